Source: an optimization exercise on an open RTL-to-GDS flow (aim: small area and a short achievable clock period). Production flows keep margins and buffers that such runs may drop.
RTL that was checked went through simulation tests only; none was proved equivalent to the original.
Order is by start time. A run may have started before the one above it ended, and the first run may already hold edits.
The series may have gaps, and a smaller design here may also do less where the tests do not look.
No functional check of the RTL was part of runs 1 and 3.
Power and IR drop assume default switching activity.

`design/flow/run.sh`:
```
#!/bin/bash
# synth_recipe.tcl (not shown) runs the flow's synth.tcl, then flattens the netlist and writes it again
# the make line also repeats each setting of config.mk as NAME=value (left out here)
make -C /OpenROAD-flow-scripts/flow DESIGN_CONFIG=/design/flow/config.mk WORK_HOME=/design/flow/orfs CLKGATE_MAP_FILE= SYNTH_SCRIPT=/design/flow/synth_recipe.tcl finish
```
`design/flow/config.mk`:
```
export PLATFORM = sky130hd
export DESIGN_NAME = riscv
export DESIGN_NICKNAME = riscv
export VERILOG_FILES = /design/flow/design.v
export SDC_FILE = /design/flow/constraint.sdc
export NUM_CORES = 4
export LEC_CHECK = 0
export CAP_MARGIN = 20
export CELL_PAD_IN_SITES_DETAIL_PLACEMENT = 1
export CORE_MARGIN = 2
export CORE_UTILIZATION = 35
export PLACE_DENSITY = 0.5
export SLEW_MARGIN = 20
```
`design/flow/constraint.sdc`:
```
create_clock -name core_clock -period 30.0 [get_ports {clk}]
set_input_delay 6.0000 -clock core_clock [delete_from_list [all_inputs] [get_ports {clk}]]
set_output_delay 6.0000 -clock core_clock [all_outputs]
set_load 0.01 [all_outputs]
```
`design/flow/design.v`:
```
module fulladder(
    input a, 
    input b,
    input cin, 
    output reg s,
    output reg cout
);
always @(*) begin
    case({a, b, cin})
        3'b000: begin
            s = 1'b0;
            cout = 1'b0;
        end
        3'b001: begin
            s = 1'b1;
            cout = 1'b0;
        end
        3'b010: begin
            s = 1'b1;
            cout = 1'b0;
        end
        3'b011: begin
            s = 1'b0;
            cout = 1'b1;
        end
        3'b100: begin
            s = 1'b1;
            cout = 1'b0;
        end
        3'b101: begin
            s = 1'b0;
            cout = 1'b1;
        end
        3'b110: begin
            s = 1'b0;
            cout = 1'b1;
        end
        3'b111: begin
            s = 1'b1;
            cout = 1'b1;
        end
        default: begin
            s = 1'b0;
            cout = 1'b0;
        end
    endcase
end
endmodule
module genadder(A, B, S, Cin, Cout);
input [31:0]A;
input [31:0]B;
input Cin;
output [31:0]S;
output Cout;
wire [32:0] internal_carry;
genvar i;
generate
    for(i = 0; i < 32; i = i + 1) begin
        fulladder U (.a(A[i]), .b(B[i]), .cin(internal_carry[i]), .s(S[i]), .cout(internal_carry[i+1]));
    end
endgenerate
assign internal_carry[0] = Cin;
assign Cout = internal_carry[32];
endmodule
module adder32(A, B, S, Cin, Cout);
input [31:0] A;
input [31:0] B;
input Cin;
output [31:0] S, Cout;
wire [31:0] internalcarry;
fulladder B0(.a(A[0]), .b(B[0]), .cin(Cin), .cout(internalcarry[0]), .s(S[0]));
fulladder B1(.a(A[1]), .b(B[1]), .cin(internalcarry[0]), .cout(internalcarry[1]), .s(S[1]));
fulladder B2(.a(A[2]), .b(B[2]), .cin(internalcarry[1]), .cout(internalcarry[2]), .s(S[2]));
fulladder B3(.a(A[3]), .b(B[3]), .cin(internalcarry[2]), .cout(internalcarry[3]), .s(S[3]));
fulladder B4(.a(A[4]), .b(B[4]), .cin(internalcarry[3]), .cout(internalcarry[4]), .s(S[4]));
fulladder B5(.a(A[5]), .b(B[5]), .cin(internalcarry[4]), .cout(internalcarry[5]), .s(S[5]));
fulladder B6(.a(A[6]), .b(B[6]), .cin(internalcarry[5]), .cout(internalcarry[6]), .s(S[6]));
fulladder B7(.a(A[7]), .b(B[7]), .cin(internalcarry[6]), .cout(internalcarry[7]), .s(S[7]));
fulladder B8(.a(A[8]), .b(B[8]), .cin(internalcarry[7]), .cout(internalcarry[8]), .s(S[8]));
fulladder B9(.a(A[9]), .b(B[9]), .cin(internalcarry[8]), .cout(internalcarry[9]), .s(S[9]));
fulladder B10(.a(A[10]), .b(B[10]), .cin(internalcarry[9]), .cout(internalcarry[10]), .s(S[10]));
fulladder B11(.a(A[11]), .b(B[11]), .cin(internalcarry[10]), .cout(internalcarry[11]), .s(S[11]));
fulladder B12(.a(A[12]), .b(B[12]), .cin(internalcarry[11]), .cout(internalcarry[12]), .s(S[12]));
fulladder B13(.a(A[13]), .b(B[13]), .cin(internalcarry[12]), .cout(internalcarry[13]), .s(S[13]));
fulladder B14(.a(A[14]), .b(B[14]), .cin(internalcarry[13]), .cout(internalcarry[14]), .s(S[14]));
fulladder B15(.a(A[15]), .b(B[15]), .cin(internalcarry[14]), .cout(internalcarry[15]), .s(S[15]));
fulladder B16(.a(A[16]), .b(B[16]), .cin(internalcarry[15]), .cout(internalcarry[16]), .s(S[16]));
fulladder B17(.a(A[17]), .b(B[17]), .cin(internalcarry[16]), .cout(internalcarry[17]), .s(S[17]));
fulladder B18(.a(A[18]), .b(B[18]), .cin(internalcarry[17]), .cout(internalcarry[18]), .s(S[18]));
fulladder B19(.a(A[19]), .b(B[19]), .cin(internalcarry[18]), .cout(internalcarry[19]), .s(S[19]));
fulladder B20(.a(A[20]), .b(B[20]), .cin(internalcarry[19]), .cout(internalcarry[20]), .s(S[20]));
fulladder B21(.a(A[21]), .b(B[21]), .cin(internalcarry[20]), .cout(internalcarry[21]), .s(S[21]));
fulladder B22(.a(A[22]), .b(B[22]), .cin(internalcarry[21]), .cout(internalcarry[22]), .s(S[22]));
fulladder B23(.a(A[23]), .b(B[23]), .cin(internalcarry[22]), .cout(internalcarry[23]), .s(S[23]));
fulladder B24(.a(A[24]), .b(B[24]), .cin(internalcarry[23]), .cout(internalcarry[24]), .s(S[24]));
fulladder B25(.a(A[25]), .b(B[25]), .cin(internalcarry[24]), .cout(internalcarry[25]), .s(S[25]));
fulladder B26(.a(A[26]), .b(B[26]), .cin(internalcarry[25]), .cout(internalcarry[26]), .s(S[26]));
fulladder B27(.a(A[27]), .b(B[27]), .cin(internalcarry[26]), .cout(internalcarry[27]), .s(S[27]));
fulladder B28(.a(A[28]), .b(B[28]), .cin(internalcarry[27]), .cout(internalcarry[28]), .s(S[28]));
fulladder B29(.a(A[29]), .b(B[29]), .cin(internalcarry[28]), .cout(internalcarry[29]), .s(S[29]));
fulladder B30(.a(A[30]), .b(B[30]), .cin(internalcarry[29]), .cout(internalcarry[30]), .s(S[30]));
fulladder B31(.a(A[31]), .b(B[31]), .cin(internalcarry[30]), .cout(internalcarry[31]), .s(S[31]));
endmodule
module alu(
input [31:0] a,b,    
input [3:0] func, 
output [31:0] out
);
reg [31:0] result;
assign out = result;
wire [31:0] add_result;
wire [31:0] cout;
adder32 alu_adder(.A(a), .B(b), .Cin(1'b0), .S(add_result), .Cout(cout));
always @(*) begin
    case(func)
        4'b0000: begin  
            result = add_result;
            end
        4'b0001: begin  
            result = a - b;
            end
        4'b0010: begin  
            result = a & b;
            end
        4'b0011: begin  
            result = a | b;
            end
        4'b0100: begin  
            result = a ^ b;
            end
        4'b1011: begin  
            result = a + b;
            end
        default: begin
            result = 32'h00000000;
        end
    endcase
end
endmodule
module alu_mux(r2, imm, sel, out);
input [31:0] r2,imm;
input [6:0] sel;
output reg [31:0] out;
always @ (*) begin
    case (sel)
        7'b0010011, 7'b0110111, 7'b0100011, 7'b0000011, 7'b1100111: begin
            out = imm;
        end
        default: begin
            out = r2;
        end
    endcase
end
endmodule
module decode (
    input  [31:0] inst_encoding,    
    output reg [6:0] opcode,  
    output reg [2:0] funct3,
    output reg [6:0] funct7,
    output reg [4:0] rs1,
    output reg [4:0] rs2,
    output reg [4:0] rd,
    output reg [31:0] imm,
    output reg writeback,
    output reg we,
    output reg mem_we,
    output reg [3:0] alu_op,       
    output reg is_jump                
);
    always @ (*) begin
        opcode = inst_encoding[6:0];
        rd     = inst_encoding[11:7];
        funct3 = inst_encoding[14:12];
        rs1    = inst_encoding[19:15];
        rs2    = inst_encoding[24:20];
        funct7 = inst_encoding[31:25];
        imm    = 32'b0;  
        alu_op = 4'b0000;
        is_jump = 1'b0;  
        case (opcode)
            7'b0110011: begin
                case (funct3)
                    3'b000: begin
                        if (funct7 == 7'b0100000)
                            alu_op = 4'b0001;
                        else
                            alu_op = 4'b0000;
                    end
                    3'b111:	alu_op = 4'b0010;
                    3'b110:		alu_op = 4'b0011;
                    default:		alu_op = 4'b1111;
                endcase
            end
            7'b0010011: begin
                case (funct3)
                    3'b000:	alu_op = 4'b1011;
                    default:		alu_op = 4'b1111;
                endcase
            end
            7'b0110111: begin  
                alu_op = 4'b1011;
                rs1 = 5'b00000;
            end
            7'b1101111: begin
                is_jump = 1'b1;
                alu_op = 4'b0000;  
            end
            7'b1100111: begin
                is_jump = 1'b1;
                alu_op = 4'b0000;
            end
            7'b0100011: begin
                case (funct3)
                    3'b010:     alu_op = 4'b1011;
                endcase
            end
            7'b0000011: begin
                case (funct3)
                    3'b010:     alu_op = 4'b1011;
                endcase
            end
        endcase
        case (opcode)
            7'b1101111: begin
                imm =       {{11{inst_encoding[31]}}, inst_encoding[31], inst_encoding[19:12], inst_encoding[20], inst_encoding[30:21], 1'b0};
            end
            7'b0010011, 7'b0000011: begin
                imm =       {{20{inst_encoding[31]}}, inst_encoding[31:20]};
            end
            7'b0110111: begin  
                imm =       {{inst_encoding[31:12]}, 12'b0};
            end
            7'b1100111: begin
                imm =       {{20{inst_encoding[31]}}, inst_encoding[31:20]};
            end
            7'b0100011: begin
                imm =       {{20{inst_encoding[31]}}, inst_encoding[31:25], inst_encoding[11:7]};
            end
            7'b0000011: begin
                imm =       {{20{inst_encoding[31]}}, inst_encoding[31:20]};
            end
        endcase
        case (opcode)
            7'b0110111, 7'b1101111, 7'b1100111, 7'b0000011: begin
                writeback = 1'b1;
            end
            default: writeback = 1'b0;
        endcase
        case (opcode)
            7'b0110011, 7'b0010011, 7'b0110111, 7'b1101111, 7'b1100111, 7'b0000011: begin
                we = 1'b1;
            end
            default: we = 1'b0;
        endcase
        case (opcode)
            7'b0100011: begin
                mem_we = 1'b1;
            end
            default mem_we = 1'b0;
        endcase
    end
endmodule
module dff (q, d, clk, rst);
    output          q;
    input           d;
    input           clk;
    input           rst;
    reg             state;
    assign q = state;
    always @(posedge clk) begin
        state <= rst? 0 : d;
    end
endmodule
module register32(din, we, dout, clk, rst);
input [31:0] din;
input we, clk, rst;
output [31:0] dout;
genvar i;
generate
    for(i = 0; i < 32; i = i + 1) begin
        dff U (.q(dout[i]), .d(we ? din[i] : dout[i]), .clk(clk), .rst(rst));
    end
endgenerate
endmodule
module register(a0, a1, wr, we, din, clk, rst, q0, q1);
    input [31:0] din;
    input [4:0] wr;
    input clk, rst, we;
    input [4:0] a0;
    input [4:0] a1;
    output [31:0] q0,q1;
    wire [31:0] r[0:31];
    assign r[0] = 32'b0;
    genvar i;
    generate
        for(i = 1; i < 32; i = i + 1) begin
            register32 rgstr(.din(din), .we(we && (wr == i)), .dout(r[i]), .clk(clk), .rst(rst));
        end
    endgenerate
    assign q0 = r[a0];
    assign q1 = r[a1];
endmodule
module tripple_mux(plus_4, jump, ra, sel, out);
input [31:0] plus_4,jump, ra;
input [6:0] sel;
output reg [31:0] out;
always @ (*) begin
    case (sel)
        7'b1101111: begin
            out = jump;
        end
        7'b1100111: begin
            out = ra;
        end
        default: begin
            out = plus_4;
        end
    endcase
end
endmodule
module write_mux(jump, alu_out, dmem_out, sel, out);
input [31:0] jump, alu_out, dmem_out;
input [6:0] sel;
output reg [31:0] out;
always @ (*) begin
    case (sel)
        7'b1101111, 7'b1100111: begin
            out = jump;
        end
        7'b0100011: begin
            out = dmem_out;
        end
        7'b0000011: begin
            out = dmem_out;
        end
        default: begin
            out = alu_out;
        end
    endcase
end
endmodule
module riscv(clk, rst, imem_addr, imem_rdata, dmem_addr, dmem_wdata, dmem_we, dmem_rdata);
input clk, rst;
output [31:0] imem_addr;
input  [31:0] imem_rdata;
output [31:0] dmem_addr;
output [31:0] dmem_wdata;
output        dmem_we;
input  [31:0] dmem_rdata;
wire [31:0] curr_pc;
wire [31:0] next_pc;
wire [31:0] pc_plus_4;
wire [31:0] pc_plus_imm;
wire [31:0] inst_encoding;
wire [6:0] opcode;
wire [2:0] funct3;
wire [6:0] funct7;
wire [4:0] rs1;
wire [4:0] rs2;
wire [4:0] rd;
wire [31:0] imm;
wire writeback;
wire we;
wire [31:0] reg_data_1;
wire [31:0] reg_data_2;
wire [3:0] alu_op;
wire [31:0] alu_out;
wire [31:0] alu_in;
wire is_jump;
wire [31:0] writeback_data;
wire mem_we;
wire [31:0] mem_out;
genadder pcadder(.A(curr_pc), .B(32'h4), .S(pc_plus_4), .Cin(1'b0), .Cout());
genadder pc_imm_adder(.A(curr_pc), .B(imm), .S(pc_plus_imm), .Cin(1'b0), .Cout());
tripple_mux pc_mux(.plus_4(pc_plus_4), .jump(pc_plus_imm), .ra({alu_out[31:1], 1'b0}), .sel(opcode), .out(next_pc));
register32 pcmodule(.din(next_pc), .we(1'b1), .dout(curr_pc), .clk(clk), .rst(rst));
assign imem_addr = curr_pc;
assign inst_encoding = imem_rdata;
decode decoder(.inst_encoding(inst_encoding), .opcode(opcode), .funct3(funct3), .funct7(funct7), .rs1(rs1), .rs2(rs2), .rd(rd), .imm(imm), .writeback(writeback), .we(we), .mem_we(mem_we), .alu_op(alu_op), .is_jump(is_jump));
write_mux reg_mux(.jump(pc_plus_4), .alu_out(alu_out), .dmem_out(mem_out), .sel(opcode), .out(writeback_data));
register registr(.a0(rs1), .a1(rs2), .wr(rd), .we(we), .din(writeback_data), .clk(clk), .rst(rst), .q0(reg_data_1), .q1(reg_data_2));
alu_mux mux1(.r2(reg_data_2), .imm(imm), .sel(opcode), .out(alu_in));
alu riscv_alu(.a(reg_data_1), .b(alu_in), .func(alu_op), .out(alu_out));
assign dmem_addr = alu_out;
assign dmem_wdata = reg_data_2;
assign dmem_we = mem_we;
assign mem_out = dmem_rdata;
endmodule
```
==> flow_metrics.env, run 1 <==
export IMPL_path_clk_slew_ps=60
export IMPL_drc=0
export IMPL_synth_async_reset_ratio_pct=0
export IMPL_skew_ps=62.2
export IMPL_cts_buffer_depth=3
export IMPL_yosysUniqueCellTypes=109
export IMPL_antenna_left=0
export IMPL_clkSinkCount=1024
export IMPL_die_w_um=411
export IMPL_stdcell_area_um2=67600
export IMPL_clockPowerShare_pct=49.0
export IMPL_start_util_pct=35.2
export IMPL_ys_flop_type="dfxtp_1"
export IMPL_avgSynthCellArea_um2=8.13
export IMPL_p_sw_share_pct=27.6
export IMPL_dpl_worst_slack_ps=284
export IMPL_worst_ep_arrival_time_ps=22710
export IMPL_dieArea_um2=169000
export IMPL_critical_path_most_common_cell="ha_1"
export IMPL_cts_tree="built"
export IMPL_grt_max_degree=121
export IMPL_combPwrFrac_pct=8.7
export IMPL_final_max_slew_violation_count=0
export IMPL_cp_slowest_cell="buf_4"
export IMPL_place_area_um2=63000
export IMPL_dp_hpwl_um=274000
export IMPL_drtIter0Drc=11200
export IMPL_switchingPower_mw=0.892
export IMPL_place_gp_congestion=1.08
export IMPL_hold_ws_ps=481
export IMPL_final_nets=7355
export IMPL_maxCapViolations=0
export IMPL_grt_pass1_wl_um=543000
export IMPL_vias=68000
export IMPL_vdd_drop_max_mv=0.0485
export IMPL_cts_buffers=119
export IMPL_cts_hold_buf=0
export IMPL_finish_utilization_pct=41.0
export IMPL_final_cell_count_no_fill=9389
export IMPL_synthCells=7140
export IMPL_fp_coreArea_um2=165000
export IMPL_setup_viol=0
export IMPL_setup_worst_path_class="input pin to output pin"
export IMPL_tns_ps=0
export IMPL_htreeDepth=3
export IMPL_io_buffers=162
export IMPL_die_h_um=411
export IMPL_maxSlewHeadroom_pct=11.7
export IMPL_wire_per_inst_um=43.2
export IMPL_seqPwrFrac_pct=42.3
export IMPL_drive_gt1_share_pct=12.7
export IMPL_ys_seq_area_share_pct=35.3
export IMPL_io_pin_count=163
export IMPL_fin_crit_sh_pct=95.7
export IMPL_viasPerCell=7.24
export IMPL_cpPeakStageDelay_ps=600
export IMPL_timing_fmax_mhz=34.8
export IMPL_core_rowCount=149
export IMPL_dr_pass1_iters=9
export IMPL_dp_cells=9088
export IMPL_worst_pin_slew_ps=1320
export IMPL_setup_ws_ps=1290
export IMPL_intPower_mw=2.34
export IMPL_grt_overflow=0
export IMPL_hold_violations=0
export IMPL_min_path_type="flip-flop to flip-flop"
export IMPL_crit_fanout=30
export IMPL_grt_pass1_vias=63100
export IMPL_cp_required_ps=24000
export IMPL_p_per_area_nw_per_um2=47.7
export IMPL_cts_root_buf="clkbuf_16"
export IMPL_areaGrowthSynthToFinish_pct=16.5
export IMPL_grtUsageTotal_pct=46.1
export IMPL_syn_area_um2=58100
export IMPL_cp_end_kind="output pin"
export IMPL_status="finished clean"
export IMPL_period_needed_ps=28710
export IMPL_synth_edf_count=0
export IMPL_p_leak_nw=25.8
export IMPL_worstSkewPairLatency_ps=830
export IMPL_start_kind="input pin"
export IMPL_ys_ff_latch=1024
export IMPL_wl_um=406000
export IMPL_antenna_found_initial=50
export IMPL_synth_warnings=8
export IMPL_synth_nets=7451
export IMPL_finalPower_mw=3.23
## what timing repair did
item / CTS / global route
setup endpoints to repair: 0 / 4
buffers inserted: 0 / 19
resized for setup: 0 / 31
## kinds of logic (layout without fill, tap and decap cells)
logic type | after synthesis | count (layout) | synth area share (%)
AO/OA/AOI/OAI | 2859 | 2859 | 33.2
AND/OR/NAND/NOR | 1886 | 1887 | 16.5
flip-flops | 1024 | 1024 | 35.3
buffers and inverters | 969 | 971 | 7.18
adder cells (fa/ha/maj) | 245 | 245 | 5.29
XOR/XNOR | 118 | 118 | 1.79
multiplexers | 39 | 39 | 0.806
other | 0 | 57 | 0
## registers in the layout, indices dropped and copies added, names as in the netlist
name	count
pc_mux.plus_4	1
pcmodule.genblk1.U.state	31
registr.genblk1.rgstr.genblk1.U.state	992
## layer usage
| layer | vias up | track usage [%] | share of wire, % |
|---|---|---|---|
| met1 | 33800 | 56.5 | 38 |
| met4 | 22 | 33.0 | 8.7 |
| met3 | 1720 | 21.1 | 15 |
| li1 | 26600 | - | - |
| met2 | 5807 | 63.0 | 39 |
| met5 | - | 0.480 | 0.037 |
## cell usage after synthesis (181+ instances only)
cell,instances,share of area (%)
nand2_1,365,2.4
nor2_1,552,3.6
clkbuf_1,524,3.4
a22oi_1,509,6.6
a21oi_1,724,6.2
dfxtp_1,1024,35
inv_1,181,1.2
a211oi_1,358,4.6
nand3_1,211,1.8
o21ai_0,586,5.1
ha_1,244,5.3
and3_1,405,4.4
## power groups by stage
| stage | logic (mW) | clock network [mW] | registers [mW] |
|---|---|---|---|
| 2_1_floorplan | 0.131 | 0 | 1.39 |
| 3_3_place_gp | 0.258 | 0 | 1.40 |
| 4_1_cts | 0.261 | 1.57 | 1.37 |
| 3_5_place_dp | 0.260 | 0 | 1.40 |
| 6_report | 0.280 | 1.58 | 1.37 |
| 5_1_grt | 0.280 | 1.63 | 1.37 |
## area by class of cell
class                           count  area (um2)
Antenna cell                       57         143
Clock buffer                      165        3450
Clock inverter                     55         682
Fill cell                       19100       97200
Inverter                          185         702
Multi-Input combinational cell   5148       34500
Sequential cell                  1024       20500
Tap cell                         2189        2740
Timing Repair Buffer              566        4930
## critical path, delay by kind of cell
kind / cells / cell delay, ps
AO/OA/AOI/OAI: 31 / 6040
adder cells (fa/ha/maj): 29 / 5300
buffers and inverters: 28 / 3400
AND/OR/NAND/NOR: 12 / 1680
XOR/XNOR: 1 / 160
multiplexers: 1 / 80
## layout by cell type, fill, tap and decap left out, drive strengths merged, types with 213 or more instances in the layout
cell	n
dfxtp	1024
a22oi	509
a211oi	378
a21oi	727
o21ai	595
nand2	366
ha	244
buf	412
and3	406
nand3	213
nor2	556
## worst paths after layout
check	startpoint	to	slack, ps	cells past startpoint
max	imem_rdata[22]	dmem_addr[31]	1290	102
min	registr.genblk1[4].rgstr.genblk1[30].U.state	registr.genblk1[4].rgstr.genblk1[30].U.state	480	2
max reg2reg	registr.genblk1[17].rgstr.genblk1[0].U.state	registr.genblk1[25].rgstr.genblk1[31].U.state	13130	107
min reg2reg	registr.genblk1[4].rgstr.genblk1[30].U.state	registr.genblk1[4].rgstr.genblk1[30].U.state	480	2
==> run 2, diff against run 1 <==
--- a/design/flow/design.v
+++ b/design/flow/design.v
@@ -349,40 +349,102 @@
 input  [31:0] dmem_rdata;
-wire [31:0] curr_pc;
-wire [31:0] next_pc;
-wire [31:0] pc_plus_4;
-wire [31:0] pc_plus_imm;
-wire [31:0] inst_encoding;
-wire [6:0] opcode;
-wire [2:0] funct3;
-wire [6:0] funct7;
-wire [4:0] rs1;
-wire [4:0] rs2;
-wire [4:0] rd;
-wire [31:0] imm;
-wire writeback;
-wire we;
-wire [31:0] reg_data_1;
-wire [31:0] reg_data_2;
-wire [3:0] alu_op;
-wire [31:0] alu_out;
-wire [31:0] alu_in;
-wire is_jump;
-wire [31:0] writeback_data;
-wire mem_we;
-wire [31:0] mem_out;
-genadder pcadder(.A(curr_pc), .B(32'h4), .S(pc_plus_4), .Cin(1'b0), .Cout());
-genadder pc_imm_adder(.A(curr_pc), .B(imm), .S(pc_plus_imm), .Cin(1'b0), .Cout());
-tripple_mux pc_mux(.plus_4(pc_plus_4), .jump(pc_plus_imm), .ra({alu_out[31:1], 1'b0}), .sel(opcode), .out(next_pc));
-register32 pcmodule(.din(next_pc), .we(1'b1), .dout(curr_pc), .clk(clk), .rst(rst));
-assign imem_addr = curr_pc;
-assign inst_encoding = imem_rdata;
-decode decoder(.inst_encoding(inst_encoding), .opcode(opcode), .funct3(funct3), .funct7(funct7), .rs1(rs1), .rs2(rs2), .rd(rd), .imm(imm), .writeback(writeback), .we(we), .mem_we(mem_we), .alu_op(alu_op), .is_jump(is_jump));
-write_mux reg_mux(.jump(pc_plus_4), .alu_out(alu_out), .dmem_out(mem_out), .sel(opcode), .out(writeback_data));
-register registr(.a0(rs1), .a1(rs2), .wr(rd), .we(we), .din(writeback_data), .clk(clk), .rst(rst), .q0(reg_data_1), .q1(reg_data_2));
-alu_mux mux1(.r2(reg_data_2), .imm(imm), .sel(opcode), .out(alu_in));
-alu riscv_alu(.a(reg_data_1), .b(alu_in), .func(alu_op), .out(alu_out));
-assign dmem_addr = alu_out;
-assign dmem_wdata = reg_data_2;
-assign dmem_we = mem_we;
-assign mem_out = dmem_rdata;
+wire [31:0] inst = imem_rdata;
+wire [6:0] op  = inst[6:0];
+wire [4:0] rd  = inst[11:7];
+wire [2:0] f3  = inst[14:12];
+wire [4:0] rs1 = inst[19:15];
+wire [4:0] rs2 = inst[24:20];
+wire [6:0] f7  = inst[31:25];
+wire is_r    = (op == 7'b0110011);
+wire is_i    = (op == 7'b0010011);
+wire is_lui  = (op == 7'b0110111);
+wire is_jal  = (op == 7'b1101111);
+wire is_jalr = (op == 7'b1100111);
+wire is_ld   = (op == 7'b0000011);
+wire is_st   = (op == 7'b0100011);
+reg  [31:0] pc;
+wire [1023:0] xs;                
+assign xs[31:0] = 32'b0;
+wire [31:0] sel1, sel2;
+dec5 dec_rs1 (.a(rs1), .y(sel1));
+dec5 dec_rs2 (.a(rs2), .y(sel2));
+wire [31:0] a, b;
+genvar g, h;
+generate
+    for (h = 0; h < 32; h = h + 1) begin : rd_bit
+        wire [30:0] col;
+        for (g = 1; g < 32; g = g + 1) begin : c
+            assign col[g-1] = xs[32*g + h];
+        end
+        sel_or31 ra (.s(sel1[31:1]), .d(col), .y(a[h]));
+        sel_or31 rb (.s(sel2[31:1]), .d(col), .y(b[h]));
+    end
+endgenerate
+wire        s_form = ~op[6] & op[5] & ~op[4];
+wire [31:0] imm_ls = {{20{inst[31]}}, inst[31:25], s_form ? inst[11:7] : inst[24:20]};
+wire [31:0] addr_sum;
+add32 addr_add (.a(a), .b(imm_ls), .s(addr_sum));
+wire        sub = (f7 == 7'b0100000);
+wire [31:0] r_sum = sub ? (a - b) : (a + b);
+wire [31:0] pc4  = {pc[31:2] + 30'd1, pc[1:0]};
+wire [31:0] immj = {{12{inst[31]}}, inst[19:12], inst[20], inst[30:21], 1'b0};
+wire [31:0] pcj  = {pc[31:1] + immj[31:1], pc[0]};
+wire nr = ~rst;
+wire w_addi = nr & is_i & (f3 == 3'b000);
+wire w_add  = nr & is_r & (f3 == 3'b000);
+wire w_and  = nr & is_r & (f3 == 3'b111);
+wire w_or   = nr & is_r & (f3 == 3'b110);
+wire w_lui  = nr & is_lui;
+wire w_link = nr & (is_jal | is_jalr);
+wire w_ld   = nr & is_ld;
+wire [31:0] wdata = ({32{w_addi}} & addr_sum)
+                  | ({32{w_add}}  & r_sum)
+                  | ({32{w_and}}  & (a & b))
+                  | ({32{w_or}}   & (a | b))
+                  | ({32{w_lui}}  & {inst[31:12], 12'b0})
+                  | ({32{w_link}} & pc4)
+                  | ({32{w_ld}}   & dmem_rdata);
+wire wen = is_r | is_i | is_lui | is_jal | is_jalr | is_ld;
+wire [31:0] seld;
+dec5 dec_rd (.a(rd), .y(seld));
+generate
+    for (g = 1; g < 32; g = g + 1) begin : regs
+        reg  [31:0] x;
+        wire [31:0] nx;
+        wire en = rst | (wen & seld[g]);
+        hold32 hx (.en(en), .en_n(~en), .d(wdata), .q(x), .y(nx));
+        always @(posedge clk)
+            x <= nx;
+        assign xs[32*g +: 32] = x;
+    end
+endgenerate
+wire [31:0] next_pc = ({32{nr & is_jal}}  & pcj)
+                    | ({32{nr & is_jalr}} & {addr_sum[31:1], 1'b0})
+                    | ({32{nr & ~is_jal & ~is_jalr}} & pc4);
+always @(posedge clk)
+    pc <= next_pc;
+assign imem_addr  = pc;
+assign dmem_addr  = addr_sum;
+assign dmem_wdata = b;
+assign dmem_we    = is_st;
+endmodule
+module dec5(a, y);
+input  [4:0]  a;
+output [31:0] y;
+assign y = 32'b1 << a;
+endmodule
+module sel_or31(s, d, y);
+input  [30:0] s, d;
+output        y;
+assign y = |(s & d);
+endmodule
+module hold32(en, en_n, d, q, y);
+input         en, en_n;
+input  [31:0] d, q;
+output [31:0] y;
+assign y = ({32{en}} & d) | ({32{en_n}} & q);
+endmodule
+module add32(a, b, s);
+input  [31:0] a, b;
+output [31:0] s;
+assign s = a + b;
 endmodule
--- a/design/flow/config.mk
+++ b/design/flow/config.mk
@@ -13 +13,3 @@
 export SLEW_MARGIN = 20
+export SYNTH_HIERARCHICAL = 1
+export SYNTH_MINIMUM_KEEP_SIZE = 0
==> flow_metrics.env, run 2 <==
export IMPL_stdcell_area_um2=58200
export IMPL_p_sw_share_pct=26.9
export IMPL_r2r_slack_ps=22390
export IMPL_final_max_slew_violation_count=0
export IMPL_io_pin_count=163
export IMPL_tns_ps=0
export IMPL_dieArea_um2=148000
export IMPL_antenna_found_initial=61
export IMPL_crit_buf_inv=3
export IMPL_setup_worst_path_class="input pin to output pin"
export IMPL_start_util_pct=35.2
export IMPL_grt_setup_unrepaired="false"
export IMPL_min_path_type="flip-flop to flip-flop"
export IMPL_drive_gt1_share_pct=12.0
export IMPL_final_nets=5241
export IMPL_io_buffers=162
export IMPL_regToRegEndpoint="regs[7].x[30]"
export IMPL_drtIter0Drc=6242
export IMPL_grt_pass1_vias=47500
export IMPL_clkSinkCount=1024
export IMPL_skew_ps=54.1
export IMPL_critical_path_most_common_cell="clkdlybuf4s50_1"
export IMPL_cts_hold_buf=0
export IMPL_hold_path_depth=1
export IMPL_place_area_um2=54000
export IMPL_rr_worst_depth=20
export IMPL_clockPowerShare_pct=47.4
export IMPL_cp_end_kind="output pin"
export IMPL_worst_ep_arrival_time_ps=12620
export IMPL_htreeDepth=3
export IMPL_hold_ws_ps=486
export IMPL_viasPerCell=6.99
export IMPL_hp_start="pc[0]"
export IMPL_cts_buffer_depth=3
export IMPL_cp_required_ps=24000
export IMPL_timing_fmax_mhz=53.7
export IMPL_intPower_mw=2.32
export IMPL_cp_cell_sequence="clkdlybuf4s50_1 -> nand2b_1 -> nor2_2 -> buf_4 -> a22o_1 -> a221oi_2 -> nand3_1 -> or4_1 -> ha_1 -> o21ai_1 -> a21o_1 -> a21o_2 -> a21oi_1 -> nor4b_1 -> a311oi_1 -> clkdlybuf4s50_1"
export IMPL_post_cts_buffers=0
export IMPL_layout_commonest_cell="dfxtp_1"
export IMPL_holdPathEnd="pc[0]"
export IMPL_fillers=15800
export IMPL_die_h_um=384
export IMPL_max_flop_register="regs.x"
export IMPL_combPwrFrac_pct=9.3
export IMPL_fin_crit_sh_pct=62.1
export IMPL_cp_slowest_cell="or4_1"
export IMPL_avgSynthCellArea_um2=10.3
export IMPL_finish_utilization_pct=40.6
export IMPL_crit_family="compound AO/OA/AOI/OAI gates"
export IMPL_maxSlewHeadroom_pct=14.3
export IMPL_cpPeakStageDelay_ps=890
export IMPL_synthCells=4887
export IMPL_final_cell_mix="dfxtp_1, a22o_1, a22oi_1, nand3_1, clkdlybuf4s50_1"
export IMPL_syn_area_um2=50600
export IMPL_period_needed_ps=18620
export IMPL_setup_viol=0
export IMPL_p_leak_nw=21.9
export IMPL_cts_tree="built"
export IMPL_maxCapViolations=0
export IMPL_status="finished clean"
export IMPL_wire_per_inst_um=37.9
export IMPL_synth_warnings=7
export IMPL_p_per_area_nw_per_um2=54.4
export IMPL_cts_root_buf="clkbuf_16"
export IMPL_worstSkewPairLatency_ps=780
export IMPL_dr_pass1_iters=9
export IMPL_die_w_um=384
export IMPL_worst_pin_slew_ps=1290
export IMPL_grt_pass1_wl_um=373000
export IMPL_areaGrowthSynthToFinish_pct=15.1
export IMPL_grt_max_degree=36
export IMPL_fp_coreArea_um2=143000
export IMPL_regArea_um2=20500
export IMPL_multi_input_area_um2=28000
export IMPL_dp_hpwl_um=173000
export IMPL_drc=0
export IMPL_start_kind="input pin"
export IMPL_place_gp_congestion=1.02
export IMPL_vdd_drop_max_mv=0.0505
export IMPL_seqPwrFrac_pct=43.4
export IMPL_antenna_left=0
export IMPL_vias=49600
export IMPL_switchingPower_mw=0.852
export IMPL_largest_reg_flops=992
export IMPL_reg2reg_from="regs[8].x[2]"
export IMPL_crit_fanout=32
export IMPL_hold_violations=0
export IMPL_grt_overflow=0
export IMPL_grtUsageTotal_pct=34.9
export IMPL_core_rowCount=139
export IMPL_synth_nets=5052
export IMPL_cts_buffers=112
export IMPL_wl_um=269000
export IMPL_cts_resized=0
export IMPL_path_clk_slew_ps=60
run 2: worst max path at each step:
stage	cells past startpoint	slack (ps)	from	to
after floorplan	14	13320	imem_rdata[18]	dmem_addr[30]
after global placement	16	11600	imem_rdata[18]	dmem_addr[29]
after detailed placement	16	11590	imem_rdata[18]	dmem_addr[29]
after CTS	16	11580	imem_rdata[18]	dmem_addr[29]
after global routing	16	11340	imem_rdata[18]	dmem_addr[29]
final	16	11380	imem_rdata[18]	dmem_addr[27]
run 2: through the flow:
stage	std cells	setup slack (ps)	total power, mW
after floorplan	4887	13320	1.58
after global placement	6855	11600	1.69
after detailed placement	6856	11590	1.69
after CTS	7066	11580	3.18
after global routing	7076	11340	3.25
final	7096	11380	3.17
run 2: power by group through the flow:
stage | sequential (mW) | clock, mW | combinational [mW]
floorplan | 1.40 | 0 | 0.176
global placement | 1.40 | 0 | 0.282
detailed placement | 1.40 | 0 | 0.285
CTS | 1.37 | 1.52 | 0.286
global route | 1.38 | 1.57 | 0.305
finish | 1.38 | 1.50 | 0.293
run 2: cell type report:
| type | count | area share, % |
|---|---|---|
| diodes | 21 | 0.0903 |
| clock buffers | 166 | 5.73 |
| clock inverters | 44 | 1.09 |
| flip-flops and latches | 1024 | 35.2 |
| multi-input cells | 3540 | 48.1 |
| inverters | 71 | 0.458 |
| well taps | 1903 | 4.09 |
| repair buffers | 327 | 5.20 |
run 2: per-layer routing:
| layer | wire length [um] | track usage, % | vias to the layer above |
|---|---|---|---|
| met4 | 19400 | 22.7 | 54 |
| met1 | 106000 | 43.9 | 25300 |
| met5 | 360 | 0 | - |
| met3 | 27200 | 8.93 | 699 |
| met2 | 116000 | 52.8 | 2816 |
| li1 | - | - | 20800 |
==> run 3, diff against run 2 <==
==> design/flow/design.v (replaced) <==
module c_inv(a, y);
input a; output y;
assign y = ~a;
endmodule
module c_nand2(a, b, y);
input a, b; output y;
assign y = ~(a & b);
endmodule
module c_nand3(a, b, c, y);
input a, b, c; output y;
assign y = ~(a & b & c);
endmodule
module c_nand4(a, b, c, d, y);
input a, b, c, d; output y;
assign y = ~(a & b & c & d);
endmodule
module c_nor2(a, b, y);
input a, b; output y;
assign y = ~(a | b);
endmodule
module c_nor3(a, b, c, y);
input a, b, c; output y;
assign y = ~(a | b | c);
endmodule
module c_xor2(a, b, y);
input a, b; output y;
assign y = a ^ b;
endmodule
module c_xnor2(a, b, y);
input a, b; output y;
assign y = ~(a ^ b);
endmodule
module c_maj3(a, b, c, y);
input a, b, c; output y;
assign y = (a & b) | (a & c) | (b & c);
endmodule
module c_a21oi(a1, a2, b1, y);
input a1, a2, b1; output y;
assign y = ~((a1 & a2) | b1);
endmodule
module c_o21ai(a1, a2, b1, y);
input a1, a2, b1; output y;
assign y = ~((a1 | a2) & b1);
endmodule
module c_aoi22(a0, b0, a1, b1, y);
input a0, b0, a1, b1; output y;
assign y = ~((a0 & b0) | (a1 & b1));
endmodule
module c_aoi222(a0, b0, a1, b1, a2, b2, y);
input a0, b0, a1, b1, a2, b2; output y;
assign y = ~((a0 & b0) | (a1 & b1) | (a2 & b2));
endmodule
module c_hold(en, en_n, d, q, y);
input en, en_n, d, q; output y;
assign y = (en & d) | (en_n & q);
endmodule
module c_ha(a, b, s, c);
input a, b; output s, c;
assign s = a ^ b;
assign c = a & b;
endmodule
module add32_ks(a, b, s);
input  [31:0] a, b;
output [31:0] s;
wire p_1, p_3, p_5, p_7, p_9, p_11, p_13, p_15;
wire p_17, p_19, p_21, p_23, p_25, p_27, p_29, p_31;
wire p_33, p_35, p_37, p_39, p_41, p_43, p_45, p_47;
wire p_49, p_51, p_53, p_55, p_57, p_59, p_61, p_63;
wire g_65, g_69, t_70, g_73, t_74, g_77, t_78, g_81;
wire t_82, g_85, t_86, g_89, t_90, g_93, t_94, g_97;
wire t_98, g_101, t_102, g_105, t_106, g_109, t_110, g_113;
wire t_114, g_117, t_118, g_121, t_122, g_125, t_126, g_129;
wire t_130, g_133, t_134, g_137, t_138, g_141, t_142, g_145;
wire t_146, g_149, t_150, g_153, t_154, g_157, t_158, g_161;
wire t_162, g_165, t_166, g_169, t_170, g_173, t_174, g_177;
wire t_178, g_181, t_182, g_185, t_186, G_189, T_191, G_193;
wire T_195, G_197, T_199, G_201, T_203, G_205, T_207, G_209;
wire T_211, G_213, T_215, G_217, T_219, G_221, T_223, G_225;
wire T_227, G_229, T_231, G_233, T_235, G_237, T_239, G_241;
wire T_243, G_245, T_247, G_249, T_251, G_253, T_255, G_257;
wire T_259, G_261, T_263, G_265, T_267, G_269, T_271, G_273;
wire T_275, G_277, T_279, G_281, T_283, G_285, T_287, G_289;
wire T_291, G_293, T_295, G_297, T_299, G_301, T_303, G_305;
wire G_307, T_309, G_311, T_313, G_315, T_317, G_319, T_321;
wire G_323, T_325, G_327, T_329, G_331, T_333, G_335, T_337;
wire G_339, T_341, G_343, T_345, G_347, T_349, G_351, T_353;
wire G_355, T_357, G_359, T_361, G_363, T_365, G_367, T_369;
wire G_371, T_373, G_375, T_377, G_379, T_381, G_383, T_385;
wire G_387, T_389, G_391, T_393, G_395, T_397, G_399, T_401;
wire G_403, T_405, G_407, T_409, G_411, T_413, G_415, i_417;
wire G_419, G_421, T_423, G_425, T_427, G_429, T_431, G_433;
wire T_435, G_437, T_439, G_441, T_443, G_445, T_447, G_449;
wire T_451, G_453, T_455, G_457, T_459, G_461, T_463, G_465;
wire T_467, G_469, T_471, G_473, T_475, G_477, T_479, G_481;
wire T_483, G_485, T_487, G_489, T_491, G_493, T_495, G_497;
wire T_499, G_501, T_503, G_505, T_507, G_509, T_511, G_513;
wire G_515, i_517, G_519, G_521, G_523, T_525, G_527, T_529;
wire G_531, T_533, G_535, T_537, G_539, T_541, G_543, T_545;
wire G_547, T_549, G_551, T_553, G_555, T_557, G_559, T_561;
wire G_563, T_565, G_567, T_569, G_571, T_573, G_575, T_577;
wire G_579, T_581, G_583, G_585, G_587, G_589, i_591, G_593;
wire i_595, G_597, G_599, G_601, G_603, G_605, G_607, G_609;
wire G_611, G_613, G_615, i_617, G_619, i_621, G_623, i_625;
wire G_627, i_629, G_631, G_633, G_635, G_637, G_639;
    c_xor2 u2 (.a(a[0]), .b(b[0]), .y(p_1));
    c_xor2 u4 (.a(a[1]), .b(b[1]), .y(p_3));
    c_xor2 u6 (.a(a[2]), .b(b[2]), .y(p_5));
    c_xor2 u8 (.a(a[3]), .b(b[3]), .y(p_7));
    c_xor2 u10 (.a(a[4]), .b(b[4]), .y(p_9));
    c_xor2 u12 (.a(a[5]), .b(b[5]), .y(p_11));
    c_xor2 u14 (.a(a[6]), .b(b[6]), .y(p_13));
    c_xor2 u16 (.a(a[7]), .b(b[7]), .y(p_15));
    c_xor2 u18 (.a(a[8]), .b(b[8]), .y(p_17));
    c_xor2 u20 (.a(a[9]), .b(b[9]), .y(p_19));
    c_xor2 u22 (.a(a[10]), .b(b[10]), .y(p_21));
    c_xor2 u24 (.a(a[11]), .b(b[11]), .y(p_23));
    c_xor2 u26 (.a(a[12]), .b(b[12]), .y(p_25));
    c_xor2 u28 (.a(a[13]), .b(b[13]), .y(p_27));
    c_xor2 u30 (.a(a[14]), .b(b[14]), .y(p_29));
    c_xor2 u32 (.a(a[15]), .b(b[15]), .y(p_31));
    c_xor2 u34 (.a(a[16]), .b(b[16]), .y(p_33));
    c_xor2 u36 (.a(a[17]), .b(b[17]), .y(p_35));
    c_xor2 u38 (.a(a[18]), .b(b[18]), .y(p_37));
    c_xor2 u40 (.a(a[19]), .b(b[19]), .y(p_39));
    c_xor2 u42 (.a(a[20]), .b(b[20]), .y(p_41));
    c_xor2 u44 (.a(a[21]), .b(b[21]), .y(p_43));
    c_xor2 u46 (.a(a[22]), .b(b[22]), .y(p_45));
    c_xor2 u48 (.a(a[23]), .b(b[23]), .y(p_47));
    c_xor2 u50 (.a(a[24]), .b(b[24]), .y(p_49));
    c_xor2 u52 (.a(a[25]), .b(b[25]), .y(p_51));
    c_xor2 u54 (.a(a[26]), .b(b[26]), .y(p_53));
    c_xor2 u56 (.a(a[27]), .b(b[27]), .y(p_55));
    c_xor2 u58 (.a(a[28]), .b(b[28]), .y(p_57));
    c_xor2 u60 (.a(a[29]), .b(b[29]), .y(p_59));
    c_xor2 u62 (.a(a[30]), .b(b[30]), .y(p_61));
    c_xor2 u64 (.a(a[31]), .b(b[31]), .y(p_63));
    c_nand2 u67 (.a(a[0]), .b(b[0]), .y(g_65));
    c_nand2 u71 (.a(a[1]), .b(b[1]), .y(g_69));
    c_nor2 u72 (.a(a[1]), .b(b[1]), .y(t_70));
    c_nand2 u75 (.a(a[2]), .b(b[2]), .y(g_73));
    c_nor2 u76 (.a(a[2]), .b(b[2]), .y(t_74));
    c_nand2 u79 (.a(a[3]), .b(b[3]), .y(g_77));
    c_nor2 u80 (.a(a[3]), .b(b[3]), .y(t_78));
    c_nand2 u83 (.a(a[4]), .b(b[4]), .y(g_81));
    c_nor2 u84 (.a(a[4]), .b(b[4]), .y(t_82));
    c_nand2 u87 (.a(a[5]), .b(b[5]), .y(g_85));
    c_nor2 u88 (.a(a[5]), .b(b[5]), .y(t_86));
    c_nand2 u91 (.a(a[6]), .b(b[6]), .y(g_89));
    c_nor2 u92 (.a(a[6]), .b(b[6]), .y(t_90));
    c_nand2 u95 (.a(a[7]), .b(b[7]), .y(g_93));
    c_nor2 u96 (.a(a[7]), .b(b[7]), .y(t_94));
    c_nand2 u99 (.a(a[8]), .b(b[8]), .y(g_97));
    c_nor2 u100 (.a(a[8]), .b(b[8]), .y(t_98));
    c_nand2 u103 (.a(a[9]), .b(b[9]), .y(g_101));
    c_nor2 u104 (.a(a[9]), .b(b[9]), .y(t_102));
    c_nand2 u107 (.a(a[10]), .b(b[10]), .y(g_105));
    c_nor2 u108 (.a(a[10]), .b(b[10]), .y(t_106));
    c_nand2 u111 (.a(a[11]), .b(b[11]), .y(g_109));
    c_nor2 u112 (.a(a[11]), .b(b[11]), .y(t_110));
    c_nand2 u115 (.a(a[12]), .b(b[12]), .y(g_113));
    c_nor2 u116 (.a(a[12]), .b(b[12]), .y(t_114));
    c_nand2 u119 (.a(a[13]), .b(b[13]), .y(g_117));
    c_nor2 u120 (.a(a[13]), .b(b[13]), .y(t_118));
    c_nand2 u123 (.a(a[14]), .b(b[14]), .y(g_121));
    c_nor2 u124 (.a(a[14]), .b(b[14]), .y(t_122));
    c_nand2 u127 (.a(a[15]), .b(b[15]), .y(g_125));
    c_nor2 u128 (.a(a[15]), .b(b[15]), .y(t_126));
    c_nand2 u131 (.a(a[16]), .b(b[16]), .y(g_129));
    c_nor2 u132 (.a(a[16]), .b(b[16]), .y(t_130));
    c_nand2 u135 (.a(a[17]), .b(b[17]), .y(g_133));
    c_nor2 u136 (.a(a[17]), .b(b[17]), .y(t_134));
    c_nand2 u139 (.a(a[18]), .b(b[18]), .y(g_137));
    c_nor2 u140 (.a(a[18]), .b(b[18]), .y(t_138));
    c_nand2 u143 (.a(a[19]), .b(b[19]), .y(g_141));
    c_nor2 u144 (.a(a[19]), .b(b[19]), .y(t_142));
    c_nand2 u147 (.a(a[20]), .b(b[20]), .y(g_145));
    c_nor2 u148 (.a(a[20]), .b(b[20]), .y(t_146));
    c_nand2 u151 (.a(a[21]), .b(b[21]), .y(g_149));
    c_nor2 u152 (.a(a[21]), .b(b[21]), .y(t_150));
    c_nand2 u155 (.a(a[22]), .b(b[22]), .y(g_153));
    c_nor2 u156 (.a(a[22]), .b(b[22]), .y(t_154));
    c_nand2 u159 (.a(a[23]), .b(b[23]), .y(g_157));
    c_nor2 u160 (.a(a[23]), .b(b[23]), .y(t_158));
    c_nand2 u163 (.a(a[24]), .b(b[24]), .y(g_161));
    c_nor2 u164 (.a(a[24]), .b(b[24]), .y(t_162));
    c_nand2 u167 (.a(a[25]), .b(b[25]), .y(g_165));
    c_nor2 u168 (.a(a[25]), .b(b[25]), .y(t_166));
    c_nand2 u171 (.a(a[26]), .b(b[26]), .y(g_169));
    c_nor2 u172 (.a(a[26]), .b(b[26]), .y(t_170));
    c_nand2 u175 (.a(a[27]), .b(b[27]), .y(g_173));
    c_nor2 u176 (.a(a[27]), .b(b[27]), .y(t_174));
    c_nand2 u179 (.a(a[28]), .b(b[28]), .y(g_177));
    c_nor2 u180 (.a(a[28]), .b(b[28]), .y(t_178));
    c_nand2 u183 (.a(a[29]), .b(b[29]), .y(g_181));
    c_nor2 u184 (.a(a[29]), .b(b[29]), .y(t_182));
    c_nand2 u187 (.a(a[30]), .b(b[30]), .y(g_185));
    c_nor2 u188 (.a(a[30]), .b(b[30]), .y(t_186));
    c_o21ai u190 (.a1(t_186), .a2(g_181), .b1(g_185), .y(G_189));
    c_nor2 u192 (.a(t_186), .b(t_182), .y(T_191));
    c_o21ai u194 (.a1(t_182), .a2(g_177), .b1(g_181), .y(G_193));
    c_nor2 u196 (.a(t_182), .b(t_178), .y(T_195));
    c_o21ai u198 (.a1(t_178), .a2(g_173), .b1(g_177), .y(G_197));
    c_nor2 u200 (.a(t_178), .b(t_174), .y(T_199));
    c_o21ai u202 (.a1(t_174), .a2(g_169), .b1(g_173), .y(G_201));
    c_nor2 u204 (.a(t_174), .b(t_170), .y(T_203));
    c_o21ai u206 (.a1(t_170), .a2(g_165), .b1(g_169), .y(G_205));
    c_nor2 u208 (.a(t_170), .b(t_166), .y(T_207));
    c_o21ai u210 (.a1(t_166), .a2(g_161), .b1(g_165), .y(G_209));
    c_nor2 u212 (.a(t_166), .b(t_162), .y(T_211));
    c_o21ai u214 (.a1(t_162), .a2(g_157), .b1(g_161), .y(G_213));
    c_nor2 u216 (.a(t_162), .b(t_158), .y(T_215));
    c_o21ai u218 (.a1(t_158), .a2(g_153), .b1(g_157), .y(G_217));
    c_nor2 u220 (.a(t_158), .b(t_154), .y(T_219));
    c_o21ai u222 (.a1(t_154), .a2(g_149), .b1(g_153), .y(G_221));
    c_nor2 u224 (.a(t_154), .b(t_150), .y(T_223));
    c_o21ai u226 (.a1(t_150), .a2(g_145), .b1(g_149), .y(G_225));
    c_nor2 u228 (.a(t_150), .b(t_146), .y(T_227));
    c_o21ai u230 (.a1(t_146), .a2(g_141), .b1(g_145), .y(G_229));
    c_nor2 u232 (.a(t_146), .b(t_142), .y(T_231));
    c_o21ai u234 (.a1(t_142), .a2(g_137), .b1(g_141), .y(G_233));
    c_nor2 u236 (.a(t_142), .b(t_138), .y(T_235));
    c_o21ai u238 (.a1(t_138), .a2(g_133), .b1(g_137), .y(G_237));
    c_nor2 u240 (.a(t_138), .b(t_134), .y(T_239));
    c_o21ai u242 (.a1(t_134), .a2(g_129), .b1(g_133), .y(G_241));
    c_nor2 u244 (.a(t_134), .b(t_130), .y(T_243));
    c_o21ai u246 (.a1(t_130), .a2(g_125), .b1(g_129), .y(G_245));
    c_nor2 u248 (.a(t_130), .b(t_126), .y(T_247));
    c_o21ai u250 (.a1(t_126), .a2(g_121), .b1(g_125), .y(G_249));
    c_nor2 u252 (.a(t_126), .b(t_122), .y(T_251));
    c_o21ai u254 (.a1(t_122), .a2(g_117), .b1(g_121), .y(G_253));
    c_nor2 u256 (.a(t_122), .b(t_118), .y(T_255));
    c_o21ai u258 (.a1(t_118), .a2(g_113), .b1(g_117), .y(G_257));
    c_nor2 u260 (.a(t_118), .b(t_114), .y(T_259));
    c_o21ai u262 (.a1(t_114), .a2(g_109), .b1(g_113), .y(G_261));
    c_nor2 u264 (.a(t_114), .b(t_110), .y(T_263));
    c_o21ai u266 (.a1(t_110), .a2(g_105), .b1(g_109), .y(G_265));
    c_nor2 u268 (.a(t_110), .b(t_106), .y(T_267));
    c_o21ai u270 (.a1(t_106), .a2(g_101), .b1(g_105), .y(G_269));
    c_nor2 u272 (.a(t_106), .b(t_102), .y(T_271));
    c_o21ai u274 (.a1(t_102), .a2(g_97), .b1(g_101), .y(G_273));
    c_nor2 u276 (.a(t_102), .b(t_98), .y(T_275));
    c_o21ai u278 (.a1(t_98), .a2(g_93), .b1(g_97), .y(G_277));
    c_nor2 u280 (.a(t_98), .b(t_94), .y(T_279));
    c_o21ai u282 (.a1(t_94), .a2(g_89), .b1(g_93), .y(G_281));
    c_nor2 u284 (.a(t_94), .b(t_90), .y(T_283));
    c_o21ai u286 (.a1(t_90), .a2(g_85), .b1(g_89), .y(G_285));
    c_nor2 u288 (.a(t_90), .b(t_86), .y(T_287));
    c_o21ai u290 (.a1(t_86), .a2(g_81), .b1(g_85), .y(G_289));
    c_nor2 u292 (.a(t_86), .b(t_82), .y(T_291));
    c_o21ai u294 (.a1(t_82), .a2(g_77), .b1(g_81), .y(G_293));
    c_nor2 u296 (.a(t_82), .b(t_78), .y(T_295));
    c_o21ai u298 (.a1(t_78), .a2(g_73), .b1(g_77), .y(G_297));
    c_nor2 u300 (.a(t_78), .b(t_74), .y(T_299));
    c_o21ai u302 (.a1(t_74), .a2(g_69), .b1(g_73), .y(G_301));
    c_nor2 u304 (.a(t_74), .b(t_70), .y(T_303));
    c_o21ai u306 (.a1(t_70), .a2(g_65), .b1(g_69), .y(G_305));
    c_a21oi u308 (.a1(T_191), .a2(G_197), .b1(G_189), .y(G_307));
    c_nand2 u310 (.a(T_191), .b(T_199), .y(T_309));
    c_a21oi u312 (.a1(T_195), .a2(G_201), .b1(G_193), .y(G_311));
    c_nand2 u314 (.a(T_195), .b(T_203), .y(T_313));
    c_a21oi u316 (.a1(T_199), .a2(G_205), .b1(G_197), .y(G_315));
    c_nand2 u318 (.a(T_199), .b(T_207), .y(T_317));
    c_a21oi u320 (.a1(T_203), .a2(G_209), .b1(G_201), .y(G_319));
    c_nand2 u322 (.a(T_203), .b(T_211), .y(T_321));
    c_a21oi u324 (.a1(T_207), .a2(G_213), .b1(G_205), .y(G_323));
    c_nand2 u326 (.a(T_207), .b(T_215), .y(T_325));
    c_a21oi u328 (.a1(T_211), .a2(G_217), .b1(G_209), .y(G_327));
    c_nand2 u330 (.a(T_211), .b(T_219), .y(T_329));
    c_a21oi u332 (.a1(T_215), .a2(G_221), .b1(G_213), .y(G_331));
    c_nand2 u334 (.a(T_215), .b(T_223), .y(T_333));
    c_a21oi u336 (.a1(T_219), .a2(G_225), .b1(G_217), .y(G_335));
    c_nand2 u338 (.a(T_219), .b(T_227), .y(T_337));
    c_a21oi u340 (.a1(T_223), .a2(G_229), .b1(G_221), .y(G_339));
    c_nand2 u342 (.a(T_223), .b(T_231), .y(T_341));
    c_a21oi u344 (.a1(T_227), .a2(G_233), .b1(G_225), .y(G_343));
    c_nand2 u346 (.a(T_227), .b(T_235), .y(T_345));
    c_a21oi u348 (.a1(T_231), .a2(G_237), .b1(G_229), .y(G_347));
    c_nand2 u350 (.a(T_231), .b(T_239), .y(T_349));
    c_a21oi u352 (.a1(T_235), .a2(G_241), .b1(G_233), .y(G_351));
    c_nand2 u354 (.a(T_235), .b(T_243), .y(T_353));
    c_a21oi u356 (.a1(T_239), .a2(G_245), .b1(G_237), .y(G_355));
    c_nand2 u358 (.a(T_239), .b(T_247), .y(T_357));
    c_a21oi u360 (.a1(T_243), .a2(G_249), .b1(G_241), .y(G_359));
    c_nand2 u362 (.a(T_243), .b(T_251), .y(T_361));
    c_a21oi u364 (.a1(T_247), .a2(G_253), .b1(G_245), .y(G_363));
    c_nand2 u366 (.a(T_247), .b(T_255), .y(T_365));
    c_a21oi u368 (.a1(T_251), .a2(G_257), .b1(G_249), .y(G_367));
    c_nand2 u370 (.a(T_251), .b(T_259), .y(T_369));
    c_a21oi u372 (.a1(T_255), .a2(G_261), .b1(G_253), .y(G_371));
    c_nand2 u374 (.a(T_255), .b(T_263), .y(T_373));
    c_a21oi u376 (.a1(T_259), .a2(G_265), .b1(G_257), .y(G_375));
    c_nand2 u378 (.a(T_259), .b(T_267), .y(T_377));
    c_a21oi u380 (.a1(T_263), .a2(G_269), .b1(G_261), .y(G_379));
    c_nand2 u382 (.a(T_263), .b(T_271), .y(T_381));
    c_a21oi u384 (.a1(T_267), .a2(G_273), .b1(G_265), .y(G_383));
    c_nand2 u386 (.a(T_267), .b(T_275), .y(T_385));
    c_a21oi u388 (.a1(T_271), .a2(G_277), .b1(G_269), .y(G_387));
    c_nand2 u390 (.a(T_271), .b(T_279), .y(T_389));
    c_a21oi u392 (.a1(T_275), .a2(G_281), .b1(G_273), .y(G_391));
    c_nand2 u394 (.a(T_275), .b(T_283), .y(T_393));
    c_a21oi u396 (.a1(T_279), .a2(G_285), .b1(G_277), .y(G_395));
    c_nand2 u398 (.a(T_279), .b(T_287), .y(T_397));
    c_a21oi u400 (.a1(T_283), .a2(G_289), .b1(G_281), .y(G_399));
    c_nand2 u402 (.a(T_283), .b(T_291), .y(T_401));
    c_a21oi u404 (.a1(T_287), .a2(G_293), .b1(G_285), .y(G_403));
    c_nand2 u406 (.a(T_287), .b(T_295), .y(T_405));
    c_a21oi u408 (.a1(T_291), .a2(G_297), .b1(G_289), .y(G_407));
    c_nand2 u410 (.a(T_291), .b(T_299), .y(T_409));
    c_a21oi u412 (.a1(T_295), .a2(G_301), .b1(G_293), .y(G_411));
    c_nand2 u414 (.a(T_295), .b(T_303), .y(T_413));
    c_a21oi u416 (.a1(T_299), .a2(G_305), .b1(G_297), .y(G_415));
    c_inv u418 (.a(g_65), .y(i_417));
    c_a21oi u420 (.a1(T_303), .a2(i_417), .b1(G_301), .y(G_419));
    c_o21ai u422 (.a1(T_309), .a2(G_323), .b1(G_307), .y(G_421));
    c_nor2 u424 (.a(T_309), .b(T_325), .y(T_423));
    c_o21ai u426 (.a1(T_313), .a2(G_327), .b1(G_311), .y(G_425));
    c_nor2 u428 (.a(T_313), .b(T_329), .y(T_427));
    c_o21ai u430 (.a1(T_317), .a2(G_331), .b1(G_315), .y(G_429));
    c_nor2 u432 (.a(T_317), .b(T_333), .y(T_431));
    c_o21ai u434 (.a1(T_321), .a2(G_335), .b1(G_319), .y(G_433));
    c_nor2 u436 (.a(T_321), .b(T_337), .y(T_435));
    c_o21ai u438 (.a1(T_325), .a2(G_339), .b1(G_323), .y(G_437));
    c_nor2 u440 (.a(T_325), .b(T_341), .y(T_439));
    c_o21ai u442 (.a1(T_329), .a2(G_343), .b1(G_327), .y(G_441));
    c_nor2 u444 (.a(T_329), .b(T_345), .y(T_443));
    c_o21ai u446 (.a1(T_333), .a2(G_347), .b1(G_331), .y(G_445));
    c_nor2 u448 (.a(T_333), .b(T_349), .y(T_447));
    c_o21ai u450 (.a1(T_337), .a2(G_351), .b1(G_335), .y(G_449));
    c_nor2 u452 (.a(T_337), .b(T_353), .y(T_451));
    c_o21ai u454 (.a1(T_341), .a2(G_355), .b1(G_339), .y(G_453));
    c_nor2 u456 (.a(T_341), .b(T_357), .y(T_455));
    c_o21ai u458 (.a1(T_345), .a2(G_359), .b1(G_343), .y(G_457));
    c_nor2 u460 (.a(T_345), .b(T_361), .y(T_459));
    c_o21ai u462 (.a1(T_349), .a2(G_363), .b1(G_347), .y(G_461));
    c_nor2 u464 (.a(T_349), .b(T_365), .y(T_463));
    c_o21ai u466 (.a1(T_353), .a2(G_367), .b1(G_351), .y(G_465));
    c_nor2 u468 (.a(T_353), .b(T_369), .y(T_467));
    c_o21ai u470 (.a1(T_357), .a2(G_371), .b1(G_355), .y(G_469));
    c_nor2 u472 (.a(T_357), .b(T_373), .y(T_471));
    c_o21ai u474 (.a1(T_361), .a2(G_375), .b1(G_359), .y(G_473));
    c_nor2 u476 (.a(T_361), .b(T_377), .y(T_475));
    c_o21ai u478 (.a1(T_365), .a2(G_379), .b1(G_363), .y(G_477));
    c_nor2 u480 (.a(T_365), .b(T_381), .y(T_479));
    c_o21ai u482 (.a1(T_369), .a2(G_383), .b1(G_367), .y(G_481));
    c_nor2 u484 (.a(T_369), .b(T_385), .y(T_483));
    c_o21ai u486 (.a1(T_373), .a2(G_387), .b1(G_371), .y(G_485));
    c_nor2 u488 (.a(T_373), .b(T_389), .y(T_487));
    c_o21ai u490 (.a1(T_377), .a2(G_391), .b1(G_375), .y(G_489));
    c_nor2 u492 (.a(T_377), .b(T_393), .y(T_491));
    c_o21ai u494 (.a1(T_381), .a2(G_395), .b1(G_379), .y(G_493));
    c_nor2 u496 (.a(T_381), .b(T_397), .y(T_495));
    c_o21ai u498 (.a1(T_385), .a2(G_399), .b1(G_383), .y(G_497));
    c_nor2 u500 (.a(T_385), .b(T_401), .y(T_499));
    c_o21ai u502 (.a1(T_389), .a2(G_403), .b1(G_387), .y(G_501));
    c_nor2 u504 (.a(T_389), .b(T_405), .y(T_503));
    c_o21ai u506 (.a1(T_393), .a2(G_407), .b1(G_391), .y(G_505));
    c_nor2 u508 (.a(T_393), .b(T_409), .y(T_507));
    c_o21ai u510 (.a1(T_397), .a2(G_411), .b1(G_395), .y(G_509));
    c_nor2 u512 (.a(T_397), .b(T_413), .y(T_511));
    c_o21ai u514 (.a1(T_401), .a2(G_415), .b1(G_399), .y(G_513));
    c_o21ai u516 (.a1(T_405), .a2(G_419), .b1(G_403), .y(G_515));
    c_inv u518 (.a(G_305), .y(i_517));
    c_o21ai u520 (.a1(T_409), .a2(i_517), .b1(G_407), .y(G_519));
    c_o21ai u522 (.a1(T_413), .a2(g_65), .b1(G_411), .y(G_521));
    c_a21oi u524 (.a1(T_423), .a2(G_453), .b1(G_421), .y(G_523));
    c_nand2 u526 (.a(T_423), .b(T_455), .y(T_525));
    c_a21oi u528 (.a1(T_427), .a2(G_457), .b1(G_425), .y(G_527));
    c_nand2 u530 (.a(T_427), .b(T_459), .y(T_529));
    c_a21oi u532 (.a1(T_431), .a2(G_461), .b1(G_429), .y(G_531));
    c_nand2 u534 (.a(T_431), .b(T_463), .y(T_533));
    c_a21oi u536 (.a1(T_435), .a2(G_465), .b1(G_433), .y(G_535));
    c_nand2 u538 (.a(T_435), .b(T_467), .y(T_537));
    c_a21oi u540 (.a1(T_439), .a2(G_469), .b1(G_437), .y(G_539));
    c_nand2 u542 (.a(T_439), .b(T_471), .y(T_541));
    c_a21oi u544 (.a1(T_443), .a2(G_473), .b1(G_441), .y(G_543));
    c_nand2 u546 (.a(T_443), .b(T_475), .y(T_545));
    c_a21oi u548 (.a1(T_447), .a2(G_477), .b1(G_445), .y(G_547));
    c_nand2 u550 (.a(T_447), .b(T_479), .y(T_549));
    c_a21oi u552 (.a1(T_451), .a2(G_481), .b1(G_449), .y(G_551));
    c_nand2 u554 (.a(T_451), .b(T_483), .y(T_553));
    c_a21oi u556 (.a1(T_455), .a2(G_485), .b1(G_453), .y(G_555));
    c_nand2 u558 (.a(T_455), .b(T_487), .y(T_557));
    c_a21oi u560 (.a1(T_459), .a2(G_489), .b1(G_457), .y(G_559));
    c_nand2 u562 (.a(T_459), .b(T_491), .y(T_561));
    c_a21oi u564 (.a1(T_463), .a2(G_493), .b1(G_461), .y(G_563));
    c_nand2 u566 (.a(T_463), .b(T_495), .y(T_565));
    c_a21oi u568 (.a1(T_467), .a2(G_497), .b1(G_465), .y(G_567));
    c_nand2 u570 (.a(T_467), .b(T_499), .y(T_569));
    c_a21oi u572 (.a1(T_471), .a2(G_501), .b1(G_469), .y(G_571));
    c_nand2 u574 (.a(T_471), .b(T_503), .y(T_573));
    c_a21oi u576 (.a1(T_475), .a2(G_505), .b1(G_473), .y(G_575));
    c_nand2 u578 (.a(T_475), .b(T_507), .y(T_577));
    c_a21oi u580 (.a1(T_479), .a2(G_509), .b1(G_477), .y(G_579));
    c_nand2 u582 (.a(T_479), .b(T_511), .y(T_581));
    c_a21oi u584 (.a1(T_483), .a2(G_513), .b1(G_481), .y(G_583));
    c_a21oi u586 (.a1(T_487), .a2(G_515), .b1(G_485), .y(G_585));
    c_a21oi u588 (.a1(T_491), .a2(G_519), .b1(G_489), .y(G_587));
    c_a21oi u590 (.a1(T_495), .a2(G_521), .b1(G_493), .y(G_589));
    c_inv u592 (.a(G_415), .y(i_591));
    c_a21oi u594 (.a1(T_499), .a2(i_591), .b1(G_497), .y(G_593));
    c_inv u596 (.a(G_419), .y(i_595));
    c_a21oi u598 (.a1(T_503), .a2(i_595), .b1(G_501), .y(G_597));
    c_a21oi u600 (.a1(T_507), .a2(G_305), .b1(G_505), .y(G_599));
    c_a21oi u602 (.a1(T_511), .a2(i_417), .b1(G_509), .y(G_601));
    c_o21ai u604 (.a1(T_525), .a2(G_585), .b1(G_523), .y(G_603));
    c_o21ai u606 (.a1(T_529), .a2(G_587), .b1(G_527), .y(G_605));
    c_o21ai u608 (.a1(T_533), .a2(G_589), .b1(G_531), .y(G_607));
    c_o21ai u610 (.a1(T_537), .a2(G_593), .b1(G_535), .y(G_609));
    c_o21ai u612 (.a1(T_541), .a2(G_597), .b1(G_539), .y(G_611));
    c_o21ai u614 (.a1(T_545), .a2(G_599), .b1(G_543), .y(G_613));
    c_o21ai u616 (.a1(T_549), .a2(G_601), .b1(G_547), .y(G_615));
    c_inv u618 (.a(G_513), .y(i_617));
    c_o21ai u620 (.a1(T_553), .a2(i_617), .b1(G_551), .y(G_619));
    c_inv u622 (.a(G_515), .y(i_621));
    c_o21ai u624 (.a1(T_557), .a2(i_621), .b1(G_555), .y(G_623));
    c_inv u626 (.a(G_519), .y(i_625));
    c_o21ai u628 (.a1(T_561), .a2(i_625), .b1(G_559), .y(G_627));
    c_inv u630 (.a(G_521), .y(i_629));
    c_o21ai u632 (.a1(T_565), .a2(i_629), .b1(G_563), .y(G_631));
    c_o21ai u634 (.a1(T_569), .a2(G_415), .b1(G_567), .y(G_633));
    c_o21ai u636 (.a1(T_573), .a2(G_419), .b1(G_571), .y(G_635));
    c_o21ai u638 (.a1(T_577), .a2(i_517), .b1(G_575), .y(G_637));
    c_o21ai u640 (.a1(T_581), .a2(g_65), .b1(G_579), .y(G_639));
    assign s[0] = p_1;
    c_xnor2 u641 (.a(p_3), .b(g_65), .y(s[1]));
    c_xor2 u642 (.a(p_5), .b(G_305), .y(s[2]));
    c_xnor2 u643 (.a(p_7), .b(G_419), .y(s[3]));
    c_xnor2 u644 (.a(p_9), .b(G_415), .y(s[4]));
    c_xor2 u645 (.a(p_11), .b(G_521), .y(s[5]));
    c_xor2 u646 (.a(p_13), .b(G_519), .y(s[6]));
    c_xor2 u647 (.a(p_15), .b(G_515), .y(s[7]));
    c_xor2 u648 (.a(p_17), .b(G_513), .y(s[8]));
    c_xnor2 u649 (.a(p_19), .b(G_601), .y(s[9]));
    c_xnor2 u650 (.a(p_21), .b(G_599), .y(s[10]));
    c_xnor2 u651 (.a(p_23), .b(G_597), .y(s[11]));
    c_xnor2 u652 (.a(p_25), .b(G_593), .y(s[12]));
    c_xnor2 u653 (.a(p_27), .b(G_589), .y(s[13]));
    c_xnor2 u654 (.a(p_29), .b(G_587), .y(s[14]));
    c_xnor2 u655 (.a(p_31), .b(G_585), .y(s[15]));
    c_xnor2 u656 (.a(p_33), .b(G_583), .y(s[16]));
    c_xor2 u657 (.a(p_35), .b(G_639), .y(s[17]));
    c_xor2 u658 (.a(p_37), .b(G_637), .y(s[18]));
    c_xor2 u659 (.a(p_39), .b(G_635), .y(s[19]));
    c_xor2 u660 (.a(p_41), .b(G_633), .y(s[20]));
    c_xor2 u661 (.a(p_43), .b(G_631), .y(s[21]));
    c_xor2 u662 (.a(p_45), .b(G_627), .y(s[22]));
    c_xor2 u663 (.a(p_47), .b(G_623), .y(s[23]));
    c_xor2 u664 (.a(p_49), .b(G_619), .y(s[24]));
    c_xor2 u665 (.a(p_51), .b(G_615), .y(s[25]));
    c_xor2 u666 (.a(p_53), .b(G_613), .y(s[26]));
    c_xor2 u667 (.a(p_55), .b(G_611), .y(s[27]));
    c_xor2 u668 (.a(p_57), .b(G_609), .y(s[28]));
    c_xor2 u669 (.a(p_59), .b(G_607), .y(s[29]));
    c_xor2 u670 (.a(p_61), .b(G_605), .y(s[30]));
    c_xor2 u671 (.a(p_63), .b(G_603), .y(s[31]));
endmodule
module add32_bk(a, b, c, s, andn, orn);
input  [31:0] a, b;
input         c;
output [31:0] s, andn, orn;
wire p_1, p_3, p_5, p_7, p_9, p_11, p_13, p_15;
wire p_17, p_19, p_21, p_23, p_25, p_27, p_29, p_31;
wire p_33, p_35, p_37, p_39, p_41, p_43, p_45, p_47;
wire p_49, p_51, p_53, p_55, p_57, p_59, p_61, p_63;
wire g_65, t_66, g_69, t_70, g_73, t_74, g_77, t_78;
wire g_81, t_82, g_85, t_86, g_89, t_90, g_93, t_94;
wire g_97, t_98, g_101, t_102, g_105, t_106, g_109, t_110;
wire g_113, t_114, g_117, t_118, g_121, t_122, g_125, t_126;
wire g_129, t_130, g_133, t_134, g_137, t_138, g_141, t_142;
wire g_145, t_146, g_149, t_150, g_153, t_154, g_157, t_158;
wire g_161, t_162, g_165, t_166, g_169, t_170, g_173, t_174;
wire g_177, t_178, g_181, t_182, g_185, t_186, g_189, t_190;
wire g_193, i_195, G_197, G_199, T_201, G_203, T_205, G_207;
wire T_209, G_211, T_213, G_215, T_217, G_219, T_221, G_223;
wire T_225, G_227, T_229, G_231, T_233, G_235, T_237, G_239;
wire T_241, G_243, T_245, G_247, T_249, G_251, T_253, G_255;
wire G_257, T_259, G_261, T_263, G_265, T_267, G_269, T_271;
wire G_273, T_275, G_277, T_279, G_281, G_283, T_285, G_287;
wire T_289, G_291, i_293, G_295, i_297, G_299, G_301, G_303;
wire i_305, G_307, G_309, G_311, G_313, G_315, i_317, G_319;
wire G_321, i_323, G_325, G_327, G_329, G_331, G_333, i_335;
wire G_337, G_339, G_341, G_343, i_345, G_347, G_349, G_351;
wire G_353, i_355, G_357, G_359;
    c_xor2 u2 (.a(a[0]), .b(b[0]), .y(p_1));
    c_xor2 u4 (.a(a[1]), .b(b[1]), .y(p_3));
    c_xor2 u6 (.a(a[2]), .b(b[2]), .y(p_5));
    c_xor2 u8 (.a(a[3]), .b(b[3]), .y(p_7));
    c_xor2 u10 (.a(a[4]), .b(b[4]), .y(p_9));
    c_xor2 u12 (.a(a[5]), .b(b[5]), .y(p_11));
    c_xor2 u14 (.a(a[6]), .b(b[6]), .y(p_13));
    c_xor2 u16 (.a(a[7]), .b(b[7]), .y(p_15));
    c_xor2 u18 (.a(a[8]), .b(b[8]), .y(p_17));
    c_xor2 u20 (.a(a[9]), .b(b[9]), .y(p_19));
    c_xor2 u22 (.a(a[10]), .b(b[10]), .y(p_21));
    c_xor2 u24 (.a(a[11]), .b(b[11]), .y(p_23));
    c_xor2 u26 (.a(a[12]), .b(b[12]), .y(p_25));
    c_xor2 u28 (.a(a[13]), .b(b[13]), .y(p_27));
    c_xor2 u30 (.a(a[14]), .b(b[14]), .y(p_29));
    c_xor2 u32 (.a(a[15]), .b(b[15]), .y(p_31));
    c_xor2 u34 (.a(a[16]), .b(b[16]), .y(p_33));
    c_xor2 u36 (.a(a[17]), .b(b[17]), .y(p_35));
    c_xor2 u38 (.a(a[18]), .b(b[18]), .y(p_37));
    c_xor2 u40 (.a(a[19]), .b(b[19]), .y(p_39));
    c_xor2 u42 (.a(a[20]), .b(b[20]), .y(p_41));
    c_xor2 u44 (.a(a[21]), .b(b[21]), .y(p_43));
    c_xor2 u46 (.a(a[22]), .b(b[22]), .y(p_45));
    c_xor2 u48 (.a(a[23]), .b(b[23]), .y(p_47));
    c_xor2 u50 (.a(a[24]), .b(b[24]), .y(p_49));
    c_xor2 u52 (.a(a[25]), .b(b[25]), .y(p_51));
    c_xor2 u54 (.a(a[26]), .b(b[26]), .y(p_53));
    c_xor2 u56 (.a(a[27]), .b(b[27]), .y(p_55));
    c_xor2 u58 (.a(a[28]), .b(b[28]), .y(p_57));
    c_xor2 u60 (.a(a[29]), .b(b[29]), .y(p_59));
    c_xor2 u62 (.a(a[30]), .b(b[30]), .y(p_61));
    c_xor2 u64 (.a(a[31]), .b(b[31]), .y(p_63));
    c_nand2 u67 (.a(a[0]), .b(b[0]), .y(g_65));
    c_nor2 u68 (.a(a[0]), .b(b[0]), .y(t_66));
    c_nand2 u71 (.a(a[1]), .b(b[1]), .y(g_69));
    c_nor2 u72 (.a(a[1]), .b(b[1]), .y(t_70));
    c_nand2 u75 (.a(a[2]), .b(b[2]), .y(g_73));
    c_nor2 u76 (.a(a[2]), .b(b[2]), .y(t_74));
    c_nand2 u79 (.a(a[3]), .b(b[3]), .y(g_77));
    c_nor2 u80 (.a(a[3]), .b(b[3]), .y(t_78));
    c_nand2 u83 (.a(a[4]), .b(b[4]), .y(g_81));
    c_nor2 u84 (.a(a[4]), .b(b[4]), .y(t_82));
    c_nand2 u87 (.a(a[5]), .b(b[5]), .y(g_85));
    c_nor2 u88 (.a(a[5]), .b(b[5]), .y(t_86));
    c_nand2 u91 (.a(a[6]), .b(b[6]), .y(g_89));
    c_nor2 u92 (.a(a[6]), .b(b[6]), .y(t_90));
    c_nand2 u95 (.a(a[7]), .b(b[7]), .y(g_93));
    c_nor2 u96 (.a(a[7]), .b(b[7]), .y(t_94));
    c_nand2 u99 (.a(a[8]), .b(b[8]), .y(g_97));
    c_nor2 u100 (.a(a[8]), .b(b[8]), .y(t_98));
    c_nand2 u103 (.a(a[9]), .b(b[9]), .y(g_101));
    c_nor2 u104 (.a(a[9]), .b(b[9]), .y(t_102));
    c_nand2 u107 (.a(a[10]), .b(b[10]), .y(g_105));
    c_nor2 u108 (.a(a[10]), .b(b[10]), .y(t_106));
    c_nand2 u111 (.a(a[11]), .b(b[11]), .y(g_109));
    c_nor2 u112 (.a(a[11]), .b(b[11]), .y(t_110));
    c_nand2 u115 (.a(a[12]), .b(b[12]), .y(g_113));
    c_nor2 u116 (.a(a[12]), .b(b[12]), .y(t_114));
    c_nand2 u119 (.a(a[13]), .b(b[13]), .y(g_117));
    c_nor2 u120 (.a(a[13]), .b(b[13]), .y(t_118));
    c_nand2 u123 (.a(a[14]), .b(b[14]), .y(g_121));
    c_nor2 u124 (.a(a[14]), .b(b[14]), .y(t_122));
    c_nand2 u127 (.a(a[15]), .b(b[15]), .y(g_125));
    c_nor2 u128 (.a(a[15]), .b(b[15]), .y(t_126));
    c_nand2 u131 (.a(a[16]), .b(b[16]), .y(g_129));
    c_nor2 u132 (.a(a[16]), .b(b[16]), .y(t_130));
    c_nand2 u135 (.a(a[17]), .b(b[17]), .y(g_133));
    c_nor2 u136 (.a(a[17]), .b(b[17]), .y(t_134));
    c_nand2 u139 (.a(a[18]), .b(b[18]), .y(g_137));
    c_nor2 u140 (.a(a[18]), .b(b[18]), .y(t_138));
    c_nand2 u143 (.a(a[19]), .b(b[19]), .y(g_141));
    c_nor2 u144 (.a(a[19]), .b(b[19]), .y(t_142));
    c_nand2 u147 (.a(a[20]), .b(b[20]), .y(g_145));
    c_nor2 u148 (.a(a[20]), .b(b[20]), .y(t_146));
    c_nand2 u151 (.a(a[21]), .b(b[21]), .y(g_149));
    c_nor2 u152 (.a(a[21]), .b(b[21]), .y(t_150));
    c_nand2 u155 (.a(a[22]), .b(b[22]), .y(g_153));
    c_nor2 u156 (.a(a[22]), .b(b[22]), .y(t_154));
    c_nand2 u159 (.a(a[23]), .b(b[23]), .y(g_157));
    c_nor2 u160 (.a(a[23]), .b(b[23]), .y(t_158));
    c_nand2 u163 (.a(a[24]), .b(b[24]), .y(g_161));
    c_nor2 u164 (.a(a[24]), .b(b[24]), .y(t_162));
    c_nand2 u167 (.a(a[25]), .b(b[25]), .y(g_165));
    c_nor2 u168 (.a(a[25]), .b(b[25]), .y(t_166));
    c_nand2 u171 (.a(a[26]), .b(b[26]), .y(g_169));
    c_nor2 u172 (.a(a[26]), .b(b[26]), .y(t_170));
    c_nand2 u175 (.a(a[27]), .b(b[27]), .y(g_173));
    c_nor2 u176 (.a(a[27]), .b(b[27]), .y(t_174));
    c_nand2 u179 (.a(a[28]), .b(b[28]), .y(g_177));
    c_nor2 u180 (.a(a[28]), .b(b[28]), .y(t_178));
    c_nand2 u183 (.a(a[29]), .b(b[29]), .y(g_181));
    c_nor2 u184 (.a(a[29]), .b(b[29]), .y(t_182));
    c_nand2 u187 (.a(a[30]), .b(b[30]), .y(g_185));
    c_nor2 u188 (.a(a[30]), .b(b[30]), .y(t_186));
    c_nand2 u191 (.a(a[31]), .b(b[31]), .y(g_189));
    c_nor2 u192 (.a(a[31]), .b(b[31]), .y(t_190));
    assign andn[0] = g_65;
    assign orn[0] = t_66;
    assign andn[1] = g_69;
    assign orn[1] = t_70;
    assign andn[2] = g_73;
    assign orn[2] = t_74;
    assign andn[3] = g_77;
    assign orn[3] = t_78;
    assign andn[4] = g_81;
    assign orn[4] = t_82;
    assign andn[5] = g_85;
    assign orn[5] = t_86;
    assign andn[6] = g_89;
    assign orn[6] = t_90;
    assign andn[7] = g_93;
    assign orn[7] = t_94;
    assign andn[8] = g_97;
    assign orn[8] = t_98;
    assign andn[9] = g_101;
    assign orn[9] = t_102;
    assign andn[10] = g_105;
    assign orn[10] = t_106;
    assign andn[11] = g_109;
    assign orn[11] = t_110;
    assign andn[12] = g_113;
    assign orn[12] = t_114;
    assign andn[13] = g_117;
    assign orn[13] = t_118;
    assign andn[14] = g_121;
    assign orn[14] = t_122;
    assign andn[15] = g_125;
    assign orn[15] = t_126;
    assign andn[16] = g_129;
    assign orn[16] = t_130;
    assign andn[17] = g_133;
    assign orn[17] = t_134;
    assign andn[18] = g_137;
    assign orn[18] = t_138;
    assign andn[19] = g_141;
    assign orn[19] = t_142;
    assign andn[20] = g_145;
    assign orn[20] = t_146;
    assign andn[21] = g_149;
    assign orn[21] = t_150;
    assign andn[22] = g_153;
    assign orn[22] = t_154;
    assign andn[23] = g_157;
    assign orn[23] = t_158;
    assign andn[24] = g_161;
    assign orn[24] = t_162;
    assign andn[25] = g_165;
    assign orn[25] = t_166;
    assign andn[26] = g_169;
    assign orn[26] = t_170;
    assign andn[27] = g_173;
    assign orn[27] = t_174;
    assign andn[28] = g_177;
    assign orn[28] = t_178;
    assign andn[29] = g_181;
    assign orn[29] = t_182;
    assign andn[30] = g_185;
    assign orn[30] = t_186;
    assign andn[31] = g_189;
    assign orn[31] = t_190;
    c_maj3 u194 (.a(a[0]), .b(b[0]), .c(c), .y(g_193));
    c_inv u196 (.a(g_193), .y(i_195));
    c_o21ai u198 (.a1(t_70), .a2(i_195), .b1(g_69), .y(G_197));
    c_o21ai u200 (.a1(t_78), .a2(g_73), .b1(g_77), .y(G_199));
    c_nor2 u202 (.a(t_78), .b(t_74), .y(T_201));
    c_o21ai u204 (.a1(t_86), .a2(g_81), .b1(g_85), .y(G_203));
    c_nor2 u206 (.a(t_86), .b(t_82), .y(T_205));
    c_o21ai u208 (.a1(t_94), .a2(g_89), .b1(g_93), .y(G_207));
    c_nor2 u210 (.a(t_94), .b(t_90), .y(T_209));
    c_o21ai u212 (.a1(t_102), .a2(g_97), .b1(g_101), .y(G_211));
    c_nor2 u214 (.a(t_102), .b(t_98), .y(T_213));
    c_o21ai u216 (.a1(t_110), .a2(g_105), .b1(g_109), .y(G_215));
    c_nor2 u218 (.a(t_110), .b(t_106), .y(T_217));
    c_o21ai u220 (.a1(t_118), .a2(g_113), .b1(g_117), .y(G_219));
    c_nor2 u222 (.a(t_118), .b(t_114), .y(T_221));
    c_o21ai u224 (.a1(t_126), .a2(g_121), .b1(g_125), .y(G_223));
    c_nor2 u226 (.a(t_126), .b(t_122), .y(T_225));
    c_o21ai u228 (.a1(t_134), .a2(g_129), .b1(g_133), .y(G_227));
    c_nor2 u230 (.a(t_134), .b(t_130), .y(T_229));
    c_o21ai u232 (.a1(t_142), .a2(g_137), .b1(g_141), .y(G_231));
    c_nor2 u234 (.a(t_142), .b(t_138), .y(T_233));
    c_o21ai u236 (.a1(t_150), .a2(g_145), .b1(g_149), .y(G_235));
    c_nor2 u238 (.a(t_150), .b(t_146), .y(T_237));
    c_o21ai u240 (.a1(t_158), .a2(g_153), .b1(g_157), .y(G_239));
    c_nor2 u242 (.a(t_158), .b(t_154), .y(T_241));
    c_o21ai u244 (.a1(t_166), .a2(g_161), .b1(g_165), .y(G_243));
    c_nor2 u246 (.a(t_166), .b(t_162), .y(T_245));
    c_o21ai u248 (.a1(t_174), .a2(g_169), .b1(g_173), .y(G_247));
    c_nor2 u250 (.a(t_174), .b(t_170), .y(T_249));
    c_o21ai u252 (.a1(t_182), .a2(g_177), .b1(g_181), .y(G_251));
    c_nor2 u254 (.a(t_182), .b(t_178), .y(T_253));
    c_a21oi u256 (.a1(T_201), .a2(G_197), .b1(G_199), .y(G_255));
    c_a21oi u258 (.a1(T_209), .a2(G_203), .b1(G_207), .y(G_257));
    c_nand2 u260 (.a(T_209), .b(T_205), .y(T_259));
    c_a21oi u262 (.a1(T_217), .a2(G_211), .b1(G_215), .y(G_261));
    c_nand2 u264 (.a(T_217), .b(T_213), .y(T_263));
    c_a21oi u266 (.a1(T_225), .a2(G_219), .b1(G_223), .y(G_265));
    c_nand2 u268 (.a(T_225), .b(T_221), .y(T_267));
    c_a21oi u270 (.a1(T_233), .a2(G_227), .b1(G_231), .y(G_269));
    c_nand2 u272 (.a(T_233), .b(T_229), .y(T_271));
    c_a21oi u274 (.a1(T_241), .a2(G_235), .b1(G_239), .y(G_273));
    c_nand2 u276 (.a(T_241), .b(T_237), .y(T_275));
    c_a21oi u278 (.a1(T_249), .a2(G_243), .b1(G_247), .y(G_277));
    c_nand2 u280 (.a(T_249), .b(T_245), .y(T_279));
    c_o21ai u282 (.a1(T_259), .a2(G_255), .b1(G_257), .y(G_281));
    c_o21ai u284 (.a1(T_267), .a2(G_261), .b1(G_265), .y(G_283));
    c_nor2 u286 (.a(T_267), .b(T_263), .y(T_285));
    c_o21ai u288 (.a1(T_275), .a2(G_269), .b1(G_273), .y(G_287));
    c_nor2 u290 (.a(T_275), .b(T_271), .y(T_289));
    c_a21oi u292 (.a1(T_285), .a2(G_281), .b1(G_283), .y(G_291));
    c_inv u294 (.a(G_291), .y(i_293));
    c_a21oi u296 (.a1(T_289), .a2(i_293), .b1(G_287), .y(G_295));
    c_inv u298 (.a(G_281), .y(i_297));
    c_o21ai u300 (.a1(T_263), .a2(i_297), .b1(G_261), .y(G_299));
    c_o21ai u302 (.a1(T_271), .a2(G_291), .b1(G_269), .y(G_301));
    c_o21ai u304 (.a1(T_279), .a2(G_295), .b1(G_277), .y(G_303));
    c_inv u306 (.a(G_255), .y(i_305));
    c_a21oi u308 (.a1(T_205), .a2(i_305), .b1(G_203), .y(G_307));
    c_a21oi u310 (.a1(T_213), .a2(G_281), .b1(G_211), .y(G_309));
    c_a21oi u312 (.a1(T_221), .a2(G_299), .b1(G_219), .y(G_311));
    c_a21oi u314 (.a1(T_229), .a2(i_293), .b1(G_227), .y(G_313));
    c_a21oi u316 (.a1(T_237), .a2(G_301), .b1(G_235), .y(G_315));
    c_inv u318 (.a(G_295), .y(i_317));
    c_a21oi u320 (.a1(T_245), .a2(i_317), .b1(G_243), .y(G_319));
    c_a21oi u322 (.a1(T_253), .a2(G_303), .b1(G_251), .y(G_321));
    c_inv u324 (.a(G_197), .y(i_323));
    c_o21ai u326 (.a1(t_74), .a2(i_323), .b1(g_73), .y(G_325));
    c_o21ai u328 (.a1(t_82), .a2(G_255), .b1(g_81), .y(G_327));
    c_o21ai u330 (.a1(t_90), .a2(G_307), .b1(g_89), .y(G_329));
    c_o21ai u332 (.a1(t_98), .a2(i_297), .b1(g_97), .y(G_331));
    c_o21ai u334 (.a1(t_106), .a2(G_309), .b1(g_105), .y(G_333));
    c_inv u336 (.a(G_299), .y(i_335));
    c_o21ai u338 (.a1(t_114), .a2(i_335), .b1(g_113), .y(G_337));
    c_o21ai u340 (.a1(t_122), .a2(G_311), .b1(g_121), .y(G_339));
    c_o21ai u342 (.a1(t_130), .a2(G_291), .b1(g_129), .y(G_341));
    c_o21ai u344 (.a1(t_138), .a2(G_313), .b1(g_137), .y(G_343));
    c_inv u346 (.a(G_301), .y(i_345));
    c_o21ai u348 (.a1(t_146), .a2(i_345), .b1(g_145), .y(G_347));
    c_o21ai u350 (.a1(t_154), .a2(G_315), .b1(g_153), .y(G_349));
    c_o21ai u352 (.a1(t_162), .a2(G_295), .b1(g_161), .y(G_351));
    c_o21ai u354 (.a1(t_170), .a2(G_319), .b1(g_169), .y(G_353));
    c_inv u356 (.a(G_303), .y(i_355));
    c_o21ai u358 (.a1(t_178), .a2(i_355), .b1(g_177), .y(G_357));
    c_o21ai u360 (.a1(t_186), .a2(G_321), .b1(g_185), .y(G_359));
    c_xor2 u362 (.a(p_1), .b(c), .y(s[0]));
    c_xor2 u363 (.a(p_3), .b(g_193), .y(s[1]));
    c_xor2 u364 (.a(p_5), .b(G_197), .y(s[2]));
    c_xor2 u365 (.a(p_7), .b(G_325), .y(s[3]));
    c_xnor2 u366 (.a(p_9), .b(G_255), .y(s[4]));
    c_xor2 u367 (.a(p_11), .b(G_327), .y(s[5]));
    c_xnor2 u368 (.a(p_13), .b(G_307), .y(s[6]));
    c_xor2 u369 (.a(p_15), .b(G_329), .y(s[7]));
    c_xor2 u370 (.a(p_17), .b(G_281), .y(s[8]));
    c_xor2 u371 (.a(p_19), .b(G_331), .y(s[9]));
    c_xnor2 u372 (.a(p_21), .b(G_309), .y(s[10]));
    c_xor2 u373 (.a(p_23), .b(G_333), .y(s[11]));
    c_xor2 u374 (.a(p_25), .b(G_299), .y(s[12]));
    c_xor2 u375 (.a(p_27), .b(G_337), .y(s[13]));
    c_xnor2 u376 (.a(p_29), .b(G_311), .y(s[14]));
    c_xor2 u377 (.a(p_31), .b(G_339), .y(s[15]));
    c_xnor2 u378 (.a(p_33), .b(G_291), .y(s[16]));
    c_xor2 u379 (.a(p_35), .b(G_341), .y(s[17]));
    c_xnor2 u380 (.a(p_37), .b(G_313), .y(s[18]));
    c_xor2 u381 (.a(p_39), .b(G_343), .y(s[19]));
    c_xor2 u382 (.a(p_41), .b(G_301), .y(s[20]));
    c_xor2 u383 (.a(p_43), .b(G_347), .y(s[21]));
    c_xnor2 u384 (.a(p_45), .b(G_315), .y(s[22]));
    c_xor2 u385 (.a(p_47), .b(G_349), .y(s[23]));
    c_xnor2 u386 (.a(p_49), .b(G_295), .y(s[24]));
    c_xor2 u387 (.a(p_51), .b(G_351), .y(s[25]));
    c_xnor2 u388 (.a(p_53), .b(G_319), .y(s[26]));
    c_xor2 u389 (.a(p_55), .b(G_353), .y(s[27]));
    c_xor2 u390 (.a(p_57), .b(G_303), .y(s[28]));
    c_xor2 u391 (.a(p_59), .b(G_357), .y(s[29]));
    c_xnor2 u392 (.a(p_61), .b(G_321), .y(s[30]));
    c_xor2 u393 (.a(p_63), .b(G_359), .y(s[31]));
endmodule
module dec5(a, y);
input  [4:0]  a;
output [31:0] y;
assign y = 32'b1 << a;
endmodule
module rbit(s, d, yn);
input  [30:0] s, d;
output        yn;
wire   [10:0] n;
wire   [2:0]  m;
genvar i;
generate
    for (i = 0; i < 10; i = i + 1) begin : t
        c_aoi222 u (.a0(s[3*i]), .b0(d[3*i]), .a1(s[3*i+1]), .b1(d[3*i+1]),
                    .a2(s[3*i+2]), .b2(d[3*i+2]), .y(n[i]));
    end
endgenerate
c_nand2 u10 (.a(s[30]), .b(d[30]), .y(n[10]));
c_nand4 v0 (.a(n[0]), .b(n[1]), .c(n[2]), .d(n[3]), .y(m[0]));
c_nand4 v1 (.a(n[4]), .b(n[5]), .c(n[6]), .d(n[7]), .y(m[1]));
c_nand3 v2 (.a(n[8]), .b(n[9]), .c(n[10]), .y(m[2]));
c_nor3  w  (.a(m[0]), .b(m[1]), .c(m[2]), .y(yn));
endmodule
module rbit_f(s, d, y);
input  [30:0] s, d;
output        y;
wire   [15:0] n;
wire   [3:0]  m;
wire   [1:0]  k;
genvar i;
generate
    for (i = 0; i < 15; i = i + 1) begin : t
        c_aoi22 u (.a0(s[2*i]), .b0(d[2*i]), .a1(s[2*i+1]), .b1(d[2*i+1]), .y(n[i]));
    end
    for (i = 0; i < 4; i = i + 1) begin : v
        c_nand4 u (.a(n[4*i]), .b(n[4*i+1]), .c(n[4*i+2]), .d(n[4*i+3]), .y(m[i]));
    end
endgenerate
c_nand2 u15 (.a(s[30]), .b(d[30]), .y(n[15]));
c_nor2  w0 (.a(m[0]), .b(m[1]), .y(k[0]));
c_nor2  w1 (.a(m[2]), .b(m[3]), .y(k[1]));
c_nand2 z  (.a(k[0]), .b(k[1]), .y(y));
endmodule
module riscv(clk, rst, imem_addr, imem_rdata, dmem_addr, dmem_wdata, dmem_we, dmem_rdata);
input clk, rst;
output [31:0] imem_addr;
input  [31:0] imem_rdata;
output [31:0] dmem_addr;
output [31:0] dmem_wdata;
output        dmem_we;
input  [31:0] dmem_rdata;
wire [31:0] inst = imem_rdata;
wire [6:0] op  = inst[6:0];
wire [4:0] rd  = inst[11:7];
wire [2:0] f3  = inst[14:12];
wire [4:0] rs1 = inst[19:15];
wire [4:0] rs2 = inst[24:20];
wire [6:0] f7  = inst[31:25];
wire is_r    = (op == 7'b0110011);
wire is_i    = (op == 7'b0010011);
wire is_lui  = (op == 7'b0110111);
wire is_jal  = (op == 7'b1101111);
wire is_jalr = (op == 7'b1100111);
wire is_ld   = (op == 7'b0000011);
wire is_st   = (op == 7'b0100011);
reg  [31:0] pc;
wire [1023:0] xs;                
assign xs[31:0] = 32'b0;
wire [31:0] sel1, sel2;
dec5 dec_rs1 (.a(rs1), .y(sel1));
dec5 dec_rs2 (.a(rs2), .y(sel2));
wire [31:0] a;                   
wire [31:0] bn;                  
wire [31:0] b = ~bn;
genvar g, h;
generate
    for (h = 0; h < 32; h = h + 1) begin : rd_bit
        wire [30:0] col;
        for (g = 1; g < 32; g = g + 1) begin : c
            assign col[g-1] = xs[32*g + h];
        end
        rbit_f ra (.s(sel1[31:1]), .d(col), .y(a[h]));
        rbit   rb (.s(sel2[31:1]), .d(col), .yn(bn[h]));
    end
endgenerate
wire        s_form = ~op[6] & op[5] & ~op[4];
wire [31:0] imm_ls = {{20{inst[31]}}, inst[31:25], s_form ? inst[11:7] : inst[24:20]};
wire [31:0] addr_sum;
add32_ks addr_add (.a(a), .b(imm_ls), .s(addr_sum));
wire        sub  = is_r & (f3 == 3'b000) & (f7 == 7'b0100000);
wire [31:0] immj = {{12{inst[31]}}, inst[19:12], inst[20], inst[30:21], 1'b0};
wire [31:0] ga   = is_jal ? pc : a;
wire [31:0] gb   = is_jal ? immj : (b ^ {32{sub}});
wire [31:0] gsum, g_andn, g_orn;
add32_bk gen_add (.a(ga), .b(gb), .c(sub), .s(gsum), .andn(g_andn), .orn(g_orn));
wire [31:0] pc4;
wire [31:3] ic;                  
assign pc4[1:0] = pc[1:0];
assign pc4[2] = ~pc[2];
assign ic[3] = pc[2];
generate
    for (h = 3; h < 31; h = h + 1) begin : inc
        c_ha u (.a(pc[h]), .b(ic[h]), .s(pc4[h]), .c(ic[h+1]));
    end
endgenerate
assign pc4[31] = pc[31] ^ ic[31];
wire nr = ~rst;
wire w_addi = nr & is_i & (f3 == 3'b000);
wire w_add  = nr & is_r & (f3 == 3'b000);
wire w_and  = nr & is_r & (f3 == 3'b111);
wire w_or   = nr & is_r & (f3 == 3'b110);
wire w_lui  = nr & is_lui;
wire w_link = nr & (is_jal | is_jalr);
wire w_ld   = nr & is_ld;
wire [31:0] wdata = ({32{w_addi}} & addr_sum)
                  | ({32{w_add}}  & gsum)
                  | ({32{w_and}}  & ~g_andn)
                  | ({32{w_or}}   & ~g_orn)
                  | ({32{w_lui}}  & {inst[31:12], 12'b0})
                  | ({32{w_link}} & pc4)
                  | ({32{w_ld}}   & dmem_rdata);
wire wen = is_r | is_i | is_lui | is_jal | is_jalr | is_ld;
wire [31:0] seld;
dec5 dec_rd (.a(rd), .y(seld));
generate
    for (g = 1; g < 32; g = g + 1) begin : regs
        reg  [31:0] x;
        wire [31:0] nx;
        wire en = rst | (wen & seld[g]);
        wire en_n = ~en;
        for (h = 0; h < 32; h = h + 1) begin : b
            c_hold hx (.en(en), .en_n(en_n), .d(wdata[h]), .q(x[h]), .y(nx[h]));
        end
        always @(posedge clk)
            x <= nx;
        assign xs[32*g +: 32] = x;
    end
endgenerate
wire [31:0] next_pc = ({32{nr & is_jal}}  & gsum)
                    | ({32{nr & is_jalr}} & {addr_sum[31:1], 1'b0})
                    | ({32{nr & ~is_jal & ~is_jalr}} & pc4);
always @(posedge clk)
    pc <= next_pc;
assign imem_addr  = pc;
assign dmem_addr  = addr_sum;
assign dmem_wdata = b;
assign dmem_we    = is_st;
endmodule
==> design/flow/flow/run.sh (new file) <==
#!/bin/bash
# Layout flow: the standard ORFS flow (standard.sh, unchanged synthesis),
# run with these differences:
#  - before floorplanning, every logic cell is set to its smallest drive
#    strength (flow/downsize.tcl), so only timing repair sizes cells up;
#  - input/output ports are buffered with buf_1 cells;
set -euo pipefail
export PRE_FLOORPLAN_TCL="$(pwd)/flow/downsize.tcl"
export BUFFER_PORTS_ARGS="-buffer_cell sky130_fd_sc_hd__buf_1"
export SETUP_SLACK_MARGIN=16
bash standard.sh > standard.log 2>&1
==> design/flow/flow/downsize.tcl (new file) <==
# Start the layout from the smallest drive strength of every logic cell:
# each combinational cell is replaced by the member of its family (same
# function and pins, another _N suffix) with the least area. Timing repair
# later sizes up the cells on paths that need it. Flip-flops are left alone.
set db [ord::get_db]
set dont_use {}
if { [info exists ::env(DONT_USE_CELLS)] } { set dont_use $::env(DONT_USE_CELLS) }
set swapped 0
foreach inst [[ord::get_db_block] getInsts] {
  set master [$inst getMaster]
  set name [$master getName]
  if { ![regexp {^(sky130_fd_sc_hd__[a-z0-9]+)_([0-9]+)$} $name -> base size] } { continue }
  if { [regexp {__(s?e?df|dl|conb|tap|fill|decap|diode)} $base] } { continue }
  set best $master
  set best_area [expr { [$master getWidth] * [$master getHeight] }]
  foreach s {0 1 2 4} {
    set cand [$db findMaster ${base}_$s]
    if { $cand eq "NULL" || [lsearch -exact $dont_use ${base}_$s] >= 0 } { continue }
    set a [expr { [$cand getWidth] * [$cand getHeight] }]
    if { $a < $best_area } { set best $cand; set best_area $a }
  }
  if { $best ne $master } {
    $inst swapMaster $best
    incr swapped
  }
}
puts "downsize: $swapped cells swapped to a smaller size"
==> design/flow/standard.sh (new file) <==
#!/bin/bash
# synth_recipe.tcl (not shown) runs the flow's synth.tcl, then flattens the netlist and writes it again
# the make line also repeats each setting of config.mk as NAME=value (left out here)
make -C /OpenROAD-flow-scripts/flow DESIGN_CONFIG=/design/flow/config.mk WORK_HOME=/design/flow/orfs CLKGATE_MAP_FILE= SYNTH_SCRIPT=/design/flow/synth_recipe.tcl "${@:-finish}"
--- a/design/flow/config.mk
+++ b/design/flow/config.mk
@@ -10,4 +10,7 @@
 export CORE_MARGIN = 2
-export CORE_UTILIZATION = 35
-export PLACE_DENSITY = 0.5
+export CORE_UTILIZATION = 55
+export CTS_BUF_LIST = sky130_fd_sc_hd__clkbuf_8
+export CTS_CLUSTER_DIAMETER = 50
+export CTS_CLUSTER_SIZE = 16
+export PLACE_DENSITY = 0.65
 export SLEW_MARGIN = 20
removed: design/flow/run.sh
==> flow_metrics.env, run 3 <==
export IMPL_cts_root_buf="clkbuf_8"
export IMPL_die_h_um=293
export IMPL_worst_path_end_type="output port"
export IMPL_grt_overflow=160
export IMPL_grtUsageTotal_pct=82.8
export IMPL_postGrtWorstEndpoint="dmem_addr[31]"
export IMPL_io_buffers=162
export IMPL_flow_stopped_at="global routing (5_1_grt)"
export IMPL_place_gp_congestion=1.11
export IMPL_synth_nets=4744
export IMPL_die_w_um=293
export IMPL_htreeDepth=3
export IMPL_status="did not finish"
export IMPL_dp_hpwl_um=155000
export IMPL_synth_warnings=7
export IMPL_avgSynthCellArea_um2=9.88
export IMPL_cts_buffer_depth=3
export IMPL_io_pin_count=163
export IMPL_grt_max_degree=65
export IMPL_synthCells=4650
export IMPL_first_error="[ERROR GRT-0232] Routing congestion too high. Check the congestion heatmap in the GUI."
export IMPL_start_util_pct=55.3
export IMPL_syn_area_um2=46000
export IMPL_cts_buffers=109
export IMPL_cts_hold_buf=0
export IMPL_core_rowCount=106
==> run 3: how the worst min path moves through the flow <==
stage | slack [ps] | end | start | cells past startpoint
after CTS | 510 | regs[21].x[7] | regs[21].x[7] | 1
after detailed placement | 480 | regs[20].x[22] | regs[20].x[22] | 1
after global placement | 480 | regs[15].x[30] | regs[15].x[30] | 1
after floorplan | 460 | regs[13].x[10] | regs[13].x[10] | 1
==> run 3: power groups by stage <==
| stage | registers [mW] | clock network, mW | logic [mW] |
|---|---|---|---|
| after CTS | 1.37 | 1.12 | 0.196 |
| after detailed placement | 1.40 | 0 | 0.164 |
| after floorplan | 1.40 | 0 | 0.0802 |
| after global placement | 1.40 | 0 | 0.160 |
==> run 3: through the flow <==
step	utilization (%)	area (um2)	setup WS (ps)	instances
after floorplan	-	46500	15650	4650
after global placement	60.0	49900	13310	5914
after detailed placement	60.0	49900	13210	5916
after CTS	69.0	57400	14870	6314
==> run 3: what timing repair did <==
action                     CTS
cloned                      23
setup buffers              169
setup endpoints to repair   64
resized for setup          641
pin swaps                  218
==> run 3: metal layers <==
metal	overflow	global-route usage [%]
met5	0	40.6
met4	86	81.5
met3	0	72.6
met2	74	95.1
met1	0	83.2
==> run 4, diff against run 3 <==
--- a/design/flow/design.v
+++ b/design/flow/design.v
@@ -763,3 +763,21 @@
 output [31:0] y;
-assign y = 32'b1 << a;
+wire   [4:0]  an;
+wire   [3:0]  lo_n;
+wire   [7:0]  hi_n;
+genvar i;
+generate
+    for (i = 0; i < 5; i = i + 1) begin : iv
+        c_inv u (.a(a[i]), .y(an[i]));
+    end
+    for (i = 0; i < 4; i = i + 1) begin : lo
+        c_nand2 u (.a((i % 2) ? a[0] : an[0]), .b(((i / 2) % 2) ? a[1] : an[1]), .y(lo_n[i]));
+    end
+    for (i = 0; i < 8; i = i + 1) begin : hi
+        c_nand3 u (.a((i % 2) ? a[2] : an[2]), .b(((i / 2) % 2) ? a[3] : an[3]),
+                   .c(((i / 4) % 2) ? a[4] : an[4]), .y(hi_n[i]));
+    end
+    for (i = 0; i < 32; i = i + 1) begin : o
+        c_nor2 u (.a(lo_n[i % 4]), .b(hi_n[i / 4]), .y(y[i]));
+    end
+endgenerate
 endmodule
==> design/flow/flow/run.sh (replaced) <==
#!/bin/bash
# Layout flow: the standard ORFS flow (standard.sh, unchanged synthesis),
# run with these differences:
#  - before floorplanning (flow/downsize.tcl), every logic cell is set to its
#    smallest drive strength, so only timing repair sizes cells up, and the
#    register read decoders start at drive 2 / 4;
#  - input/output ports are buffered with buf_1 cells (repair may size them);
set -euo pipefail
export PRE_FLOORPLAN_TCL="$(pwd)/flow/downsize.tcl"
export BUFFER_PORTS_ARGS="-buffer_cell sky130_fd_sc_hd__buf_1"
export SETUP_SLACK_MARGIN=14
export GRT_SETUP_SLACK_MARGIN=13
export PRE_GLOBAL_ROUTE_TCL="$(pwd)/flow/grt_margin.tcl"
bash standard.sh > standard.log 2>&1
--- a/design/flow/flow/downsize.tcl
+++ b/design/flow/flow/downsize.tcl
@@ -27 +27,29 @@
 puts "downsize: $swapped cells swapped to a smaller size"
+
+# The register read decoders (dec_rs1, dec_rs2) start larger: their outputs
+# drive one gate in each of the 32 bit slices of a read port.
+proc size_driver { pattern size } {
+  set db [ord::get_db]
+  set n 0
+  foreach net [[ord::get_db_block] getNets] {
+    if { ![string match $pattern [$net getName]] } { continue }
+    foreach it [$net getITerms] {
+      if { ![$it isOutputSignal] } { continue }
+      set inst [$it getInst]
+      set name [[$inst getMaster] getName]
+      if { [regexp {^(sky130_fd_sc_hd__[a-z0-9]+)_([0-9]+)$} $name -> base s] } {
+        set cand [$db findMaster ${base}_$size]
+        if { $cand ne "NULL" } { $inst swapMaster $cand; incr n }
+      }
+    }
+  }
+  return $n
+}
+set sized 0
+foreach d {dec_rs1 dec_rs2} {
+  incr sized [size_driver "$d.an*" 2]
+  incr sized [size_driver "$d.lo*" 2]
+  incr sized [size_driver "$d.hi*" 2]
+  incr sized [size_driver "$d.o*" 4]
+}
+puts "downsize: $sized read-decoder cells sized up"
==> design/flow/flow/grt_margin.tcl (new file) <==
# Global-route stage: repair only setup slack below GRT_SETUP_SLACK_MARGIN,
# not the full margin used before, so the more pessimistic global-route
# parasitics do not trigger another round of sizing.
if { [info exists ::env(GRT_SETUP_SLACK_MARGIN)] } {
  set ::env(SETUP_SLACK_MARGIN) $::env(GRT_SETUP_SLACK_MARGIN)
}
--- a/design/flow/config.mk
+++ b/design/flow/config.mk
@@ -12,4 +12,4 @@
 export CTS_BUF_LIST = sky130_fd_sc_hd__clkbuf_8
-export CTS_CLUSTER_DIAMETER = 50
-export CTS_CLUSTER_SIZE = 16
+export CTS_CLUSTER_DIAMETER = 45
+export CTS_CLUSTER_SIZE = 14
 export PLACE_DENSITY = 0.65
==> flow_metrics.env, run 4 <==
export IMPL_drc=0
export IMPL_stdcell_area_um2=53300
export IMPL_critical_path_most_common_cell="buf_1"
export IMPL_min_path_type="flip-flop to flip-flop"
export IMPL_crit_cells=10
export IMPL_worst_pin_slew_ps=1370
export IMPL_grt_overflow=0
export IMPL_grt_setup_unrepaired="false"
export IMPL_rr_worst_depth=23
export IMPL_setup_worst_path_class="input pin to output pin"
export IMPL_timing_fmax_mhz=60.0
export IMPL_crit_fanout=32
export IMPL_cts_tree="built"
export IMPL_worstSkewPairLatency_ps=870
export IMPL_crit_buf_inv=5
export IMPL_reg2reg_from="regs[10].x[0]"
export IMPL_wl_um=256000
export IMPL_synthCells=4656
export IMPL_grt_pass1_vias=49200
export IMPL_maxCapViolations=0
export IMPL_cts_buffers=118
export IMPL_syn_area_um2=46500
export IMPL_path_clk_slew_ps=80
export IMPL_synth_nets=4750
export IMPL_place_gp_congestion=1.07
export IMPL_grtUsageTotal_pct=56.1
export IMPL_avgSynthCellArea_um2=9.98
export IMPL_final_max_slew_violation_count=0
export IMPL_drtIter0Drc=11200
export IMPL_start_kind="input pin"
export IMPL_hold_violations=0
export IMPL_place_area_um2=49800
export IMPL_cp_slowest_cell="nor3_2"
export IMPL_fin_crit_sh_pct=55.6
export IMPL_clkSinkCount=1024
export IMPL_layout_commonest_cell="dfxtp_1"
export IMPL_crit_family="simple AND/OR/NAND/NOR gates"
export IMPL_r2r_slack_ps=21640
export IMPL_setup_viol=0
export IMPL_start_util_pct=55.5
export IMPL_antenna_found_initial=26
export IMPL_vdd_drop_max_mv=0.0554
export IMPL_cp_required_ps=24000
export IMPL_cp_cell_sequence="buf_1 -> inv_2 -> nand2_2 -> nor2_4 -> buf_4 -> a222oi_1 -> nand4_1 -> nor3_2 -> inv_1 -> buf_1"
export IMPL_max_flop_register="regs.x"
export IMPL_io_pin_count=163
export IMPL_cp_end_kind="output pin"
export IMPL_core_rowCount=106
export IMPL_dpl_worst_slack_ps=13300
export IMPL_p_per_area_nw_per_um2=50.5
export IMPL_cpPeakStageDelay_ps=1260
export IMPL_cts_root_buf="clkbuf_8"
export IMPL_fp_coreArea_um2=83700
export IMPL_period_needed_ps=16680
export IMPL_areaGrowthSynthToFinish_pct=14.6
export IMPL_wire_per_inst_um=40.9
export IMPL_viasPerCell=8.36
export IMPL_largest_reg_flops=992
export IMPL_p_leak_nw=19.9
export IMPL_final_nets=5093
export IMPL_status="finished clean"
export IMPL_regToRegEndpoint="regs[14].x[31]"
export IMPL_die_h_um=295
export IMPL_vias=52200
export IMPL_grt_pass1_wl_um=358000
export IMPL_final_cell_mix="dfxtp_1, a22o_1, a22oi_1, nand2_1, a222oi_1"
export IMPL_synth_warnings=7
export IMPL_die_w_um=295
export IMPL_skew_ps=50.4
export IMPL_dp_hpwl_um=158000
export IMPL_cp_endpoint="dmem_wdata[25]"
export IMPL_drive_gt1_share_pct=12.3
export IMPL_htreeDepth=3
export IMPL_dieArea_um2=86800
export IMPL_tns_ps=0
export IMPL_dr_pass1_iters=13
export IMPL_setup_ws_ps=13320
export IMPL_worst_ep_arrival_time_ps=10680
export IMPL_io_buffers=162
export IMPL_finalPower_mw=2.69
export IMPL_cts_buffer_depth=3
export IMPL_grt_max_degree=65
export IMPL_startpoint="imem_rdata[20]"
export IMPL_maxSlewHeadroom_pct=8.43
export IMPL_antenna_left=0
export IMPL_hold_ws_ps=504
## run 4: per-layer routing
layer / up-vias / part of all wire (%) / wire length (um) / global-route usage, %
li1: 20200 / - / - / -
met1: 25500 / 34 / 87400 / 69.3
met2: 5253 / 39 / 98900 / 76.2
met3: 1229 / 18 / 45000 / 26.0
met4: 28 / 9.4 / 24100 / 39.9
met5: - / 0.088 / 226 / 0.0567
## run 4: worst min-delay path by stage
stage,depth (start not counted),endpoint,from,slack (ps)
after floorplan,1,regs[13].x[0],regs[13].x[0],460
after detailed placement,1,regs[31].x[24],regs[31].x[24],480
after global routing,1,regs[28].x[24],regs[28].x[24],520
after CTS,1,regs[29].x[16],regs[29].x[16],500
final,1,regs[31].x[18],regs[31].x[18],500
after global placement,1,regs[10].x[9],regs[10].x[9],480
## run 4: power breakdown
part           switching (mW)  internal (mW)  total [mW]
clock                   0.615          0.520        1.13
sequential            0.00655           1.36        1.37
combinational           0.152         0.0338       0.186
## run 4: repair_timing
item,in CTS,in global routing
gates resized for setup,38,0
hold buffers,0,0
setup buffers,18,0
endpoints found under the setup margin,29,0
## run 4: cell type report
class	count	area (um2)
timing repair buffer	347	2230
clock buffer	129	1780
antenna	12	30.0
fill	9159	30400
tap	1134	1420
sequential	1024	20500
inverter	67	251
clock inverter	90	962
multi-input combinational	3441	26100
## run 4: stage by stage
step | utilization (%) | cells
2_1_floorplan | - | 4656
3_3_place_gp | 59.5 | 5968
3_5_place_dp | 59.5 | 5970
4_1_cts | 63.3 | 6221
5_1_grt | 63.6 | 6238
6_report | 63.6 | 6244
==> run 5, diff against run 4 <==
--- a/design/flow/design.v
+++ b/design/flow/design.v
@@ -61,4 +61,4 @@
 endmodule
-module add32_ks(a, b, s);
-input  [31:0] a, b;
+module add32_ks(a, k0, k1, b, s);
+input  [31:0] a, k0, k1, b;
 output [31:0] s;
@@ -68,17 +68,17 @@
 wire p_49, p_51, p_53, p_55, p_57, p_59, p_61, p_63;
-wire g_65, g_69, t_70, g_73, t_74, g_77, t_78, g_81;
-wire t_82, g_85, t_86, g_89, t_90, g_93, t_94, g_97;
-wire t_98, g_101, t_102, g_105, t_106, g_109, t_110, g_113;
-wire t_114, g_117, t_118, g_121, t_122, g_125, t_126, g_129;
-wire t_130, g_133, t_134, g_137, t_138, g_141, t_142, g_145;
-wire t_146, g_149, t_150, g_153, t_154, g_157, t_158, g_161;
-wire t_162, g_165, t_166, g_169, t_170, g_173, t_174, g_177;
-wire t_178, g_181, t_182, g_185, t_186, G_189, T_191, G_193;
-wire T_195, G_197, T_199, G_201, T_203, G_205, T_207, G_209;
-wire T_211, G_213, T_215, G_217, T_219, G_221, T_223, G_225;
-wire T_227, G_229, T_231, G_233, T_235, G_237, T_239, G_241;
-wire T_243, G_245, T_247, G_249, T_251, G_253, T_255, G_257;
-wire T_259, G_261, T_263, G_265, T_267, G_269, T_271, G_273;
-wire T_275, G_277, T_279, G_281, T_283, G_285, T_287, G_289;
-wire T_291, G_293, T_295, G_297, T_299, G_301, T_303, G_305;
+wire bn_65, bn_67, bn_69, bn_71, bn_73, bn_75, bn_77, bn_79;
+wire bn_81, bn_83, bn_85, bn_87, bn_89, bn_91, bn_93, bn_95;
+wire bn_97, bn_99, bn_101, bn_103, bn_105, bn_107, bn_109, bn_111;
+wire bn_113, bn_115, bn_117, bn_119, bn_121, bn_123, bn_125, g_127;
+wire g_131, t_132, g_135, t_136, g_139, t_140, g_143, t_144;
+wire g_147, t_148, g_151, t_152, g_155, t_156, g_159, t_160;
+wire g_163, t_164, g_167, t_168, g_171, t_172, g_175, t_176;
+wire g_179, t_180, g_183, t_184, g_187, t_188, g_191, t_192;
+wire g_195, t_196, g_199, t_200, g_203, t_204, g_207, t_208;
+wire g_211, t_212, g_215, t_216, g_219, t_220, g_223, t_224;
+wire g_227, t_228, g_231, t_232, g_235, t_236, g_239, t_240;
+wire g_243, t_244, g_247, t_248, G_251, T_253, G_255, T_257;
+wire G_259, T_261, G_263, T_265, G_267, T_269, G_271, T_273;
+wire G_275, T_277, G_279, T_281, G_283, T_285, G_287, T_289;
+wire G_291, T_293, G_295, T_297, G_299, T_301, G_303, T_305;
 wire G_307, T_309, G_311, T_313, G_315, T_317, G_319, T_321;
@@ -86,20 +86,24 @@
 wire G_339, T_341, G_343, T_345, G_347, T_349, G_351, T_353;
-wire G_355, T_357, G_359, T_361, G_363, T_365, G_367, T_369;
-wire G_371, T_373, G_375, T_377, G_379, T_381, G_383, T_385;
-wire G_387, T_389, G_391, T_393, G_395, T_397, G_399, T_401;
-wire G_403, T_405, G_407, T_409, G_411, T_413, G_415, i_417;
-wire G_419, G_421, T_423, G_425, T_427, G_429, T_431, G_433;
+wire G_355, T_357, G_359, T_361, G_363, T_365, G_367, G_369;
+wire T_371, G_373, T_375, G_377, T_379, G_381, T_383, G_385;
+wire T_387, G_389, T_391, G_393, T_395, G_397, T_399, G_401;
+wire T_403, G_405, T_407, G_409, T_411, G_413, T_415, G_417;
+wire T_419, G_421, T_423, G_425, T_427, G_429, T_431, G_433;
 wire T_435, G_437, T_439, G_441, T_443, G_445, T_447, G_449;
 wire T_451, G_453, T_455, G_457, T_459, G_461, T_463, G_465;
-wire T_467, G_469, T_471, G_473, T_475, G_477, T_479, G_481;
-wire T_483, G_485, T_487, G_489, T_491, G_493, T_495, G_497;
-wire T_499, G_501, T_503, G_505, T_507, G_509, T_511, G_513;
-wire G_515, i_517, G_519, G_521, G_523, T_525, G_527, T_529;
+wire T_467, G_469, T_471, G_473, T_475, G_477, i_479, G_481;
+wire G_483, T_485, G_487, T_489, G_491, T_493, G_495, T_497;
+wire G_499, T_501, G_503, T_505, G_507, T_509, G_511, T_513;
+wire G_515, T_517, G_519, T_521, G_523, T_525, G_527, T_529;
 wire G_531, T_533, G_535, T_537, G_539, T_541, G_543, T_545;
 wire G_547, T_549, G_551, T_553, G_555, T_557, G_559, T_561;
-wire G_563, T_565, G_567, T_569, G_571, T_573, G_575, T_577;
-wire G_579, T_581, G_583, G_585, G_587, G_589, i_591, G_593;
-wire i_595, G_597, G_599, G_601, G_603, G_605, G_607, G_609;
-wire G_611, G_613, G_615, i_617, G_619, i_621, G_623, i_625;
-wire G_627, i_629, G_631, G_633, G_635, G_637, G_639;
+wire G_563, T_565, G_567, T_569, G_571, T_573, G_575, G_577;
+wire i_579, G_581, G_583, G_585, T_587, G_589, T_591, G_593;
+wire T_595, G_597, T_599, G_601, T_603, G_605, T_607, G_609;
+wire T_611, G_613, T_615, G_617, T_619, G_621, T_623, G_625;
+wire T_627, G_629, T_631, G_633, T_635, G_637, T_639, G_641;
+wire T_643, G_645, G_647, G_649, G_651, i_653, G_655, i_657;
+wire G_659, G_661, G_663, G_665, G_667, G_669, G_671, G_673;
+wire G_675, G_677, i_679, G_681, i_683, G_685, i_687, G_689;
+wire i_691, G_693, G_695, G_697, G_699, G_701;
     c_xor2 u2 (.a(a[0]), .b(b[0]), .y(p_1));
@@ -136,321 +140,352 @@
     c_xor2 u64 (.a(a[31]), .b(b[31]), .y(p_63));
-    c_nand2 u67 (.a(a[0]), .b(b[0]), .y(g_65));
-    c_nand2 u71 (.a(a[1]), .b(b[1]), .y(g_69));
-    c_nor2 u72 (.a(a[1]), .b(b[1]), .y(t_70));
-    c_nand2 u75 (.a(a[2]), .b(b[2]), .y(g_73));
-    c_nor2 u76 (.a(a[2]), .b(b[2]), .y(t_74));
-    c_nand2 u79 (.a(a[3]), .b(b[3]), .y(g_77));
-    c_nor2 u80 (.a(a[3]), .b(b[3]), .y(t_78));
-    c_nand2 u83 (.a(a[4]), .b(b[4]), .y(g_81));
-    c_nor2 u84 (.a(a[4]), .b(b[4]), .y(t_82));
-    c_nand2 u87 (.a(a[5]), .b(b[5]), .y(g_85));
-    c_nor2 u88 (.a(a[5]), .b(b[5]), .y(t_86));
-    c_nand2 u91 (.a(a[6]), .b(b[6]), .y(g_89));
-    c_nor2 u92 (.a(a[6]), .b(b[6]), .y(t_90));
-    c_nand2 u95 (.a(a[7]), .b(b[7]), .y(g_93));
-    c_nor2 u96 (.a(a[7]), .b(b[7]), .y(t_94));
-    c_nand2 u99 (.a(a[8]), .b(b[8]), .y(g_97));
-    c_nor2 u100 (.a(a[8]), .b(b[8]), .y(t_98));
-    c_nand2 u103 (.a(a[9]), .b(b[9]), .y(g_101));
-    c_nor2 u104 (.a(a[9]), .b(b[9]), .y(t_102));
-    c_nand2 u107 (.a(a[10]), .b(b[10]), .y(g_105));
-    c_nor2 u108 (.a(a[10]), .b(b[10]), .y(t_106));
-    c_nand2 u111 (.a(a[11]), .b(b[11]), .y(g_109));
-    c_nor2 u112 (.a(a[11]), .b(b[11]), .y(t_110));
-    c_nand2 u115 (.a(a[12]), .b(b[12]), .y(g_113));
-    c_nor2 u116 (.a(a[12]), .b(b[12]), .y(t_114));
-    c_nand2 u119 (.a(a[13]), .b(b[13]), .y(g_117));
-    c_nor2 u120 (.a(a[13]), .b(b[13]), .y(t_118));
-    c_nand2 u123 (.a(a[14]), .b(b[14]), .y(g_121));
-    c_nor2 u124 (.a(a[14]), .b(b[14]), .y(t_122));
-    c_nand2 u127 (.a(a[15]), .b(b[15]), .y(g_125));
-    c_nor2 u128 (.a(a[15]), .b(b[15]), .y(t_126));
-    c_nand2 u131 (.a(a[16]), .b(b[16]), .y(g_129));
-    c_nor2 u132 (.a(a[16]), .b(b[16]), .y(t_130));
-    c_nand2 u135 (.a(a[17]), .b(b[17]), .y(g_133));
-    c_nor2 u136 (.a(a[17]), .b(b[17]), .y(t_134));
-    c_nand2 u139 (.a(a[18]), .b(b[18]), .y(g_137));
-    c_nor2 u140 (.a(a[18]), .b(b[18]), .y(t_138));
-    c_nand2 u143 (.a(a[19]), .b(b[19]), .y(g_141));
-    c_nor2 u144 (.a(a[19]), .b(b[19]), .y(t_142));
-    c_nand2 u147 (.a(a[20]), .b(b[20]), .y(g_145));
-    c_nor2 u148 (.a(a[20]), .b(b[20]), .y(t_146));
-    c_nand2 u151 (.a(a[21]), .b(b[21]), .y(g_149));
-    c_nor2 u152 (.a(a[21]), .b(b[21]), .y(t_150));
-    c_nand2 u155 (.a(a[22]), .b(b[22]), .y(g_153));
-    c_nor2 u156 (.a(a[22]), .b(b[22]), .y(t_154));
-    c_nand2 u159 (.a(a[23]), .b(b[23]), .y(g_157));
-    c_nor2 u160 (.a(a[23]), .b(b[23]), .y(t_158));
-    c_nand2 u163 (.a(a[24]), .b(b[24]), .y(g_161));
-    c_nor2 u164 (.a(a[24]), .b(b[24]), .y(t_162));
-    c_nand2 u167 (.a(a[25]), .b(b[25]), .y(g_165));
-    c_nor2 u168 (.a(a[25]), .b(b[25]), .y(t_166));
-    c_nand2 u171 (.a(a[26]), .b(b[26]), .y(g_169));
-    c_nor2 u172 (.a(a[26]), .b(b[26]), .y(t_170));
-    c_nand2 u175 (.a(a[27]), .b(b[27]), .y(g_173));
-    c_nor2 u176 (.a(a[27]), .b(b[27]), .y(t_174));
-    c_nand2 u179 (.a(a[28]), .b(b[28]), .y(g_177));
-    c_nor2 u180 (.a(a[28]), .b(b[28]), .y(t_178));
-    c_nand2 u183 (.a(a[29]), .b(b[29]), .y(g_181));
-    c_nor2 u184 (.a(a[29]), .b(b[29]), .y(t_182));
-    c_nand2 u187 (.a(a[30]), .b(b[30]), .y(g_185));
-    c_nor2 u188 (.a(a[30]), .b(b[30]), .y(t_186));
-    c_o21ai u190 (.a1(t_186), .a2(g_181), .b1(g_185), .y(G_189));
-    c_nor2 u192 (.a(t_186), .b(t_182), .y(T_191));
-    c_o21ai u194 (.a1(t_182), .a2(g_177), .b1(g_181), .y(G_193));
-    c_nor2 u196 (.a(t_182), .b(t_178), .y(T_195));
-    c_o21ai u198 (.a1(t_178), .a2(g_173), .b1(g_177), .y(G_197));
-    c_nor2 u200 (.a(t_178), .b(t_174), .y(T_199));
-    c_o21ai u202 (.a1(t_174), .a2(g_169), .b1(g_173), .y(G_201));
-    c_nor2 u204 (.a(t_174), .b(t_170), .y(T_203));
-    c_o21ai u206 (.a1(t_170), .a2(g_165), .b1(g_169), .y(G_205));
-    c_nor2 u208 (.a(t_170), .b(t_166), .y(T_207));
-    c_o21ai u210 (.a1(t_166), .a2(g_161), .b1(g_165), .y(G_209));
-    c_nor2 u212 (.a(t_166), .b(t_162), .y(T_211));
-    c_o21ai u214 (.a1(t_162), .a2(g_157), .b1(g_161), .y(G_213));
-    c_nor2 u216 (.a(t_162), .b(t_158), .y(T_215));
-    c_o21ai u218 (.a1(t_158), .a2(g_153), .b1(g_157), .y(G_217));
-    c_nor2 u220 (.a(t_158), .b(t_154), .y(T_219));
-    c_o21ai u222 (.a1(t_154), .a2(g_149), .b1(g_153), .y(G_221));
-    c_nor2 u224 (.a(t_154), .b(t_150), .y(T_223));
-    c_o21ai u226 (.a1(t_150), .a2(g_145), .b1(g_149), .y(G_225));
-    c_nor2 u228 (.a(t_150), .b(t_146), .y(T_227));
-    c_o21ai u230 (.a1(t_146), .a2(g_141), .b1(g_145), .y(G_229));
-    c_nor2 u232 (.a(t_146), .b(t_142), .y(T_231));
-    c_o21ai u234 (.a1(t_142), .a2(g_137), .b1(g_141), .y(G_233));
-    c_nor2 u236 (.a(t_142), .b(t_138), .y(T_235));
-    c_o21ai u238 (.a1(t_138), .a2(g_133), .b1(g_137), .y(G_237));
-    c_nor2 u240 (.a(t_138), .b(t_134), .y(T_239));
-    c_o21ai u242 (.a1(t_134), .a2(g_129), .b1(g_133), .y(G_241));
-    c_nor2 u244 (.a(t_134), .b(t_130), .y(T_243));
-    c_o21ai u246 (.a1(t_130), .a2(g_125), .b1(g_129), .y(G_245));
-    c_nor2 u248 (.a(t_130), .b(t_126), .y(T_247));
-    c_o21ai u250 (.a1(t_126), .a2(g_121), .b1(g_125), .y(G_249));
-    c_nor2 u252 (.a(t_126), .b(t_122), .y(T_251));
-    c_o21ai u254 (.a1(t_122), .a2(g_117), .b1(g_121), .y(G_253));
-    c_nor2 u256 (.a(t_122), .b(t_118), .y(T_255));
-    c_o21ai u258 (.a1(t_118), .a2(g_113), .b1(g_117), .y(G_257));
-    c_nor2 u260 (.a(t_118), .b(t_114), .y(T_259));
-    c_o21ai u262 (.a1(t_114), .a2(g_109), .b1(g_113), .y(G_261));
-    c_nor2 u264 (.a(t_114), .b(t_110), .y(T_263));
-    c_o21ai u266 (.a1(t_110), .a2(g_105), .b1(g_109), .y(G_265));
-    c_nor2 u268 (.a(t_110), .b(t_106), .y(T_267));
-    c_o21ai u270 (.a1(t_106), .a2(g_101), .b1(g_105), .y(G_269));
-    c_nor2 u272 (.a(t_106), .b(t_102), .y(T_271));
-    c_o21ai u274 (.a1(t_102), .a2(g_97), .b1(g_101), .y(G_273));
-    c_nor2 u276 (.a(t_102), .b(t_98), .y(T_275));
-    c_o21ai u278 (.a1(t_98), .a2(g_93), .b1(g_97), .y(G_277));
-    c_nor2 u280 (.a(t_98), .b(t_94), .y(T_279));
-    c_o21ai u282 (.a1(t_94), .a2(g_89), .b1(g_93), .y(G_281));
-    c_nor2 u284 (.a(t_94), .b(t_90), .y(T_283));
-    c_o21ai u286 (.a1(t_90), .a2(g_85), .b1(g_89), .y(G_285));
-    c_nor2 u288 (.a(t_90), .b(t_86), .y(T_287));
-    c_o21ai u290 (.a1(t_86), .a2(g_81), .b1(g_85), .y(G_289));
-    c_nor2 u292 (.a(t_86), .b(t_82), .y(T_291));
-    c_o21ai u294 (.a1(t_82), .a2(g_77), .b1(g_81), .y(G_293));
-    c_nor2 u296 (.a(t_82), .b(t_78), .y(T_295));
-    c_o21ai u298 (.a1(t_78), .a2(g_73), .b1(g_77), .y(G_297));
-    c_nor2 u300 (.a(t_78), .b(t_74), .y(T_299));
-    c_o21ai u302 (.a1(t_74), .a2(g_69), .b1(g_73), .y(G_301));
-    c_nor2 u304 (.a(t_74), .b(t_70), .y(T_303));
-    c_o21ai u306 (.a1(t_70), .a2(g_65), .b1(g_69), .y(G_305));
-    c_a21oi u308 (.a1(T_191), .a2(G_197), .b1(G_189), .y(G_307));
-    c_nand2 u310 (.a(T_191), .b(T_199), .y(T_309));
-    c_a21oi u312 (.a1(T_195), .a2(G_201), .b1(G_193), .y(G_311));
-    c_nand2 u314 (.a(T_195), .b(T_203), .y(T_313));
-    c_a21oi u316 (.a1(T_199), .a2(G_205), .b1(G_197), .y(G_315));
-    c_nand2 u318 (.a(T_199), .b(T_207), .y(T_317));
-    c_a21oi u320 (.a1(T_203), .a2(G_209), .b1(G_201), .y(G_319));
-    c_nand2 u322 (.a(T_203), .b(T_211), .y(T_321));
-    c_a21oi u324 (.a1(T_207), .a2(G_213), .b1(G_205), .y(G_323));
-    c_nand2 u326 (.a(T_207), .b(T_215), .y(T_325));
-    c_a21oi u328 (.a1(T_211), .a2(G_217), .b1(G_209), .y(G_327));
-    c_nand2 u330 (.a(T_211), .b(T_219), .y(T_329));
-    c_a21oi u332 (.a1(T_215), .a2(G_221), .b1(G_213), .y(G_331));
-    c_nand2 u334 (.a(T_215), .b(T_223), .y(T_333));
-    c_a21oi u336 (.a1(T_219), .a2(G_225), .b1(G_217), .y(G_335));
-    c_nand2 u338 (.a(T_219), .b(T_227), .y(T_337));
-    c_a21oi u340 (.a1(T_223), .a2(G_229), .b1(G_221), .y(G_339));
-    c_nand2 u342 (.a(T_223), .b(T_231), .y(T_341));
-    c_a21oi u344 (.a1(T_227), .a2(G_233), .b1(G_225), .y(G_343));
-    c_nand2 u346 (.a(T_227), .b(T_235), .y(T_345));
-    c_a21oi u348 (.a1(T_231), .a2(G_237), .b1(G_229), .y(G_347));
-    c_nand2 u350 (.a(T_231), .b(T_239), .y(T_349));
-    c_a21oi u352 (.a1(T_235), .a2(G_241), .b1(G_233), .y(G_351));
-    c_nand2 u354 (.a(T_235), .b(T_243), .y(T_353));
-    c_a21oi u356 (.a1(T_239), .a2(G_245), .b1(G_237), .y(G_355));
-    c_nand2 u358 (.a(T_239), .b(T_247), .y(T_357));
-    c_a21oi u360 (.a1(T_243), .a2(G_249), .b1(G_241), .y(G_359));
-    c_nand2 u362 (.a(T_243), .b(T_251), .y(T_361));
-    c_a21oi u364 (.a1(T_247), .a2(G_253), .b1(G_245), .y(G_363));
-    c_nand2 u366 (.a(T_247), .b(T_255), .y(T_365));
-    c_a21oi u368 (.a1(T_251), .a2(G_257), .b1(G_249), .y(G_367));
-    c_nand2 u370 (.a(T_251), .b(T_259), .y(T_369));
-    c_a21oi u372 (.a1(T_255), .a2(G_261), .b1(G_253), .y(G_371));
-    c_nand2 u374 (.a(T_255), .b(T_263), .y(T_373));
-    c_a21oi u376 (.a1(T_259), .a2(G_265), .b1(G_257), .y(G_375));
-    c_nand2 u378 (.a(T_259), .b(T_267), .y(T_377));
-    c_a21oi u380 (.a1(T_263), .a2(G_269), .b1(G_261), .y(G_379));
-    c_nand2 u382 (.a(T_263), .b(T_271), .y(T_381));
-    c_a21oi u384 (.a1(T_267), .a2(G_273), .b1(G_265), .y(G_383));
-    c_nand2 u386 (.a(T_267), .b(T_275), .y(T_385));
-    c_a21oi u388 (.a1(T_271), .a2(G_277), .b1(G_269), .y(G_387));
-    c_nand2 u390 (.a(T_271), .b(T_279), .y(T_389));
-    c_a21oi u392 (.a1(T_275), .a2(G_281), .b1(G_273), .y(G_391));
-    c_nand2 u394 (.a(T_275), .b(T_283), .y(T_393));
-    c_a21oi u396 (.a1(T_279), .a2(G_285), .b1(G_277), .y(G_395));
-    c_nand2 u398 (.a(T_279), .b(T_287), .y(T_397));
-    c_a21oi u400 (.a1(T_283), .a2(G_289), .b1(G_281), .y(G_399));
-    c_nand2 u402 (.a(T_283), .b(T_291), .y(T_401));
-    c_a21oi u404 (.a1(T_287), .a2(G_293), .b1(G_285), .y(G_403));
-    c_nand2 u406 (.a(T_287), .b(T_295), .y(T_405));
-    c_a21oi u408 (.a1(T_291), .a2(G_297), .b1(G_289), .y(G_407));
-    c_nand2 u410 (.a(T_291), .b(T_299), .y(T_409));
-    c_a21oi u412 (.a1(T_295), .a2(G_301), .b1(G_293), .y(G_411));
-    c_nand2 u414 (.a(T_295), .b(T_303), .y(T_413));
-    c_a21oi u416 (.a1(T_299), .a2(G_305), .b1(G_297), .y(G_415));
-    c_inv u418 (.a(g_65), .y(i_417));
-    c_a21oi u420 (.a1(T_303), .a2(i_417), .b1(G_301), .y(G_419));
-    c_o21ai u422 (.a1(T_309), .a2(G_323), .b1(G_307), .y(G_421));
-    c_nor2 u424 (.a(T_309), .b(T_325), .y(T_423));
-    c_o21ai u426 (.a1(T_313), .a2(G_327), .b1(G_311), .y(G_425));
-    c_nor2 u428 (.a(T_313), .b(T_329), .y(T_427));
-    c_o21ai u430 (.a1(T_317), .a2(G_331), .b1(G_315), .y(G_429));
-    c_nor2 u432 (.a(T_317), .b(T_333), .y(T_431));
-    c_o21ai u434 (.a1(T_321), .a2(G_335), .b1(G_319), .y(G_433));
-    c_nor2 u436 (.a(T_321), .b(T_337), .y(T_435));
-    c_o21ai u438 (.a1(T_325), .a2(G_339), .b1(G_323), .y(G_437));
-    c_nor2 u440 (.a(T_325), .b(T_341), .y(T_439));
-    c_o21ai u442 (.a1(T_329), .a2(G_343), .b1(G_327), .y(G_441));
-    c_nor2 u444 (.a(T_329), .b(T_345), .y(T_443));
-    c_o21ai u446 (.a1(T_333), .a2(G_347), .b1(G_331), .y(G_445));
-    c_nor2 u448 (.a(T_333), .b(T_349), .y(T_447));
-    c_o21ai u450 (.a1(T_337), .a2(G_351), .b1(G_335), .y(G_449));
-    c_nor2 u452 (.a(T_337), .b(T_353), .y(T_451));
-    c_o21ai u454 (.a1(T_341), .a2(G_355), .b1(G_339), .y(G_453));
-    c_nor2 u456 (.a(T_341), .b(T_357), .y(T_455));
-    c_o21ai u458 (.a1(T_345), .a2(G_359), .b1(G_343), .y(G_457));
-    c_nor2 u460 (.a(T_345), .b(T_361), .y(T_459));
-    c_o21ai u462 (.a1(T_349), .a2(G_363), .b1(G_347), .y(G_461));
-    c_nor2 u464 (.a(T_349), .b(T_365), .y(T_463));
-    c_o21ai u466 (.a1(T_353), .a2(G_367), .b1(G_351), .y(G_465));
-    c_nor2 u468 (.a(T_353), .b(T_369), .y(T_467));
-    c_o21ai u470 (.a1(T_357), .a2(G_371), .b1(G_355), .y(G_469));
-    c_nor2 u472 (.a(T_357), .b(T_373), .y(T_471));
-    c_o21ai u474 (.a1(T_361), .a2(G_375), .b1(G_359), .y(G_473));
-    c_nor2 u476 (.a(T_361), .b(T_377), .y(T_475));
-    c_o21ai u478 (.a1(T_365), .a2(G_379), .b1(G_363), .y(G_477));
-    c_nor2 u480 (.a(T_365), .b(T_381), .y(T_479));
-    c_o21ai u482 (.a1(T_369), .a2(G_383), .b1(G_367), .y(G_481));
-    c_nor2 u484 (.a(T_369), .b(T_385), .y(T_483));
-    c_o21ai u486 (.a1(T_373), .a2(G_387), .b1(G_371), .y(G_485));
-    c_nor2 u488 (.a(T_373), .b(T_389), .y(T_487));
-    c_o21ai u490 (.a1(T_377), .a2(G_391), .b1(G_375), .y(G_489));
-    c_nor2 u492 (.a(T_377), .b(T_393), .y(T_491));
-    c_o21ai u494 (.a1(T_381), .a2(G_395), .b1(G_379), .y(G_493));
-    c_nor2 u496 (.a(T_381), .b(T_397), .y(T_495));
-    c_o21ai u498 (.a1(T_385), .a2(G_399), .b1(G_383), .y(G_497));
-    c_nor2 u500 (.a(T_385), .b(T_401), .y(T_499));
-    c_o21ai u502 (.a1(T_389), .a2(G_403), .b1(G_387), .y(G_501));
-    c_nor2 u504 (.a(T_389), .b(T_405), .y(T_503));
-    c_o21ai u506 (.a1(T_393), .a2(G_407), .b1(G_391), .y(G_505));
-    c_nor2 u508 (.a(T_393), .b(T_409), .y(T_507));
-    c_o21ai u510 (.a1(T_397), .a2(G_411), .b1(G_395), .y(G_509));
-    c_nor2 u512 (.a(T_397), .b(T_413), .y(T_511));
-    c_o21ai u514 (.a1(T_401), .a2(G_415), .b1(G_399), .y(G_513));
-    c_o21ai u516 (.a1(T_405), .a2(G_419), .b1(G_403), .y(G_515));
-    c_inv u518 (.a(G_305), .y(i_517));
-    c_o21ai u520 (.a1(T_409), .a2(i_517), .b1(G_407), .y(G_519));
-    c_o21ai u522 (.a1(T_413), .a2(g_65), .b1(G_411), .y(G_521));
-    c_a21oi u524 (.a1(T_423), .a2(G_453), .b1(G_421), .y(G_523));
-    c_nand2 u526 (.a(T_423), .b(T_455), .y(T_525));
-    c_a21oi u528 (.a1(T_427), .a2(G_457), .b1(G_425), .y(G_527));
-    c_nand2 u530 (.a(T_427), .b(T_459), .y(T_529));
-    c_a21oi u532 (.a1(T_431), .a2(G_461), .b1(G_429), .y(G_531));
-    c_nand2 u534 (.a(T_431), .b(T_463), .y(T_533));
-    c_a21oi u536 (.a1(T_435), .a2(G_465), .b1(G_433), .y(G_535));
-    c_nand2 u538 (.a(T_435), .b(T_467), .y(T_537));
-    c_a21oi u540 (.a1(T_439), .a2(G_469), .b1(G_437), .y(G_539));
-    c_nand2 u542 (.a(T_439), .b(T_471), .y(T_541));
-    c_a21oi u544 (.a1(T_443), .a2(G_473), .b1(G_441), .y(G_543));
-    c_nand2 u546 (.a(T_443), .b(T_475), .y(T_545));
-    c_a21oi u548 (.a1(T_447), .a2(G_477), .b1(G_445), .y(G_547));
-    c_nand2 u550 (.a(T_447), .b(T_479), .y(T_549));
-    c_a21oi u552 (.a1(T_451), .a2(G_481), .b1(G_449), .y(G_551));
-    c_nand2 u554 (.a(T_451), .b(T_483), .y(T_553));
-    c_a21oi u556 (.a1(T_455), .a2(G_485), .b1(G_453), .y(G_555));
-    c_nand2 u558 (.a(T_455), .b(T_487), .y(T_557));
-    c_a21oi u560 (.a1(T_459), .a2(G_489), .b1(G_457), .y(G_559));
-    c_nand2 u562 (.a(T_459), .b(T_491), .y(T_561));
-    c_a21oi u564 (.a1(T_463), .a2(G_493), .b1(G_461), .y(G_563));
-    c_nand2 u566 (.a(T_463), .b(T_495), .y(T_565));
-    c_a21oi u568 (.a1(T_467), .a2(G_497), .b1(G_465), .y(G_567));
-    c_nand2 u570 (.a(T_467), .b(T_499), .y(T_569));
-    c_a21oi u572 (.a1(T_471), .a2(G_501), .b1(G_469), .y(G_571));
-    c_nand2 u574 (.a(T_471), .b(T_503), .y(T_573));
-    c_a21oi u576 (.a1(T_475), .a2(G_505), .b1(G_473), .y(G_575));
-    c_nand2 u578 (.a(T_475), .b(T_507), .y(T_577));
-    c_a21oi u580 (.a1(T_479), .a2(G_509), .b1(G_477), .y(G_579));
-    c_nand2 u582 (.a(T_479), .b(T_511), .y(T_581));
-    c_a21oi u584 (.a1(T_483), .a2(G_513), .b1(G_481), .y(G_583));
-    c_a21oi u586 (.a1(T_487), .a2(G_515), .b1(G_485), .y(G_585));
-    c_a21oi u588 (.a1(T_491), .a2(G_519), .b1(G_489), .y(G_587));
-    c_a21oi u590 (.a1(T_495), .a2(G_521), .b1(G_493), .y(G_589));
-    c_inv u592 (.a(G_415), .y(i_591));
-    c_a21oi u594 (.a1(T_499), .a2(i_591), .b1(G_497), .y(G_593));
-    c_inv u596 (.a(G_419), .y(i_595));
-    c_a21oi u598 (.a1(T_503), .a2(i_595), .b1(G_501), .y(G_597));
-    c_a21oi u600 (.a1(T_507), .a2(G_305), .b1(G_505), .y(G_599));
-    c_a21oi u602 (.a1(T_511), .a2(i_417), .b1(G_509), .y(G_601));
-    c_o21ai u604 (.a1(T_525), .a2(G_585), .b1(G_523), .y(G_603));
-    c_o21ai u606 (.a1(T_529), .a2(G_587), .b1(G_527), .y(G_605));
-    c_o21ai u608 (.a1(T_533), .a2(G_589), .b1(G_531), .y(G_607));
-    c_o21ai u610 (.a1(T_537), .a2(G_593), .b1(G_535), .y(G_609));
-    c_o21ai u612 (.a1(T_541), .a2(G_597), .b1(G_539), .y(G_611));
-    c_o21ai u614 (.a1(T_545), .a2(G_599), .b1(G_543), .y(G_613));
-    c_o21ai u616 (.a1(T_549), .a2(G_601), .b1(G_547), .y(G_615));
-    c_inv u618 (.a(G_513), .y(i_617));
-    c_o21ai u620 (.a1(T_553), .a2(i_617), .b1(G_551), .y(G_619));
-    c_inv u622 (.a(G_515), .y(i_621));
-    c_o21ai u624 (.a1(T_557), .a2(i_621), .b1(G_555), .y(G_623));
-    c_inv u626 (.a(G_519), .y(i_625));
-    c_o21ai u628 (.a1(T_561), .a2(i_625), .b1(G_559), .y(G_627));
-    c_inv u630 (.a(G_521), .y(i_629));
-    c_o21ai u632 (.a1(T_565), .a2(i_629), .b1(G_563), .y(G_631));
-    c_o21ai u634 (.a1(T_569), .a2(G_415), .b1(G_567), .y(G_633));
-    c_o21ai u636 (.a1(T_573), .a2(G_419), .b1(G_571), .y(G_635));
-    c_o21ai u638 (.a1(T_577), .a2(i_517), .b1(G_575), .y(G_637));
-    c_o21ai u640 (.a1(T_581), .a2(g_65), .b1(G_579), .y(G_639));
+    c_inv u66 (.a(b[0]), .y(bn_65));
+    c_inv u68 (.a(b[1]), .y(bn_67));
+    c_inv u70 (.a(b[2]), .y(bn_69));
+    c_inv u72 (.a(b[3]), .y(bn_71));
+    c_inv u74 (.a(b[4]), .y(bn_73));
+    c_inv u76 (.a(b[5]), .y(bn_75));
+    c_inv u78 (.a(b[6]), .y(bn_77));
+    c_inv u80 (.a(b[7]), .y(bn_79));
+    c_inv u82 (.a(b[8]), .y(bn_81));
+    c_inv u84 (.a(b[9]), .y(bn_83));
+    c_inv u86 (.a(b[10]), .y(bn_85));
+    c_inv u88 (.a(b[11]), .y(bn_87));
+    c_inv u90 (.a(b[12]), .y(bn_89));
+    c_inv u92 (.a(b[13]), .y(bn_91));
+    c_inv u94 (.a(b[14]), .y(bn_93));
+    c_inv u96 (.a(b[15]), .y(bn_95));
+    c_inv u98 (.a(b[16]), .y(bn_97));
+    c_inv u100 (.a(b[17]), .y(bn_99));
+    c_inv u102 (.a(b[18]), .y(bn_101));
+    c_inv u104 (.a(b[19]), .y(bn_103));
+    c_inv u106 (.a(b[20]), .y(bn_105));
+    c_inv u108 (.a(b[21]), .y(bn_107));
+    c_inv u110 (.a(b[22]), .y(bn_109));
+    c_inv u112 (.a(b[23]), .y(bn_111));
+    c_inv u114 (.a(b[24]), .y(bn_113));
+    c_inv u116 (.a(b[25]), .y(bn_115));
+    c_inv u118 (.a(b[26]), .y(bn_117));
+    c_inv u120 (.a(b[27]), .y(bn_119));
+    c_inv u122 (.a(b[28]), .y(bn_121));
+    c_inv u124 (.a(b[29]), .y(bn_123));
+    c_inv u126 (.a(b[30]), .y(bn_125));
+    c_a21oi u129 (.a1(k0[0]), .a2(k1[0]), .b1(bn_65), .y(g_127));
+    c_a21oi u133 (.a1(k0[1]), .a2(k1[1]), .b1(bn_67), .y(g_131));
+    c_nand3 u134 (.a(k0[1]), .b(k1[1]), .c(bn_67), .y(t_132));
+    c_a21oi u137 (.a1(k0[2]), .a2(k1[2]), .b1(bn_69), .y(g_135));
+    c_nand3 u138 (.a(k0[2]), .b(k1[2]), .c(bn_69), .y(t_136));
+    c_a21oi u141 (.a1(k0[3]), .a2(k1[3]), .b1(bn_71), .y(g_139));
+    c_nand3 u142 (.a(k0[3]), .b(k1[3]), .c(bn_71), .y(t_140));
+    c_a21oi u145 (.a1(k0[4]), .a2(k1[4]), .b1(bn_73), .y(g_143));
+    c_nand3 u146 (.a(k0[4]), .b(k1[4]), .c(bn_73), .y(t_144));
+    c_a21oi u149 (.a1(k0[5]), .a2(k1[5]), .b1(bn_75), .y(g_147));
+    c_nand3 u150 (.a(k0[5]), .b(k1[5]), .c(bn_75), .y(t_148));
+    c_a21oi u153 (.a1(k0[6]), .a2(k1[6]), .b1(bn_77), .y(g_151));
+    c_nand3 u154 (.a(k0[6]), .b(k1[6]), .c(bn_77), .y(t_152));
+    c_a21oi u157 (.a1(k0[7]), .a2(k1[7]), .b1(bn_79), .y(g_155));
+    c_nand3 u158 (.a(k0[7]), .b(k1[7]), .c(bn_79), .y(t_156));
+    c_a21oi u161 (.a1(k0[8]), .a2(k1[8]), .b1(bn_81), .y(g_159));
+    c_nand3 u162 (.a(k0[8]), .b(k1[8]), .c(bn_81), .y(t_160));
+    c_a21oi u165 (.a1(k0[9]), .a2(k1[9]), .b1(bn_83), .y(g_163));
+    c_nand3 u166 (.a(k0[9]), .b(k1[9]), .c(bn_83), .y(t_164));
+    c_a21oi u169 (.a1(k0[10]), .a2(k1[10]), .b1(bn_85), .y(g_167));
+    c_nand3 u170 (.a(k0[10]), .b(k1[10]), .c(bn_85), .y(t_168));
+    c_a21oi u173 (.a1(k0[11]), .a2(k1[11]), .b1(bn_87), .y(g_171));
+    c_nand3 u174 (.a(k0[11]), .b(k1[11]), .c(bn_87), .y(t_172));
+    c_a21oi u177 (.a1(k0[12]), .a2(k1[12]), .b1(bn_89), .y(g_175));
+    c_nand3 u178 (.a(k0[12]), .b(k1[12]), .c(bn_89), .y(t_176));
+    c_a21oi u181 (.a1(k0[13]), .a2(k1[13]), .b1(bn_91), .y(g_179));
+    c_nand3 u182 (.a(k0[13]), .b(k1[13]), .c(bn_91), .y(t_180));
+    c_a21oi u185 (.a1(k0[14]), .a2(k1[14]), .b1(bn_93), .y(g_183));
+    c_nand3 u186 (.a(k0[14]), .b(k1[14]), .c(bn_93), .y(t_184));
+    c_a21oi u189 (.a1(k0[15]), .a2(k1[15]), .b1(bn_95), .y(g_187));
+    c_nand3 u190 (.a(k0[15]), .b(k1[15]), .c(bn_95), .y(t_188));
+    c_a21oi u193 (.a1(k0[16]), .a2(k1[16]), .b1(bn_97), .y(g_191));
+    c_nand3 u194 (.a(k0[16]), .b(k1[16]), .c(bn_97), .y(t_192));
+    c_a21oi u197 (.a1(k0[17]), .a2(k1[17]), .b1(bn_99), .y(g_195));
+    c_nand3 u198 (.a(k0[17]), .b(k1[17]), .c(bn_99), .y(t_196));
+    c_a21oi u201 (.a1(k0[18]), .a2(k1[18]), .b1(bn_101), .y(g_199));
+    c_nand3 u202 (.a(k0[18]), .b(k1[18]), .c(bn_101), .y(t_200));
+    c_a21oi u205 (.a1(k0[19]), .a2(k1[19]), .b1(bn_103), .y(g_203));
+    c_nand3 u206 (.a(k0[19]), .b(k1[19]), .c(bn_103), .y(t_204));
+    c_a21oi u209 (.a1(k0[20]), .a2(k1[20]), .b1(bn_105), .y(g_207));
+    c_nand3 u210 (.a(k0[20]), .b(k1[20]), .c(bn_105), .y(t_208));
+    c_a21oi u213 (.a1(k0[21]), .a2(k1[21]), .b1(bn_107), .y(g_211));
+    c_nand3 u214 (.a(k0[21]), .b(k1[21]), .c(bn_107), .y(t_212));
+    c_a21oi u217 (.a1(k0[22]), .a2(k1[22]), .b1(bn_109), .y(g_215));
+    c_nand3 u218 (.a(k0[22]), .b(k1[22]), .c(bn_109), .y(t_216));
+    c_a21oi u221 (.a1(k0[23]), .a2(k1[23]), .b1(bn_111), .y(g_219));
+    c_nand3 u222 (.a(k0[23]), .b(k1[23]), .c(bn_111), .y(t_220));
+    c_a21oi u225 (.a1(k0[24]), .a2(k1[24]), .b1(bn_113), .y(g_223));
+    c_nand3 u226 (.a(k0[24]), .b(k1[24]), .c(bn_113), .y(t_224));
+    c_a21oi u229 (.a1(k0[25]), .a2(k1[25]), .b1(bn_115), .y(g_227));
+    c_nand3 u230 (.a(k0[25]), .b(k1[25]), .c(bn_115), .y(t_228));
+    c_a21oi u233 (.a1(k0[26]), .a2(k1[26]), .b1(bn_117), .y(g_231));
+    c_nand3 u234 (.a(k0[26]), .b(k1[26]), .c(bn_117), .y(t_232));
+    c_a21oi u237 (.a1(k0[27]), .a2(k1[27]), .b1(bn_119), .y(g_235));
+    c_nand3 u238 (.a(k0[27]), .b(k1[27]), .c(bn_119), .y(t_236));
+    c_a21oi u241 (.a1(k0[28]), .a2(k1[28]), .b1(bn_121), .y(g_239));
+    c_nand3 u242 (.a(k0[28]), .b(k1[28]), .c(bn_121), .y(t_240));
+    c_a21oi u245 (.a1(k0[29]), .a2(k1[29]), .b1(bn_123), .y(g_243));
+    c_nand3 u246 (.a(k0[29]), .b(k1[29]), .c(bn_123), .y(t_244));
+    c_a21oi u249 (.a1(k0[30]), .a2(k1[30]), .b1(bn_125), .y(g_247));
+    c_nand3 u250 (.a(k0[30]), .b(k1[30]), .c(bn_125), .y(t_248));
+    c_a21oi u252 (.a1(t_248), .a2(g_243), .b1(g_247), .y(G_251));
+    c_nand2 u254 (.a(t_248), .b(t_244), .y(T_253));
+    c_a21oi u256 (.a1(t_244), .a2(g_239), .b1(g_243), .y(G_255));
+    c_nand2 u258 (.a(t_244), .b(t_240), .y(T_257));
+    c_a21oi u260 (.a1(t_240), .a2(g_235), .b1(g_239), .y(G_259));
+    c_nand2 u262 (.a(t_240), .b(t_236), .y(T_261));
+    c_a21oi u264 (.a1(t_236), .a2(g_231), .b1(g_235), .y(G_263));
+    c_nand2 u266 (.a(t_236), .b(t_232), .y(T_265));
+    c_a21oi u268 (.a1(t_232), .a2(g_227), .b1(g_231), .y(G_267));
+    c_nand2 u270 (.a(t_232), .b(t_228), .y(T_269));
+    c_a21oi u272 (.a1(t_228), .a2(g_223), .b1(g_227), .y(G_271));
+    c_nand2 u274 (.a(t_228), .b(t_224), .y(T_273));
+    c_a21oi u276 (.a1(t_224), .a2(g_219), .b1(g_223), .y(G_275));
+    c_nand2 u278 (.a(t_224), .b(t_220), .y(T_277));
+    c_a21oi u280 (.a1(t_220), .a2(g_215), .b1(g_219), .y(G_279));
+    c_nand2 u282 (.a(t_220), .b(t_216), .y(T_281));
+    c_a21oi u284 (.a1(t_216), .a2(g_211), .b1(g_215), .y(G_283));
+    c_nand2 u286 (.a(t_216), .b(t_212), .y(T_285));
+    c_a21oi u288 (.a1(t_212), .a2(g_207), .b1(g_211), .y(G_287));
+    c_nand2 u290 (.a(t_212), .b(t_208), .y(T_289));
+    c_a21oi u292 (.a1(t_208), .a2(g_203), .b1(g_207), .y(G_291));
+    c_nand2 u294 (.a(t_208), .b(t_204), .y(T_293));
+    c_a21oi u296 (.a1(t_204), .a2(g_199), .b1(g_203), .y(G_295));
+    c_nand2 u298 (.a(t_204), .b(t_200), .y(T_297));
+    c_a21oi u300 (.a1(t_200), .a2(g_195), .b1(g_199), .y(G_299));
+    c_nand2 u302 (.a(t_200), .b(t_196), .y(T_301));
+    c_a21oi u304 (.a1(t_196), .a2(g_191), .b1(g_195), .y(G_303));
+    c_nand2 u306 (.a(t_196), .b(t_192), .y(T_305));
+    c_a21oi u308 (.a1(t_192), .a2(g_187), .b1(g_191), .y(G_307));
+    c_nand2 u310 (.a(t_192), .b(t_188), .y(T_309));
+    c_a21oi u312 (.a1(t_188), .a2(g_183), .b1(g_187), .y(G_311));
+    c_nand2 u314 (.a(t_188), .b(t_184), .y(T_313));
+    c_a21oi u316 (.a1(t_184), .a2(g_179), .b1(g_183), .y(G_315));
+    c_nand2 u318 (.a(t_184), .b(t_180), .y(T_317));
+    c_a21oi u320 (.a1(t_180), .a2(g_175), .b1(g_179), .y(G_319));
+    c_nand2 u322 (.a(t_180), .b(t_176), .y(T_321));
+    c_a21oi u324 (.a1(t_176), .a2(g_171), .b1(g_175), .y(G_323));
+    c_nand2 u326 (.a(t_176), .b(t_172), .y(T_325));
+    c_a21oi u328 (.a1(t_172), .a2(g_167), .b1(g_171), .y(G_327));
+    c_nand2 u330 (.a(t_172), .b(t_168), .y(T_329));
+    c_a21oi u332 (.a1(t_168), .a2(g_163), .b1(g_167), .y(G_331));
+    c_nand2 u334 (.a(t_168), .b(t_164), .y(T_333));
+    c_a21oi u336 (.a1(t_164), .a2(g_159), .b1(g_163), .y(G_335));
+    c_nand2 u338 (.a(t_164), .b(t_160), .y(T_337));
+    c_a21oi u340 (.a1(t_160), .a2(g_155), .b1(g_159), .y(G_339));
+    c_nand2 u342 (.a(t_160), .b(t_156), .y(T_341));
+    c_a21oi u344 (.a1(t_156), .a2(g_151), .b1(g_155), .y(G_343));
+    c_nand2 u346 (.a(t_156), .b(t_152), .y(T_345));
+    c_a21oi u348 (.a1(t_152), .a2(g_147), .b1(g_151), .y(G_347));
+    c_nand2 u350 (.a(t_152), .b(t_148), .y(T_349));
+    c_a21oi u352 (.a1(t_148), .a2(g_143), .b1(g_147), .y(G_351));
+    c_nand2 u354 (.a(t_148), .b(t_144), .y(T_353));
+    c_a21oi u356 (.a1(t_144), .a2(g_139), .b1(g_143), .y(G_355));
+    c_nand2 u358 (.a(t_144), .b(t_140), .y(T_357));
+    c_a21oi u360 (.a1(t_140), .a2(g_135), .b1(g_139), .y(G_359));
+    c_nand2 u362 (.a(t_140), .b(t_136), .y(T_361));
+    c_a21oi u364 (.a1(t_136), .a2(g_131), .b1(g_135), .y(G_363));
+    c_nand2 u366 (.a(t_136), .b(t_132), .y(T_365));
+    c_a21oi u368 (.a1(t_132), .a2(g_127), .b1(g_131), .y(G_367));
+    c_o21ai u370 (.a1(T_253), .a2(G_259), .b1(G_251), .y(G_369));
+    c_nor2 u372 (.a(T_253), .b(T_261), .y(T_371));
+    c_o21ai u374 (.a1(T_257), .a2(G_263), .b1(G_255), .y(G_373));
+    c_nor2 u376 (.a(T_257), .b(T_265), .y(T_375));
+    c_o21ai u378 (.a1(T_261), .a2(G_267), .b1(G_259), .y(G_377));
+    c_nor2 u380 (.a(T_261), .b(T_269), .y(T_379));
+    c_o21ai u382 (.a1(T_265), .a2(G_271), .b1(G_263), .y(G_381));
+    c_nor2 u384 (.a(T_265), .b(T_273), .y(T_383));
+    c_o21ai u386 (.a1(T_269), .a2(G_275), .b1(G_267), .y(G_385));
+    c_nor2 u388 (.a(T_269), .b(T_277), .y(T_387));
+    c_o21ai u390 (.a1(T_273), .a2(G_279), .b1(G_271), .y(G_389));
+    c_nor2 u392 (.a(T_273), .b(T_281), .y(T_391));
+    c_o21ai u394 (.a1(T_277), .a2(G_283), .b1(G_275), .y(G_393));
+    c_nor2 u396 (.a(T_277), .b(T_285), .y(T_395));
+    c_o21ai u398 (.a1(T_281), .a2(G_287), .b1(G_279), .y(G_397));
+    c_nor2 u400 (.a(T_281), .b(T_289), .y(T_399));
+    c_o21ai u402 (.a1(T_285), .a2(G_291), .b1(G_283), .y(G_401));
+    c_nor2 u404 (.a(T_285), .b(T_293), .y(T_403));
+    c_o21ai u406 (.a1(T_289), .a2(G_295), .b1(G_287), .y(G_405));
+    c_nor2 u408 (.a(T_289), .b(T_297), .y(T_407));
+    c_o21ai u410 (.a1(T_293), .a2(G_299), .b1(G_291), .y(G_409));
+    c_nor2 u412 (.a(T_293), .b(T_301), .y(T_411));
+    c_o21ai u414 (.a1(T_297), .a2(G_303), .b1(G_295), .y(G_413));
+    c_nor2 u416 (.a(T_297), .b(T_305), .y(T_415));
+    c_o21ai u418 (.a1(T_301), .a2(G_307), .b1(G_299), .y(G_417));
+    c_nor2 u420 (.a(T_301), .b(T_309), .y(T_419));
+    c_o21ai u422 (.a1(T_305), .a2(G_311), .b1(G_303), .y(G_421));
+    c_nor2 u424 (.a(T_305), .b(T_313), .y(T_423));
+    c_o21ai u426 (.a1(T_309), .a2(G_315), .b1(G_307), .y(G_425));
+    c_nor2 u428 (.a(T_309), .b(T_317), .y(T_427));
+    c_o21ai u430 (.a1(T_313), .a2(G_319), .b1(G_311), .y(G_429));
+    c_nor2 u432 (.a(T_313), .b(T_321), .y(T_431));
+    c_o21ai u434 (.a1(T_317), .a2(G_323), .b1(G_315), .y(G_433));
+    c_nor2 u436 (.a(T_317), .b(T_325), .y(T_435));
+    c_o21ai u438 (.a1(T_321), .a2(G_327), .b1(G_319), .y(G_437));
+    c_nor2 u440 (.a(T_321), .b(T_329), .y(T_439));
+    c_o21ai u442 (.a1(T_325), .a2(G_331), .b1(G_323), .y(G_441));
+    c_nor2 u444 (.a(T_325), .b(T_333), .y(T_443));
+    c_o21ai u446 (.a1(T_329), .a2(G_335), .b1(G_327), .y(G_445));
+    c_nor2 u448 (.a(T_329), .b(T_337), .y(T_447));
+    c_o21ai u450 (.a1(T_333), .a2(G_339), .b1(G_331), .y(G_449));
+    c_nor2 u452 (.a(T_333), .b(T_341), .y(T_451));
+    c_o21ai u454 (.a1(T_337), .a2(G_343), .b1(G_335), .y(G_453));
+    c_nor2 u456 (.a(T_337), .b(T_345), .y(T_455));
+    c_o21ai u458 (.a1(T_341), .a2(G_347), .b1(G_339), .y(G_457));
+    c_nor2 u460 (.a(T_341), .b(T_349), .y(T_459));
+    c_o21ai u462 (.a1(T_345), .a2(G_351), .b1(G_343), .y(G_461));
+    c_nor2 u464 (.a(T_345), .b(T_353), .y(T_463));
+    c_o21ai u466 (.a1(T_349), .a2(G_355), .b1(G_347), .y(G_465));
+    c_nor2 u468 (.a(T_349), .b(T_357), .y(T_467));
+    c_o21ai u470 (.a1(T_353), .a2(G_359), .b1(G_351), .y(G_469));
+    c_nor2 u472 (.a(T_353), .b(T_361), .y(T_471));
+    c_o21ai u474 (.a1(T_357), .a2(G_363), .b1(G_355), .y(G_473));
+    c_nor2 u476 (.a(T_357), .b(T_365), .y(T_475));
+    c_o21ai u478 (.a1(T_361), .a2(G_367), .b1(G_359), .y(G_477));
+    c_inv u480 (.a(g_127), .y(i_479));
+    c_o21ai u482 (.a1(T_365), .a2(i_479), .b1(G_363), .y(G_481));
+    c_a21oi u484 (.a1(T_371), .a2(G_385), .b1(G_369), .y(G_483));
+    c_nand2 u486 (.a(T_371), .b(T_387), .y(T_485));
+    c_a21oi u488 (.a1(T_375), .a2(G_389), .b1(G_373), .y(G_487));
+    c_nand2 u490 (.a(T_375), .b(T_391), .y(T_489));
+    c_a21oi u492 (.a1(T_379), .a2(G_393), .b1(G_377), .y(G_491));
+    c_nand2 u494 (.a(T_379), .b(T_395), .y(T_493));
+    c_a21oi u496 (.a1(T_383), .a2(G_397), .b1(G_381), .y(G_495));
+    c_nand2 u498 (.a(T_383), .b(T_399), .y(T_497));
+    c_a21oi u500 (.a1(T_387), .a2(G_401), .b1(G_385), .y(G_499));
+    c_nand2 u502 (.a(T_387), .b(T_403), .y(T_501));
+    c_a21oi u504 (.a1(T_391), .a2(G_405), .b1(G_389), .y(G_503));
+    c_nand2 u506 (.a(T_391), .b(T_407), .y(T_505));
+    c_a21oi u508 (.a1(T_395), .a2(G_409), .b1(G_393), .y(G_507));
+    c_nand2 u510 (.a(T_395), .b(T_411), .y(T_509));
+    c_a21oi u512 (.a1(T_399), .a2(G_413), .b1(G_397), .y(G_511));
+    c_nand2 u514 (.a(T_399), .b(T_415), .y(T_513));
+    c_a21oi u516 (.a1(T_403), .a2(G_417), .b1(G_401), .y(G_515));
+    c_nand2 u518 (.a(T_403), .b(T_419), .y(T_517));
+    c_a21oi u520 (.a1(T_407), .a2(G_421), .b1(G_405), .y(G_519));
+    c_nand2 u522 (.a(T_407), .b(T_423), .y(T_521));
+    c_a21oi u524 (.a1(T_411), .a2(G_425), .b1(G_409), .y(G_523));
+    c_nand2 u526 (.a(T_411), .b(T_427), .y(T_525));
+    c_a21oi u528 (.a1(T_415), .a2(G_429), .b1(G_413), .y(G_527));
+    c_nand2 u530 (.a(T_415), .b(T_431), .y(T_529));
+    c_a21oi u532 (.a1(T_419), .a2(G_433), .b1(G_417), .y(G_531));
+    c_nand2 u534 (.a(T_419), .b(T_435), .y(T_533));
+    c_a21oi u536 (.a1(T_423), .a2(G_437), .b1(G_421), .y(G_535));
+    c_nand2 u538 (.a(T_423), .b(T_439), .y(T_537));
+    c_a21oi u540 (.a1(T_427), .a2(G_441), .b1(G_425), .y(G_539));
+    c_nand2 u542 (.a(T_427), .b(T_443), .y(T_541));
+    c_a21oi u544 (.a1(T_431), .a2(G_445), .b1(G_429), .y(G_543));
+    c_nand2 u546 (.a(T_431), .b(T_447), .y(T_545));
+    c_a21oi u548 (.a1(T_435), .a2(G_449), .b1(G_433), .y(G_547));
+    c_nand2 u550 (.a(T_435), .b(T_451), .y(T_549));
+    c_a21oi u552 (.a1(T_439), .a2(G_453), .b1(G_437), .y(G_551));
+    c_nand2 u554 (.a(T_439), .b(T_455), .y(T_553));
+    c_a21oi u556 (.a1(T_443), .a2(G_457), .b1(G_441), .y(G_555));
+    c_nand2 u558 (.a(T_443), .b(T_459), .y(T_557));
+    c_a21oi u560 (.a1(T_447), .a2(G_461), .b1(G_445), .y(G_559));
+    c_nand2 u562 (.a(T_447), .b(T_463), .y(T_561));
+    c_a21oi u564 (.a1(T_451), .a2(G_465), .b1(G_449), .y(G_563));
+    c_nand2 u566 (.a(T_451), .b(T_467), .y(T_565));
+    c_a21oi u568 (.a1(T_455), .a2(G_469), .b1(G_453), .y(G_567));
+    c_nand2 u570 (.a(T_455), .b(T_471), .y(T_569));
+    c_a21oi u572 (.a1(T_459), .a2(G_473), .b1(G_457), .y(G_571));
+    c_nand2 u574 (.a(T_459), .b(T_475), .y(T_573));
+    c_a21oi u576 (.a1(T_463), .a2(G_477), .b1(G_461), .y(G_575));
+    c_a21oi u578 (.a1(T_467), .a2(G_481), .b1(G_465), .y(G_577));
+    c_inv u580 (.a(G_367), .y(i_579));
+    c_a21oi u582 (.a1(T_471), .a2(i_579), .b1(G_469), .y(G_581));
+    c_a21oi u584 (.a1(T_475), .a2(g_127), .b1(G_473), .y(G_583));
+    c_o21ai u586 (.a1(T_485), .a2(G_515), .b1(G_483), .y(G_585));
+    c_nor2 u588 (.a(T_485), .b(T_517), .y(T_587));
+    c_o21ai u590 (.a1(T_489), .a2(G_519), .b1(G_487), .y(G_589));
+    c_nor2 u592 (.a(T_489), .b(T_521), .y(T_591));
+    c_o21ai u594 (.a1(T_493), .a2(G_523), .b1(G_491), .y(G_593));
+    c_nor2 u596 (.a(T_493), .b(T_525), .y(T_595));
+    c_o21ai u598 (.a1(T_497), .a2(G_527), .b1(G_495), .y(G_597));
+    c_nor2 u600 (.a(T_497), .b(T_529), .y(T_599));
+    c_o21ai u602 (.a1(T_501), .a2(G_531), .b1(G_499), .y(G_601));
+    c_nor2 u604 (.a(T_501), .b(T_533), .y(T_603));
+    c_o21ai u606 (.a1(T_505), .a2(G_535), .b1(G_503), .y(G_605));
+    c_nor2 u608 (.a(T_505), .b(T_537), .y(T_607));
+    c_o21ai u610 (.a1(T_509), .a2(G_539), .b1(G_507), .y(G_609));
+    c_nor2 u612 (.a(T_509), .b(T_541), .y(T_611));
+    c_o21ai u614 (.a1(T_513), .a2(G_543), .b1(G_511), .y(G_613));
+    c_nor2 u616 (.a(T_513), .b(T_545), .y(T_615));
+    c_o21ai u618 (.a1(T_517), .a2(G_547), .b1(G_515), .y(G_617));
+    c_nor2 u620 (.a(T_517), .b(T_549), .y(T_619));
+    c_o21ai u622 (.a1(T_521), .a2(G_551), .b1(G_519), .y(G_621));
+    c_nor2 u624 (.a(T_521), .b(T_553), .y(T_623));
+    c_o21ai u626 (.a1(T_525), .a2(G_555), .b1(G_523), .y(G_625));
+    c_nor2 u628 (.a(T_525), .b(T_557), .y(T_627));
+    c_o21ai u630 (.a1(T_529), .a2(G_559), .b1(G_527), .y(G_629));
+    c_nor2 u632 (.a(T_529), .b(T_561), .y(T_631));
+    c_o21ai u634 (.a1(T_533), .a2(G_563), .b1(G_531), .y(G_633));
+    c_nor2 u636 (.a(T_533), .b(T_565), .y(T_635));
+    c_o21ai u638 (.a1(T_537), .a2(G_567), .b1(G_535), .y(G_637));
+    c_nor2 u640 (.a(T_537), .b(T_569), .y(T_639));
+    c_o21ai u642 (.a1(T_541), .a2(G_571), .b1(G_539), .y(G_641));
+    c_nor2 u644 (.a(T_541), .b(T_573), .y(T_643));
+    c_o21ai u646 (.a1(T_545), .a2(G_575), .b1(G_543), .y(G_645));
+    c_o21ai u648 (.a1(T_549), .a2(G_577), .b1(G_547), .y(G_647));
+    c_o21ai u650 (.a1(T_553), .a2(G_581), .b1(G_551), .y(G_649));
+    c_o21ai u652 (.a1(T_557), .a2(G_583), .b1(G_555), .y(G_651));
+    c_inv u654 (.a(G_477), .y(i_653));
+    c_o21ai u656 (.a1(T_561), .a2(i_653), .b1(G_559), .y(G_655));
+    c_inv u658 (.a(G_481), .y(i_657));
+    c_o21ai u660 (.a1(T_565), .a2(i_657), .b1(G_563), .y(G_659));
+    c_o21ai u662 (.a1(T_569), .a2(G_367), .b1(G_567), .y(G_661));
+    c_o21ai u664 (.a1(T_573), .a2(i_479), .b1(G_571), .y(G_663));
+    c_a21oi u666 (.a1(T_587), .a2(G_647), .b1(G_585), .y(G_665));
+    c_a21oi u668 (.a1(T_591), .a2(G_649), .b1(G_589), .y(G_667));
+    c_a21oi u670 (.a1(T_595), .a2(G_651), .b1(G_593), .y(G_669));
+    c_a21oi u672 (.a1(T_599), .a2(G_655), .b1(G_597), .y(G_671));
+    c_a21oi u674 (.a1(T_603), .a2(G_659), .b1(G_601), .y(G_673));
+    c_a21oi u676 (.a1(T_607), .a2(G_661), .b1(G_605), .y(G_675));
+    c_a21oi u678 (.a1(T_611), .a2(G_663), .b1(G_609), .y(G_677));
+    c_inv u680 (.a(G_575), .y(i_679));
+    c_a21oi u682 (.a1(T_615), .a2(i_679), .b1(G_613), .y(G_681));
+    c_inv u684 (.a(G_577), .y(i_683));
+    c_a21oi u686 (.a1(T_619), .a2(i_683), .b1(G_617), .y(G_685));
+    c_inv u688 (.a(G_581), .y(i_687));
+    c_a21oi u690 (.a1(T_623), .a2(i_687), .b1(G_621), .y(G_689));
+    c_inv u692 (.a(G_583), .y(i_691));
+    c_a21oi u694 (.a1(T_627), .a2(i_691), .b1(G_625), .y(G_693));
+    c_a21oi u696 (.a1(T_631), .a2(G_477), .b1(G_629), .y(G_695));
+    c_a21oi u698 (.a1(T_635), .a2(G_481), .b1(G_633), .y(G_697));
+    c_a21oi u700 (.a1(T_639), .a2(i_579), .b1(G_637), .y(G_699));
+    c_a21oi u702 (.a1(T_643), .a2(g_127), .b1(G_641), .y(G_701));
     assign s[0] = p_1;
-    c_xnor2 u641 (.a(p_3), .b(g_65), .y(s[1]));
-    c_xor2 u642 (.a(p_5), .b(G_305), .y(s[2]));
-    c_xnor2 u643 (.a(p_7), .b(G_419), .y(s[3]));
-    c_xnor2 u644 (.a(p_9), .b(G_415), .y(s[4]));
-    c_xor2 u645 (.a(p_11), .b(G_521), .y(s[5]));
-    c_xor2 u646 (.a(p_13), .b(G_519), .y(s[6]));
-    c_xor2 u647 (.a(p_15), .b(G_515), .y(s[7]));
-    c_xor2 u648 (.a(p_17), .b(G_513), .y(s[8]));
-    c_xnor2 u649 (.a(p_19), .b(G_601), .y(s[9]));
-    c_xnor2 u650 (.a(p_21), .b(G_599), .y(s[10]));
-    c_xnor2 u651 (.a(p_23), .b(G_597), .y(s[11]));
-    c_xnor2 u652 (.a(p_25), .b(G_593), .y(s[12]));
-    c_xnor2 u653 (.a(p_27), .b(G_589), .y(s[13]));
-    c_xnor2 u654 (.a(p_29), .b(G_587), .y(s[14]));
-    c_xnor2 u655 (.a(p_31), .b(G_585), .y(s[15]));
-    c_xnor2 u656 (.a(p_33), .b(G_583), .y(s[16]));
-    c_xor2 u657 (.a(p_35), .b(G_639), .y(s[17]));
-    c_xor2 u658 (.a(p_37), .b(G_637), .y(s[18]));
-    c_xor2 u659 (.a(p_39), .b(G_635), .y(s[19]));
-    c_xor2 u660 (.a(p_41), .b(G_633), .y(s[20]));
-    c_xor2 u661 (.a(p_43), .b(G_631), .y(s[21]));
-    c_xor2 u662 (.a(p_45), .b(G_627), .y(s[22]));
-    c_xor2 u663 (.a(p_47), .b(G_623), .y(s[23]));
-    c_xor2 u664 (.a(p_49), .b(G_619), .y(s[24]));
-    c_xor2 u665 (.a(p_51), .b(G_615), .y(s[25]));
-    c_xor2 u666 (.a(p_53), .b(G_613), .y(s[26]));
-    c_xor2 u667 (.a(p_55), .b(G_611), .y(s[27]));
-    c_xor2 u668 (.a(p_57), .b(G_609), .y(s[28]));
-    c_xor2 u669 (.a(p_59), .b(G_607), .y(s[29]));
-    c_xor2 u670 (.a(p_61), .b(G_605), .y(s[30]));
-    c_xor2 u671 (.a(p_63), .b(G_603), .y(s[31]));
+    c_xor2 u703 (.a(p_3), .b(g_127), .y(s[1]));
+    c_xnor2 u704 (.a(p_5), .b(G_367), .y(s[2]));
+    c_xor2 u705 (.a(p_7), .b(G_481), .y(s[3]));
+    c_xor2 u706 (.a(p_9), .b(G_477), .y(s[4]));
+    c_xnor2 u707 (.a(p_11), .b(G_583), .y(s[5]));
+    c_xnor2 u708 (.a(p_13), .b(G_581), .y(s[6]));
+    c_xnor2 u709 (.a(p_15), .b(G_577), .y(s[7]));
+    c_xnor2 u710 (.a(p_17), .b(G_575), .y(s[8]));
+    c_xor2 u711 (.a(p_19), .b(G_663), .y(s[9]));
+    c_xor2 u712 (.a(p_21), .b(G_661), .y(s[10]));
+    c_xor2 u713 (.a(p_23), .b(G_659), .y(s[11]));
+    c_xor2 u714 (.a(p_25), .b(G_655), .y(s[12]));
+    c_xor2 u715 (.a(p_27), .b(G_651), .y(s[13]));
+    c_xor2 u716 (.a(p_29), .b(G_649), .y(s[14]));
+    c_xor2 u717 (.a(p_31), .b(G_647), .y(s[15]));
+    c_xor2 u718 (.a(p_33), .b(G_645), .y(s[16]));
+    c_xnor2 u719 (.a(p_35), .b(G_701), .y(s[17]));
+    c_xnor2 u720 (.a(p_37), .b(G_699), .y(s[18]));
+    c_xnor2 u721 (.a(p_39), .b(G_697), .y(s[19]));
+    c_xnor2 u722 (.a(p_41), .b(G_695), .y(s[20]));
+    c_xnor2 u723 (.a(p_43), .b(G_693), .y(s[21]));
+    c_xnor2 u724 (.a(p_45), .b(G_689), .y(s[22]));
+    c_xnor2 u725 (.a(p_47), .b(G_685), .y(s[23]));
+    c_xnor2 u726 (.a(p_49), .b(G_681), .y(s[24]));
+    c_xnor2 u727 (.a(p_51), .b(G_677), .y(s[25]));
+    c_xnor2 u728 (.a(p_53), .b(G_675), .y(s[26]));
+    c_xnor2 u729 (.a(p_55), .b(G_673), .y(s[27]));
+    c_xnor2 u730 (.a(p_57), .b(G_671), .y(s[28]));
+    c_xnor2 u731 (.a(p_59), .b(G_669), .y(s[29]));
+    c_xnor2 u732 (.a(p_61), .b(G_667), .y(s[30]));
+    c_xnor2 u733 (.a(p_63), .b(G_665), .y(s[31]));
 endmodule
@@ -760,5 +795,5 @@
 endmodule
-module dec5(a, y);
+module dec5(a, y, yb);
 input  [4:0]  a;
-output [31:0] y;
+output [31:0] y, yb;
 wire   [4:0]  an;
@@ -780,2 +815,3 @@
         c_nor2 u (.a(lo_n[i % 4]), .b(hi_n[i / 4]), .y(y[i]));
+        c_nor2 v (.a(lo_n[i % 4]), .b(hi_n[i / 4]), .y(yb[i]));
     end
@@ -801,8 +837,8 @@
 endmodule
-module rbit_f(s, d, y);
+module rbit_f(s, d, y, k);
 input  [30:0] s, d;
 output        y;
+output [1:0]  k;
 wire   [15:0] n;
 wire   [3:0]  m;
-wire   [1:0]  k;
 genvar i;
@@ -846,6 +882,8 @@
 assign xs[31:0] = 32'b0;
-wire [31:0] sel1, sel2;
-dec5 dec_rs1 (.a(rs1), .y(sel1));
-dec5 dec_rs2 (.a(rs2), .y(sel2));
+wire [31:0] sel1, sel2;          
+wire [31:0] sel1h, sel2h;        
+dec5 dec_rs1 (.a(rs1), .y(sel1), .yb(sel1h));
+dec5 dec_rs2 (.a(rs2), .y(sel2), .yb(sel2h));
 wire [31:0] a;                   
+wire [31:0] ak0, ak1;            
 wire [31:0] bn;                  
@@ -859,4 +897,5 @@
         end
-        rbit_f ra (.s(sel1[31:1]), .d(col), .y(a[h]));
-        rbit   rb (.s(sel2[31:1]), .d(col), .yn(bn[h]));
+        rbit_f ra (.s(h < 16 ? sel1[31:1] : sel1h[31:1]), .d(col), .y(a[h]),
+                   .k({ak1[h], ak0[h]}));
+        rbit   rb (.s(h < 16 ? sel2[31:1] : sel2h[31:1]), .d(col), .yn(bn[h]));
     end
@@ -866,3 +905,3 @@
 wire [31:0] addr_sum;
-add32_ks addr_add (.a(a), .b(imm_ls), .s(addr_sum));
+add32_ks addr_add (.a(a), .k0(ak0), .k1(ak1), .b(imm_ls), .s(addr_sum));
 wire        sub  = is_r & (f3 == 3'b000) & (f7 == 7'b0100000);
@@ -901,3 +940,3 @@
 wire [31:0] seld;
-dec5 dec_rd (.a(rd), .y(seld));
+dec5 dec_rd (.a(rd), .y(seld), .yb());
 generate
--- a/design/flow/flow/run.sh
+++ b/design/flow/flow/run.sh
@@ -7,2 +7,6 @@
 #  - input/output ports are buffered with buf_1 cells (repair may size them);
+#  - clock tree synthesis runs with the same clustering as config.mk sets,
+#    without dummy loads.
+# The SDC and clock period are the design's. The make run writes its full
+# output to standard.log here; ORFS's per-step logs are under orfs/logs.
 set -euo pipefail
@@ -10,5 +14,6 @@
 export BUFFER_PORTS_ARGS="-buffer_cell sky130_fd_sc_hd__buf_1"
-export SETUP_SLACK_MARGIN=14
+export SETUP_SLACK_MARGIN=14.5
 export GRT_SETUP_SLACK_MARGIN=13
 export PRE_GLOBAL_ROUTE_TCL="$(pwd)/flow/grt_margin.tcl"
+export CTS_ARGS="-sink_clustering_enable -repair_clock_nets -sink_clustering_size 14 -sink_clustering_max_diameter 45 -buf_list sky130_fd_sc_hd__clkbuf_8 -dont_use_dummy_load"
 bash standard.sh > standard.log 2>&1
--- a/design/flow/flow/downsize.tcl
+++ b/design/flow/flow/downsize.tcl
@@ -29,3 +29,3 @@
 # The register read decoders (dec_rs1, dec_rs2) start larger: their outputs
-# drive one gate in each of the 32 bit slices of a read port.
+# drive one gate in each of 16 bit slices of a read port.
 proc size_driver { pattern size } {
@@ -52,4 +52,8 @@
   incr sized [size_driver "$d.hi*" 2]
-  incr sized [size_driver "$d.o*" 4]
+  incr sized [size_driver "$d.o*" 2]
 }
-puts "downsize: $sized read-decoder cells sized up"
+# The rs2 read port's last stage (nor3, net bn) drives the store data output
+# and the general adder: drive 2, not 1, so its load stays in the library's
+# max-capacitance limit.
+incr sized [size_driver "bn*" 2]
+puts "downsize: $sized read-decoder and read-port cells sized up"
==> flow_metrics.env, run 5 <==
export IMPL_reg2reg_from="regs[13].x[0]"
export IMPL_synth_nets=4843
export IMPL_die_h_um=296
export IMPL_io_pin_count=163
export IMPL_htreeDepth=3
export IMPL_grt_max_degree=56
export IMPL_setup_worst_path_class="input pin to output pin"
export IMPL_crit_fanout=16
export IMPL_dr_pass1_iters=13
export IMPL_cpPeakStageDelay_ps=760
export IMPL_cp_cell_sequence="buf_1 -> inv_2 -> nand2_2 -> nor2_2 -> a222oi_1 -> nand4_1 -> nor3_2 -> inv_1 -> buf_1"
export IMPL_drtIter0Drc=9687
export IMPL_clkSinkCount=1024
export IMPL_cp_end_kind="output pin"
export IMPL_core_rowCount=107
export IMPL_drive_gt1_share_pct=12.9
export IMPL_regToRegEndpoint="regs[11].x[31]"
export IMPL_path_clk_slew_ps=60
export IMPL_antenna_left=0
export IMPL_max_flop_register="regs.x"
export IMPL_r2r_slack_ps=22820
export IMPL_vias=51100
export IMPL_grt_setup_unrepaired="false"
export IMPL_cp_endpoint="dmem_wdata[13]"
export IMPL_vdd_drop_max_mv=0.0440
export IMPL_period_needed_ps=16090
export IMPL_fillers=9410
export IMPL_startpoint="imem_rdata[20]"
export IMPL_antenna_found_initial=14
export IMPL_dp_hpwl_um=154000
export IMPL_io_buffers=162
export IMPL_tns_ps=0
export IMPL_cts_hold_buf=0
export IMPL_synthCells=4749
export IMPL_grt_overflow=0
export IMPL_p_per_area_nw_per_um2=45.6
export IMPL_maxCapViolations=0
export IMPL_worstSkewPairLatency_ps=860
export IMPL_fp_coreArea_um2=84900
export IMPL_areaGrowthSynthToFinish_pct=12.9
export IMPL_p_leak_nw=19.7
export IMPL_worst_pin_slew_ps=1290
export IMPL_grtUsageTotal_pct=50.6
export IMPL_crit_buf_inv=4
export IMPL_cts_tree="built"
export IMPL_synth_warnings=7
export IMPL_rr_worst_depth=23
export IMPL_worst_ep_arrival_time_ps=10090
export IMPL_fin_crit_sh_pct=53.6
export IMPL_hold_ws_ps=505
export IMPL_syn_area_um2=46900
export IMPL_layout_commonest_cell="dfxtp_1"
export IMPL_final_nets=5180
export IMPL_avgSynthCellArea_um2=9.88
export IMPL_grt_pass1_vias=49800
export IMPL_die_w_um=296
export IMPL_grt_pass1_wl_um=334000
export IMPL_min_path_type="flip-flop to flip-flop"
export IMPL_timing_fmax_mhz=62.2
export IMPL_crit_cells=9
export IMPL_cp_required_ps=24000
export IMPL_final_max_slew_violation_count=0
export IMPL_maxSlewHeadroom_pct=13.7
export IMPL_cts_root_buf="clkbuf_8"
export IMPL_hp_start="regs[13].x[3]"
export IMPL_status="finished clean"
export IMPL_cts_buffer_depth=3
export IMPL_place_gp_congestion=1.05
export IMPL_wire_per_inst_um=37.0
export IMPL_start_util_pct=55.3
export IMPL_start_kind="input pin"
export IMPL_skew_ps=107
export IMPL_critical_path_most_common_cell="buf_1"
export IMPL_cts_buffers=120
export IMPL_drc=0
export IMPL_wl_um=231000
export IMPL_hold_violations=0
export IMPL_crit_family="simple AND/OR/NAND/NOR gates"
export IMPL_setup_viol=0
export IMPL_largest_reg_flops=992
export IMPL_cp_slowest_cell="a222oi_1"
export IMPL_viasPerCell=8.20
export IMPL_dieArea_um2=87600
export IMPL_final_cell_mix="dfxtp_1, a22o_1, a22oi_1, nand2_1, a222oi_1"
[run 5: worst min path at each step]
stage / to / slack, ps / depth (start not counted)
after floorplan: regs[13].x[0] / 460 / 1
final: regs[13].x[3] / 500 / 1
after CTS: regs[21].x[4] / 500 / 1
after global placement: regs[7].x[20] / 470 / 1
after global routing: regs[17].x[28] / 520 / 1
after detailed placement: regs[10].x[27] / 480 / 1
[run 5: timing repair]
action                     in CTS  in global routing
setup endpoints to repair      31                  0
buffers inserted               70                  0
resized for setup             128                  0
[run 5: worst reg2reg max path, stage by stage, from the launching register on]
cell	delay, ps
dfxtp_1	350
a222oi_1	400
nand4_1	410
nor3_2	600
inv_1	170
a21oi_1	150
nor3_1	120
maj3_1	410
inv_1	90
o21ai_1	140
a21oi_1	360
o21ai_1	280
a21oi_1	680
inv_1	180
a21oi_1	480
o21ai_1	260
a21oi_1	430
o21ai_1	190
xor2_1	200
mux2_2	280
a22oi_1	220
o21ai_2	70
buf_4	260
a22o_1	290
[run 5: metal layers]
layer / GRT usage (%) / vias to the layer above / routed length, um
li1: - / 20400 / -
met1: 61.0 / 25200 / 82400
met2: 77.3 / 4415 / 99200
met3: 20.9 / 1162 / 34800
met4: 25.7 / 14 / 14500
met5: 0 / - / 173
[run 5: final cells by class]
class	instances	area (um2)	share of cell area [%]
diodes	9	22.5	0.0426
repair buffers	352	2470	4.67
well taps	1144	1430	2.70
flip-flops and latches	1024	20500	38.7
multi-input cells	3490	26500	50.0
inverters	98	368	0.695
clock buffers	120	1650	3.12
[run 5: report_power, final]
| part | switching [mW] | internal, mW |
|---|---|---|
| clock network | 0.498 | 0.350 |
| registers | 0.00630 | 1.37 |
| logic | 0.153 | 0.0388 |
| total | 0.657 | 1.75 |
[run 5: through the flow]
step	cell area (um2)	utilization (%)	instances	power [mW]	setup slack, ps
CTS	52800	62.2	6223	2.38	14470
floorplan	46900	-	4749	1.48	15470
finish	52900	62.4	6237	2.41	13910
detailed placement	49800	58.7	6032	1.57	13200
global route	52900	62.3	6232	2.45	14040
global placement	49700	58.5	6027	1.56	13360
==> run 6, diff against run 5 <==
--- a/design/flow/flow/run.sh
+++ b/design/flow/flow/run.sh
@@ -15,3 +15,3 @@
 export SETUP_SLACK_MARGIN=14.5
-export GRT_SETUP_SLACK_MARGIN=13
+export GRT_SETUP_SLACK_MARGIN=14.5
 export PRE_GLOBAL_ROUTE_TCL="$(pwd)/flow/grt_margin.tcl"
==> flow_metrics.env, run 6 <==
export IMPL_dr_pass1_iters=11
export IMPL_cts_buffers=120
export IMPL_worst_ep_arrival_time_ps=9970
export IMPL_dieArea_um2=87600
export IMPL_dp_hpwl_um=154000
export IMPL_hp_start="regs[28].x[22]"
export IMPL_fp_coreArea_um2=84900
export IMPL_grt_pass1_vias=49800
export IMPL_regToRegEndpoint="regs[10].x[31]"
export IMPL_skew_ps=97.0
export IMPL_synth_nets=4843
export IMPL_cpPeakStageDelay_ps=570
export IMPL_antenna_found_initial=9
export IMPL_status="finished clean"
export IMPL_start_kind="input pin"
export IMPL_place_gp_congestion=1.05
export IMPL_worst_pin_slew_ps=1300
export IMPL_final_max_slew_violation_count=0
export IMPL_die_h_um=296
export IMPL_grt_pass1_wl_um=334000
export IMPL_maxSlewHeadroom_pct=13.3
export IMPL_wire_per_inst_um=38.6
export IMPL_r2r_slack_ps=22820
export IMPL_grt_setup_unrepaired="true"
export IMPL_die_w_um=296
export IMPL_worstSkewPairLatency_ps=870
export IMPL_wl_um=244000
export IMPL_tns_ps=0
export IMPL_final_cell_mix="dfxtp_1, a22o_1, a22oi_1, nand2_1, a222oi_1"
export IMPL_final_nets=5249
export IMPL_reg2reg_from="regs[13].x[0]"
export IMPL_synth_warnings=7
export IMPL_max_flop_register="regs.x"
export IMPL_finalPower_mw=2.43
export IMPL_cts_root_buf="clkbuf_8"
export IMPL_syn_area_um2=46900
export IMPL_hold_violations=0
export IMPL_multi_input_area_um2=27100
export IMPL_grt_max_degree=56
export IMPL_fin_crit_sh_pct=53.2
export IMPL_setup_viol=0
export IMPL_areaGrowthSynthToFinish_pct=15.5
export IMPL_drtIter0Drc=10500
export IMPL_vdd_drop_max_mv=0.0451
export IMPL_maxCapViolations=0
export IMPL_min_path_type="flip-flop to flip-flop"
export IMPL_htreeDepth=3
export IMPL_cp_slowest_cell="nand4_1"
export IMPL_setup_ws_ps=14030
export IMPL_avgSynthCellArea_um2=9.88
export IMPL_dpl_worst_slack_ps=13200
export IMPL_period_needed_ps=15970
export IMPL_cts_tree="built"
export IMPL_hold_path_depth=1
export IMPL_viasPerCell=8.39
export IMPL_drive_gt1_share_pct=15.9
export IMPL_drc=0
export IMPL_grt_overflow=0
export IMPL_crit_fanout=7
export IMPL_rr_worst_depth=23
export IMPL_startpoint="imem_rdata[18]"
export IMPL_p_leak_nw=20.3
export IMPL_holdPathEnd="regs[28].x[22]"
export IMPL_regArea_um2=20500
export IMPL_cp_cell_sequence="buf_6 -> inv_2 -> nand3_4 -> buf_12 -> nor2_4 -> buf_4 -> a22oi_1 -> nand4_1 -> nor2_2 -> nand3_1 -> a21oi_1 -> o21ai_1 -> a21oi_2 -> o21ai_1 -> a21oi_2 -> xnor2_2 -> buf_1"
export IMPL_layout_commonest_cell="dfxtp_1"
export IMPL_path_clk_slew_ps=60
export IMPL_fillers=9245
export IMPL_synthCells=4749
export IMPL_timing_fmax_mhz=62.6
export IMPL_cts_buffer_depth=3
export IMPL_start_util_pct=55.3
export IMPL_p_per_area_nw_per_um2=44.9
export IMPL_hold_ws_ps=507
export IMPL_clkSinkCount=1024
export IMPL_grtUsageTotal_pct=50.6
export IMPL_cp_required_ps=24000
export IMPL_vias=52900
export IMPL_io_pin_count=163
export IMPL_largest_reg_flops=992
export IMPL_cp_end_kind="output pin"
export IMPL_io_buffers=162
export IMPL_core_rowCount=107
export IMPL_setup_worst_path_class="input pin to output pin"
export IMPL_antenna_left=0
==> run 6: cell type report <==
class / count / share of cell area [%]
Multi-Input combinational cell: 3495 / 50.0
Sequential cell: 1024 / 37.9
Timing Repair Buffer: 416 / 5.72
Clock buffer: 120 / 3.05
Tap cell: 1144 / 2.64
Inverter: 98 / 0.688
Antenna cell: 6 / 0.0277
==> run 6: timing repair <==
action                                  4_1_cts  5_1_grt
buffers inserted                             70       64
pin swaps                                    49       65
endpoints found under the setup margin       31       56
endpoints found under the hold margin         0        0
cloned                                        1        5
hold buffers                                  0        0
resized for setup                           128      143
==> run 6: critical path: cells and delay by family <==
family                    cells  cell delay (ps)
AOI/OAI and AO/OA             6             1610
buffers and inverters         5              790
and+or+nand+nor               5             1280
xor gates and xnor gates      1              240
==> run 6: worst max path at each step <==
stage	to	slack, ps	cells past startpoint
after floorplan	dmem_addr[28]	15470	11
after CTS	dmem_addr[21]	14470	15
after global routing	dmem_addr[21]	14090	17
after global placement	dmem_addr[31]	13360	14
final	dmem_addr[21]	14030	17
after detailed placement	dmem_addr[31]	13200	14
==> run 6: power breakdown <==
group | internal [mW] | switching [mW]
clock | 0.351 | 0.504
combinational | 0.0446 | 0.161
sequential | 1.37 | 0.00656
==> run 6: metal layers <==
| metal | global-route usage (%) | wire [um] |
|---|---|---|
| met5 | 0 | 48 |
| met1 | 61.0 | 83300 |
| met2 | 77.3 | 103000 |
| met4 | 25.7 | 18000 |
| met3 | 20.9 | 38700 |
==> run 6: per-stage QoR <==
stage                     utilization (%)  cells  instance area [um2]
after detailed placement             58.7   6032                49800
after CTS                            62.2   6223                52800
after global placement               58.5   6027                49700
after global routing                 63.8   6300                54200
final                                63.8   6303                54200
after floorplan                         -   4749                46900
==> run 7, diff against run 6 <==
--- a/design/flow/flow/run.sh
+++ b/design/flow/flow/run.sh
@@ -5,4 +5,5 @@
 #    smallest drive strength, so only timing repair sizes cells up, and the
-#    register read decoders start at drive 2 / 4;
-#  - input/output ports are buffered with buf_1 cells (repair may size them);
+#    register read decoders start at drive 2 / 4 and the rs2 read port last
+#    stage at drive 2;
+#  - input/output ports are buffered with buf_2 cells (repair may size them);
 #  - clock tree synthesis runs with the same clustering as config.mk sets,
@@ -13,5 +14,5 @@
 export PRE_FLOORPLAN_TCL="$(pwd)/flow/downsize.tcl"
-export BUFFER_PORTS_ARGS="-buffer_cell sky130_fd_sc_hd__buf_1"
+export BUFFER_PORTS_ARGS="-buffer_cell sky130_fd_sc_hd__buf_2"
 export SETUP_SLACK_MARGIN=14.5
-export GRT_SETUP_SLACK_MARGIN=14.5
+export GRT_SETUP_SLACK_MARGIN=13
 export PRE_GLOBAL_ROUTE_TCL="$(pwd)/flow/grt_margin.tcl"
--- a/design/flow/flow/downsize.tcl
+++ b/design/flow/flow/downsize.tcl
@@ -52,3 +52,3 @@
   incr sized [size_driver "$d.hi*" 2]
-  incr sized [size_driver "$d.o*" 2]
+  incr sized [size_driver "$d.o*" 4]
 }
==> flow_metrics.env, run 7 <==
export IMPL_grt_setup_unrepaired="false"
export IMPL_cp_required_ps=24000
export IMPL_io_buffers=162
export IMPL_cts_buffers=131
export IMPL_worst_ep_arrival_time_ps=9890
export IMPL_worstSkewPairLatency_ps=870
export IMPL_syn_area_um2=47500
export IMPL_avgSynthCellArea_um2=10.0
export IMPL_setup_ws_ps=14110
export IMPL_cp_slowest_cell="nand4_1"
export IMPL_io_pin_count=163
export IMPL_antenna_found_initial=8
export IMPL_maxSlewHeadroom_pct=14.5
export IMPL_htreeDepth=4
export IMPL_period_needed_ps=15900
export IMPL_final_cell_count_no_fill=6234
export IMPL_timing_fmax_mhz=62.9
export IMPL_cp_cell_sequence="buf_4 -> inv_2 -> nand3_4 -> buf_12 -> nor2_4 -> buf_12 -> a22oi_1 -> nand4_1 -> nor2_1 -> nand3_1 -> a21oi_2 -> o21ai_1 -> a21oi_2 -> inv_1 -> a21oi_2 -> xnor2_1 -> buf_2"
export IMPL_p_sw_share_pct=26.8
export IMPL_cts_buffer_depth=3
export IMPL_wl_um=221000
export IMPL_max_flop_register="regs.x"
export IMPL_synthCells=4749
export IMPL_layout_commonest_cell="dfxtp_1"
export IMPL_dr_pass1_iters=14
export IMPL_synth_nets=4843
export IMPL_fin_crit_sh_pct=53.0
export IMPL_crit_buf_inv=6
export IMPL_skew_ps=76.7
export IMPL_final_max_slew_violation_count=0
export IMPL_drc=0
export IMPL_die_w_um=298
export IMPL_viasPerCell=8.03
export IMPL_areaGrowthSynthToFinish_pct=12.9
export IMPL_p_leak_nw=20.3
export IMPL_crit_fanout=10
export IMPL_final_nets=5182
export IMPL_antenna_left=0
export IMPL_drive_gt1_share_pct=16.1
export IMPL_synth_warnings=7
export IMPL_wl_met3_um=32100
export IMPL_place_gp_congestion=1.06
export IMPL_vias=50100
export IMPL_p_per_area_nw_per_um2=45.7
export IMPL_grt_overflow=0
export IMPL_wire_per_inst_um=35.5
export IMPL_wl_met1_um=81700
export IMPL_grt_pass1_wl_um=324000
export IMPL_grtUsageTotal_pct=47.5
export IMPL_switchingPower_mw=0.658
export IMPL_stdcell_area_um2=53700
export IMPL_critical_path_most_common_cell="a21oi_2"
export IMPL_place_area_um2=50500
export IMPL_fillers=9276
export IMPL_dpl_worst_slack_ps=13640
export IMPL_worst_pin_slew_ps=1280
export IMPL_tns_ps=0
export IMPL_vdd_drop_max_mv=0.0489
export IMPL_setup_viol=0
export IMPL_clkSinkCount=1024
export IMPL_grt_pass1_vias=49200
export IMPL_final_cell_mix="dfxtp_1, a22o_1, a22oi_1, nand2_1, a222oi_1"
export IMPL_status="finished clean"
export IMPL_start_util_pct=55.6
export IMPL_cpPeakStageDelay_ps=410
export IMPL_core_rowCount=107
export IMPL_crit_family="compound AO/OA/AOI/OAI gates"
export IMPL_min_path_type="flip-flop to flip-flop"
export IMPL_path_clk_slew_ps=70
export IMPL_grt_max_degree=62
export IMPL_setup_worst_path_class="input pin to output pin"
export IMPL_fp_coreArea_um2=85400
export IMPL_start_kind="input pin"
export IMPL_cts_hold_buf=0
export IMPL_combPwrFrac_pct=7.8
export IMPL_top_layer_used="met5"
export IMPL_maxCapViolations=0
export IMPL_cp_end_kind="output pin"
export IMPL_dp_cells=6019
export IMPL_clockPowerShare_pct=36.2
export IMPL_hold_violations=0
export IMPL_cts_root_buf="clkbuf_8"
export IMPL_intPower_mw=1.79
export IMPL_dieArea_um2=88800
export IMPL_dp_hpwl_um=151000
export IMPL_dr_wl_met2_um=95600
export IMPL_cts_tree="built"
export IMPL_largest_reg_flops=992
export IMPL_die_h_um=298
export IMPL_drtIter0Drc=9396
export IMPL_seqPwrFrac_pct=56.0
[run 7: worst paths after layout]
check	start	end	slack (ps)	cells after the start
max reg2reg	pc[3]	regs[19].x[31]	22840	33
max	imem_rdata[18]	dmem_addr[24]	14110	17
min reg2reg	regs[11].x[20]	regs[11].x[20]	500	1
min	regs[11].x[20]	regs[11].x[20]	500	1
[run 7: layer usage]
metal | up-vias | global-route usage [%]
li1 | 20400 | -
met1 | 24800 | 58.7
met2 | 4008 | 72.2
met3 | 901 | 18.6
met4 | 4 | 23.3
met5 | - | 0
[run 7: final cells by class]
class / count / area, um2 / area share, %
Tap cell: 1144 / 1430 / 2.67
Sequential cell: 1024 / 20500 / 38.2
Timing Repair Buffer: 342 / 2660 / 4.96
Clock buffer: 131 / 1800 / 3.36
Inverter: 98 / 368 / 0.686
Multi-Input combinational cell: 3491 / 26900 / 50.1
Antenna cell: 4 / 10.0 / 0.0187
[run 7: power groups by stage]
stage / clock network, mW / registers (mW) / logic (mW)
floorplan: 0 / 1.40 / 0.0888
global placement: 0 / 1.40 / 0.166
detailed placement: 0 / 1.40 / 0.171
CTS: 0.883 / 1.37 / 0.180
global route: 0.940 / 1.37 / 0.192
finish: 0.888 / 1.37 / 0.191
[run 7: repair_timing]
item                                    CTS  global route
buffers inserted                         77             0
resized for setup                        88             0
endpoints found under the setup margin   30             0
[run 7: per-stage QoR]
step	hold WS [ps]	util, %	total power [mW]
after floorplan	461	-	1.49
after global placement	474	59.0	1.57
after detailed placement	480	59.2	1.57
after CTS	499	62.8	2.43
after global routing	518	62.8	2.50
final	503	62.8	2.45
==> run 8, diff against run 7 <==
--- a/design/flow/flow/run.sh
+++ b/design/flow/flow/run.sh
@@ -6,3 +6,3 @@
 #    register read decoders start at drive 2 / 4 and the rs2 read port last
-#    stage at drive 2;
+#    two stages at drive 2;
 #  - input/output ports are buffered with buf_2 cells (repair may size them);
--- a/design/flow/flow/downsize.tcl
+++ b/design/flow/flow/downsize.tcl
@@ -58,2 +58,4 @@
 incr sized [size_driver "bn*" 2]
+# ... and the stage before it (nand4/nand3, nets m) as well.
+incr sized [size_driver "rd_bit*rb.m*" 2]
 puts "downsize: $sized read-decoder and read-port cells sized up"
==> flow_metrics.env, run 8 <==
export IMPL_status="finished clean"
export IMPL_setup_viol=0
export IMPL_worstSkewPairLatency_ps=850
export IMPL_p_per_area_nw_per_um2=44.4
export IMPL_fillers=9491
export IMPL_period_needed_ps=15770
export IMPL_vdd_drop_max_mv=0.0432
export IMPL_start_kind="input pin"
export IMPL_timing_fmax_mhz=63.4
export IMPL_cts_tree="built"
export IMPL_syn_area_um2=48100
export IMPL_p_leak_nw=20.3
export IMPL_drtIter0Drc=8235
export IMPL_cp_cell_sequence="buf_2 -> nand2_2 -> buf_6 -> nor2_4 -> buf_12 -> a22oi_1 -> nand4_1 -> nor2_4 -> nand3_1 -> a21oi_1 -> o21ai_1 -> a21oi_1 -> o21ai_1 -> a21oi_1 -> xnor2_1 -> buf_2"
export IMPL_crit_buf_inv=4
export IMPL_dr_pass1_iters=12
export IMPL_core_rowCount=108
export IMPL_io_pin_count=163
export IMPL_final_cell_mix="dfxtp_1, a22o_1, a22oi_1, nand2_1, a222oi_1"
export IMPL_fin_crit_sh_pct=52.6
export IMPL_rr_worst_depth=33
export IMPL_finish_utilization_pct=61.8
export IMPL_grt_overflow=0
export IMPL_regToRegEndpoint="regs[26].x[31]"
export IMPL_hp_start="regs[10].x[12]"
export IMPL_grt_pass1_wl_um=320000
export IMPL_dp_hpwl_um=156000
export IMPL_tns_ps=0
export IMPL_maxSlewHeadroom_pct=20.0
export IMPL_avgSynthCellArea_um2=10.1
export IMPL_wire_per_inst_um=35.0
export IMPL_wl_met1_um=82700
export IMPL_final_max_slew_violation_count=0
export IMPL_die_h_um=300
export IMPL_vias=48900
export IMPL_synth_nets=4843
export IMPL_setup_worst_path_class="input pin to output pin"
export IMPL_cts_buffers=117
export IMPL_synthCells=4749
export IMPL_layout_commonest_cell="dfxtp_1"
export IMPL_wl_met3_um=28200
export IMPL_holdPathEnd="regs[10].x[12]"
export IMPL_skew_ps=128
export IMPL_cts_hold_buf=0
export IMPL_drive_gt1_share_pct=17.1
export IMPL_final_cell_count_no_fill=6214
export IMPL_hold_violations=0
export IMPL_top_layer_used="met4"
export IMPL_max_flop_register="regs.x"
export IMPL_place_gp_congestion=1.06
export IMPL_antenna_left=0
export IMPL_fp_coreArea_um2=86800
export IMPL_htreeDepth=3
export IMPL_dp_cells=6036
export IMPL_worst_pin_slew_ps=1200
export IMPL_grtUsageTotal_pct=46.5
export IMPL_dieArea_um2=89800
export IMPL_crit_family="simple AND/OR/NAND/NOR gates"
export IMPL_path_clk_slew_ps=60
export IMPL_viasPerCell=7.87
export IMPL_cp_end_kind="output pin"
export IMPL_worst_ep_arrival_time_ps=9770
export IMPL_place_area_um2=51100
export IMPL_grt_max_degree=49
export IMPL_io_buffers=162
export IMPL_cp_slowest_cell="nor2_4"
export IMPL_start_util_pct=55.4
export IMPL_areaGrowthSynthToFinish_pct=11.5
export IMPL_maxCapViolations=0
export IMPL_wl_um=217000
export IMPL_largest_reg_flops=992
export IMPL_die_w_um=300
export IMPL_cts_root_buf="clkbuf_8"
export IMPL_reg2reg_from="pc[2]"
export IMPL_grt_setup_unrepaired="false"
export IMPL_drc=0
export IMPL_grt_pass1_vias=47600
export IMPL_final_nets=5146
export IMPL_hold_path_depth=1
export IMPL_cpPeakStageDelay_ps=390
export IMPL_clkSinkCount=1024
export IMPL_r2r_slack_ps=22840
export IMPL_stdcell_area_um2=53600
export IMPL_cts_buffer_depth=3
export IMPL_cp_required_ps=24000
export IMPL_synth_warnings=7
export IMPL_min_path_type="flip-flop to flip-flop"
export IMPL_dr_wl_met2_um=94000
export IMPL_antenna_found_initial=7
export IMPL_critical_path_most_common_cell="a21oi_1"
export IMPL_crit_fanout=16
[run 8: timing repair]
action,4_1_cts,5_1_grt
setup buffers,51,0
setup endpoints to repair,30,0
resized for setup,88,0
[run 8: worst register-to-register path: cells and delay by family (launching register included)]
kind,cells,cell delay (ps)
xor+xnor,1,180
compound gates,3,900
fa+ha+maj,28,5420
flops,1,350
buf+inv,1,270
[run 8: final cells by class]
type                            instances  area (um2)  share of cell area, %
Inverter                               98         368                  0.686
Clock buffer                          117        1610                   3.00
Tap cell                             1155        1450                   2.70
Timing Repair Buffer                  321        2230                   4.16
Antenna cell                            9        22.5                 0.0420
Multi-Input combinational cell       3490       27400                   51.2
Sequential cell                      1024       20500                   38.2
[run 8: worst max-delay path by stage]
stage / startpoint / to / slack, ps / cells after the start
final: imem_rdata[15] / dmem_addr[20] / 14230 / 16
after global routing: imem_rdata[15] / dmem_addr[23] / 14120 / 17
after CTS: imem_rdata[15] / dmem_addr[31] / 14480 / 17
after detailed placement: imem_rdata[17] / dmem_addr[16] / 13760 / 14
after global placement: imem_rdata[16] / dmem_addr[24] / 13840 / 16
after floorplan: imem_rdata[16] / dmem_addr[28] / 15460 / 13
[run 8: metrics by stage]
step | hold slack [ps] | total power, mW | setup slack (ps)
2_1_floorplan | 461 | 1.49 | 15460
3_3_place_gp | 475 | 1.57 | 13840
3_5_place_dp | 481 | 1.57 | 13760
4_1_cts | 499 | 2.37 | 14480
5_1_grt | 514 | 2.44 | 14120
6_report | 504 | 2.38 | 14230
[run 8: routing by layer]
layer  up-vias  GRT usage, %
li1      20300             -
met1     24400          60.3
met2      3478          70.5
met3       755          14.1
met4         0          22.5
met5         -             0
[run 8: where the power goes]
| group | leakage, nW | switching (mW) | internal (mW) |
|---|---|---|---|
| Sequential | 8.25 | 0.00611 | 1.37 |
| Clock | 0.841 | 0.483 | 0.342 |
| Combinational | 11.2 | 0.149 | 0.0363 |

port drivers added, routing unchanged:
No port has a modelled driver above. Below, the same layouts with a new extraction and two added sets of constraints. Step 1, drivers: a clkbuf_16 drives clk and a buf_2 each remaining input, both assumed. Step 2 times the ports against the registers' clock, not the clock port: input delays grow and output delays shrink by t, the midpoint of the rising clock arrivals with the driver on. Slacks: ideal / step 1 / step 2; pairs: ideal / step 1.
run | t (ns) | setup WS [ns] | worst setup path at the end | latest minus earliest clock arrival (ns)
run 1 | 0.882 | 1.286 / 1.113 / 1.113 | input to output | 0.062 / 0.062
run 2 | 0.836 | 11.381 / 11.351 / 11.351 | input to output | 0.054 / 0.054
run 4 | 0.915 | 13.323 / 13.295 / 13.295 | input to output | 0.050 / 0.051
run 5 | 0.879 | 13.913 / 13.876 / 13.876 | input to output | 0.107 / 0.107
run 6 | 0.894 | 14.032 / 13.981 / 13.981 | input to output | 0.097 / 0.097
run 7 | 0.896 | 14.105 / 14.075 / 14.075 | input to output | 0.077 / 0.076
run 8 | 0.856 | 14.231 / 14.207 / 14.207 | input to output | 0.128 / 0.128
After both steps every run listed still meets setup and hold. For run 1, which loses most, drivers alone change the setup slack by -0.173 ns; drivers and shift together by -0.173 ns.
